This design comes from an exercise in tuning for small area, a short achievable clock period and few clock cycles on the open sky130 flow, not from production work. RTL that was checked went through simulation tests only; none was proved equivalent to the original. Order is by start time. A run may have started before the one above it ended, and the first run may already hold edits. Not every run is shown, and edits may drop behaviour that the tests do not exercise. No functional check of the RTL was part of runs 2 to 4, 6, 7 and 9 to 14. Power and IR drop assume default switching activity.

===== flow/config.mk =====
export PLATFORM = sky130hd
export DESIGN_NAME = risc_processor
export DESIGN_NICKNAME = risc_processor
export VERILOG_FILES = /design/flow/design.v
export SDC_FILE = /design/flow/constraint.sdc
export NUM_CORES = 4
export LEC_CHECK = 0
export CAP_MARGIN = 20
export CORE_MARGIN = 2
export CORE_UTILIZATION = 40
export PLACE_DENSITY = 0.6
export SLEW_MARGIN = 20

===== flow/constraint.sdc =====
create_clock -name core_clock -period 6.0 [get_ports {clk}]
set_input_delay 1.2000 -clock core_clock [delete_from_list [all_inputs] [get_ports {clk}]]
set_output_delay 1.2000 -clock core_clock [all_outputs]
set_load 0.01 [all_outputs]

===== flow/run.sh =====
#!/bin/bash
# synth_recipe.tcl (not shown) runs the flow's synth.tcl, then flattens the netlist and writes it again
# the make line also repeats each setting of config.mk as NAME=value (left out here)
make -C /OpenROAD-flow-scripts/flow DESIGN_CONFIG=/design/flow/config.mk WORK_HOME=/design/flow/orfs CLKGATE_MAP_FILE= SYNTH_SCRIPT=/design/flow/synth_recipe.tcl finish

===== flow/design.v =====
module risc_processor (
    input wire clk,reset,
    output wire [9:0] imem_addr,
    input wire [31:0] imem_data,
    output wire [9:0] dmem_addr,
    output wire [31:0] dmem_wdata,
    output wire dmem_we,
    input wire [31:0] dmem_rdata,
    output wire halted
);
reg  [9:0]  pc;
reg         halt_r;
reg  [31:0] xa, xb;           
reg  [9:0]  ximm;             
reg  [3:0]  xrd;              
reg         xwen;             
reg         xld, xst;         
reg         xcbr;             
reg  [1:0]  xbop;             
reg         xpred;            
reg  [9:0]  xalt;             
reg  [3:0]  xfn;              
reg  [31:0] rf [1:15];
assign imem_addr = pc;
assign halted    = halt_r;
wire [31:0] bx   = xb ^ {32{xfn == 4'd1}};
wire [31:0] sum  = xa + bx + {31'b0, xfn == 4'd1};
reg  [31:0] alu;
always @(*) begin
    case (xfn)
        4'd2:    alu = xa & xb;
        4'd3:    alu = xa ^ xb;
        4'd4:    alu = xa | xb;
        4'd5:    alu = ~xa;
        4'd6,
        4'd7:    alu = xb[0] ? {xa[30:0], 1'b0} : xa;
        4'd8:    alu = xb[0] ? {xa[31], xa[31:1]} : xa;
        4'd9:    alu = xb[0] ? {1'b0, xa[31:1]} : xa;
        default: alu = sum;
    endcase
end
wire [31:0] xres = xld ? dmem_rdata : alu;
assign dmem_addr  = xa[9:0] + ximm;
assign dmem_wdata = xb;
assign dmem_we    = xst;
wire azero = (xa == 32'd0);
wire taken = (xbop == 2'b01) ? xa[31] :
             (xbop == 2'b10) ? (~xa[31] & ~azero) : azero;
wire mispredict = xcbr & (taken != xpred);
always @(posedge clk)
    if (xwen) rf[xrd] <= xres;
wire [31:0] ins = imem_data;
wire [5:0]  op  = ins[31:26];
wire [3:0]  rs  = ins[24:21];
wire [3:0]  rt  = ins[19:16];
wire [3:0]  rd  = ins[14:11];
wire is_halt = (ins == 32'hFFFFFFFF);
wire is_r    = (op[5:4] == 2'b00);
wire is_i    = (op[5:4] == 2'b01);
wire is_mem  = (op[5:4] == 2'b10);
wire is_br   = (op[5:4] == 2'b11) & ~is_halt;
wire is_ld   = is_mem & ~op[1];
wire is_st   = is_mem & op[1];
wire is_bru  = is_br & (op[1:0] == 2'b00);
wire [3:0] dst = is_r ? rd : rt;
wire wr      = (is_r | is_i | is_ld) & (dst != 4'd0);
reg [3:0] fn;
always @(*) begin
    if (is_r)
        fn = ins[3:0] - 4'd1;
    else if (is_i)
        fn = (op[3:0] == 4'd10) ? 4'd0 : op[3:0];
    else
        fn = 4'd0;
end
wire [31:0] ra = (rs == 4'd0) ? 32'd0 : rf[rs];
wire [31:0] rb = (rt == 4'd0) ? 32'd0 : rf[rt];
wire fwa = xwen & (xrd == rs);
wire fwb = xwen & (xrd == rt);
wire [31:0] opa = fwa ? xres : ra;
wire [31:0] opb = is_i ? {{16{ins[15]}}, ins[15:0]} : (fwb ? xres : rb);
wire [9:0] pc1    = pc + 10'd1;
wire [9:0] target = pc1 + ins[9:0];
wire pred         = is_br & (is_bru | ins[15]);
wire issue = ~mispredict & ~halt_r;
always @(posedge clk) begin
    xa   <= opa;
    xb   <= opb;
    ximm <= ins[9:0];
    xrd  <= dst;
    xfn  <= fn;
    xbop <= op[1:0];
    xpred <= pred;
    xalt <= pred ? pc1 : target;
    if (reset) begin
        pc     <= 10'd0;
        halt_r <= 1'b0;
        xwen   <= 1'b0;
        xld    <= 1'b0;
        xst    <= 1'b0;
        xcbr   <= 1'b0;
    end else begin
        xwen <= issue & wr;
        xld  <= issue & is_ld;
        xst  <= issue & is_st;
        xcbr <= issue & is_br & ~is_bru;
        if (issue & is_halt)
            halt_r <= 1'b1;
        if (mispredict)
            pc <= xalt;
        else if (~halt_r & ~is_halt)
            pc <= pred ? target : pc1;
    end
end
endmodule

==> metrics.md, run 1 <==
| Metric | Value |
|---|---|
| Crit start category | `register` |
| Peak VDD IR | `between 0.2 and 0.25 mV` |
| Yosys warning count | `1` |
| Leakage Power | `roughly 0.013 uW` |
| Setup WS pre-CTS | `roughly 1.2 ns` |
| Simple-gate share of the synthesized area | `0.06466` |
| Tcrit/Tclk final | `0.8265` |
| Clock root cell | `clkbuf_16` |
| Normalized max-slew margin | `0.2736` |
| Die area | `roughly 83000 um^2` |
| Slowest-stage cell, CP | `nor2_1` |
| Total clock sinks | `590` |
| Grt ovf | `0` |
| Setup TNS | `0 ns` |
| Crit-path cells | `nor4b_4, buf_4, xnor2_1, inv_1, fa_1, nand2b_1, a211oi_2, o211ai_1, a2111oi_0, nor3_1, xnor2_1, a21oi_1, nor2_1` |
| Via count | `between 20000 and 25000` |
| Area grow syn2layout | `13.34%` |
| CTS Hold Bufs | `0` |
| Final Cell Area | `about 37000 um^2` |
| Final Util | `0.4566` |
| Resize count post-CTS | `0` |
| Status | `no timing/DRC/antenna violations` |
| Register area share after synthesis | `0.5129` |
| Worst hold slack | `0.4340 ns` |
| Max Buffers Root-to-Sink | `3` |
| Worst setup margin | `1.041 ns` |
| Critical path class | `register to register` |
| Synth cell count leaders | `edfxtp_1, mux4_2, nor2_1` |
| Post-route ant nets | `0` |
| Crit end category | `register` |
| Arrival time at the worst endpoint | `about 5.2 ns` |
| Pin count of the biggest net entering global routing | `about 150` |
| Router iterations before antenna repair | `6` |
| FFs w/ async S/R, synth | `0` |
| WP data required | `approximately 6.3 ns` |
| Post-synthesis compound-gate area fraction | `0.1115` |
| Antenna Cells | `0` |
| Setup bufs post-CTS | `0` |
| Core Area | `between 80000 and 90000 um^2` |
| Post-synth EDFFs | `480` |
| DRC viols | `0` |
| RR Startpoint | `xfn[3]` |
| Routed wire per std cell | `around 28 um` |
| CTS buffer count | `between 50 and 60` |
| Syn Area/Cell | `between 10 and 15 um^2` |
| Most common cell on crit path | `xnor2_1` |
| Cells after Synth | `~2400` |
| Worst Hold Class | `register to register` |
| Slew @ Worst Pin | `~1.1 ns` |
| Later-pin clock latency in the skew report | `approximately 0.63 ns` |
| Post-synthesis xor/xnor area fraction | `0.02271` |
| DP Area | `roughly 35000 um^2` |
| Seq cells post-synth | `590` |
| Hold Path End | `pc[8]` |
| Synthesized Nets | `approximately 2600` |
| Final setup fails | `0` |
| Vias in the first global route | `between 20000 and 25000` |
| Drt total wl | `slightly above 100000 um` |
| Crit path largest cell delay | `0.80 ns` |
| CTS tree | `yes` |
| Crit Path Max Fanout | `26` |
| Initial Utilization | `0.4028` |
| Reg2Reg Capture Point | `rf[14][28]` |
| Area contributors post-synth | `edfxtp_1, mux4_2, dfxtp_1, ha_1, mux2i_1` |
| Main combinational cell family by area after synthesis | `multiplexers` |
| Synth top area share | `0.4449` |
| Distinct cell type count after synthesis | `88` |
| Most common cell in the netlist | `edfxtp_1` |
| Synth Flop Type | `edfxtp_1` |
| Vias per cell | `~6.2` |
| PwrDens | `roughly 330 nW/um^2` |
| Top-level port count | `120` |
| Fin. Hold Viols | `0` |
| Max_cap viols | `0` |
| PortBufs | `between 100 and 150` |
| First-pass GRT wire length | `149300 um` |
| Die width | `between 200 and 300 um` |
| Reg2Reg Setup Slack | `between 1 and 1.5 ns` |
| Clock transition at path regs | `0.06 ns` |
| DRT iter0 DRCs | `approximately 2300` |
| Initial antenna violation count | `0` |
| Min-delay src | `xalt[8]` |
| Share of cells above drive strength 1 | `0.1799` |
| Synth area leader | `edfxtp_1` |
| Slew Viols, Final | `0` |
| Final GP Congestion | `a little under 1` |
| Synth Cell Area | `~32000 um^2` |
| Detail Placement HPWL | `64480 um` |
| Peak Freq | `between 200 and 250 MHz` |
| Clk_skew | `~0.027 ns` |
| Min Clock Period, post-route | `around 5.0 ns` |
| All-Layer GR Usage | `0.2413` |
| RSZ-0062 raised after global routing | `no` |
| # H-tree levels | `2` |
| R2R depth | `13` |
| Post-synthesis mux area share | `0.2030` |
| # rows | `around 100` |
| Die height | `between 200 and 300 um` |
| Post-synthesis adder-cell area fraction | `0.04782` |
| Fin nets | `~2700` |
| Hold Path Depth | `2` |
report_power, final:
| group | switching [uW] | leakage (uW) | internal, uW |
|---|---|---|---|
| clock | 1600 | 0.000931 | 2010 |
| combinational | 1970 | 0.00659 | 1090 |
| sequential | 211 | 0.00526 | 5080 |
how the worst max path moves through the flow:
stage / from / to / slack, ns / cells past startpoint
final: xfn[3] / rf[14][28] / 1.04 / 13
after global routing: xfn[3] / rf[3][28] / 0.58 / 13
after CTS: xfn[3] / rf[14][28] / 1.11 / 13
after detailed placement: xfn[3] / rf[14][28] / 1.18 / 13
after global placement: xfn[3] / rf[6][24] / 1.35 / 11
after floorplan: xfn[2] / rf[10][27] / 1.78 / 15
cell families (layout without fill, tap and decap cells):
group,after synthesis,after routing
flops,590,590
simple gates,442,442
mux,353,353
compound gates,529,529
buf+inv,302,420
fa+ha+maj,122,122
xor+xnor,84,84
layer usage:
layer | up-vias | global-route usage | wire [um]
li1 | 9707 | - | -
met1 | 11550 | 0.3308 | 41330
met2 | 1016 | 0.3993 | 49080
met3 | 166 | 0.03910 | 8176
met4 | 0 | 0.06598 | 2724
met5 | - | 0 | 0
state kept, by name (all words and copies together), names as in the netlist:
signal / count
xalt: 10
xrd: 4
xbop: 2
pc: 10
xwen: 1
xld: 1
rf: 480
xpred: 1
halt_r: 1
xst: 1
xfn: 4
xcbr: 1
xb: 32
xa: 32
ximm: 10
layout by cell type (no fill, tap or decap), types with 19 or more instances in the layout:
cell,instances
a211oi_1,55
o21ai_0,59
nand4_1,22
a21o_1,26
inv_1,128
clkdlybuf4s50_1,111
ha_1,119
edfxtp_1,480
xnor2_1,64
nand2_1,88
nor3_1,22
nor2_1,172
clkbuf_16,60
o211ai_1,22
dfxtp_1,110
clkinv_2,19
o22ai_1,59
mux4_2,242
mux2i_1,99
buf_4,57
a221oi_1,26
a21oi_1,140
nand3_1,34
layout make-up:
| type | count | area [um^2] |
|---|---|---|
| inverters | 130 | 488.0 |
| repair buffers | 179 | 1669 |
| clock buffers | 69 | 1535 |
| multi-input cells | 1530 | 14740 |
| flip-flops and latches | 590 | 16620 |
| clock inverters | 42 | 344.1 |
| fillers | 7095 | 43700 |
| well taps | 1060 | 1326 |
per-stage QoR:
step	power, uW	instances
final	11950	3600
after global routing	12440	3600
after CTS	11960	3600
after detailed placement	8363	3489
after global placement	8285	3489
after floorplan	7172	2422
critical path: cells and delay by family, from the launching register on:
kind / cells / cell delay [ns]
compound gates: 4 / 1.25
simple gates: 4 / 1.48
flops: 1 / 0.48
buf+inv: 2 / 0.55
xor+xnor: 2 / 0.45
fa+ha+maj: 1 / 0.39
Testbench counts, summed over its fixed seeds: cycles 30,735.
==> inputs of run 2 (changes only) <==
--- a/flow/design.v
+++ b/flow/design.v
@@ -10,8 +10,9 @@
 );
 reg  [9:0]  pc;
 reg         halt_r;
-reg  [31:0] xa, xb;           
-reg  [9:0]  ximm;             
+reg  [31:0] xa;               
+reg  [31:0] xb;               
+reg  [9:0]  xaddr;            
 reg  [3:0]  xrd;              
 reg         xwen;             
 reg         xld, xst;         
@@ -19,28 +20,22 @@
 reg  [1:0]  xbop;             
 reg         xpred;            
 reg  [9:0]  xalt;             
-reg  [3:0]  xfn;              
+reg         xsub, xadd, xand, xxor, xor_, xnot, xshl, xsra, xsrl, xpass;
 reg  [31:0] rf [1:15];
 assign imem_addr = pc;
 assign halted    = halt_r;
-wire [31:0] bx   = xb ^ {32{xfn == 4'd1}};
-wire [31:0] sum  = xa + bx + {31'b0, xfn == 4'd1};
-reg  [31:0] alu;
-always @(*) begin
-    case (xfn)
-        4'd2:    alu = xa & xb;
-        4'd3:    alu = xa ^ xb;
-        4'd4:    alu = xa | xb;
-        4'd5:    alu = ~xa;
-        4'd6,
-        4'd7:    alu = xb[0] ? {xa[30:0], 1'b0} : xa;
-        4'd8:    alu = xb[0] ? {xa[31], xa[31:1]} : xa;
-        4'd9:    alu = xb[0] ? {1'b0, xa[31:1]} : xa;
-        default: alu = sum;
-    endcase
-end
-wire [31:0] xres = xld ? dmem_rdata : alu;
-assign dmem_addr  = xa[9:0] + ximm;
+wire [31:0] sum = xa + xb + {31'b0, xsub};
+wire [31:0] xres = ({32{xld}}  & dmem_rdata)
+                 | ({32{xadd}} & sum)
+                 | ({32{xand}} & (xa & xb))
+                 | ({32{xxor}} & (xa ^ xb))
+                 | ({32{xor_}} & (xa | xb))
+                 | ({32{xnot}} & ~xa)
+                 | ({32{xshl}} & {xa[30:0], 1'b0})
+                 | ({32{xsra}} & {xa[31], xa[31:1]})
+                 | ({32{xsrl}} & {1'b0, xa[31:1]})
+                 | ({32{xpass}} & xa);
+assign dmem_addr  = xaddr;
 assign dmem_wdata = xb;
 assign dmem_we    = xst;
 wire azero = (xa == 32'd0);
@@ -68,8 +63,8 @@
 always @(*) begin
     if (is_r)
         fn = ins[3:0] - 4'd1;
-    else if (is_i)
-        fn = (op[3:0] == 4'd10) ? 4'd0 : op[3:0];
+    else if (is_i & (op[3:0] != 4'd10))
+        fn = op[3:0];
     else
         fn = 4'd0;
 end
@@ -79,19 +74,31 @@
 wire fwb = xwen & (xrd == rt);
 wire [31:0] opa = fwa ? xres : ra;
 wire [31:0] opb = is_i ? {{16{ins[15]}}, ins[15:0]} : (fwb ? xres : rb);
+wire sub = (fn == 4'd1);
+wire b0  = opb[0];
+wire addr_stall = is_mem & fwa;
 wire [9:0] pc1    = pc + 10'd1;
 wire [9:0] target = pc1 + ins[9:0];
 wire pred         = is_br & (is_bru | ins[15]);
-wire issue = ~mispredict & ~halt_r;
+wire issue = ~mispredict & ~halt_r & ~addr_stall;
 always @(posedge clk) begin
-    xa   <= opa;
-    xb   <= opb;
-    ximm <= ins[9:0];
-    xrd  <= dst;
-    xfn  <= fn;
-    xbop <= op[1:0];
+    xa    <= opa;
+    xb    <= opb ^ {32{sub}};
+    xaddr <= ra[9:0] + ins[9:0];
+    xrd   <= dst;
+    xbop  <= op[1:0];
     xpred <= pred;
-    xalt <= pred ? pc1 : target;
+    xalt  <= pred ? pc1 : target;
+    xsub  <= sub;
+    xadd  <= ((fn == 4'd0) | sub) & ~is_ld;
+    xand  <= (fn == 4'd2);
+    xxor  <= (fn == 4'd3);
+    xor_  <= (fn == 4'd4);
+    xnot  <= (fn == 4'd5);
+    xshl  <= ((fn == 4'd6) | (fn == 4'd7)) & b0;
+    xsra  <= (fn == 4'd8) & b0;
+    xsrl  <= (fn == 4'd9) & b0;
+    xpass <= (fn >= 4'd6) & (fn <= 4'd9) & ~b0;
     if (reset) begin
         pc     <= 10'd0;
         halt_r <= 1'b0;
@@ -108,7 +115,7 @@
             halt_r <= 1'b1;
         if (mispredict)
             pc <= xalt;
-        else if (~halt_r & ~is_halt)
+        else if (issue & ~is_halt)
             pc <= pred ? target : pc1;
     end
 end
--- a/flow/config.mk
+++ b/flow/config.mk
@@ -9,4 +9,5 @@
 export CORE_MARGIN = 2
 export CORE_UTILIZATION = 40
 export PLACE_DENSITY = 0.6
+export SETUP_SLACK_MARGIN = 3.3
 export SLEW_MARGIN = 20
==> run 2 against run 1 <==
Still clean. Register-to-register slack improved by 1.7 ns. Setup slack improved by 1.6 ns. Clock skew is 0.0045 ns lower. Maximum frequency up 49%. Worst hold slack hardly changed. Count of clock-buffer cells in the layout grew 15. Sequential power about the same. Largest power group unchanged.
==> metrics.md, run 2 <==
| Metric | Value |
|---|---|
| WP data required | `6.51 ns (was 6.28 ns)` |
| Final GP Congestion | `0.8994 (was 0.9629)` |
| FILL cells | `6394 (was 7095)` |
| Synthesized Nets | `2588 (was 2610)` |
| All-Layer GR Usage | `0.2653 (was 0.2413)` |
| RR Startpoint | `xsub (was xfn[3])` |
| Crit Path Max Fanout | `5 (was 26)` |
| Total clock sinks | `596 (was 590)` |
| Slew Viols, Final | `0 (unchanged)` |
| RSZ-0062 raised after global routing | `yes (was no)` |
| Register area share after synthesis | `0.5239 (was 0.5129)` |
| Crit start category | `input pin (was register)` |
| Most common cell after layout, fill and taps aside | `edfxtp_1 (unchanged)` |
| Share of cells above drive strength 1 | `0.3621 (was 0.1799)` |
| Crit-path leading delay family | `compound AO/OA/AOI/OAI gates (was simple AND/OR/NAND/NOR gates)` |
| Most common cell in the netlist | `edfxtp_1 (unchanged)` |
| Slowest-stage cell, CP | `fa_2 (was nor2_1)` |
| Synth area leader | `edfxtp_1 (unchanged)` |
| Max_cap viols | `0 (unchanged)` |
| CTS tree | `yes (unchanged)` |
| Synth Flop Type | `edfxtp_1 (unchanged)` |
| Max Buffers Root-to-Sink | `3 (unchanged)` |
| Switch Pwr | `4299 uW (was 3776 uW)` |
| Setup crit end | `xaddr[8] (was rf[14][28])` |
| First-pass GRT wire length | `161300 um (was 149300 um)` |
| Peak Freq | `300.7 MHz (was 201.7 MHz)` |
| PwrDens | `320.1 nW/um^2 (was 325.5 nW/um^2)` |
| Area of the multi-input gates | `16610 um^2 (was 14740 um^2)` |
| Die width | `286.6 um (was 288.6 um)` |
| Critical path class | `input pin to register (was register to register)` |
| Yosys warning count | `1 (unchanged)` |
| Most common cell on crit path | `a21o_1 (was xnor2_1)` |
| Regs by FF count | `rf (480), xa (32), xb (32) (unchanged)` |
| Later-pin clock latency in the skew report | `0.63 ns (about the same)` |
| Seq cells post-synth | `596 (was 590)` |
| Worst setup margin | `2.674 ns (was 1.041 ns)` |
| Synth top area share | `0.4512 (was 0.4449)` |
| Synth Cell Area | `31940 um^2 (was 32390 um^2)` |
| R2R depth | `14 (was 13)` |
| Crit path largest cell delay | `0.36 ns (was 0.80 ns)` |
| Initial Utilization | `0.4044 (was 0.4028)` |
| Worst Hold Class | `register to register (unchanged)` |
| Post-synth EDFFs | `480 (unchanged)` |
| Vias per cell | `6.370 (was 6.232)` |
| Fin nets | `2888 (was 2678)` |
| Min Clock Period, post-route | `3.326 ns (was 4.959 ns)` |
| Router iterations before antenna repair | `6 (unchanged)` |
| Tcrit/Tclk final | `0.5543 (was 0.8265)` |
| Peak VDD IR | `0.2580 mV (was 0.2404 mV)` |
| Detail Placement HPWL | `63690 um (was 64480 um)` |
| Slew @ Worst Pin | `0.8544 ns (was 1.090 ns)` |
| Drt total wl | `114200 um (was 101300 um)` |
| Status | `no timing/DRC/antenna violations (unchanged)` |
| Reg2Reg Capture Point | `rf[10][24] (was rf[14][28])` |
| # H-tree levels | `2 (unchanged)` |
| Max reg flops | `480 (unchanged)` |
| Pint | `9071 uW (was 8176 uW)` |
| PortBufs | `119 (unchanged)` |
| Setup TNS | `0 ns (unchanged)` |
| Final Util | `0.5287 (was 0.4566)` |
| Hold Path Depth | `2 (unchanged)` |
| Leakage Power | `0.01499 uW (was 0.01278 uW)` |
| Clock transition at path regs | `0.06 ns (about the same)` |
| Clk_skew | `0.02301 ns (was 0.02746 ns)` |
| CP Depth | `16 (was 13)` |
| Die area | `82140 um^2 (was 83280 um^2)` |
| Routed wire per std cell | `29.80 um (was 28.14 um)` |
| Pin count of the biggest net entering global routing | `55 (was 154)` |
| Post-route ant nets | `0 (unchanged)` |
| Crit-path cells | `buf_12, or2_4, o221ai_4, o21ai_2, a2111oi_4, ha_2, inv_2, fa_2, inv_2, a21oi_2, o21bai_1, a21o_1, a21o_1, a21o_1, a21oi_2, xnor2_1 (was nor4b_4, buf_4, xnor2_1, inv_1, fa_1, nand2b_1, a211oi_2, o211ai_1, a2111oi_0, nor3_1, xnor2_1, a21oi_1, nor2_1)` |
| Area grow syn2layout | `30.75% (was 13.34%)` |
| DRT iter0 DRCs | `2983 (was 2254)` |
| Crit path from | `imem_data[23] (was xfn[3])` |
| Cells after Synth | `2433 (was 2422)` |
| CTS buffer count | `61 (was 59)` |
| # rows | `103 (was 104)` |
| Die height | `286.6 um (was 288.6 um)` |
| Register area | `16880 um^2 (was 16620 um^2)` |
| Arrival time at the worst endpoint | `3.84 ns (was 5.24 ns)` |
| Final setup fails | `0 (unchanged)` |
| Clk pwr share | `0.278 (was 0.302)` |
| Vias in the first global route | `23960 (was 22430)` |
| Reg2Reg Setup Slack | `2.79 ns (was 1.04 ns)` |
| Grt ovf | `0 (unchanged)` |
| Crit end category | `register (unchanged)` |
| Via count | `24420 (was 22440)` |
| Top-level port count | `120 (unchanged)` |
| Seq pwr share | `0.393 (was 0.442)` |
| Initial antenna violation count | `2 (was 0)` |
| FFs w/ async S/R, synth | `0 (unchanged)` |
| Crit path buffers/inverters | `3 (was 2)` |
| Antenna Cells | `0 (unchanged)` |
| Clock root cell | `clkbuf_16 (unchanged)` |
| Synth cell count leaders | `edfxtp_1, mux4_2, a21oi_1 (was edfxtp_1, mux4_2, nor2_1)` |
| Syn Area/Cell | `13.13 um^2 (was 13.38 um^2)` |
| Total Power | `13370 uW (was 11950 uW)` |
| Setup WS pre-CTS | `1.226 ns (was 1.178 ns)` |
| Most frequent cells in the layout | `edfxtp_1, mux4_2, buf_4 (was edfxtp_1, mux4_2, nor2_1)` |
| Core Area | `79000 um^2 (was 80420 um^2)` |
| Distinct cell type count after synthesis | `81 (was 88)` |
| Area contributors post-synth | `edfxtp_1, mux4_2, dfxtp_1, mux2i_1, ha_1 (was edfxtp_1, mux4_2, dfxtp_1, ha_1, mux2i_1)` |
| Fin. Hold Viols | `0 (unchanged)` |
| Normalized max-slew margin | `0.4304 (was 0.2736)` |
| Logic pwr share | `0.329 (was 0.256)` |
| Largest Register | `rf (unchanged)` |
| Sw Ratio | `0.3216 (was 0.3159)` |
| DRC viols | `0 (unchanged)` |
run 2: changes by cell type after synthesis, moves of 18 or more:
cell / before / now
nand2_1: 88 / 157
o21ai_0: 59 / 113
o22ai_1: 59 / 10
ha_1: 119 / 85
a211oi_1: 55 / 23
mux2i_1: 99 / 131
nor2_1: 185 / 155
inv_1: 128 / 101
a21oi_1: 140 / 166
a222oi_1: 4 / 30
o221ai_1: 4 / 26
mux4_2: 242 / 221
o211ai_1: 22 / 4
xnor2_1: 65 / 47
run 2: tightest hold or removal path: cells and delay by family (launching register included):
kind               cells  cell delay [ns]
DFF                    1             0.29
and+or+nand+nor        1             0.05
AOI/OAI and AO/OA      1             0.05
run 2: power by group through the flow:
| stage | sequential, uW | clock [uW] | combinational [uW] |
|---|---|---|---|
| 2_1_floorplan | 5280 | 0 | 1780 |
| 3_3_place_gp | 5330 | 0 | 2690 |
| 3_5_place_dp | 5340 | 0 | 2760 |
| 4_1_cts | 5240 | 3760 | 3760 |
| 5_1_grt | 5270 | 3930 | 4590 |
| 6_report | 5260 | 3720 | 4390 |
run 2: layout make-up:
class | instances | area share
clock inverter | 30 | 0.006980
clock buffer | 84 | 0.03957
sequential | 596 | 0.4042
timing repair buffer | 400 | 0.1092
inverter | 103 | 0.01046
tap | 1050 | 0.03146
multi-input combinational | 1568 | 0.3976
timing repair inverter | 3 | 0.0004793
run 2: cells by family (layout without fill, tap and decap cells):
kind of cell	Yosys count	after routing	synth area share
flops	596	596	0.5239
compound gates	531	538	0.1096
simple gates	501	502	0.07266
mux	361	361	0.2000
buf+inv	277	620	0.03666
fa+ha+maj	89	89	0.03580
xor+xnor	78	78	0.02139
run 2: per-layer routing:
| layer | vias to the layer above | GRT usage | routed length [um] |
|---|---|---|---|
| li1 | 10200 | - | - |
| met1 | 12440 | 0.3590 | 44300 |
| met2 | 1491 | 0.4258 | 53450 |
| met3 | 286 | 0.05477 | 11980 |
| met4 | 6 | 0.09097 | 4472 |
| met5 | - | 0 | 41 |
run 2: how the worst min path moves through the flow:
stage,start,endpoint,slack [ns]
after detailed placement,xalt[2],pc[2],0.43
final,xalt[3],pc[3],0.43
after global placement,xalt[3],pc[3],0.42
after global routing,xalt[4],pc[4],0.44
after CTS,xalt[3],pc[3],0.43
after floorplan,xalt[7],pc[7],0.42
run 2: timing repair:
item                       4_1_cts  5_1_grt
setup endpoints to repair      578      464
cloned                          25       15
buffers inserted               123       72
resized for setup              496      229
hold buffers                     0        0
pin swaps                      119      127
run 2: stage by stage:
stage	instance area (um^2)	instances	hold slack, ns
5_1_grt	41770	3834	0.4419
4_1_cts	39830	3747	0.4293
3_5_place_dp	34610	3485	0.4327
6_report	41770	3834	0.4344
3_3_place_gp	34610	3485	0.4226
2_1_floorplan	32660	2433	0.4174
==> inputs of run 3 (changes only) <==
--- a/flow/config.mk
+++ b/flow/config.mk
@@ -9,5 +9,5 @@
 export CORE_MARGIN = 2
 export CORE_UTILIZATION = 40
 export PLACE_DENSITY = 0.6
-export SETUP_SLACK_MARGIN = 3.3
+export SETUP_SLACK_MARGIN = 3.7
 export SLEW_MARGIN = 20
==> run 3 against run 2 <==
Total power grew 5.5%. Setup slack lost 0.047 ns. Synthesized cell count is the same. Combinational power grew about 10%. Worst hold slack gained 0.0021 ns. Clock skew shrank 0.00086 ns. Die area is the same. Global-route usage grew 0.91 points. First-iteration DRC count grew 20%. Sequential share of layout area shrank 1.4 points. Maximum frequency shrank 1.4%.
==> metrics.md, run 3 <==
| Metric | Value |
|---|---|
| Status | `no timing/DRC/antenna violations (unchanged)` |
| Seq cells post-synth | `596 (unchanged)` |
| Later-pin clock latency in the skew report | `0.64 ns (was 0.63 ns)` |
| PwrDens | `324.2 nW/um^2 (was 320.1 nW/um^2)` |
| Synth area leader | `edfxtp_1 (unchanged)` |
| Register area | `16950 um^2 (was 16880 um^2)` |
| Peak VDD IR | `0.2553 mV (was 0.2580 mV)` |
| Area grow syn2layout | `36.14% (was 30.75%)` |
| Tcrit/Tclk final | `0.5621 (was 0.5543)` |
| Share of cells above drive strength 1 | `0.4244 (was 0.3621)` |
| DRT iter0 DRCs | `3566 (was 2983)` |
| Crit start category | `input pin (unchanged)` |
| Final GP Congestion | `0.9114 (was 0.8994)` |
| Worst Hold Class | `register to register (unchanged)` |
| Synth cell count leaders | `edfxtp_1, mux4_2, a21oi_1 (unchanged)` |
| Fin nets | `2976 (was 2888)` |
| Slew Viols, Final | `0 (unchanged)` |
| Placed Cells | `3483 (was 3485)` |
| Arrival time at the worst endpoint | `3.89 ns (was 3.84 ns)` |
| Routed wire per std cell | `29.72 um (was 29.80 um)` |
| Regs by FF count | `rf (480), xa (32), xb (32) (unchanged)` |
| Most common cell after layout, fill and taps aside | `edfxtp_1 (unchanged)` |
| Setup TNS | `0 ns (unchanged)` |
| Synth top area share | `0.4512 (unchanged)` |
| Largest Register | `rf (unchanged)` |
| Yosys warning count | `1 (unchanged)` |
| Crit Path Max Fanout | `3 (was 5)` |
| Min Clock Period, post-route | `3.373 ns (was 3.326 ns)` |
| Clock transition at path regs | `0.06 ns (about the same)` |
| Vias in the first global route | `24740 (was 23960)` |
| Slowest-stage cell, CP | `a2111oi_4 (was fa_2)` |
| Top-level port count | `120 (unchanged)` |
| PortBufs | `119 (unchanged)` |
| Die area | `82140 um^2 (unchanged)` |
| Cells after Synth | `2433 (unchanged)` |
| Via count | `25000 (was 24420)` |
| Hold Path End | `pc[4] (was pc[3])` |
| R2R depth | `14 (unchanged)` |
| Max reg flops | `480 (unchanged)` |
| Synth Cell Area | `31940 um^2 (unchanged)` |
| FFs w/ async S/R, synth | `0 (unchanged)` |
| CTS buffer count | `60 (was 61)` |
| Reg2Reg Setup Slack | `2.78 ns (was 2.79 ns)` |
| Max_cap viols | `0 (unchanged)` |
| Critical path class | `input pin to register (unchanged)` |
| Most common cell on crit path | `a21o_1 (unchanged)` |
| Normalized max-slew margin | `0.4133 (was 0.4304)` |
| Pin count of the biggest net entering global routing | `54 (was 55)` |
| CTS Hold Bufs | `0 (unchanged)` |
| First-pass GRT wire length | `166100 um (was 161300 um)` |
| Most common cell in the netlist | `edfxtp_1 (unchanged)` |
| Area contributors post-synth | `edfxtp_1, mux4_2, dfxtp_1, mux2i_1, ha_1 (unchanged)` |
| Crit-path cells | `buf_12, buf_12, or2_4, o221ai_4, o21ai_2, a2111oi_4, ha_2, inv_2, fa_2, inv_2, a21oi_2, o21bai_1, a21o_1, a21o_1, a21o_1, a21oi_2, xnor2_1 (was buf_12, or2_4, o221ai_4, o21ai_2, a2111oi_4, ha_2, inv_2, fa_2, inv_2, a21oi_2, o21bai_1, a21o_1, a21o_1, a21o_1, a21oi_2, xnor2_1)` |
| Crit path buffers/inverters | `4 (was 3)` |
| Fin. Hold Viols | `0 (unchanged)` |
| Total clock sinks | `596 (unchanged)` |
| Clk_skew | `0.02215 ns (was 0.02301 ns)` |
| Router iterations before antenna repair | `7 (was 6)` |
| CTS tree | `yes (unchanged)` |
| Max Buffers Root-to-Sink | `3 (unchanged)` |
| Final Non-Filler Cells | `3923 (was 3834)` |
| Drt total wl | `116600 um (was 114200 um)` |
| Distinct cell type count after synthesis | `81 (unchanged)` |
| Min-delay src | `xalt[4] (was xalt[3])` |
| Initial antenna violation count | `1 (was 2)` |
| Peak Freq | `296.5 MHz (was 300.7 MHz)` |
| DRC viols | `0 (unchanged)` |
| Post-route ant nets | `0 (unchanged)` |
| Grt ovf | `0 (unchanged)` |
| Crit end category | `register (unchanged)` |
| RR Startpoint | `xa[0] (was xsub)` |
| All-Layer GR Usage | `0.2744 (was 0.2653)` |
| Core Area | `79000 um^2 (unchanged)` |
| Detail Placement HPWL | `63470 um (was 63690 um)` |
| Synth Flop Type | `edfxtp_1 (unchanged)` |
| Initial Utilization | `0.4044 (unchanged)` |
| Crit-path leading delay family | `compound AO/OA/AOI/OAI gates (unchanged)` |
| Most frequent cells in the layout | `edfxtp_1, mux4_2, buf_4 (unchanged)` |
| # H-tree levels | `2 (unchanged)` |
| WP data required | `6.52 ns (was 6.51 ns)` |
| Hold Path Depth | `2 (unchanged)` |
| Vias per cell | `6.372 (was 6.370)` |
| # rows | `103 (unchanged)` |
| Reg2Reg Capture Point | `xb[18] (was rf[10][24])` |
| Crit path largest cell delay | `0.36 ns (about the same)` |
| Area of the multi-input gates | `16820 um^2 (was 16610 um^2)` |
| Syn Area/Cell | `13.13 um^2 (unchanged)` |
| RSZ-0062 raised after global routing | `yes (unchanged)` |
| Die height | `286.6 um (unchanged)` |
| Slew @ Worst Pin | `0.8801 ns (was 0.8544 ns)` |
| Post-synth EDFFs | `480 (unchanged)` |
| Synthesized Nets | `2588 (unchanged)` |
| Final setup fails | `0 (unchanged)` |
| Leakage Power | `0.01576 uW (was 0.01499 uW)` |
| Die width | `286.6 um (unchanged)` |
| Register area share after synthesis | `0.5239 (unchanged)` |
| FILL cells | `6178 (was 6394)` |
| Clock root cell | `clkbuf_16 (unchanged)` |
## run 3: cell counts after synthesis
No cell type changed its count.
## run 3: final cells by class
type / instances / share of cell area
Tap cell: 1050 / 0.03021
Clock inverter: 39 / 0.01042
Clock buffer: 74 / 0.03786
Sequential cell: 596 / 0.3899
Timing Repair inverter: 1 / 0.0001726
Antenna cell: 1 / 0.00005754
Inverter: 103 / 0.01053
Timing Repair Buffer: 491 / 0.1341
Multi-Input combinational cell: 1568 / 0.3868
## run 3: what timing repair did
item                                    4_1_cts  5_1_grt
hold endpoints to repair                      0        0
setup buffers                               210       70
gates resized for setup                     830      215
gates cloned                                 40        6
endpoints found under the setup margin      805      638
pin swaps                                   120      127
## run 3: layer usage
layer | share of wire | GRT usage
met1 | 0.38 | 0.3711
met2 | 0.48 | 0.4527
met3 | 0.098 | 0.04388
met4 | 0.033 | 0.08927
met5 | 0 | 0
## run 3: cell families after synthesis
| kind of cell | Yosys count | synth area share |
|---|---|---|
| flip-flops | 596 | 0.5239 |
| buffers and inverters | 277 | 0.03666 |
| multiplexers | 361 | 0.2000 |
| AND/OR/NAND/NOR | 501 | 0.07266 |
| adder cells (fa/ha/maj) | 89 | 0.03580 |
| XOR/XNOR | 78 | 0.02139 |
| AO/OA/AOI/OAI | 531 | 0.1096 |
## run 3: worst min-delay path: cells and delay by family (launching register included)
kind / cells / cell delay [ns]
compound gates: 1 / 0.05
flops: 1 / 0.30
simple gates: 1 / 0.05
## run 3: through the flow
step / utilization / setup WS, ns / power (uW) / hold slack (ns) / area [um^2]
detailed placement: 0.4419 / 1.401 / 8202 / 0.4305 / 34910
CTS: 0.5304 / 2.595 / 13480 / 0.4296 / 41900
global placement: 0.4419 / 1.533 / 8126 / 0.4239 / 34910
finish: 0.5505 / 2.627 / 14100 / 0.4365 / 43490
floorplan: - / 2.171 / 7201 / 0.4174 / 33140
global route: 0.5505 / 2.523 / 14520 / 0.4490 / 43490
## run 3: how the worst max path moves through the flow
stage / start / slack (ns) / cells after the start / end
after floorplan: imem_data[23] / 2.17 / 17 / xaddr[8]
after global placement: imem_data[1] / 1.53 / 11 / xb[24]
after detailed placement: imem_data[1] / 1.40 / 11 / xb[24]
after CTS: imem_data[23] / 2.60 / 17 / xaddr[8]
after global routing: imem_data[23] / 2.52 / 17 / xaddr[8]
final: imem_data[23] / 2.63 / 17 / xaddr[8]
## run 3: report_power, final
| group | switching [uW] | total [uW] | internal, uW | leakage [uW] |
|---|---|---|---|---|
| logic | 2580 | 4850 | 2270 | 0.00937 |
| registers | 199 | 5260 | 5060 | 0.00535 |
| clock network | 1660 | 3990 | 2330 | 0.00103 |
| total | 4440 | 14100 | 9660 | 0.0158 |
==> inputs of run 4 (changes only) <==
--- a/flow/design.v
+++ b/flow/design.v
@@ -24,9 +24,10 @@
 reg  [31:0] rf [1:15];
 assign imem_addr = pc;
 assign halted    = halt_r;
-wire [31:0] sum = xa + xb + {31'b0, xsub};
+wire [31:0] sum = xa + xb;
 wire [31:0] xres = ({32{xld}}  & dmem_rdata)
                  | ({32{xadd}} & sum)
+                 | ({32{xsub}} & ~sum)
                  | ({32{xand}} & (xa & xb))
                  | ({32{xxor}} & (xa ^ xb))
                  | ({32{xor_}} & (xa | xb))
@@ -68,29 +69,39 @@
     else
         fn = 4'd0;
 end
-wire [31:0] ra = (rs == 4'd0) ? 32'd0 : rf[rs];
-wire [31:0] rb = (rt == 4'd0) ? 32'd0 : rf[rt];
 wire fwa = xwen & (xrd == rs);
 wire fwb = xwen & (xrd == rt);
+reg  [31:0] ra, rb;
+integer i;
+always @(*) begin
+    ra = 32'd0;
+    rb = 32'd0;
+    for (i = 1; i < 16; i = i + 1) begin
+        ra = ra | ({32{rs == i}} & rf[i]);
+        rb = rb | ({32{rt == i}} & rf[i]);
+    end
+end
 wire [31:0] opa = fwa ? xres : ra;
 wire [31:0] opb = is_i ? {{16{ins[15]}}, ins[15:0]} : (fwb ? xres : rb);
 wire sub = (fn == 4'd1);
 wire b0  = opb[0];
 wire addr_stall = is_mem & fwa;
+wire [9:0] addr = ra[9:0] + ins[9:0];
 wire [9:0] pc1    = pc + 10'd1;
-wire [9:0] target = pc1 + ins[9:0];
+wire [10:0] tgt1  = {pc, 1'b1} + {ins[9:0], 1'b1};  
+wire [9:0] target = tgt1[10:1];
 wire pred         = is_br & (is_bru | ins[15]);
 wire issue = ~mispredict & ~halt_r & ~addr_stall;
 always @(posedge clk) begin
-    xa    <= opa;
-    xb    <= opb ^ {32{sub}};
-    xaddr <= ra[9:0] + ins[9:0];
+    xa    <= opa ^ {32{sub}};
+    xb    <= opb;
+    xaddr <= addr;
     xrd   <= dst;
     xbop  <= op[1:0];
     xpred <= pred;
     xalt  <= pred ? pc1 : target;
     xsub  <= sub;
-    xadd  <= ((fn == 4'd0) | sub) & ~is_ld;
+    xadd  <= (fn == 4'd0) & ~is_ld;
     xand  <= (fn == 4'd2);
     xxor  <= (fn == 4'd3);
     xor_  <= (fn == 4'd4);
--- a/flow/config.mk
+++ b/flow/config.mk
@@ -9,5 +9,6 @@
 export CORE_MARGIN = 2
 export CORE_UTILIZATION = 40
 export PLACE_DENSITY = 0.6
-export SETUP_SLACK_MARGIN = 3.7
+export SETUP_SLACK_MARGIN = 3.0
 export SLEW_MARGIN = 20
+export TNS_END_PERCENT = 5
==> run 4 against run 3 <==
The layout now fails its checks (max-capacitance violations, max-slew violations). Clock skew up 0.0013 ns. Register-to-register slack worse by 0.36 ns. Synthesized cell count up 3.1%. Total power down 13%. Maximum frequency down 5.7%. Synthesized area down 7.7%. Highest routed layer is now met5.
==> metrics.md, run 4 <==
| Metric | Value |
|---|---|
| Clock root cell | `clkbuf_16 (unchanged)` |
| Clk_skew | `0.02344 ns (was 0.02215 ns)` |
| Synth Flop Type | `edfxtp_1 (unchanged)` |
| Router iterations before antenna repair | `11 (was 7)` |
| Switch Pwr | `3823 uW (was 4435 uW)` |
| Synth Cell Area | `29470 um^2 (was 31940 um^2)` |
| Register area | `16780 um^2 (was 16950 um^2)` |
| Leakage Power | `0.01248 uW (was 0.01576 uW)` |
| DRT iter0 DRCs | `5163 (was 3566)` |
| Regs by FF count | `rf (480), xa (32), xb (32) (unchanged)` |
| PwrDens | `344.0 nW/um^2 (was 324.2 nW/um^2)` |
| Seq cells post-synth | `596 (unchanged)` |
| Setup TNS | `0 ns (unchanged)` |
| Detail Placement HPWL | `72410 um (was 63470 um)` |
| Top-level port count | `120 (unchanged)` |
| Most common cell after layout, fill and taps aside | `edfxtp_1 (unchanged)` |
| Pint | `8441 uW (was 9665 uW)` |
| Crit Path Max Fanout | `18 (was 3)` |
| Peak Freq | `279.7 MHz (was 296.5 MHz)` |
| Area grow syn2layout | `20.97% (was 36.14%)` |
| Slew Viols, Final | `5 (was 0)` |
| Final Util | `0.4887 (was 0.5505)` |
| Synth top area share | `0.4890 (was 0.4512)` |
| # rows | `99 (was 103)` |
| Area contributors post-synth | `edfxtp_1, dfxtp_1, a22oi_1, ha_1, a222oi_1 (was edfxtp_1, mux4_2, dfxtp_1, mux2i_1, ha_1)` |
| Fin nets | `2836 (was 2976)` |
| Distinct cell type count after synthesis | `81 (unchanged)` |
| Tcrit/Tclk final | `0.5959 (was 0.5621)` |
| DRC viols | `0 (unchanged)` |
| Clock transition at path regs | `0.07 ns (was 0.06 ns)` |
| Sw Ratio | `0.3118 (was 0.3146)` |
| Arrival time at the worst endpoint | `3.82 ns (was 3.89 ns)` |
| Via count | `25660 (was 25000)` |
| Post-synth EDFFs | `480 (unchanged)` |
| Worst Hold Class | `register to register (unchanged)` |
| Seq pwr share | `0.440 (was 0.373)` |
| Syn Area/Cell | `11.75 um^2 (was 13.13 um^2)` |
| Share of cells above drive strength 1 | `0.1735 (was 0.4244)` |
| Total Power | `12260 uW (was 14100 uW)` |
| R2R depth | `5 (was 14)` |
| Status | `complete, but fails checks (was no timing/DRC/antenna violations)` |
| Normalized max-slew margin | `-0.1016 (was 0.4133)` |
| Final setup fails | `0 (unchanged)` |
| Area of the multi-input gates | `12560 um^2 (was 16820 um^2)` |
| Largest Register | `rf (unchanged)` |
| Routed wire per std cell | `32.59 um (was 29.72 um)` |
| Most frequent cells in the layout | `edfxtp_1, a22oi_1, buf_4 (was edfxtp_1, mux4_2, buf_4)` |
| Initial Utilization | `0.4040 (was 0.4044)` |
| FILL cells | `6240 (was 6178)` |
| Initial antenna violation count | `6 (was 1)` |
| CTS tree | `yes (unchanged)` |
| # H-tree levels | `2 (unchanged)` |
| Synthesized Nets | `2662 (was 2588)` |
| CTS Hold Bufs | `0 (unchanged)` |
| Pin count of the biggest net entering global routing | `37 (was 54)` |
| First-pass GRT wire length | `170300 um (was 166100 um)` |
| Critical path class | `register to register (was input pin to register)` |
| Slowest-stage cell, CP | `a211oi_1 (was a2111oi_4)` |
| Final GP Congestion | `0.9510 (was 0.9114)` |
| RSZ-0062 raised after global routing | `yes (unchanged)` |
| Die height | `275.5 um (was 286.6 um)` |
| Crit-path cells | `or2_1, a222oi_1, o211ai_1, a211oi_1, nand2_4 (was buf_12, buf_12, or2_4, o221ai_4, o21ai_2, a2111oi_4, ha_2, inv_2, fa_2, inv_2, a21oi_2, o21bai_1, a21o_1, a21o_1, a21o_1, a21oi_2, xnor2_1)` |
| Slew @ Worst Pin | `1.643 ns (was 0.8801 ns)` |
| Core Area | `72960 um^2 (was 79000 um^2)` |
| Fin. Hold Viols | `0 (unchanged)` |
| Grt ovf | `0 (unchanged)` |
| WP data required | `6.24 ns (was 6.52 ns)` |
| Later-pin clock latency in the skew report | `0.63 ns (was 0.64 ns)` |
| Register area share after synthesis | `0.5678 (was 0.5239)` |
| Crit start category | `register (was input pin)` |
| Reg2Reg Setup Slack | `2.42 ns (was 2.78 ns)` |
| Crit end category | `register (unchanged)` |
| Max reg flops | `480 (unchanged)` |
| Yosys warning count | `1 (unchanged)` |
| Post-route ant nets | `0 (unchanged)` |
| Min Clock Period, post-route | `3.576 ns (was 3.373 ns)` |
| Hold Path Depth | `2 (unchanged)` |
| Most common cell in the netlist | `edfxtp_1 (unchanged)` |
| CP Depth | `5 (was 17)` |
| PortBufs | `119 (unchanged)` |
| Die area | `75870 um^2 (was 82140 um^2)` |
| Die width | `275.5 um (was 286.6 um)` |
| FFs w/ async S/R, synth | `0 (unchanged)` |
| Synth area leader | `edfxtp_1 (unchanged)` |
| Max_cap viols | `1 (was 0)` |
| Logic pwr share | `0.248 (was 0.344)` |
| Total clock sinks | `596 (unchanged)` |
| Crit-path leading delay family | `compound AO/OA/AOI/OAI gates (unchanged)` |
| Vias in the first global route | `24870 (was 24740)` |
| Peak VDD IR | `0.2680 mV (was 0.2553 mV)` |
| Crit path largest cell delay | `1.27 ns (was 0.36 ns)` |
| Crit path buffers/inverters | `0 (was 4)` |
| Synth cell count leaders | `edfxtp_1, a22oi_1, clkbuf_1 (was edfxtp_1, mux4_2, a21oi_1)` |
| All-Layer GR Usage | `0.3069 (was 0.2744)` |
| Clk pwr share | `0.312 (was 0.283)` |
| CTS buffer count | `60 (unchanged)` |
| Layout check failures | `max-capacitance violations, max-slew violations` |
| Drt total wl | `120300 um (was 116600 um)` |
| Max Buffers Root-to-Sink | `3 (unchanged)` |
| Cells after Synth | `2508 (was 2433)` |
| Vias per cell | `6.949 (was 6.372)` |
[run 4: per-stage QoR]
stage | instances | worst slack, ns | area, um^2 | hold WS [ns]
floorplan | 2508 | 2.208 | 29680 | 0.4365
global placement | 3486 | 0.8406 | 32150 | 0.4434
detailed placement | 3486 | 0.7791 | 32150 | 0.4586
CTS | 3667 | 2.614 | 35090 | 0.4720
global route | 3691 | 2.465 | 35650 | 0.4965
finish | 3693 | 2.424 | 35650 | 0.4740
[run 4: area by class of cell]
class,count,area share
clock buffer,74,0.04594
clock inverter,38,0.01070
sequential,596,0.4707
inverter,90,0.009826
multi-input combinational,1646,0.3523
antenna,2,0.0001404
tap,959,0.03365
timing repair buffer,288,0.07671
[run 4: routing by layer]
metal / up-vias / routed length [um] / share of wire / GRT usage
met5: - / 120 / 0.0010 / 0
met4: 10 / 6996 / 0.058 / 0.1488
met3: 537 / 16360 / 0.14 / 0.08639
met2: 2357 / 53090 / 0.44 / 0.4759
met1: 12400 / 43770 / 0.36 / 0.3958
li1: 10360 / - / - / -
[run 4: worst reg2reg max path: stages, from the launching register on]
cell and delay [ns]:
dfxtp_1 0.39, or2_1 0.60, a222oi_1 0.44, o211ai_1 0.14, a211oi_1 1.27, nand2_4 0.35
[run 4: power by group through the flow]
stage | Combinational [uW] | Sequential, uW | Clock (uW)
2_1_floorplan | 1600 | 5360 | 0
3_3_place_gp | 2520 | 5460 | 0
3_5_place_dp | 2570 | 5460 | 0
4_1_cts | 2760 | 5370 | 3860
5_1_grt | 3220 | 5400 | 4010
6_report | 3040 | 5390 | 3830
[run 4: final timing paths]
kind / startpoint / to
worst max register to register: xsra / rf[15][30]
worst min-delay path: xalt[6] / pc[6]
worst min register to register: xalt[6] / pc[6]
worst max-delay path: xsra / rf[15][30]
[run 4: cell families (layout without fill, tap and decap cells)]
logic type      Yosys count  in the layout  synth area share
flops                   596            596            0.5678
fa+ha+maj                88             88           0.03812
xor+xnor                 97             97           0.02908
mux                      63             63           0.02186
compound gates          818            818            0.2080
buf+inv                 272            490           0.03757
simple gates            574            580           0.09755
other cells               0              2                 0
[run 4: what timing repair did]
| item | 4_1_cts | 5_1_grt |
|---|---|---|
| pin swaps | 35 | 33 |
| hold endpoints to repair | 0 | 0 |
| buffers inserted | 65 | 22 |
| gates cloned | 4 | 2 |
| gates resized for setup | 145 | 91 |
| endpoints found under the setup margin | 464 | 483 |
==> inputs of run 5 (changes only) <==
--- a/flow/design.v
+++ b/flow/design.v
@@ -71,16 +71,8 @@
 end
 wire fwa = xwen & (xrd == rs);
 wire fwb = xwen & (xrd == rt);
-reg  [31:0] ra, rb;
-integer i;
-always @(*) begin
-    ra = 32'd0;
-    rb = 32'd0;
-    for (i = 1; i < 16; i = i + 1) begin
-        ra = ra | ({32{rs == i}} & rf[i]);
-        rb = rb | ({32{rt == i}} & rf[i]);
-    end
-end
+wire [31:0] ra = (rs == 4'd0) ? 32'd0 : rf[rs];
+wire [31:0] rb = (rt == 4'd0) ? 32'd0 : rf[rt];
 wire [31:0] opa = fwa ? xres : ra;
 wire [31:0] opb = is_i ? {{16{ins[15]}}, ins[15:0]} : (fwb ? xres : rb);
 wire sub = (fn == 4'd1);
==> run 5 against run 4 <==
The run now finishes clean. Combinational power rose by 6%. Via count decreased by 13%. Global-route usage decreased by 6.5 points. Count of clock-buffer cells in the layout is 9 higher. Synthesized area rose by 6.7%. Register-to-register slack gained 0.30 ns. Core utilization fell by 0.49 points. Largest power group unchanged.
==> metrics.md, run 5 <==
| Metric | Value |
|---|---|
| Final GP Congestion | `0.9523 (was 0.9510)` |
| Regs by FF count | `rf (480), xa (32), xb (32) (unchanged)` |
| Crit Path Max Fanout | `6 (was 18)` |
| Crit path largest cell delay | `0.54 ns (was 1.27 ns)` |
| All-Layer GR Usage | `0.2418 (was 0.3069)` |
| Clock root cell | `clkbuf_16 (unchanged)` |
| Synth area leader | `edfxtp_1 (unchanged)` |
| Slew Viols, Final | `0 (was 5)` |
| Total clock sinks | `596 (unchanged)` |
| R2R depth | `10 (was 5)` |
| First-pass GRT wire length | `146500 um (was 170300 um)` |
| FILL cells | `6816 (was 6240)` |
| Synth cell count leaders | `edfxtp_1, mux4_2, a21oi_1 (was edfxtp_1, a22oi_1, clkbuf_1)` |
| CTS buffer count | `58 (was 60)` |
| Most common cell on crit path | `a21oi_2` |
| Most common cell after layout, fill and taps aside | `edfxtp_1 (unchanged)` |
| Worst hold slack | `0.4638 ns (was 0.4740 ns)` |
| Reg2Reg Setup Slack | `2.72 ns (was 2.42 ns)` |
| Seq pwr share | `0.437 (was 0.440)` |
| Via count | `22450 (was 25660)` |
| Routed wire per std cell | `28.08 um (was 32.59 um)` |
| Area contributors post-synth | `edfxtp_1, mux4_2, dfxtp_1, mux2i_1, ha_1 (was edfxtp_1, dfxtp_1, a22oi_1, ha_1, a222oi_1)` |
| Most common cell in the netlist | `edfxtp_1 (unchanged)` |
| Slowest-stage cell, CP | `mux4_2 (was a211oi_1)` |
| Seq cells post-synth | `596 (unchanged)` |
| Critical path class | `input pin to register (was register to register)` |
| Core Area | `77590 um^2 (was 72960 um^2)` |
| Drt total wl | `100900 um (was 120300 um)` |
| Crit end category | `register (unchanged)` |
| Reg2Reg Capture Point | `xst (was rf[15][30])` |
| Worst Hold Class | `register to register (unchanged)` |
| Syn Area/Cell | `13.47 um^2 (was 11.75 um^2)` |
| Crit-path leading delay family | `multiplexers (was compound AO/OA/AOI/OAI gates)` |
| Synthesized Nets | `2487 (was 2662)` |
| Max Buffers Root-to-Sink | `3 (unchanged)` |
| Area grow syn2layout | `19.40% (was 20.97%)` |
| Router iterations before antenna repair | `9 (was 11)` |
| Pin count of the biggest net entering global routing | `71 (was 37)` |
| Crit-path cells | `clkbuf_16, mux4_2, mux4_2, ha_4, fa_2, a21oi_2, nor2_1, nor2_1, o21bai_1, a21oi_2, o21bai_1, a21oi_2, xnor2_1 (was or2_1, a222oi_1, o211ai_1, a211oi_1, nand2_4)` |
| Register area share after synthesis | `0.5324 (was 0.5678)` |
| Die height | `284.3 um (was 275.5 um)` |
| CTS Hold Bufs | `0 (unchanged)` |
| Normalized max-slew margin | `0.3317 (was -0.1016)` |
| Crit start category | `input pin (was register)` |
| Switch Pwr | `3669 uW (was 3823 uW)` |
| Final Non-Filler Cells | `3594 (was 3693)` |
| WP data required | `6.55 ns (was 6.24 ns)` |
| RR Startpoint | `xa[18] (was xsra)` |
| Setup crit end | `xaddr[8] (was rf[15][30])` |
| Cells after Synth | `2333 (was 2508)` |
| Yosys warning count | `1 (unchanged)` |
| FFs w/ async S/R, synth | `0 (unchanged)` |
| DRC viols | `0 (unchanged)` |
| Setup TNS | `0 ns (unchanged)` |
| Share of cells above drive strength 1 | `0.2711 (was 0.1735)` |
| Fin. Hold Viols | `0 (unchanged)` |
| Clock transition at path regs | `0.06 ns (was 0.07 ns)` |
| DRT iter0 DRCs | `2725 (was 5163)` |
| Slew @ Worst Pin | `0.9994 ns (was 1.643 ns)` |
| Post-synth EDFFs | `480 (unchanged)` |
| Synth Flop Type | `edfxtp_1 (unchanged)` |
| CTS tree | `yes (unchanged)` |
| PortBufs | `119 (unchanged)` |
| Top-level port count | `120 (unchanged)` |
| Vias in the first global route | `22140 (was 24870)` |
| Peak VDD IR | `0.2585 mV (was 0.2680 mV)` |
| Die width | `284.3 um (was 275.5 um)` |
| # rows | `102 (was 99)` |
| Leakage Power | `0.01310 uW (was 0.01248 uW)` |
| Final setup fails | `0 (unchanged)` |
| Tcrit/Tclk final | `0.5596 (was 0.5959)` |
| Distinct cell type count after synthesis | `78 (was 81)` |
| Sw Ratio | `0.3014 (was 0.3118)` |
| Logic pwr share | `0.263 (was 0.248)` |
| Vias per cell | `6.245 (was 6.949)` |
| Crit path from | `imem_data[21] (was xsra)` |
| Pint | `8505 uW (was 8441 uW)` |
| Area of the multi-input gates | `14400 um^2 (was 12560 um^2)` |
| RSZ-0062 raised after global routing | `yes (unchanged)` |
| Grt ovf | `0 (unchanged)` |
| PwrDens | `324.3 nW/um^2 (was 344.0 nW/um^2)` |
| Max reg flops | `480 (unchanged)` |
| Initial Utilization | `0.4051 (was 0.4040)` |
| Most frequent cells in the layout | `edfxtp_1, mux4_2, a21oi_1 (was edfxtp_1, a22oi_1, buf_4)` |
| Peak Freq | `297.8 MHz (was 279.7 MHz)` |
| Total Power | `12170 uW (was 12260 uW)` |
| Post-route ant nets | `0 (unchanged)` |
| Arrival time at the worst endpoint | `3.91 ns (was 3.82 ns)` |
| Die area | `80850 um^2 (was 75870 um^2)` |
| DP Area | `33990 um^2 (was 32150 um^2)` |
| Detail Placement HPWL | `61390 um (was 72410 um)` |
| Synth top area share | `0.4585 (was 0.4890)` |
| Initial antenna violation count | `2 (was 6)` |
| Crit path buffers/inverters | `1 (was 0)` |
| Synth Cell Area | `31440 um^2 (was 29470 um^2)` |
| # H-tree levels | `2 (unchanged)` |
| Max_cap viols | `0 (was 1)` |
| Clk_skew | `0.02641 ns (was 0.02344 ns)` |
| Final Cell Area | `37540 um^2 (was 35650 um^2)` |
| Min Clock Period, post-route | `3.358 ns (was 3.576 ns)` |
| Register area | `16830 um^2 (was 16780 um^2)` |
| Later-pin clock latency in the skew report | `0.63 ns (about the same)` |
| Placed Cells | `3394 (was 3486)` |
| Clk pwr share | `0.300 (was 0.312)` |
| Fin nets | `2661 (was 2836)` |
| Largest Register | `rf (unchanged)` |
| CP Depth | `13 (was 5)` |
| Status | `no timing/DRC/antenna violations (was complete, but fails checks)` |
-- run 5: layout make-up --
class                      instances  share of cell area
sequential                       596              0.4485
multi-input combinational       1477              0.3835
timing repair buffer             280             0.07297
clock buffer                      83             0.04357
tap                             1040             0.03467
inverter                          94             0.01013
clock inverter                    23            0.006600
antenna                            1          0.00006667
-- run 5: worst min-delay path by stage --
stage | slack [ns] | end | start | cells after the start
floorplan | 0.44 | pc[1] | xalt[1] | 2
finish | 0.46 | pc[8] | xalt[8] | 2
global placement | 0.45 | pc[5] | xalt[5] | 2
detailed placement | 0.45 | pc[1] | xalt[1] | 2
CTS | 0.46 | pc[8] | xalt[8] | 2
global route | 0.50 | pc[7] | xalt[7] | 2
-- run 5: worst min-delay path: stages (launching register included) --
cell and delay, ns:
dfxtp_1 0.30, mux2i_1 0.05, nor2_1 0.07
-- run 5: logic make-up (layout without fill, tap and decap cells) --
| group | Yosys count | in the layout | share of synthesized area |
|---|---|---|---|
| buffers and inverters | 260 | 480 | 0.03439 |
| adder cells (fa/ha/maj) | 88 | 88 | 0.03574 |
| AO/OA/AOI/OAI | 519 | 519 | 0.1062 |
| other | 0 | 1 | 0 |
| flip-flops | 596 | 596 | 0.5324 |
| multiplexers | 399 | 399 | 0.2100 |
| XOR/XNOR | 93 | 93 | 0.02591 |
| AND/OR/NAND/NOR | 378 | 378 | 0.05532 |
-- run 5: timing repair --
item                                    4_1_cts  5_1_grt
gates cloned                                  7        1
gates resized for setup                     116      101
setup buffers                                46       39
endpoints found under the setup margin      473      468
pin swaps                                    25       40
-- run 5: power groups by stage --
| stage | clock, uW | combinational [uW] | sequential (uW) |
|---|---|---|---|
| after global routing | 3860 | 3410 | 5330 |
| after CTS | 3710 | 2960 | 5310 |
| final | 3650 | 3210 | 5320 |
| after floorplan | 0 | 1680 | 5320 |
| after detailed placement | 0 | 2610 | 5400 |
| after global placement | 0 | 2530 | 5400 |
-- run 5: metal layers --
metal  track usage  wire, um  up-vias
li1              -         -     9520
met1        0.3277     41050    11590
met2        0.3982     48550     1154
met3       0.03981      8243      182
met4       0.07618      3085        0
met5             0         0        -
-- run 5: per-stage QoR --
step	setup WS, ns	utilization
final	2.642	0.4837
after global routing	2.551	0.4837
after CTS	2.645	0.4753
after detailed placement	1.286	0.4380
after global placement	1.391	0.4380
after floorplan	2.080	-
Testbench counts for the RTL of run 5, summed over its fixed seeds: cycles 31,508.
==> inputs of run 6 (changes only) <==
--- a/flow/design.v
+++ b/flow/design.v
@@ -1,3 +1,6 @@
+module add10 (input wire [9:0] a, b, output wire [9:0] s);
+assign s = a + b;
+endmodule
 module risc_processor (
     input wire clk,reset,
     output wire [9:0] imem_addr,
@@ -25,9 +28,7 @@
 assign imem_addr = pc;
 assign halted    = halt_r;
 wire [31:0] sum = xa + xb;
-wire [31:0] xres = ({32{xld}}  & dmem_rdata)
-                 | ({32{xadd}} & sum)
-                 | ({32{xsub}} & ~sum)
+wire [31:0] xoth = ({32{xld}}  & dmem_rdata)
                  | ({32{xand}} & (xa & xb))
                  | ({32{xxor}} & (xa ^ xb))
                  | ({32{xor_}} & (xa | xb))
@@ -36,6 +37,7 @@
                  | ({32{xsra}} & {xa[31], xa[31:1]})
                  | ({32{xsrl}} & {1'b0, xa[31:1]})
                  | ({32{xpass}} & xa);
+wire [31:0] xres = ({32{xadd}} & sum) | ({32{xsub}} & ~sum) | xoth;
 assign dmem_addr  = xaddr;
 assign dmem_wdata = xb;
 assign dmem_we    = xst;
@@ -73,20 +75,31 @@
 wire fwb = xwen & (xrd == rt);
 wire [31:0] ra = (rs == 4'd0) ? 32'd0 : rf[rs];
 wire [31:0] rb = (rt == 4'd0) ? 32'd0 : rf[rt];
-wire [31:0] opa = fwa ? xres : ra;
-wire [31:0] opb = is_i ? {{16{ins[15]}}, ins[15:0]} : (fwb ? xres : rb);
 wire sub = (fn == 4'd1);
-wire b0  = opb[0];
+wire [31:0] imm = {{16{ins[15]}}, ins[15:0]};
+wire fa_p = fwa & ((xadd & ~sub) | (xsub & sub));
+wire fa_n = fwa & ((xsub & ~sub) | (xadd & sub));
+wire fa_o = fwa & ~xadd & ~xsub;
+wire [31:0] xa_d = ({32{fa_p}} & sum) | ({32{fa_n}} & ~sum)
+                 | ({32{fa_o}} & (xoth ^ {32{sub}}))
+                 | ({32{~fwa}} & (ra ^ {32{sub}}));
+wire fb   = fwb & ~is_i;
+wire [31:0] xb_d = ({32{fb & xadd}} & sum) | ({32{fb & xsub}} & ~sum)
+                 | ({32{fb}} & xoth)
+                 | ({32{~fwb & ~is_i}} & rb)
+                 | ({32{is_i}} & imm);
+wire b0  = is_i ? ins[0] : (fwb ? xres[0] : rb[0]);
 wire addr_stall = is_mem & fwa;
-wire [9:0] addr = ra[9:0] + ins[9:0];
+wire [9:0] addr;
+add10 addr_add (.a(ra[9:0]), .b(ins[9:0]), .s(addr));
 wire [9:0] pc1    = pc + 10'd1;
 wire [10:0] tgt1  = {pc, 1'b1} + {ins[9:0], 1'b1};  
 wire [9:0] target = tgt1[10:1];
 wire pred         = is_br & (is_bru | ins[15]);
 wire issue = ~mispredict & ~halt_r & ~addr_stall;
 always @(posedge clk) begin
-    xa    <= opa ^ {32{sub}};
-    xb    <= opb;
+    xa    <= xa_d;
+    xb    <= xb_d;
     xaddr <= addr;
     xrd   <= dst;
     xbop  <= op[1:0];
--- a/flow/config.mk
+++ b/flow/config.mk
@@ -11,4 +11,6 @@
 export PLACE_DENSITY = 0.6
 export SETUP_SLACK_MARGIN = 3.0
 export SLEW_MARGIN = 20
+export SYNTH_HIERARCHICAL = 1
+export SYNTH_MINIMUM_KEEP_SIZE = 0
 export TNS_END_PERCENT = 5
==> run 6 against run 5 <==
Still clean on timing, DRC and antenna. Design area increased by 3.0%. Clock skew down 0.0030 ns. Register-to-register slack worse by 0.06 ns. Critical path type is now register to register. Critical endpoint is now xcbr. Largest power group unchanged.
==> metrics.md, run 6 <==
| Metric | Value |
|---|---|
| Status | `no timing/DRC/antenna violations (unchanged)` |
| Peak VDD IR | `0.2467 mV (was 0.2585 mV)` |
| Synth top area share | `0.4409 (was 0.4585)` |
| Fin. Hold Viols | `0 (unchanged)` |
| Synth cell count leaders | `edfxtp_1, mux4_2, mux2i_1 (was edfxtp_1, mux4_2, a21oi_1)` |
| Hold Path Depth | `2 (unchanged)` |
| Area contributors post-synth | `edfxtp_1, mux4_2, dfxtp_1, mux2i_1, ha_1 (unchanged)` |
| Yosys warning count | `7 (was 1)` |
| Slew @ Worst Pin | `1.116 ns (was 0.9994 ns)` |
| CTS buffer count | `60 (was 58)` |
| Synth Flop Type | `edfxtp_1 (unchanged)` |
| Seq cells post-synth | `596 (unchanged)` |
| Area grow syn2layout | `18.31% (was 19.40%)` |
| PwrDens | `330.2 nW/um^2 (was 324.3 nW/um^2)` |
| Post-route ant nets | `0 (unchanged)` |
| Drt total wl | `109300 um (was 100900 um)` |
| Slew Viols, Final | `0 (unchanged)` |
| Core Area | `80680 um^2 (was 77590 um^2)` |
| # H-tree levels | `2 (unchanged)` |
| Initial antenna violation count | `2 (unchanged)` |
| Pin count of the biggest net entering global routing | `71 (unchanged)` |
| Critical path class | `register to register (was input pin to register)` |
| Simple-gate share of the synthesized area | `0.07421 (was 0.05532)` |
| PortBufs | `119 (unchanged)` |
| Post-synthesis mux area share | `0.2006 (was 0.2100)` |
| Arrival time at the worst endpoint | `3.88 ns (was 3.91 ns)` |
| Most common cell in the netlist | `edfxtp_1 (unchanged)` |
| Max Buffers Root-to-Sink | `3 (unchanged)` |
| Fin nets | `2838 (was 2661)` |
| Crit start category | `register (was input pin)` |
| CTS Hold Bufs | `0 (unchanged)` |
| Hold Path End | `pc[7] (was pc[8])` |
| Clk_skew | `0.02339 ns (was 0.02641 ns)` |
| Clock transition at path regs | `0.07 ns (was 0.06 ns)` |
| Final setup fails | `0 (unchanged)` |
| Area of the multi-input gates | `15570 um^2 (was 14400 um^2)` |
| Peak Freq | `299.5 MHz (was 297.8 MHz)` |
| Post-synthesis xor/xnor area fraction | `0.01661 (was 0.02591)` |
| Final GP Congestion | `0.9264 (was 0.9523)` |
| Via count | `24070 (was 22450)` |
| Initial Utilization | `0.4052 (was 0.4051)` |
| Min-delay src | `xalt[7] (was xalt[8])` |
| Crit Path Max Fanout | `16 (was 6)` |
| Final Non-Filler Cells | `3793 (was 3594)` |
| All-Layer GR Usage | `0.2552 (was 0.2418)` |
| Register area | `16820 um^2 (was 16830 um^2)` |
| Synthesized Nets | `2706 (was 2487)` |
| Grt ovf | `0 (unchanged)` |
| Antenna Cells | `0 (was 1)` |
| Largest Register | `rf (unchanged)` |
| First-pass GRT wire length | `160600 um (was 146500 um)` |
| Placed Cells | `3621 (was 3394)` |
| CTS tree | `yes (unchanged)` |
| FFs w/ async S/R, synth | `0 (unchanged)` |
| Routed wire per std cell | `28.82 um (was 28.08 um)` |
| Die height | `289.9 um (was 284.3 um)` |
| Vias per cell | `6.345 (was 6.245)` |
| Post-synth EDFFs | `480 (unchanged)` |
| Synth area leader | `edfxtp_1 (unchanged)` |
| Die width | `289.9 um (was 284.3 um)` |
| Crit end category | `register (unchanged)` |
| DRT iter0 DRCs | `2957 (was 2725)` |
| Max reg flops | `480 (unchanged)` |
| Router iterations before antenna repair | `7 (was 9)` |
| Regs by FF count | `rf (480), xa (32), xb (32) (unchanged)` |
| Synth Cell Area | `32690 um^2 (was 31440 um^2)` |
| R2R depth | `10 (unchanged)` |
| Reg2Reg Setup Slack | `2.66 ns (was 2.72 ns)` |
| Clock root cell | `clkbuf_16 (unchanged)` |
| RR Startpoint | `xa[0] (was xa[18])` |
| Main combinational cell family by area after synthesis | `multiplexers (unchanged)` |
| Min Clock Period, post-route | `3.339 ns (was 3.358 ns)` |
| Register area share after synthesis | `0.5119 (was 0.5324)` |
| Leakage Power | `0.01365 uW (was 0.01310 uW)` |
| WP data required | `6.54 ns (was 6.55 ns)` |
| Share of cells above drive strength 1 | `0.2430 (was 0.2711)` |
| Post-synthesis adder-cell area fraction | `0.03437 (was 0.03574)` |
| RSZ-0062 raised after global routing | `yes (unchanged)` |
| FILL cells | `7016 (was 6816)` |
| DRC viols | `0 (unchanged)` |
| Syn Area/Cell | `12.81 um^2 (was 13.47 um^2)` |
| # rows | `104 (was 102)` |
| Most common cell after layout, fill and taps aside | `edfxtp_1 (unchanged)` |
| Post-synthesis compound-gate area fraction | `0.1248 (was 0.1062)` |
| Total clock sinks | `596 (unchanged)` |
| Max_cap viols | `0 (unchanged)` |
| Later-pin clock latency in the skew report | `0.65 ns (was 0.63 ns)` |
| Worst Hold Class | `register to register (unchanged)` |
| Reg2Reg Capture Point | `xcbr (was xst)` |
| Detail Placement HPWL | `69910 um (was 61390 um)` |
| Cells after Synth | `2552 (was 2333)` |
| Tcrit/Tclk final | `0.5565 (was 0.5596)` |
| Normalized max-slew margin | `0.2552 (was 0.3317)` |
| Top-level port count | `120 (unchanged)` |
| Setup TNS | `0 ns (unchanged)` |
| Die area | `84030 um^2 (was 80850 um^2)` |
| Most frequent cells in the layout | `edfxtp_1, mux4_2, mux2i_1 (was edfxtp_1, mux4_2, a21oi_1)` |
| Vias in the first global route | `23660 (was 22140)` |
| Distinct cell type count after synthesis | `74 (was 78)` |
run 6: changes by cell type in the layout (fill, tap and decap cells not counted), sizes merged, moves of 18 or more:
cell,delta
nor3,+43
mux2,-42
a222oi,+30
nand4,-18
buf,-23
mux2i,+36
inv,+30
a21oi,-58
xnor2,-28
nor2,+31
nand2,+25
and3,+21
run 6: modules after synthesis, one instance, submodules excluded:
module,flops+latches,cells,cell area (um^2),times used
add10,0,51,385.4,1
risc_processor,596,2501,32310,1
run 6: power breakdown:
group	leakage, uW	internal, uW	switching [uW]	total (uW)
combinational	0.00736	1410	2200	3600
sequential	0.00533	5120	225	5340
clock	0.000965	2190	1640	3830
total	0.0137	8710	4060	12800
run 6: cell families after synthesis:
group,after synthesis
XOR/XNOR,62
adder cells (fa/ha/maj),88
flip-flops,596
buffers and inverters,312
multiplexers,396
AO/OA/AOI/OAI,577
AND/OR/NAND/NOR,521
run 6: area by class of cell:
class / instances / area share
sequential: 596 / 0.4350
timing repair buffer: 257 / 0.06479
multi-input combinational: 1646 / 0.4026
tap: 1060 / 0.03429
clock inverter: 36 / 0.009187
clock buffer: 75 / 0.04222
inverter: 123 / 0.01194
run 6: critical path, cell delays in order (launching register included):
cell      delay [ns]
dfxtp_4         0.36
buf_4           0.14
nor4_2          0.50
nand4_1         0.27
nor2_1          0.24
mux2i_1         0.10
mux2i_1         0.42
xnor2_1         0.17
nand2_2         0.32
nand3b_1        0.34
nor4b_1         0.37
run 6: per-stage QoR:
| step | instance area, um^2 | setup slack, ns | power (uW) | hold slack (ns) | utilization |
|---|---|---|---|---|---|
| 2_1_floorplan | 32700 | 1.993 | 7184 | 0.4365 | - |
| 3_3_place_gp | 35180 | 1.223 | 8326 | 0.4430 | 0.4361 |
| 3_5_place_dp | 35180 | 1.140 | 8386 | 0.4535 | 0.4361 |
| 4_1_cts | 38350 | 2.673 | 12590 | 0.4664 | 0.4754 |
| 5_1_grt | 38680 | 2.593 | 13210 | 0.4874 | 0.4794 |
| 6_report | 38680 | 2.661 | 12770 | 0.4675 | 0.4794 |
run 6: per-layer routing:
layer	global-route usage	part of all wire	vias up	wire length [um]
li1	-	-	10370	-
met1	0.3508	0.40	12250	44200
met2	0.4179	0.47	1241	51730
met3	0.03722	0.087	208	9530
met4	0.08206	0.035	0	3855
met5	0	0	-	0
run 6: worst max path at each step:
stage,slack (ns),startpoint,cells past startpoint,to
after global routing,2.59,xa[0],14,xb[26]
after floorplan,1.99,imem_data[21],14,xaddr[8]
final,2.66,xa[0],10,xcbr
after CTS,2.67,xa[0],12,rf[15][28]
after detailed placement,1.14,imem_data[1],12,xa[25]
after global placement,1.22,imem_data[1],12,xa[25]
run 6: what timing repair did:
item | CTS | global route
buffers inserted | 43 | 10
gates cloned | 8 | 0
gates resized for setup | 172 | 70
pin swaps | 32 | 23
endpoints found under the setup margin | 480 | 502
==> inputs of run 7 (changes only) <==
--- a/flow/config.mk
+++ b/flow/config.mk
@@ -7,8 +7,8 @@
 export LEC_CHECK = 0
 export CAP_MARGIN = 20
 export CORE_MARGIN = 2
-export CORE_UTILIZATION = 40
-export PLACE_DENSITY = 0.6
+export CORE_UTILIZATION = 65
+export PLACE_DENSITY = 0.8
 export SETUP_SLACK_MARGIN = 3.0
 export SLEW_MARGIN = 20
 export SYNTH_HIERARCHICAL = 1
==> run 7 against run 6 <==
Critical path depth rose by 2. Clock skew increased by 0.0069 ns. Sequential share of layout area decreased by 0.31 points. Clock power grew 1%. Cell count decreased by 8.8%. Synthesized area stayed put. Sequential cell count is the same. Register-to-register slack better by 0.06 ns. Global-route usage increased by 17 points. Setup slack improved by 0.063 ns. Routed wire length increased by 4.8%. Core utilization up 30 points.
==> metrics.md, run 7 <==
| Metric | Value |
|---|---|
| Status | `no timing/DRC/antenna violations (unchanged)` |
| All-Layer GR Usage | `0.4228 (was 0.2552)` |
| FILL cells | `2903 (was 7016)` |
| # rows | `82 (was 104)` |
| RSZ-0062 raised after global routing | `yes (unchanged)` |
| DP Area | `34630 um^2 (was 35180 um^2)` |
| Peak VDD IR | `0.2987 mV (was 0.2467 mV)` |
| Crit end category | `register (unchanged)` |
| Post-route ant nets | `0 (unchanged)` |
| Most common cell in the netlist | `edfxtp_1 (unchanged)` |
| Peak Freq | `305.3 MHz (was 299.5 MHz)` |
| Vias in the first global route | `25640 (was 23660)` |
| Clk_skew | `0.03026 ns (was 0.02339 ns)` |
| Synth Cell Area | `32690 um^2 (unchanged)` |
| Crit Path Max Fanout | `6 (was 16)` |
| Fin. Hold Viols | `0 (unchanged)` |
| Cells after Synth | `2552 (unchanged)` |
| Core Area | `49860 um^2 (was 80680 um^2)` |
| Min Clock Period, post-route | `3.276 ns (was 3.339 ns)` |
| DRC viols | `0 (unchanged)` |
| Max reg flops | `480 (unchanged)` |
| Die height | `228.3 um (was 289.9 um)` |
| Detail Placement HPWL | `66870 um (was 69910 um)` |
| Final GP Congestion | `0.9548 (was 0.9264)` |
| Vias per cell | `7.649 (was 6.345)` |
| Normalized max-slew margin | `0.2268 (was 0.2552)` |
| Register area share after synthesis | `0.5119 (unchanged)` |
| Distinct cell type count after synthesis | `74 (unchanged)` |
| PortBufs | `119 (unchanged)` |
| Area of the multi-input gates | `15830 um^2 (was 15570 um^2)` |
| Max Buffers Root-to-Sink | `3 (unchanged)` |
| Critical path class | `register to register (unchanged)` |
| Synth area leader | `edfxtp_1 (unchanged)` |
| Area grow syn2layout | `19.31% (was 18.31%)` |
| Grt ovf | `0 (unchanged)` |
| Most frequent cells in the layout | `edfxtp_1, mux4_2, mux2i_1 (unchanged)` |
| Slew Viols, Final | `0 (unchanged)` |
| Routed wire per std cell | `33.09 um (was 28.82 um)` |
| Pin count of the biggest net entering global routing | `79 (was 71)` |
| Worst Hold Class | `register to register (unchanged)` |
| Post-synth EDFFs | `480 (unchanged)` |
| CTS buffer count | `61 (was 60)` |
| Later-pin clock latency in the skew report | `0.67 ns (was 0.65 ns)` |
| Arrival time at the worst endpoint | `3.79 ns (was 3.88 ns)` |
| Max_cap viols | `0 (unchanged)` |
| Largest Register | `rf (unchanged)` |
| Router iterations before antenna repair | `8 (was 7)` |
| Clock transition at path regs | `0.07 ns (about the same)` |
| Yosys warning count | `7 (unchanged)` |
| First-pass GRT wire length | `163100 um (was 160600 um)` |
| Drt total wl | `114500 um (was 109300 um)` |
| Final Cell Area | `39000 um^2 (was 38680 um^2)` |
| FFs w/ async S/R, synth | `0 (unchanged)` |
| Register area | `16850 um^2 (was 16820 um^2)` |
| Setup TNS | `0 ns (unchanged)` |
| Crit start category | `register (unchanged)` |
| Top-level port count | `120 (unchanged)` |
| PwrDens | `335.9 nW/um^2 (was 330.2 nW/um^2)` |
| Most common cell after layout, fill and taps aside | `edfxtp_1 (unchanged)` |
| Synth cell count leaders | `edfxtp_1, mux4_2, mux2i_1 (unchanged)` |
| Slew @ Worst Pin | `1.154 ns (was 1.116 ns)` |
| Clock root cell | `clkbuf_16 (unchanged)` |
| Syn Area/Cell | `12.81 um^2 (unchanged)` |
| Die area | `52110 um^2 (was 84030 um^2)` |
| Area contributors post-synth | `edfxtp_1, mux4_2, dfxtp_1, mux2i_1, ha_1 (unchanged)` |
| Final setup fails | `0 (unchanged)` |
| Initial antenna violation count | `1 (was 2)` |
| Antenna Cells | `0 (unchanged)` |
| WP data required | `6.51 ns (was 6.54 ns)` |
| Share of cells above drive strength 1 | `0.2761 (was 0.2430)` |
| Leakage Power | `0.01400 uW (was 0.01365 uW)` |
| Synthesized Nets | `2706 (unchanged)` |
| Synth Flop Type | `edfxtp_1 (unchanged)` |
| CTS tree | `yes (unchanged)` |
| Synth top area share | `0.4409 (unchanged)` |
| Total clock sinks | `596 (unchanged)` |
| Via count | `26470 (was 24070)` |
| # H-tree levels | `2 (unchanged)` |
| Fin nets | `2891 (was 2838)` |
| DRT iter0 DRCs | `4792 (was 2957)` |
| Tcrit/Tclk final | `0.5460 (was 0.5565)` |
| Initial Utilization | `0.6557 (was 0.4052)` |
| Regs by FF count | `rf (480), xa (32), xb (32) (unchanged)` |
| Seq cells post-synth | `596 (unchanged)` |
| Die width | `228.3 um (was 289.9 um)` |
[run 7: area by class of cell]
cell class | count | share of cell area
Sequential cell | 596 | 0.4319
Multi-Input combinational cell | 1645 | 0.4058
Timing Repair Buffer | 310 | 0.07663
Clock buffer | 82 | 0.04375
Tap cell | 672 | 0.02156
Inverter | 123 | 0.01206
Clock inverter | 33 | 0.008276
[run 7: kinds of logic (layout without fill, tap and decap cells)]
kind of cell,count (synthesis),in the layout,share of synthesized area
adder cells (fa/ha/maj),88,88,0.03437
flip-flops,596,596,0.5119
XOR/XNOR,62,62,0.01661
AND/OR/NAND/NOR,521,522,0.07421
multiplexers,396,396,0.2006
buffers and inverters,312,548,0.03747
AO/OA/AOI/OAI,577,577,0.1248
[run 7: worst max-delay path: stages (launching register included)]
cell and delay, ns:
dfxtp_4 0.39, inv_2 0.05, ha_4 0.23, a21oi_4 0.14, nor3b_2 0.07, o31a_1 0.37
a311o_2 0.50, a31o_4 0.27, a311oi_4 0.23, buf_6 0.18, mux2i_4 0.24, nand2_4 0.06
a221o_1 0.38
[run 7: worst paths after layout]
kind / start / endpoint / slack [ns] / cells past startpoint
setup / recovery: xa[1] / xb[27] / 2.72 / 12
hold / removal: xalt[7] / pc[7] / 0.46 / 2
setup reg to reg: xa[1] / xb[27] / 2.72 / 12
hold reg to reg: xalt[7] / pc[7] / 0.46 / 2
[run 7: per-module statistics from Yosys, one instance, submodules excluded]
module | area, um^2 | copies in the design | cells inside
add10 | 385.4 | 1 | 51
risc_processor | 32310 | 1 | 2501
[run 7: stage by stage]
step	total power (uW)	std cells	hold WS [ns]	utilization	setup WS (ns)
final	13100	3461	0.4642	0.7822	2.724
after global routing	13400	3461	0.5000	0.7822	2.693
after CTS	12510	3412	0.4700	0.7632	2.728
after detailed placement	8318	3225	0.4613	0.6945	1.111
after global placement	8232	3224	0.4436	0.6943	1.269
after floorplan	7184	2552	0.4365	-	1.993
[run 7: repair_timing]
| action | in CTS | in global routing |
|---|---|---|
| setup buffers | 64 | 46 |
| hold buffers | 0 | 0 |
| resized for setup | 205 | 132 |
| cloned | 8 | 3 |
| endpoints found under the setup margin | 470 | 450 |
| pin swaps | 39 | 48 |
| endpoints found under the hold margin | 0 | 0 |
[run 7: power by group]
part | leakage (uW) | internal, uW | switching, uW | total, uW
combinational | 0.00766 | 1540 | 2330 | 3880
sequential | 0.00533 | 5120 | 224 | 5340
clock | 0.00101 | 2180 | 1710 | 3880
total | 0.0140 | 8840 | 4260 | 13100
[run 7: routing by layer]
layer / GRT usage / vias up / part of all wire
met2: 0.6442 / 2499 / 0.45
met1: 0.5553 / 12900 / 0.33
met4: 0.2394 / 2 / 0.072
li1: - / 10480 / -
met3: 0.1131 / 602 / 0.15
met5: 0 / - / 0.00011
==> inputs of run 8 (changes only) <==
--- a/flow/design.v
+++ b/flow/design.v
@@ -28,7 +28,9 @@
 assign imem_addr = pc;
 assign halted    = halt_r;
 wire [31:0] sum = xa + xb;
-wire [31:0] xoth = ({32{xld}}  & dmem_rdata)
+wire [31:0] xres = ({32{xld}}  & dmem_rdata)
+                 | ({32{xadd}} & sum)
+                 | ({32{xsub}} & ~sum)
                  | ({32{xand}} & (xa & xb))
                  | ({32{xxor}} & (xa ^ xb))
                  | ({32{xor_}} & (xa | xb))
@@ -37,7 +39,6 @@
                  | ({32{xsra}} & {xa[31], xa[31:1]})
                  | ({32{xsrl}} & {1'b0, xa[31:1]})
                  | ({32{xpass}} & xa);
-wire [31:0] xres = ({32{xadd}} & sum) | ({32{xsub}} & ~sum) | xoth;
 assign dmem_addr  = xaddr;
 assign dmem_wdata = xb;
 assign dmem_we    = xst;
@@ -75,20 +76,10 @@
 wire fwb = xwen & (xrd == rt);
 wire [31:0] ra = (rs == 4'd0) ? 32'd0 : rf[rs];
 wire [31:0] rb = (rt == 4'd0) ? 32'd0 : rf[rt];
+wire [31:0] opa = fwa ? xres : ra;
+wire [31:0] opb = is_i ? {{16{ins[15]}}, ins[15:0]} : (fwb ? xres : rb);
 wire sub = (fn == 4'd1);
-wire [31:0] imm = {{16{ins[15]}}, ins[15:0]};
-wire fa_p = fwa & ((xadd & ~sub) | (xsub & sub));
-wire fa_n = fwa & ((xsub & ~sub) | (xadd & sub));
-wire fa_o = fwa & ~xadd & ~xsub;
-wire [31:0] xa_d = ({32{fa_p}} & sum) | ({32{fa_n}} & ~sum)
-                 | ({32{fa_o}} & (xoth ^ {32{sub}}))
-                 | ({32{~fwa}} & (ra ^ {32{sub}}));
-wire fb   = fwb & ~is_i;
-wire [31:0] xb_d = ({32{fb & xadd}} & sum) | ({32{fb & xsub}} & ~sum)
-                 | ({32{fb}} & xoth)
-                 | ({32{~fwb & ~is_i}} & rb)
-                 | ({32{is_i}} & imm);
-wire b0  = is_i ? ins[0] : (fwb ? xres[0] : rb[0]);
+wire b0  = opb[0];
 wire addr_stall = is_mem & fwa;
 wire [9:0] addr;
 add10 addr_add (.a(ra[9:0]), .b(ins[9:0]), .s(addr));
@@ -98,8 +89,8 @@
 wire pred         = is_br & (is_bru | ins[15]);
 wire issue = ~mispredict & ~halt_r & ~addr_stall;
 always @(posedge clk) begin
-    xa    <= xa_d;
-    xb    <= xb_d;
+    xa    <= opa ^ {32{sub}};
+    xb    <= opb;
     xaddr <= addr;
     xrd   <= dst;
     xbop  <= op[1:0];
--- a/flow/config.mk
+++ b/flow/config.mk
@@ -7,8 +7,9 @@
 export LEC_CHECK = 0
 export CAP_MARGIN = 20
 export CORE_MARGIN = 2
-export CORE_UTILIZATION = 65
-export PLACE_DENSITY = 0.8
+export CORE_UTILIZATION = 40
+export CTS_BUF_LIST = sky130_fd_sc_hd__clkbuf_8
+export PLACE_DENSITY = 0.6
 export SETUP_SLACK_MARGIN = 3.0
 export SLEW_MARGIN = 20
 export SYNTH_HIERARCHICAL = 1
==> run 8 against run 7 <==
Setup slack improved by 0.061 ns. Count of clock-buffer cells in the layout is 21 higher. Sequential cell count stayed put. Non-clock buffer count shrank 77. Critical path type unchanged. Highest routed layer is now met4. Still clean on timing, DRC and antenna. Clock power shrank about 10%. Worst hold slack better by 0.0085 ns.
==> metrics.md, run 8 <==
| Metric | Value |
|---|---|
| Crit Path Max Fanout | `17 (was 6)` |
| Critical path class | `register to register (unchanged)` |
| Via count | `23830 (was 26470)` |
| CTS buffer count | `96 (was 61)` |
| Register area share after synthesis | `0.5150 (was 0.5119)` |
| DP Area | `34920 um^2 (was 34630 um^2)` |
| Top-level port count | `120 (unchanged)` |
| Worst hold slack | `0.4727 ns (was 0.4642 ns)` |
| # rows | `104 (was 82)` |
| Total clock sinks | `596 (unchanged)` |
| Gr busiest metal | `met2 (unchanged)` |
| Router iterations before antenna repair | `9 (was 8)` |
| Status | `no timing/DRC/antenna violations (unchanged)` |
| Share of cells above drive strength 1 | `0.2516 (was 0.2761)` |
| WP data required | `6.61 ns (was 6.51 ns)` |
| GR Util met3 | `0.03677 (was 0.1131)` |
| Area contributors post-synth | `edfxtp_1, mux4_2, dfxtp_1, mux2i_1, ha_1 (unchanged)` |
| Yosys warning count | `7 (unchanged)` |
| Worst setup margin | `2.785 ns (was 2.724 ns)` |
| All-Layer GR Usage | `0.2478 (was 0.4228)` |
| Max reg flops | `480 (unchanged)` |
| Pin count of the biggest net entering global routing | `74 (was 79)` |
| DRT iter0 DRCs | `2763 (was 4792)` |
| Syn Area/Cell | `12.84 um^2 (was 12.81 um^2)` |
| Area grow syn2layout | `17.23% (was 19.31%)` |
| Regs by FF count | `rf (480), xa (32), xb (32) (unchanged)` |
| Synthesized Nets | `2685 (was 2706)` |
| Synth Flop Type | `edfxtp_1 (unchanged)` |
| FILL cells | `7049 (was 2903)` |
| Most frequent cells in the layout | `edfxtp_1, mux4_2, inv_1 (was edfxtp_1, mux4_2, mux2i_1)` |
| Global-route met2 utilization | `0.4103 (was 0.6442)` |
| # H-tree levels | `3 (was 2)` |
| Setup WS pre-CTS | `1.409 ns (was 1.111 ns)` |
| Arrival time at the worst endpoint | `3.82 ns (was 3.79 ns)` |
| Grt ovf | `0 (unchanged)` |
| Synth area leader | `edfxtp_1 (unchanged)` |
| Largest Register | `rf (unchanged)` |
| Vias in the first global route | `23520 (was 25640)` |
| PortBufs | `119 (unchanged)` |
| Seq cells post-synth | `596 (unchanged)` |
| Die height | `289.0 um (was 228.3 um)` |
| Vias per cell | `6.239 (was 7.649)` |
| Post-route ant nets | `0 (unchanged)` |
| Synth top area share | `0.4436 (was 0.4409)` |
| Met1 usage | `0.3289 (was 0.5553)` |
| Tcrit/Tclk final | `0.5358 (was 0.5460)` |
| Most common cell after layout, fill and taps aside | `edfxtp_1 (unchanged)` |
| CTS tree | `yes (unchanged)` |
| Core Area | `80420 um^2 (was 49860 um^2)` |
| Clock root cell | `clkbuf_8 (was clkbuf_16)` |
| Drt total wl | `105900 um (was 114500 um)` |
| Normalized max-slew margin | `0.2772 (was 0.2268)` |
| Post-synth EDFFs | `480 (unchanged)` |
| Clock transition at path regs | `0.07 ns (about the same)` |
| Slew @ Worst Pin | `1.078 ns (was 1.154 ns)` |
| PwrDens | `325.9 nW/um^2 (was 335.9 nW/um^2)` |
| Later-pin clock latency in the skew report | `0.74 ns (was 0.67 ns)` |
| Register area | `16790 um^2 (was 16850 um^2)` |
| Area of the multi-input gates | `15250 um^2 (was 15830 um^2)` |
| Crit end category | `register (unchanged)` |
| Worst Hold Class | `register to register (unchanged)` |
| Max_cap viols | `0 (unchanged)` |
| Synth cell count leaders | `edfxtp_1, mux4_2, nor2_1 (was edfxtp_1, mux4_2, mux2i_1)` |
| Clk_skew | `0.05220 ns (was 0.03026 ns)` |
| Die width | `289.0 um (was 228.3 um)` |
| Die area | `83530 um^2 (was 52110 um^2)` |
| Reg2Reg Setup Slack | `2.79 ns (was 2.72 ns)` |
| Synth Cell Area | `32490 um^2 (was 32690 um^2)` |
| RSZ-0062 raised after global routing | `yes (unchanged)` |
| Setup TNS | `0 ns (unchanged)` |
| FFs w/ async S/R, synth | `0 (unchanged)` |
| First-pass GRT wire length | `153400 um (was 163100 um)` |
| Max Buffers Root-to-Sink | `3 (unchanged)` |
| Final setup fails | `0 (unchanged)` |
| Cells after Synth | `2531 (was 2552)` |
| Initial antenna violation count | `3 (was 1)` |
| Routed wire per std cell | `27.72 um (was 33.09 um)` |
| Peak Freq | `311.0 MHz (was 305.3 MHz)` |
| Fin. Hold Viols | `0 (unchanged)` |
| CTS Hold Bufs | `0 (unchanged)` |
| Peak VDD IR | `0.1983 mV (was 0.2987 mV)` |
| Most common cell in the netlist | `edfxtp_1 (unchanged)` |
| Slew Viols, Final | `0 (unchanged)` |
| Initial Utilization | `0.4041 (was 0.6557)` |
| Min Clock Period, post-route | `3.215 ns (was 3.276 ns)` |
| Detail Placement HPWL | `67010 um (was 66870 um)` |
| DRC viols | `0 (unchanged)` |
| Final Cell Area | `38100 um^2 (was 39000 um^2)` |
| Crit start category | `register (unchanged)` |
| Leakage Power | `0.01348 uW (was 0.01400 uW)` |
| Hold Path Depth | `2 (unchanged)` |
| R2R depth | `9 (was 12)` |
| Distinct cell type count after synthesis | `83 (was 74)` |
| Final GP Congestion | `0.9146 (was 0.9548)` |
| Fin nets | `2831 (was 2891)` |
[run 8: worst max-delay path: stages, from the launching register on]
cell     delay (ns)
dfxtp_2        0.38
nor4_1         0.72
nand4_1        0.17
nor2_1         0.35
mux2i_1        0.24
mux2i_1        0.11
xnor2_1        0.15
nand2_2        0.34
nand2_1        0.26
nor4b_1        0.40
[run 8: logic make-up (layout without fill, tap and decap cells)]
group	after synthesis	count (layout)	share of synthesized area
flip-flops	596	596	0.5150
AO/OA/AOI/OAI	565	565	0.1228
AND/OR/NAND/NOR	490	491	0.07096
multiplexers	395	395	0.1961
buffers and inverters	320	546	0.03981
adder cells (fa/ha/maj)	88	88	0.03458
XOR/XNOR	77	77	0.02075
other	0	2	0
[run 8: path summary, 6_finish.rpt]
path	to	from
setup reg to reg	xst	xa[14]
hold reg to reg	pc[1]	xalt[1]
hold / removal	pc[1]	xalt[1]
setup / recovery	xst	xa[14]
[run 8: per-module statistics from Yosys, one instance, submodules excluded]
| module | flops+latches | times used | cells inside | cell area, um^2 |
|---|---|---|---|---|
| risc_processor | 596 | 1 | 2480 | 32110 |
| add10 | 0 | 1 | 51 | 385.4 |
[run 8: power by group]
group	internal [uW]	switching (uW)	leakage, uW
sequential	5160	234	0.00531
clock	1820	1670	0.00111
combinational	1360	2170	0.00705
[run 8: final cells by class]
cell class,count,share of cell area
Clock inverter,76,0.01278
Sequential cell,596,0.4408
Antenna cell,2,0.0001314
Timing Repair Buffer,233,0.06024
Tap cell,1060,0.03481
Clock buffer,103,0.03721
Inverter,134,0.01363
Multi-Input combinational cell,1616,0.4004
[run 8: repair_timing]
action | 4_1_cts | 5_1_grt
cloned | 2 | 3
setup endpoints to repair | 520 | 453
pin swaps | 10 | 31
resized for setup | 111 | 100
buffers inserted | 20 | 24
[run 8: metrics by stage]
| step | utilization | total power (uW) | std cells |
|---|---|---|---|
| final | 0.4737 | 12410 | 3820 |
| after CTS | 0.4658 | 12220 | 3791 |
| after floorplan | - | 7313 | 2531 |
| after detailed placement | 0.4343 | 8508 | 3590 |
| after global placement | 0.4343 | 8429 | 3590 |
| after global routing | 0.4737 | 12890 | 3819 |
[run 8: per-layer routing]
metal  up-vias  part of all wire  wire length (um)
met5         -                 0                 0
met4         0             0.035              3687
met3       229             0.079              8409
met2      1172              0.48             51150
met1     12150              0.40             42660
li1      10280                 -                 -
Testbench counts for the RTL of run 8, summed over its fixed seeds: cycles 31,508.
==> inputs of run 9 (changes only) <==
--- a/flow/design.v
+++ b/flow/design.v
@@ -28,9 +28,7 @@
 assign imem_addr = pc;
 assign halted    = halt_r;
 wire [31:0] sum = xa + xb;
-wire [31:0] xres = ({32{xld}}  & dmem_rdata)
-                 | ({32{xadd}} & sum)
-                 | ({32{xsub}} & ~sum)
+wire [31:0] xoth = ({32{xld}}  & dmem_rdata)
                  | ({32{xand}} & (xa & xb))
                  | ({32{xxor}} & (xa ^ xb))
                  | ({32{xor_}} & (xa | xb))
@@ -39,6 +37,7 @@
                  | ({32{xsra}} & {xa[31], xa[31:1]})
                  | ({32{xsrl}} & {1'b0, xa[31:1]})
                  | ({32{xpass}} & xa);
+wire [31:0] xres = ({32{xadd}} & sum) | ({32{xsub}} & ~sum) | xoth;
 assign dmem_addr  = xaddr;
 assign dmem_wdata = xb;
 assign dmem_we    = xst;
@@ -53,11 +52,11 @@
 wire [3:0]  rs  = ins[24:21];
 wire [3:0]  rt  = ins[19:16];
 wire [3:0]  rd  = ins[14:11];
-wire is_halt = (ins == 32'hFFFFFFFF);
+wire is_halt = (op[5:2] == 4'b1111);
 wire is_r    = (op[5:4] == 2'b00);
 wire is_i    = (op[5:4] == 2'b01);
 wire is_mem  = (op[5:4] == 2'b10);
-wire is_br   = (op[5:4] == 2'b11) & ~is_halt;
+wire is_br   = (op[5:2] == 4'b1100);
 wire is_ld   = is_mem & ~op[1];
 wire is_st   = is_mem & op[1];
 wire is_bru  = is_br & (op[1:0] == 2'b00);
@@ -76,10 +75,20 @@
 wire fwb = xwen & (xrd == rt);
 wire [31:0] ra = (rs == 4'd0) ? 32'd0 : rf[rs];
 wire [31:0] rb = (rt == 4'd0) ? 32'd0 : rf[rt];
-wire [31:0] opa = fwa ? xres : ra;
-wire [31:0] opb = is_i ? {{16{ins[15]}}, ins[15:0]} : (fwb ? xres : rb);
 wire sub = (fn == 4'd1);
-wire b0  = opb[0];
+wire [31:0] imm = {{16{ins[15]}}, ins[15:0]};
+wire fa_p = fwa & ((xadd & ~sub) | (xsub & sub));
+wire fa_n = fwa & ((xsub & ~sub) | (xadd & sub));
+wire fa_o = fwa & ~xadd & ~xsub;
+wire [31:0] xa_d = ({32{fa_p}} & sum) | ({32{fa_n}} & ~sum)
+                 | ({32{fa_o}} & (xoth ^ {32{sub}}))
+                 | ({32{~fwa}} & (ra ^ {32{sub}}));
+wire fb   = fwb & ~is_i;
+wire [31:0] xb_d = ({32{fb & xadd}} & sum) | ({32{fb & xsub}} & ~sum)
+                 | ({32{fb}} & xoth)
+                 | ({32{~fwb & ~is_i}} & rb)
+                 | ({32{is_i}} & imm);
+wire b0  = is_i ? ins[0] : (fwb ? xres[0] : rb[0]);
 wire addr_stall = is_mem & fwa;
 wire [9:0] addr;
 add10 addr_add (.a(ra[9:0]), .b(ins[9:0]), .s(addr));
@@ -89,8 +98,8 @@
 wire pred         = is_br & (is_bru | ins[15]);
 wire issue = ~mispredict & ~halt_r & ~addr_stall;
 always @(posedge clk) begin
-    xa    <= opa ^ {32{sub}};
-    xb    <= opb;
+    xa    <= xa_d;
+    xb    <= xb_d;
     xaddr <= addr;
     xrd   <= dst;
     xbop  <= op[1:0];
@@ -122,7 +131,7 @@
             halt_r <= 1'b1;
         if (mispredict)
             pc <= xalt;
-        else if (issue & ~is_halt)
+        else if (issue)
             pc <= pred ? target : pc1;
     end
 end
==> run 9 against run 8 <==
Still clean on timing, DRC and antenna. Core utilization rose by 0.44 points. Die area rose by 1.6%. Maximum frequency rose by 1.8%. Global-route usage fell by 0.33 points. Clock power fell by 1%. Clock skew fell by 0.024 ns. Combinational power rose by 3%. Non-clock buffer count rose by 30. First-iteration DRC count rose by 8.5%. Synthesized cell count rose by 4.0%. Register-to-register slack improved by 0.06 ns. Total power fell by 0.45%.
==> metrics.md, run 9 <==
| Metric | Value |
|---|---|
| Synth Flop Type | `edfxtp_1 (unchanged)` |
| Initial antenna violation count | `1 (was 3)` |
| Area grow syn2layout | `18.54% (was 17.23%)` |
| CTS buffer count | `97 (was 96)` |
| Syn Area/Cell | `12.54 um^2 (was 12.84 um^2)` |
| Total clock sinks | `596 (unchanged)` |
| Peak VDD IR | `0.1506 mV (was 0.1983 mV)` |
| Min-delay src | `xalt[6] (was xalt[1])` |
| Detail Placement HPWL | `65860 um (was 67010 um)` |
| Arrival time at the worst endpoint | `3.59 ns (was 3.82 ns)` |
| Seq cells post-synth | `596 (unchanged)` |
| Reg2Reg Capture Point | `rf[8][22] (was xst)` |
| FFs w/ async S/R, synth | `0 (unchanged)` |
| Most frequent cells in the layout | `edfxtp_1, nor2_1, mux4_2 (was edfxtp_1, mux4_2, inv_1)` |
| Setup WS pre-CTS | `1.045 ns (was 1.409 ns)` |
| DRC viols | `0 (unchanged)` |
| Pin count of the biggest net entering global routing | `95 (was 74)` |
| Die area | `84840 um^2 (was 83530 um^2)` |
| FILL cells | `7104 (was 7049)` |
| Worst Hold Class | `register to register (unchanged)` |
| Fin nets | `2949 (was 2831)` |
| Cells after Synth | `2632 (was 2531)` |
| Area contributors post-synth | `edfxtp_1, mux4_2, dfxtp_1, mux2i_1, ha_1 (unchanged)` |
| Register area share after synthesis | `0.5070 (was 0.5150)` |
| Worst setup margin | `2.843 ns (was 2.785 ns)` |
| Worst hold slack | `0.4676 ns (was 0.4727 ns)` |
| Vias in the first global route | `24100 (was 23520)` |
| # rows | `105 (was 104)` |
| Later-pin clock latency in the skew report | `0.71 ns (was 0.74 ns)` |
| RR Startpoint | `xb[0] (was xa[14])` |
| Largest Register | `rf (unchanged)` |
| Clk_skew | `0.02850 ns (was 0.05220 ns)` |
| Hold Path Depth | `2 (unchanged)` |
| Grt ovf | `0 (unchanged)` |
| # H-tree levels | `3 (unchanged)` |
| Clock transition at path regs | `0.06 ns (was 0.07 ns)` |
| Normalized max-slew margin | `0.2011 (was 0.2772)` |
| Post-synth EDFFs | `480 (unchanged)` |
| CTS tree | `yes (unchanged)` |
| Sw Ratio | `0.3329 (was 0.3285)` |
| Synthesized Nets | `2785 (was 2685)` |
| Regs by FF count | `rf (480), xa (32), xb (32) (unchanged)` |
| Slowest-stage cell, CP | `fa_2 (was nor4_1)` |
| Crit path largest cell delay | `0.40 ns (was 0.72 ns)` |
| Pint | `8245 uW (was 8336 uW)` |
| Slew Viols, Final | `0 (unchanged)` |
| Drt total wl | `109200 um (was 105900 um)` |
| Crit end category | `register (unchanged)` |
| Share of cells above drive strength 1 | `0.2474 (was 0.2516)` |
| Leakage Power | `0.01398 uW (was 0.01348 uW)` |
| Reg2Reg Setup Slack | `2.84 ns (was 2.79 ns)` |
| R2R depth | `13 (was 9)` |
| Slew @ Worst Pin | `1.197 ns (was 1.078 ns)` |
| Synth top area share | `0.4366 (was 0.4436)` |
| Logic pwr share | `0.293 (was 0.284)` |
| Final Util | `0.4781 (was 0.4737)` |
| CTS Hold Bufs | `0 (unchanged)` |
| Crit-path cells | `ha_4, fa_2, a21oi_4, o21ai_4, a2111oi_4, buf_4, o21ai_4, buf_4, a31oi_4, xnor2_2, nor2_1, a211o_4, buf_12 (was nor4_1, nand4_1, nor2_1, mux2i_1, mux2i_1, xnor2_1, nand2_2, nand2_1, nor4b_1)` |
| Final setup fails | `0 (unchanged)` |
| RSZ-0062 raised after global routing | `yes (unchanged)` |
| Most common cell after layout, fill and taps aside | `edfxtp_1 (unchanged)` |
| Core Area | `81850 um^2 (was 80420 um^2)` |
| Most common cell in the netlist | `edfxtp_1 (unchanged)` |
| Yosys warning count | `7 (unchanged)` |
| Final GP Congestion | `0.9209 (was 0.9146)` |
| Via count | `24980 (was 23830)` |
| Max reg flops | `480 (unchanged)` |
| Clock root cell | `clkbuf_8 (unchanged)` |
| Top-level port count | `120 (unchanged)` |
| Die width | `291.3 um (was 289.0 um)` |
| Switch Pwr | `4114 uW (was 4078 uW)` |
| DRT iter0 DRCs | `2998 (was 2763)` |
| Synth area leader | `edfxtp_1 (unchanged)` |
| PortBufs | `117 (was 119)` |
| Status | `no timing/DRC/antenna violations (unchanged)` |
| Hold Path End | `pc[6] (was pc[1])` |
| Synth cell count leaders | `edfxtp_1, nor2_1, mux4_2 (was edfxtp_1, mux4_2, nor2_1)` |
| Setup TNS | `0 ns (unchanged)` |
| Distinct cell type count after synthesis | `78 (was 83)` |
| Max Buffers Root-to-Sink | `3 (unchanged)` |
| Min Clock Period, post-route | `3.158 ns (was 3.215 ns)` |
| WP data required | `6.44 ns (was 6.61 ns)` |
| Initial Utilization | `0.4033 (was 0.4041)` |
| Tcrit/Tclk final | `0.5263 (was 0.5358)` |
| Seq pwr share | `0.428 (was 0.435)` |
| Routed wire per std cell | `27.66 um (was 27.72 um)` |
| Router iterations before antenna repair | `9 (unchanged)` |
| Synth Cell Area | `33010 um^2 (was 32490 um^2)` |
| Critical path class | `register to register (unchanged)` |
| Fin. Hold Viols | `0 (unchanged)` |
| Total Power | `12360 uW (was 12410 uW)` |
| Die height | `291.3 um (was 289.0 um)` |
| Peak Freq | `316.7 MHz (was 311.0 MHz)` |
| PwrDens | `315.8 nW/um^2 (was 325.9 nW/um^2)` |
| Clk pwr share | `0.279 (was 0.281)` |
| Max_cap viols | `0 (unchanged)` |
| Crit Path Max Fanout | `15 (was 17)` |
| All-Layer GR Usage | `0.2445 (was 0.2478)` |
| Crit start category | `register (unchanged)` |
| Post-route ant nets | `0 (unchanged)` |
| Vias per cell | `6.331 (was 6.239)` |
| First-pass GRT wire length | `155500 um (was 153400 um)` |
-- run 9: changes by cell type in the layout (fill, tap and decap cells not counted), moves of 26 or more --
cell,previous run,this run
o22ai_1,3,29
xnor2_1,57,30
nor2_1,155,202
mux2_2,81,34
a22oi_1,50,6
mux2i_1,124,176
a21oi_1,148,106
a211oi_1,34,69
nand2_1,99,129
-- run 9: kinds of logic after synthesis --
group,Yosys count,share of synthesized area
buffers and inverters,332,0.04124
multiplexers,397,0.1922
adder cells (fa/ha/maj),87,0.03366
XOR/XNOR,60,0.01615
AO/OA/AOI/OAI,619,0.1361
flip-flops,596,0.5070
AND/OR/NAND/NOR,541,0.07372
-- run 9: routing by layer --
metal,vias to the layer above,share of wire,global-route usage
li1,10740,-,-
met1,12680,0.40,0.3278
met2,1343,0.47,0.4011
met3,215,0.091,0.04192
met4,0,0.032,0.08492
met5,-,0,0
-- run 9: critical path, delay by kind of cell (launching register included) --
family / cells / cell delay (ns)
fa+ha+maj: 2 / 0.57
simple gates: 1 / 0.10
compound gates: 6 / 1.14
xor+xnor: 1 / 0.19
flops: 1 / 0.36
buf+inv: 3 / 0.49
-- run 9: final cells by class --
type                       instances  area, um^2  share of cell area
inverter                         133       511.7             0.01308
clock inverter                    76       470.5             0.01202
multi-input combinational       1705       15910              0.4067
antenna                            2       5.005           0.0001279
sequential                       596       16820              0.4298
timing repair buffer             263        2683             0.06856
tap                             1070        1339             0.03421
clock buffer                     101        1390             0.03552
-- run 9: repair_timing --
action	in CTS	in global routing
buffers inserted	14	54
cloned	2	8
resized for setup	83	209
pin swaps	17	55
endpoints found under the setup margin	464	433
-- run 9: stage by stage --
| step | area [um^2] | cells |
|---|---|---|
| global route | 39130 | 3945 |
| finish | 39130 | 3946 |
| floorplan | 33020 | 2632 |
| detailed placement | 35340 | 3687 |
| CTS | 37660 | 3880 |
| global placement | 35340 | 3687 |
-- run 9: how the worst max path moves through the flow --
stage / startpoint / to
floorplan: imem_data[21] / xaddr[8]
global placement: imem_data[1] / xa[24]
detailed placement: imem_data[1] / xa[30]
CTS: xa[31] / xb[31]
global route: xb[0] / rf[8][22]
finish: xb[0] / rf[8][22]
-- run 9: modules after synthesis (local to each module, per instance) --
module          times used  cell area [um^2]  flops+latches  cells
add10                    1             385.4              0     51
risc_processor           1             32630            596   2581
-- run 9: power groups by stage --
stage	sequential [uW]	clock, uW	combinational (uW)
after detailed placement	5370	0	2930
after CTS	5280	3500	3080
after floorplan	5300	0	1880
final	5290	3440	3620
after global routing	5300	3690	3840
after global placement	5360	0	2870
==> inputs of run 10 (changes only) <==
--- a/flow/config.mk
+++ b/flow/config.mk
@@ -8,7 +8,6 @@
 export CAP_MARGIN = 20
 export CORE_MARGIN = 2
 export CORE_UTILIZATION = 40
-export CTS_BUF_LIST = sky130_fd_sc_hd__clkbuf_8
 export PLACE_DENSITY = 0.6
 export SETUP_SLACK_MARGIN = 3.0
 export SLEW_MARGIN = 20
==> run 10 against run 9 <==
First-iteration DRC count shrank 2.3%. Core utilization fell by 0.24 points. Cell count decreased by 2.0%. Routed wire length decreased by 0.86%. Synthesized cell count did not move. Clock skew fell by 0.0086 ns. Via count is 1.4% lower. Worst hold slack lost 0.00067 ns. Combinational power is 3% lower. Setup slack got worse by 0.064 ns. Synthesized area unchanged. Sequential share of layout area rose by 0.19 points.
==> metrics.md, run 10 <==
| Metric | Value |
|---|---|
| Critical path class | `input pin to register (was register to register)` |
| Share of cells above drive strength 1 | `0.2303 (was 0.2474)` |
| Synthesized Nets | `2785 (unchanged)` |
| First-pass GRT wire length | `154300 um (was 155500 um)` |
| Area grow syn2layout | `17.94% (was 18.54%)` |
| Largest Register | `rf (unchanged)` |
| PwrDens | `317.3 nW/um^2 (was 315.8 nW/um^2)` |
| Switch Pwr | `3961 uW (was 4114 uW)` |
| Crit start category | `input pin (was register)` |
| Tcrit/Tclk final | `0.5369 (was 0.5263)` |
| Routed wire per std cell | `27.99 um (was 27.66 um)` |
| Synth top area share | `0.4366 (unchanged)` |
| Register area share after synthesis | `0.5070 (unchanged)` |
| DRC viols | `0 (unchanged)` |
| Setup TNS | `0 ns (unchanged)` |
| FILL cells | `7077 (was 7104)` |
| Die width | `291.3 um (unchanged)` |
| Most frequent cells in the layout | `edfxtp_1, nor2_1, mux4_2 (unchanged)` |
| Detail Placement HPWL | `65860 um (unchanged)` |
| Later-pin clock latency in the skew report | `0.65 ns (was 0.71 ns)` |
| Top-level port count | `120 (unchanged)` |
| Antenna Cells | `0 (was 2)` |
| Crit end category | `register (unchanged)` |
| # H-tree levels | `2 (was 3)` |
| Max_cap viols | `0 (unchanged)` |
| Final Cell Area | `38930 um^2 (was 39130 um^2)` |
| Normalized max-slew margin | `0.2077 (was 0.2011)` |
| Max Buffers Root-to-Sink | `3 (unchanged)` |
| Status | `no timing/DRC/antenna violations (unchanged)` |
| Leakage Power | `0.01379 uW (was 0.01398 uW)` |
| Clk_skew | `0.01987 ns (was 0.02850 ns)` |
| Yosys warning count | `7 (unchanged)` |
| Fin. Hold Viols | `0 (unchanged)` |
| Slew Viols, Final | `0 (unchanged)` |
| WP data required | `6.53 ns (was 6.44 ns)` |
| Via count | `24630 (was 24980)` |
| Seq cells post-synth | `596 (unchanged)` |
| FFs w/ async S/R, synth | `0 (unchanged)` |
| Synth Cell Area | `33010 um^2 (unchanged)` |
| Grt ovf | `0 (unchanged)` |
| PortBufs | `117 (unchanged)` |
| Synth Flop Type | `edfxtp_1 (unchanged)` |
| Synth area leader | `edfxtp_1 (unchanged)` |
| Die area | `84840 um^2 (unchanged)` |
| CTS buffer count | `59 (was 97)` |
| Most common cell in the netlist | `edfxtp_1 (unchanged)` |
| # rows | `105 (unchanged)` |
| Syn Area/Cell | `12.54 um^2 (unchanged)` |
| Post-synth EDFFs | `480 (unchanged)` |
| Total Power | `12350 uW (was 12360 uW)` |
| Max reg flops | `480 (unchanged)` |
| Post-route ant nets | `0 (unchanged)` |
| Final setup fails | `0 (unchanged)` |
| Pin count of the biggest net entering global routing | `95 (unchanged)` |
| Clk pwr share | `0.288 (was 0.279)` |
| DRT iter0 DRCs | `2928 (was 2998)` |
| Slew @ Worst Pin | `1.187 ns (was 1.197 ns)` |
| Worst Hold Class | `register to register (unchanged)` |
| Pint | `8393 uW (was 8245 uW)` |
| Peak VDD IR | `0.2461 mV (was 0.1506 mV)` |
| Min Clock Period, post-route | `3.221 ns (was 3.158 ns)` |
| CTS tree | `yes (unchanged)` |
| Arrival time at the worst endpoint | `3.75 ns (was 3.59 ns)` |
| Crit Path Max Fanout | `94 (was 15)` |
| DP Area | `35340 um^2 (unchanged)` |
| Peak Freq | `310.4 MHz (was 316.7 MHz)` |
| Fin nets | `2901 (was 2949)` |
| Synth cell count leaders | `edfxtp_1, nor2_1, mux4_2 (unchanged)` |
| Most common cell after layout, fill and taps aside | `edfxtp_1 (unchanged)` |
| RSZ-0062 raised after global routing | `yes (unchanged)` |
| Sw Ratio | `0.3206 (was 0.3329)` |
| Area contributors post-synth | `edfxtp_1, mux4_2, dfxtp_1, mux2i_1, ha_1 (unchanged)` |
| Core Area | `81850 um^2 (unchanged)` |
| Vias in the first global route | `23680 (was 24100)` |
| Initial Utilization | `0.4033 (unchanged)` |
| Seq pwr share | `0.428 (about the same)` |
| Final Util | `0.4757 (was 0.4781)` |
| Drt total wl | `108200 um (was 109200 um)` |
| Die height | `291.3 um (unchanged)` |
| Initial antenna violation count | `0 (was 1)` |
| Final GP Congestion | `0.9209 (unchanged)` |
| Vias per cell | `6.371 (was 6.331)` |
| Distinct cell type count after synthesis | `78 (unchanged)` |
| Logic pwr share | `0.284 (was 0.293)` |
| Router iterations before antenna repair | `9 (unchanged)` |
| Clock transition at path regs | `0.07 ns (was 0.06 ns)` |
| Total clock sinks | `596 (unchanged)` |
| Clock root cell | `clkbuf_16 (was clkbuf_8)` |
| Cells after Synth | `2632 (unchanged)` |
| All-Layer GR Usage | `0.2419 (was 0.2445)` |
| Regs by FF count | `rf (480), xa (32), xb (32) (unchanged)` |
==> run 10: cell counts after synthesis <==
No cell type changed its count.
==> run 10: metrics by stage <==
stage / worst slack (ns) / hold slack, ns / instances
after floorplan: 2.157 / 0.4325 / 2632
after global routing: 2.750 / 0.4935 / 3866
after detailed placement: 1.045 / 0.4538 / 3687
after global placement: 1.111 / 0.4463 / 3687
after CTS: 2.462 / 0.4677 / 3812
final: 2.779 / 0.4670 / 3866
==> run 10: cells by family (layout without fill, tap and decap cells) <==
family | Yosys count | after routing | synth area share
xor+xnor | 60 | 60 | 0.01615
fa+ha+maj | 87 | 87 | 0.03366
mux | 397 | 397 | 0.1922
buf+inv | 332 | 496 | 0.04124
flops | 596 | 596 | 0.5070
compound gates | 619 | 619 | 0.1361
simple gates | 541 | 541 | 0.07372
==> run 10: routing by layer <==
metal  vias up  wire length [um]  GRT usage
li1      10640                 -          -
met1     12480             43160     0.3279
met2      1310             51990     0.3977
met3       208              9780    0.03879
met4         0              3290    0.07785
met5         -                 0          0
==> run 10: cell type report <==
cell class	instances	area (um^2)	area share
clock buffers	77	1607	0.04126
clock inverters	32	222.7	0.005720
inverters	133	514.2	0.01321
multi-input cells	1704	15850	0.4071
flip-flops and latches	596	16810	0.4317
well taps	1070	1339	0.03439
repair buffers	254	2595	0.06665
==> run 10: worst paths after layout <==
check,from,to,slack (ns),cells after the start
setup / recovery,imem_data[17],xb[30],2.78,6
hold / removal,xalt[6],pc[6],0.47,2
setup reg to reg,xa[0],xb[30],2.81,12
hold reg to reg,xalt[6],pc[6],0.47,2
==> run 10: modules after synthesis (local to each module, per instance) <==
module          times used  flops+latches  cells inside  area (um^2)
risc_processor           1            596          2581        32630
add10                    1              0            51        385.4
==> run 10: what timing repair did <==
item	in CTS	in global routing
resized for setup	91	191
pin swaps	16	48
hold buffers	0	0
setup endpoints to repair	455	429
gates cloned	2	6
setup buffers	14	46
==> run 10: power by group through the flow <==
| stage | sequential [uW] | combinational (uW) | clock, uW |
|---|---|---|---|
| 3_3_place_gp | 5360 | 2870 | 0 |
| 2_1_floorplan | 5300 | 1880 | 0 |
| 3_5_place_dp | 5370 | 2930 | 0 |
| 4_1_cts | 5280 | 3070 | 3610 |
| 6_report | 5290 | 3510 | 3560 |
| 5_1_grt | 5300 | 3740 | 3770 |
==> run 10: critical path: stages <==
cell and delay [ns]:
clkbuf_8 0.53, mux4_2 0.42, mux4_2 0.57, a21o_1 0.24, or4b_1 0.51, o211a_1 0.14
==> inputs of run 11 (changes only) <==
--- a/flow/config.mk
+++ b/flow/config.mk
@@ -8,8 +8,9 @@
 export CAP_MARGIN = 20
 export CORE_MARGIN = 2
 export CORE_UTILIZATION = 40
+export CTS_BUF_LIST = sky130_fd_sc_hd__clkbuf_8
 export PLACE_DENSITY = 0.6
-export SETUP_SLACK_MARGIN = 3.0
+export SETUP_SLACK_MARGIN = 2.6
 export SLEW_MARGIN = 20
 export SYNTH_HIERARCHICAL = 1
 export SYNTH_MINIMUM_KEEP_SIZE = 0
==> run 11 against run 10 <==
Still clean. Routed wire length decreased by 2.2%. Non-clock buffer count decreased by 45. First-iteration DRC count decreased by 3.5%. Sequential share of layout area increased by 1.3 points. Die area unchanged. Synthesized cell count unchanged. Synthesized area unchanged. Maximum frequency decreased by 7.0%. Cell count increased by 0.62%. Sequential power about the same. Critical endpoint is now xb[22].
==> metrics.md, run 11 <==
| Metric | Value |
|---|---|
| Area of the multi-input gates | `15230 um^2 (was 15850 um^2)` |
| Largest Register | `rf (unchanged)` |
| Fin. Hold Viols | `0 (unchanged)` |
| Share of cells above drive strength 1 | `0.1923 (was 0.2303)` |
| Crit Path Max Fanout | `16 (was 94)` |
| CP Depth | `11 (was 6)` |
| Final setup fails | `0 (unchanged)` |
| Reg2Reg Capture Point | `xb[22] (was xb[30])` |
| Crit start category | `register (was input pin)` |
| Die height | `291.3 um (unchanged)` |
| Most common cell in the netlist | `edfxtp_1 (unchanged)` |
| Hold Path Depth | `2 (unchanged)` |
| Area grow syn2layout | `14.20% (was 17.94%)` |
| Initial antenna violation count | `1 (was 0)` |
| # H-tree levels | `3 (was 2)` |
| # rows | `105 (unchanged)` |
| Via count | `24430 (was 24630)` |
| Post-synth EDFFs | `480 (unchanged)` |
| Peak Freq | `288.6 MHz (was 310.4 MHz)` |
| First-pass GRT wire length | `153800 um (was 154300 um)` |
| CTS tree | `yes (unchanged)` |
| Slew Viols, Final | `0 (unchanged)` |
| Max Buffers Root-to-Sink | `3 (unchanged)` |
| Slew @ Worst Pin | `1.145 ns (was 1.187 ns)` |
| Syn Area/Cell | `12.54 um^2 (unchanged)` |
| Grt ovf | `0 (unchanged)` |
| Crit path largest cell delay | `0.49 ns (was 0.57 ns)` |
| DRC viols | `0 (unchanged)` |
| Die width | `291.3 um (unchanged)` |
| Arrival time at the worst endpoint | `4.06 ns (was 3.75 ns)` |
| Critical path class | `register to register (was input pin to register)` |
| Later-pin clock latency in the skew report | `0.71 ns (was 0.65 ns)` |
| R2R depth | `11 (was 12)` |
| CTS Hold Bufs | `0 (unchanged)` |
| Area contributors post-synth | `edfxtp_1, mux4_2, dfxtp_1, mux2i_1, ha_1 (unchanged)` |
| Reg2Reg Setup Slack | `2.54 ns (was 2.81 ns)` |
| Synth area leader | `edfxtp_1 (unchanged)` |
| Core Area | `81850 um^2 (unchanged)` |
| Crit path buffers/inverters | `0 (was 1)` |
| Top-level port count | `120 (unchanged)` |
| Register area share after synthesis | `0.5070 (unchanged)` |
| Slowest-stage cell, CP | `a2111oi_4 (was mux4_2)` |
| Tcrit/Tclk final | `0.5775 (was 0.5369)` |
| Seq cells post-synth | `596 (unchanged)` |
| Pin count of the biggest net entering global routing | `124 (was 95)` |
| Crit-path cells | `ha_1, fa_1, a21oi_2, o21ai_2, a2111oi_4, o21ai_2, a31oi_1, xnor2_1, nor2_1, a211o_2, a211o_1 (was clkbuf_8, mux4_2, mux4_2, a21o_1, or4b_1, o211a_1)` |
| Vias in the first global route | `23930 (was 23680)` |
| Most common cell on crit path | `o21ai_2 (was mux4_2)` |
| DRT iter0 DRCs | `2825 (was 2928)` |
| Drt total wl | `105900 um (was 108200 um)` |
| Synth cell count leaders | `edfxtp_1, nor2_1, mux4_2 (unchanged)` |
| PwrDens | `314.8 nW/um^2 (was 317.3 nW/um^2)` |
| Synth Flop Type | `edfxtp_1 (unchanged)` |
| Detail Placement HPWL | `65860 um (unchanged)` |
| Peak VDD IR | `0.1481 mV (was 0.2461 mV)` |
| Synth top area share | `0.4366 (unchanged)` |
| CTS buffer count | `97 (was 59)` |
| Router iterations before antenna repair | `9 (unchanged)` |
| Regs by FF count | `rf (480), xa (32), xb (32) (unchanged)` |
| Final GP Congestion | `0.9209 (unchanged)` |
| Routed wire per std cell | `27.21 um (was 27.99 um)` |
| Hold Path End | `pc[6] (unchanged)` |
| Most common cell after layout, fill and taps aside | `edfxtp_1 (unchanged)` |
| RR Startpoint | `xb[0] (was xa[0])` |
| Most frequent cells in the layout | `edfxtp_1, nor2_1, mux4_2 (unchanged)` |
| Final Non-Filler Cells | `3890 (was 3866)` |
| All-Layer GR Usage | `0.2417 (was 0.2419)` |
| Normalized max-slew margin | `0.2356 (was 0.2077)` |
| Leakage Power | `0.01352 uW (was 0.01379 uW)` |
| Status | `no timing/DRC/antenna violations (unchanged)` |
| RSZ-0062 raised after global routing | `yes (unchanged)` |
| WP data required | `6.59 ns (was 6.53 ns)` |
| Setup TNS | `0 ns (unchanged)` |
| Min Clock Period, post-route | `3.465 ns (was 3.221 ns)` |
| PortBufs | `117 (unchanged)` |
| Total clock sinks | `596 (unchanged)` |
| FFs w/ async S/R, synth | `0 (unchanged)` |
| Vias per cell | `6.280 (was 6.371)` |
| Fin nets | `2894 (was 2901)` |
| Worst Hold Class | `register to register (unchanged)` |
| Max reg flops | `480 (unchanged)` |
| Synthesized Nets | `2785 (unchanged)` |
| Die area | `84840 um^2 (unchanged)` |
| Post-route ant nets | `0 (unchanged)` |
| Synth Cell Area | `33010 um^2 (unchanged)` |
| Min-delay src | `xalt[6] (unchanged)` |
| Initial Utilization | `0.4033 (unchanged)` |
| Distinct cell type count after synthesis | `78 (unchanged)` |
| FILL cells | `7232 (was 7077)` |
| Yosys warning count | `7 (unchanged)` |
| Crit end category | `register (unchanged)` |
| Clock root cell | `clkbuf_8 (was clkbuf_16)` |
| Clk_skew | `0.03383 ns (was 0.01987 ns)` |
| Crit-path leading delay family | `compound AO/OA/AOI/OAI gates (was multiplexers)` |
| Register area | `16740 um^2 (was 16810 um^2)` |
| Cells after Synth | `2632 (unchanged)` |
| Clock transition at path regs | `0.06 ns (was 0.07 ns)` |
| Max_cap viols | `0 (unchanged)` |
| Placed Cells | `3687 (unchanged)` |
-- run 11: timing repair --
item                                    4_1_cts  5_1_grt
resized for setup                            16       61
cloned                                        0        1
endpoints found under the setup margin      319      376
pin swaps                                     3        6
buffers inserted                              2       17
-- run 11: worst max-delay path by stage --
stage | slack, ns | from | end
floorplan | 2.16 | imem_data[21] | xaddr[8]
global placement | 1.11 | imem_data[1] | xa[24]
detailed placement | 1.05 | imem_data[1] | xa[30]
CTS | 2.06 | imem_data[23] | xaddr[8]
global route | 2.44 | xb[1] | xb[27]
finish | 2.54 | xb[0] | xb[22]
-- run 11: stage by stage --
step | utilization | cell area (um^2) | total power (uW) | setup slack [ns] | hold slack (ns)
finish | 0.4606 | 37700 | 11870 | 2.535 | 0.4698
global placement | 0.4317 | 35340 | 8237 | 1.111 | 0.4463
global route | 0.4606 | 37700 | 12360 | 2.438 | 0.4839
floorplan | - | 33020 | 7186 | 2.157 | 0.4325
CTS | 0.4554 | 37280 | 11760 | 2.059 | 0.4686
detailed placement | 0.4317 | 35340 | 8299 | 1.045 | 0.4538
-- run 11: cell families (layout without fill, tap and decap cells) --
kind of cell / count (synthesis) / count (layout) / synth area share
flip-flops: 596 / 596 / 0.5070
AND/OR/NAND/NOR: 541 / 541 / 0.07372
multiplexers: 397 / 397 / 0.1922
adder cells (fa/ha/maj): 87 / 87 / 0.03366
XOR/XNOR: 60 / 60 / 0.01615
buffers and inverters: 332 / 519 / 0.04124
other: 0 / 1 / 0
AO/OA/AOI/OAI: 619 / 619 / 0.1361
-- run 11: layout make-up --
type                       count  area share
clock inverter                76     0.01248
sequential                   596      0.4442
clock buffer                 101     0.03687
inverter                     133     0.01347
tap                         1070     0.03551
antenna                        1  0.00006638
timing repair buffer         209     0.05334
multi-input combinational   1704      0.4041
-- run 11: where the power goes --
| part | internal, uW | leakage [uW] | switching [uW] |
|---|---|---|---|
| sequential | 5070 | 0.00533 | 215 |
| clock | 1720 | 0.00103 | 1730 |
| combinational | 1160 | 0.00716 | 1980 |
| total | 7950 | 0.0135 | 3920 |
-- run 11: worst reg2reg max path, delay by kind of cell, from the launching register on --
kind                     cells  cell delay [ns]
adder cells (fa/ha/maj)      2             0.70
AND/OR/NAND/NOR              1             0.07
XOR/XNOR                     1             0.25
AO/OA/AOI/OAI                7             1.99
flip-flops                   1             0.36
-- run 11: layer usage --
layer,GRT usage,wire [um],up-vias
li1,-,-,10620
met1,0.3246,43010,12380
met2,0.3939,50380,1227
met3,0.04352,9133,199
met4,0.08480,3335,0
met5,0,0,-
-- run 11: Yosys stat by module, one instance, submodules excluded --
module,flip-flops and latches,times used,cells inside
risc_processor,596,1,2581
add10,0,1,51
==> inputs of run 12 (changes only) <==
--- a/flow/config.mk
+++ b/flow/config.mk
@@ -8,9 +8,9 @@
 export CAP_MARGIN = 20
 export CORE_MARGIN = 2
 export CORE_UTILIZATION = 40
-export CTS_BUF_LIST = sky130_fd_sc_hd__clkbuf_8
+export CTS_BUF_LIST = sky130_fd_sc_hd__clkbuf_4
 export PLACE_DENSITY = 0.6
-export SETUP_SLACK_MARGIN = 2.6
+export SETUP_SLACK_MARGIN = 3.0
 export SLEW_MARGIN = 20
 export SYNTH_HIERARCHICAL = 1
 export SYNTH_MINIMUM_KEEP_SIZE = 0
==> run 12 against run 11 <==
Still clean. Non-clock buffer count increased by 9. Design area grew 1.6%. Synthesized cell count unchanged. Critical endpoint is now xb[27]. Largest cell class unchanged. Largest power group unchanged.
==> metrics.md, run 12 <==
| Metric | Value |
|---|---|
| Register area share after synthesis | `0.5070 (unchanged)` |
| DRC viols | `0 (unchanged)` |
| Vias per cell | `6.270 (was 6.280)` |
| Synth top area share | `0.4366 (unchanged)` |
| Routed wire per std cell | `26.92 um (was 27.21 um)` |
| Vias in the first global route | `24470 (was 23930)` |
| Grt ovf | `0 (unchanged)` |
| PwrDens | `316.5 nW/um^2 (was 314.8 nW/um^2)` |
| First-pass GRT wire length | `155800 um (was 153800 um)` |
| Detail Placement HPWL | `65860 um (unchanged)` |
| Leakage Power | `0.01377 uW (was 0.01352 uW)` |
| Router iterations before antenna repair | `8 (was 9)` |
| Drt total wl | `107700 um (was 105900 um)` |
| Post-route ant nets | `0 (unchanged)` |
| Initial antenna violation count | `1 (unchanged)` |
| All-Layer GR Usage | `0.2458 (was 0.2417)` |
| Worst Hold Class | `register to register (unchanged)` |
| Slew Viols, Final | `0 (unchanged)` |
| DRT iter0 DRCs | `2810 (was 2825)` |
| Area contributors post-synth | `edfxtp_1, mux4_2, dfxtp_1, mux2i_1, ha_1 (unchanged)` |
| Final Util | `0.4679 (was 0.4606)` |
| Final GP Congestion | `0.9209 (unchanged)` |
| CTS buffer count | `156 (was 97)` |
| Worst hold slack | `0.4650 ns (was 0.4698 ns)` |
| Area of the multi-input gates | `15640 um^2 (was 15230 um^2)` |
| Syn Area/Cell | `12.54 um^2 (unchanged)` |
| RSZ-0062 raised after global routing | `yes (unchanged)` |
| Cells after Synth | `2632 (unchanged)` |
| # rows | `105 (unchanged)` |
| Post-synth EDFFs | `480 (unchanged)` |
| Later-pin clock latency in the skew report | `1.02 ns (was 0.71 ns)` |
| Seq pwr share | `0.437 (was 0.445)` |
| Status | `no timing/DRC/antenna violations (unchanged)` |
| Final Cell Area | `38300 um^2 (was 37700 um^2)` |
| Tcrit/Tclk final | `0.5342 (was 0.5775)` |
| Seq cells post-synth | `596 (unchanged)` |
| Area grow syn2layout | `16.01% (was 14.20%)` |
| # H-tree levels | `4 (was 3)` |
| Yosys warning count | `7 (unchanged)` |
| Max Buffers Root-to-Sink | `3 (unchanged)` |
| Die area | `84840 um^2 (unchanged)` |
| Synthesized Nets | `2785 (unchanged)` |
| Fin. Hold Viols | `0 (unchanged)` |
| CTS Hold Bufs | `0 (unchanged)` |
| Distinct cell type count after synthesis | `78 (unchanged)` |
| Top-level port count | `120 (unchanged)` |
| Clk pwr share | `0.283 (was 0.290)` |
| Die width | `291.3 um (unchanged)` |
| Peak VDD IR | `0.1433 mV (was 0.1481 mV)` |
| Logic pwr share | `0.280 (was 0.264)` |
| Synth Flop Type | `edfxtp_1 (unchanged)` |
| Most frequent cells in the layout | `edfxtp_1, clkbuf_4, nor2_1 (was edfxtp_1, nor2_1, mux4_2)` |
| Max_cap viols | `0 (unchanged)` |
| Sw Ratio | `0.3332 (was 0.3305)` |
| PortBufs | `117 (unchanged)` |
| Core Area | `81850 um^2 (unchanged)` |
| Peak Freq | `312.0 MHz (was 288.6 MHz)` |
| WP data required | `6.86 ns (was 6.59 ns)` |
| Most common cell in the netlist | `edfxtp_1 (unchanged)` |
| Normalized max-slew margin | `0.3293 (was 0.2356)` |
| Synth cell count leaders | `edfxtp_1, nor2_1, mux4_2 (unchanged)` |
| Crit Path Max Fanout | `6 (was 16)` |
| Clock transition at path regs | `0.06 ns (about the same)` |
| Min Clock Period, post-route | `3.205 ns (was 3.465 ns)` |
| Pint | `8082 uW (was 7945 uW)` |
| Total Power | `12120 uW (was 11870 uW)` |
| Synth Cell Area | `33010 um^2 (unchanged)` |
| Pin count of the biggest net entering global routing | `124 (unchanged)` |
| Largest Register | `rf (unchanged)` |
| DP Area | `35340 um^2 (unchanged)` |
| Switch Pwr | `4039 uW (was 3922 uW)` |
| Crit start category | `register (unchanged)` |
| Critical path class | `register to register (unchanged)` |
| Crit end category | `register (unchanged)` |
| Most common cell after layout, fill and taps aside | `edfxtp_1 (unchanged)` |
| CTS tree | `yes (unchanged)` |
| Total clock sinks | `596 (unchanged)` |
| Clock root cell | `clkbuf_4 (was clkbuf_8)` |
| Share of cells above drive strength 1 | `0.2567 (was 0.1923)` |
| Clk_skew | `0.05768 ns (was 0.03383 ns)` |
| Fin nets | `2963 (was 2894)` |
| Max reg flops | `480 (unchanged)` |
| Setup TNS | `0 ns (unchanged)` |
| Slew @ Worst Pin | `1.006 ns (was 1.145 ns)` |
| FILL cells | `7301 (was 7232)` |
| Synth area leader | `edfxtp_1 (unchanged)` |
| Die height | `291.3 um (unchanged)` |
| Final setup fails | `0 (unchanged)` |
| Register area | `16830 um^2 (was 16740 um^2)` |
| Via count | `25090 (was 24430)` |
| Initial Utilization | `0.4033 (unchanged)` |
| FFs w/ async S/R, synth | `0 (unchanged)` |
| Regs by FF count | `rf (480), xa (32), xb (32) (unchanged)` |
| Arrival time at the worst endpoint | `4.07 ns (was 4.06 ns)` |
==> run 12: final timing paths <==
kind                            cells past startpoint     from  slack [ns]     end
worst min-delay path                                2  xalt[6]        0.46   pc[6]
worst max-delay path                               12    xa[3]        2.79  xb[27]
worst min register to register                      2  xalt[6]        0.46   pc[6]
worst max register to register                     12    xa[3]        2.79  xb[27]
==> run 12: power by group through the flow <==
| stage | Sequential (uW) | Combinational [uW] | Clock (uW) |
|---|---|---|---|
| final | 5300 | 3390 | 3430 |
| after global routing | 5310 | 3610 | 3740 |
| after CTS | 5280 | 3130 | 3530 |
| after detailed placement | 5370 | 2930 | 0 |
| after global placement | 5360 | 2870 | 0 |
| after floorplan | 5300 | 1880 | 0 |
==> run 12: cell type report <==
class | count | area share
repair buffers | 218 | 0.05430
multi-input cells | 1705 | 0.4083
clock buffers | 214 | 0.04195
inverters | 133 | 0.01317
diodes | 2 | 0.0001307
well taps | 1070 | 0.03496
flip-flops and latches | 596 | 0.4395
clock inverters | 63 | 0.007645
==> run 12: modules after synthesis (local to each module, per instance) <==
module,cells,area [um^2],copies in the design
risc_processor,2581,32630,1
add10,51,385.4,1
==> run 12: logic make-up after synthesis <==
| kind of cell | after synthesis | synth area share |
|---|---|---|
| mux | 397 | 0.1922 |
| simple gates | 541 | 0.07372 |
| flops | 596 | 0.5070 |
| buf+inv | 332 | 0.04124 |
| compound gates | 619 | 0.1361 |
| fa+ha+maj | 87 | 0.03366 |
| xor+xnor | 60 | 0.01615 |
==> run 12: layer usage <==
layer	part of all wire	vias to the layer above	GRT usage
met1	0.41	12700	0.3274
met2	0.48	1309	0.3951
met5	0	-	0
met3	0.086	223	0.05444
li1	-	10860	-
met4	0.030	0	0.08859
==> run 12: repair_timing <==
| action | in CTS | in global routing |
|---|---|---|
| resized for setup | 129 | 96 |
| cloned | 0 | 3 |
| buffers inserted | 15 | 15 |
| setup endpoints to repair | 498 | 451 |
| hold endpoints to repair | 0 | 0 |
| pin swaps | 19 | 19 |
==> run 12: critical path, cell delays in order, from the launching register on <==
cell and delay, ns:
dfxtp_2 0.42, inv_1 0.10, ha_4 0.30, nand2_2 0.10, nor3b_4 0.26, o21ai_4 0.11, a21o_1 0.24, a2111oi_4 0.35
buf_4 0.20, a21oi_2 0.05, and3_4 0.21, a211o_4 0.34, a221o_1 0.39
==> run 12: metrics by stage <==
stage          instances  setup slack (ns)
2_1_floorplan       2632             2.157
4_1_cts             3979             2.731
3_5_place_dp        3687             1.045
5_1_grt             4000             2.728
6_report            4001             2.795
3_3_place_gp        3687             1.111
==> inputs of run 13 (changes only) <==
--- a/flow/config.mk
+++ b/flow/config.mk
@@ -8,9 +8,9 @@
 export CAP_MARGIN = 20
 export CORE_MARGIN = 2
 export CORE_UTILIZATION = 40
-export CTS_BUF_LIST = sky130_fd_sc_hd__clkbuf_4
+export CTS_BUF_LIST = sky130_fd_sc_hd__clkbuf_8
 export PLACE_DENSITY = 0.6
-export SETUP_SLACK_MARGIN = 3.0
+export SETUP_SLACK_MARGIN = 3.2
 export SLEW_MARGIN = 20
 export SYNTH_HIERARCHICAL = 1
 export SYNTH_MINIMUM_KEEP_SIZE = 0
==> run 13 against run 12 <==
Still clean on timing, DRC and antenna. Combinational power up 6.2%. Maximum frequency up 2.8%. Worst hold slack better by 0.0078 ns. Via count down 0.56%. Total power up 1.6%. Cell count down 1.7%. Routed wire length up 3.2%. First-iteration DRC count up 14%. Sequential share of layout area down 0.93 points. Die area unchanged. Critical endpoint is now xb[30].
==> metrics.md, run 13 <==
| Metric | Value |
|---|---|
| Crit-path leading delay family | `simple AND/OR/NAND/NOR gates (was compound AO/OA/AOI/OAI gates)` |
| Status | `no timing/DRC/antenna violations (unchanged)` |
| Clk pwr share | `0.278 (was 0.283)` |
| Crit path largest cell delay | `0.50 ns (was 0.42 ns)` |
| Later-pin clock latency in the skew report | `0.75 ns (was 1.02 ns)` |
| Arrival time at the worst endpoint | `3.71 ns (was 4.07 ns)` |
| Crit-path cells | `buf_2, xor2_1, nor3_1, nand3_1, and2_1, buf_4, a21o_1, or4b_1, o211a_1 (was inv_1, ha_4, nand2_2, nor3b_4, o21ai_4, a21o_1, a2111oi_4, buf_4, a21oi_2, and3_4, a211o_4, a221o_1)` |
| Synth cell count leaders | `edfxtp_1, nor2_1, mux4_2 (unchanged)` |
| Crit start category | `input pin (was register)` |
| Cells after Synth | `2632 (unchanged)` |
| Main combinational cell family by area after synthesis | `multiplexers (unchanged)` |
| First-pass GRT wire length | `159700 um (was 155800 um)` |
| Share of cells above drive strength 1 | `0.2432 (was 0.2567)` |
| Worst Hold Class | `register to register (unchanged)` |
| Grt ovf | `0 (unchanged)` |
| Detail Placement HPWL | `66300 um (was 65860 um)` |
| Max reg flops | `480 (unchanged)` |
| Max Buffers Root-to-Sink | `3 (unchanged)` |
| Fin. Hold Viols | `0 (unchanged)` |
| Min Clock Period, post-route | `3.118 ns (was 3.205 ns)` |
| Leakage Power | `0.01401 uW (was 0.01377 uW)` |
| Most common cell in the netlist | `edfxtp_1 (unchanged)` |
| Simple-gate share of the synthesized area | `0.07372 (unchanged)` |
| Die height | `291.3 um (unchanged)` |
| Post-synthesis compound-gate area fraction | `0.1361 (unchanged)` |
| Critical path class | `input pin to register (was register to register)` |
| Post-synthesis mux area share | `0.1922 (unchanged)` |
| Top-level port count | `120 (unchanged)` |
| Synthesized Nets | `2785 (unchanged)` |
| FFs w/ async S/R, synth | `0 (unchanged)` |
| CTS Hold Bufs | `0 (unchanged)` |
| Synth Cell Area | `33010 um^2 (unchanged)` |
| Post-synth EDFFs | `480 (unchanged)` |
| Slew @ Worst Pin | `1.057 ns (was 1.006 ns)` |
| Final setup fails | `0 (unchanged)` |
| Clock transition at path regs | `0.06 ns (about the same)` |
| Largest Register | `rf (unchanged)` |
| Initial antenna violation count | `1 (unchanged)` |
| Synth area leader | `edfxtp_1 (unchanged)` |
| Final Cell Area | `39150 um^2 (was 38300 um^2)` |
| Final GP Congestion | `0.8995 (was 0.9209)` |
| Router iterations before antenna repair | `8 (unchanged)` |
| Distinct cell type count after synthesis | `78 (unchanged)` |
| Core Area | `81850 um^2 (unchanged)` |
| Clk_skew | `0.04784 ns (was 0.05768 ns)` |
| Area grow syn2layout | `18.61% (was 16.01%)` |
| Area contributors post-synth | `edfxtp_1, mux4_2, dfxtp_1, mux2i_1, ha_1 (unchanged)` |
| Vias per cell | `6.346 (was 6.270)` |
| PwrDens | `314.5 nW/um^2 (was 316.5 nW/um^2)` |
| Peak VDD IR | `0.1928 mV (was 0.1433 mV)` |
| Most common cell after layout, fill and taps aside | `edfxtp_1 (unchanged)` |
| Crit Path Max Fanout | `21 (was 6)` |
| Gr busiest metal | `met2 (unchanged)` |
| Regs by FF count | `rf (480), xa (32), xb (32) (unchanged)` |
| Logic pwr share | `0.292 (was 0.280)` |
| Placed Cells | `3687 (unchanged)` |
| CTS tree | `yes (unchanged)` |
| Peak Freq | `320.7 MHz (was 312.0 MHz)` |
| Crit end category | `register (unchanged)` |
| Normalized max-slew margin | `0.2914 (was 0.3293)` |
| Routed wire per std cell | `28.29 um (was 26.92 um)` |
| Via count | `24950 (was 25090)` |
| Seq pwr share | `0.430 (was 0.437)` |
| Die width | `291.3 um (unchanged)` |
| # rows | `105 (unchanged)` |
| RSZ-0062 raised after global routing | `yes (unchanged)` |
| Max_cap viols | `0 (unchanged)` |
| Switch Pwr | `4085 uW (was 4039 uW)` |
| Total Power | `12310 uW (was 12120 uW)` |
| Met1 usage | `0.3405 (was 0.3274)` |
| Slowest-stage cell, CP | `buf_2 (was dfxtp_2)` |
| Sw Ratio | `0.3318 (was 0.3332)` |
| Pint | `8228 uW (was 8082 uW)` |
| Slew Viols, Final | `0 (unchanged)` |
| Setup TNS | `0 ns (unchanged)` |
| FILL cells | `7051 (was 7301)` |
| Most frequent cells in the layout | `edfxtp_1, nor2_1, mux4_2 (was edfxtp_1, clkbuf_4, nor2_1)` |
| Synth Flop Type | `edfxtp_1 (unchanged)` |
| PortBufs | `117 (unchanged)` |
| GR Util met3 | `0.04245 (was 0.05444)` |
| Post-synthesis adder-cell area fraction | `0.03366 (unchanged)` |
| Register area share after synthesis | `0.5070 (unchanged)` |
| Final Non-Filler Cells | `3931 (was 4001)` |
| DP Area | `35390 um^2 (was 35340 um^2)` |
| Initial Utilization | `0.4033 (unchanged)` |
| Synth top area share | `0.4366 (unchanged)` |
| Pin count of the biggest net entering global routing | `73 (was 124)` |
| Syn Area/Cell | `12.54 um^2 (unchanged)` |
| WP data required | `6.59 ns (was 6.86 ns)` |
| All-Layer GR Usage | `0.2511 (was 0.2458)` |
| Tcrit/Tclk final | `0.5197 (was 0.5342)` |
| Global-route met2 utilization | `0.4037 (was 0.3951)` |
| # H-tree levels | `3 (was 4)` |
| CTS buffer count | `97 (was 156)` |
| Post-route ant nets | `0 (unchanged)` |
| Total clock sinks | `596 (unchanged)` |
| DRT iter0 DRCs | `3212 (was 2810)` |
| Crit path buffers/inverters | `2 (unchanged)` |
| Post-synthesis xor/xnor area fraction | `0.01615 (unchanged)` |
| Clock root cell | `clkbuf_8 (was clkbuf_4)` |
| Fin nets | `2938 (was 2963)` |
| Die area | `84840 um^2 (unchanged)` |
| DRC viols | `0 (unchanged)` |
| Yosys warning count | `7 (unchanged)` |
| Seq cells post-synth | `596 (unchanged)` |
| Drt total wl | `111200 um (was 107700 um)` |
| Vias in the first global route | `24850 (was 24470)` |
-- run 13: changes by cell type in the layout (fill, tap and decap cells not counted), sizes merged, moves of 6 or more --
cell,previous run,this run
clkbuf,221,109
inv,138,178
clkinv,54,24
buf,104,132
dlygate4sd2,7,1
-- run 13: what timing repair did --
action	CTS	global route
pin swaps	36	24
cloned	5	9
setup buffers	40	14
hold endpoints to repair	0	0
gates resized for setup	179	140
setup endpoints to repair	527	535
-- run 13: area by class of cell --
class | count | area (um^2) | share of cell area
diodes | 3 | 7.507 | 0.0001917
clock buffers | 97 | 1335 | 0.03410
clock inverters | 75 | 486.7 | 0.01243
inverters | 133 | 519.2 | 0.01326
multi-input cells | 1705 | 15940 | 0.4071
flip-flops and latches | 596 | 16840 | 0.4302
well taps | 1070 | 1339 | 0.03419
repair buffers | 250 | 2668 | 0.06813
repair inverters | 2 | 13.76 | 0.0003515
-- run 13: cell families (layout without fill, tap and decap cells) --
group | after synthesis | after routing
AND/OR/NAND/NOR | 541 | 542
adder cells (fa/ha/maj) | 87 | 87
other | 0 | 3
multiplexers | 397 | 397
flip-flops | 596 | 596
AO/OA/AOI/OAI | 619 | 619
XOR/XNOR | 60 | 60
buffers and inverters | 332 | 557
-- run 13: per-layer routing --
layer | vias up | routed length, um
met1 | 12630 | 44640
met3 | 247 | 10440
met2 | 1374 | 51970
li1 | 10700 | -
met4 | 0 | 4144
met5 | - | 0
-- run 13: path summary, 6_finish.rpt --
| kind | cells past startpoint | start | slack [ns] | endpoint |
|---|---|---|---|---|
| hold / removal | 2 | xalt[6] | 0.47 | pc[6] |
| setup / recovery | 9 | imem_data[19] | 2.88 | xb[30] |
| setup reg to reg | 12 | xb[0] | 2.90 | rf[15][30] |
| hold reg to reg | 2 | xalt[6] | 0.47 | pc[6] |
-- run 13: worst register-to-register path: cells and delay by family, from the launching register on --
kind            cells  cell delay (ns)
compound gates      6             1.16
fa+ha+maj           2             0.53
flops               1             0.36
buf+inv             2             0.36
xor+xnor            1             0.30
simple gates        1             0.16
-- run 13: power groups by stage --
stage	logic [uW]	registers, uW	clock network (uW)
6_report	3600	5300	3420
5_1_grt	3820	5310	3650
4_1_cts	3360	5280	3480
3_5_place_dp	2960	5370	0
3_3_place_gp	2890	5360	0
2_1_floorplan	1900	5300	0
-- run 13: metrics by stage --
step / utilization / hold WS [ns] / worst slack [ns]
6_report: 0.4784 / 0.4728 / 2.882
5_1_grt: 0.4783 / 0.4986 / 2.816
4_1_cts: 0.4682 / 0.4788 / 2.944
3_5_place_dp: 0.4324 / 0.4665 / 1.379
3_3_place_gp: 0.4323 / 0.4461 / 1.391
2_1_floorplan: - / 0.4325 / 2.530
-- run 13: per-module statistics from Yosys (local to each module, per instance) --
module / cells / times used / flip-flops and latches
risc_processor: 2581 / 1 / 596
add10: 51 / 1 / 0
==> inputs of run 14 (changes only) <==
--- a/flow/config.mk
+++ b/flow/config.mk
@@ -10,8 +10,8 @@
 export CORE_UTILIZATION = 40
 export CTS_BUF_LIST = sky130_fd_sc_hd__clkbuf_8
 export PLACE_DENSITY = 0.6
-export SETUP_SLACK_MARGIN = 3.2
+export SETUP_SLACK_MARGIN = 3.0
 export SLEW_MARGIN = 20
 export SYNTH_HIERARCHICAL = 1
 export SYNTH_MINIMUM_KEEP_SIZE = 0
-export TNS_END_PERCENT = 5
+export TNS_END_PERCENT = 100
==> run 14 against run 13 <==
Design area up 2.4%. Routed wire length down 0.24%. Critical endpoint unchanged. Sequential cell count unchanged. First-iteration DRC count up 4.3%. Clock power up 7.6%. Register-to-register slack worse by 0.11 ns.
==> metrics.md, run 14 <==
| Metric | Value |
|---|---|
| Status | `no timing/DRC/antenna violations (unchanged)` |
| Max Buffers Root-to-Sink | `3 (unchanged)` |
| # H-tree levels | `3 (unchanged)` |
| Final GP Congestion | `0.9424 (was 0.8995)` |
| Crit end category | `register (unchanged)` |
| Placed Cells | `3691 (was 3687)` |
| PortBufs | `117 (unchanged)` |
| Area grow syn2layout | `21.45% (was 18.61%)` |
| Post-route ant nets | `0 (unchanged)` |
| Synth cell count leaders | `edfxtp_1, nor2_1, mux4_2 (unchanged)` |
| Fin nets | `3000 (was 2938)` |
| Register area | `16860 um^2 (was 16840 um^2)` |
| Distinct cell type count after synthesis | `78 (unchanged)` |
| Min Clock Period, post-route | `3.210 ns (was 3.118 ns)` |
| Arrival time at the worst endpoint | `3.79 ns (was 3.71 ns)` |
| Max_cap viols | `0 (unchanged)` |
| Synth top area share | `0.4366 (unchanged)` |
| Worst setup margin | `2.790 ns (was 2.882 ns)` |
| Critical path class | `register to register (was input pin to register)` |
| Initial antenna violation count | `2 (was 1)` |
| Via count | `25390 (was 24950)` |
| Regs by FF count | `rf (480), xa (32), xb (32) (unchanged)` |
| Routed wire per std cell | `27.74 um (was 28.29 um)` |
| First-pass GRT wire length | `161800 um (was 159700 um)` |
| Die width | `291.3 um (unchanged)` |
| Crit start category | `register (was input pin)` |
| Setup TNS | `0 ns (unchanged)` |
| Tcrit/Tclk final | `0.5350 (was 0.5197)` |
| CTS Hold Bufs | `0 (unchanged)` |
| Peak VDD IR | `0.1823 mV (was 0.1928 mV)` |
| Peak Freq | `311.5 MHz (was 320.7 MHz)` |
| Worst Hold Class | `register to register (unchanged)` |
| Synth area leader | `edfxtp_1 (unchanged)` |
| Largest Register | `rf (unchanged)` |
| Detail Placement HPWL | `66550 um (was 66300 um)` |
| Seq cells post-synth | `596 (unchanged)` |
| Top-level port count | `120 (unchanged)` |
| Die height | `291.3 um (unchanged)` |
| Yosys warning count | `7 (unchanged)` |
| Normalized max-slew margin | `0.2083 (was 0.2914)` |
| DRT iter0 DRCs | `3351 (was 3212)` |
| Most common cell after layout, fill and taps aside | `edfxtp_1 (unchanged)` |
| Final Non-Filler Cells | `3999 (was 3931)` |
| Vias per cell | `6.350 (was 6.346)` |
| Fin. Hold Viols | `0 (unchanged)` |
| # rows | `105 (unchanged)` |
| FFs w/ async S/R, synth | `0 (unchanged)` |
| Area contributors post-synth | `edfxtp_1, mux4_2, dfxtp_1, mux2i_1, ha_1 (unchanged)` |
| Core Area | `81850 um^2 (unchanged)` |
| Most frequent cells in the layout | `edfxtp_1, nor2_1, mux4_2 (unchanged)` |
| Drt total wl | `110900 um (was 111200 um)` |
| Initial Utilization | `0.4033 (unchanged)` |
| Clock transition at path regs | `0.06 ns (about the same)` |
| Max reg flops | `480 (unchanged)` |
| Synth Flop Type | `edfxtp_1 (unchanged)` |
| Vias in the first global route | `25240 (was 24850)` |
| CTS buffer count | `100 (was 97)` |
| Post-synth EDFFs | `480 (unchanged)` |
| Cells after Synth | `2632 (unchanged)` |
| CTS tree | `yes (unchanged)` |
| Later-pin clock latency in the skew report | `0.72 ns (was 0.75 ns)` |
| Clock root cell | `clkbuf_8 (unchanged)` |
| Setup WS pre-CTS | `1.481 ns (was 1.379 ns)` |
| Router iterations before antenna repair | `8 (unchanged)` |
| Slew Viols, Final | `0 (unchanged)` |
| Crit Path Max Fanout | `4 (was 21)` |
| Grt ovf | `0 (unchanged)` |
| Total clock sinks | `596 (unchanged)` |
| Share of cells above drive strength 1 | `0.2780 (was 0.2432)` |
| Synthesized Nets | `2785 (unchanged)` |
| WP data required | `6.58 ns (was 6.59 ns)` |
| Most common cell in the netlist | `edfxtp_1 (unchanged)` |
| All-Layer GR Usage | `0.2542 (was 0.2511)` |
| Die area | `84840 um^2 (unchanged)` |
| Slew @ Worst Pin | `1.186 ns (was 1.057 ns)` |
| FILL cells | `7057 (was 7051)` |
| RSZ-0062 raised after global routing | `yes (unchanged)` |
| Area of the multi-input gates | `16150 um^2 (was 15940 um^2)` |
| Synth Cell Area | `33010 um^2 (unchanged)` |
| Syn Area/Cell | `12.54 um^2 (unchanged)` |
| Final setup fails | `0 (unchanged)` |
| Register area share after synthesis | `0.5070 (unchanged)` |
| PwrDens | `322.0 nW/um^2 (was 314.5 nW/um^2)` |
| Pin count of the biggest net entering global routing | `75 (was 73)` |
| DRC viols | `0 (unchanged)` |
| Clk_skew | `0.04156 ns (was 0.04784 ns)` |
| Leakage Power | `0.01441 uW (was 0.01401 uW)` |
[run 14: kinds of logic after synthesis]
| family | share of synthesized area |
|---|---|
| simple gates | 0.07372 |
| compound gates | 0.1361 |
| fa+ha+maj | 0.03366 |
| mux | 0.1922 |
| buf+inv | 0.04124 |
| flops | 0.5070 |
| xor+xnor | 0.01615 |
[run 14: layout make-up]
class / count / area share
Timing Repair Buffer: 310 / 0.07995
Clock buffer: 107 / 0.03673
Antenna cell: 1 / 0.00006242
Sequential cell: 596 / 0.4205
Multi-Input combinational cell: 1705 / 0.4027
Inverter: 133 / 0.01276
Timing Repair inverter: 1 / 0.00009362
Tap cell: 1070 / 0.03339
Clock inverter: 76 / 0.01376
[run 14: repair_timing]
action                                  4_1_cts  5_1_grt
hold endpoints to repair                      0        0
cloned                                        9        4
buffers inserted                             57       53
pin swaps                                    43       57
endpoints found under the setup margin      453      274
gates resized for setup                     234      123
[run 14: Yosys stat by module (local to each module, per instance)]
module          times used  flip-flops and latches
add10                    1                       0
risc_processor           1                     596
[run 14: stage by stage]
step / total power, uW / hold WS, ns / utilization / cell area, um^2
3_5_place_dp: 8337 / 0.4503 / 0.4335 / 35480
3_3_place_gp: 8254 / 0.4453 / 0.4331 / 35450
4_1_cts: 12500 / 0.4764 / 0.4778 / 39100
6_report: 12910 / 0.4752 / 0.4898 / 40090
2_1_floorplan: 7219 / 0.4325 / - / 33330
5_1_grt: 13400 / 0.4875 / 0.4898 / 40090
[run 14: path summary, 6_finish.rpt]
| check | depth (start not counted) | from | to | slack (ns) |
|---|---|---|---|---|
| worst min-delay path | 2 | xalt[2] | pc[2] | 0.48 |
| worst min register to register | 2 | xalt[2] | pc[2] | 0.48 |
| worst max register to register | 13 | xa[0] | xb[30] | 2.79 |
| worst max-delay path | 13 | xa[0] | xb[30] | 2.79 |
[run 14: worst max-delay path: stages (launching register included)]
cell       delay, ns
dfxtp_4         0.36
ha_4            0.18
fa_2            0.37
a21oi_4         0.18
o21ai_4         0.08
a2111oi_4       0.43
buf_4           0.20
o21ai_4         0.07
nand2_2         0.13
o41ai_4         0.09
xor2_2          0.24
buf_4           0.18
or4b_1          0.46
o211a_1         0.14
[run 14: per-layer routing]
| metal | vias up | wire length (um) | global-route usage |
|---|---|---|---|
| met5 | - | 8 | 0 |
| met4 | 2 | 3455 | 0.08619 |
| met3 | 239 | 10500 | 0.04436 |
| met2 | 1425 | 52340 | 0.4157 |
| met1 | 12880 | 44620 | 0.3423 |
| li1 | 10850 | - | - |
[run 14: power breakdown]
part | switching [uW] | internal (uW) | total [uW]
Clock | 1720 | 1960 | 3680
Combinational | 2260 | 1680 | 3930
Sequential | 212 | 5090 | 5300
Total | 4190 | 8720 | 12900

## what the ideal ports hide
The results above use ideal ports. As a check the final layouts listed here were re-extracted and re-timed, cells and wires unchanged. Step 1 sets driving cells, clkbuf_16 on the clock port and buf_2 on the other inputs (assumed; they add their load-dependent delay and slew). Step 2 moves the port delays by t, midway between the first and last clock arrival at a register: inputs arrive t later, outputs are due t later. That takes back most of the time a late clock gives input paths. Three values: no drivers, after step 1, after step 2; two values: the first two.
| run | t, ns | setup slack, ns | worst setup path at the end | slew at the worst register clock pin (ns) | cell pins on the clock port's net |
|---|---|---|---|---|---|
| run 1 | 0.681 | 1.041 / 1.041 / 1.041 | register to register | 0.07 / 0.07 | 1 |
| run 2 | 0.684 | 2.674 / 2.525 / 1.841 | input to register | 0.07 / 0.07 | 1 |
| run 3 | 0.695 | 2.627 / 2.563 / 1.868 | input to register | 0.07 / 0.07 | 1 |
| run 4 | 0.682 | 2.424 / 2.424 / 1.791 | input to register | 0.07 / 0.07 | 1 |
| run 5 | 0.680 | 2.642 / 2.453 / 1.773 | input to register | 0.07 / 0.07 | 1 |
| run 6 | 0.698 | 2.661 / 2.504 / 1.806 | input to register | 0.07 / 0.07 | 1 |
| run 7 | 0.716 | 2.724 / 2.509 / 1.792 | input to register | 0.07 / 0.07 | 1 |
| run 8 | 0.770 | 2.785 / 2.728 / 1.958 | input to register | 0.07 / 0.07 | 1 |
| run 9 | 0.758 | 2.843 / 2.737 / 1.979 | input to register | 0.08 / 0.08 | 1 |
| run 10 | 0.706 | 2.779 / 2.678 / 1.972 | input to register | 0.08 / 0.08 | 1 |
| run 11 | 0.756 | 2.535 / 2.517 / 1.762 | input to register | 0.07 / 0.07 | 1 |
| run 12 | 1.042 | 2.795 / 2.786 / 1.763 | input to register | 0.08 / 0.08 | 1 |
| run 13 | 0.781 | 2.882 / 2.729 / 1.948 | input to register | 0.08 / 0.08 | 1 |
| run 14 | 0.757 | 2.790 / 2.749 / 1.992 | input to register | 0.07 / 0.07 | 1 |
For run 12, which loses most, drivers alone change the setup slack by -0.009 ns; drivers and shift together by -1.032 ns.
